This is an optimization exercise on Yosys and OpenROAD, whose aim is small area, a short achievable clock period and few clock cycles, not a production implementation. At most, simulation tests tie the RTL to the original design; equivalence was not proved. The runs stand in the order in which they began. Some may have run side by side, so a run need not build on the results above it, and the first need not be the original design. Not every run is shown, and edits may drop behaviour that the tests do not exercise. For runs 7 to 10, 13 to 15, 19 and 20, only the layout was checked, not whether the RTL still works.

==> flow/design.v <==
`timescale 1ns/100ps
module ALU (OPERAND1, OPERAND2, ALU_OP, ALU_RESULT, COMPARATOR);
    input [7:0] OPERAND1, OPERAND2;              
    input [2:0] ALU_OP;                          
    output reg [7:0] ALU_RESULT;                 
    output wire COMPARATOR;                      
    wire [7:0] TEMP_FWD, TEMP_ADD, TEMP_AND, TEMP_OR;  
    assign TEMP_FWD = OPERAND2;  
    assign TEMP_ADD = OPERAND1 + OPERAND2;  
    assign TEMP_AND = OPERAND1 & OPERAND2;  
    assign TEMP_OR =  OPERAND1 | OPERAND2;  
    always @ (*) 
    begin
        case (ALU_OP)
            3'b000: begin ALU_RESULT = TEMP_FWD; end
            3'b001: begin ALU_RESULT = TEMP_ADD; end
            3'b010: begin ALU_RESULT = TEMP_OR; end
            3'b011: begin ALU_RESULT = TEMP_AND; end
            default ALU_RESULT = 8'b0;
        endcase
    end
    assign COMPARATOR = ~(ALU_RESULT[0] | ALU_RESULT[1] | ALU_RESULT[2] | ALU_RESULT[3] | ALU_RESULT[4] | ALU_RESULT[5] |ALU_RESULT[6] | ALU_RESULT[7]);
endmodule
`timescale 1ns/100ps
module REG_file(REGWRITE, REGOUT1, REGOUT2, WRITEREG, READREG1, READREG2, WRITEENABLE, CLK, RESET);
input CLK, RESET, WRITEENABLE;                               
input [7:0] REGWRITE;                                        
input [2:0] WRITEREG, READREG1, READREG2;                    
output wire [7:0] REGOUT1, REGOUT2;                          
integer i;                                                   
reg [7:0] register_array [0:7];
always @ (posedge CLK) begin
    if(RESET) begin
        for(i=0; i<8; i=i+1) begin
            register_array[i] <= 8'd0;
        end
    end
    else if(WRITEENABLE) begin
        register_array[WRITEREG] <= REGWRITE;
    end
end   
assign REGOUT1 =  register_array[READREG1];
assign REGOUT2 =  register_array[READREG2];
endmodule
`timescale 1ns/100ps
module Control_unit(
    INSTRCT_ARRAY, newPC, PC, 
    IM_INPUT, PC_offset, 
    READREG1, READREG2, WRITEREG, ALU_OP, SHIFT_AMOUNT, 
    WRITEENABLE,  ImMUX_SELECT, InvtMUX_SELECT, jump_SELECT, BEQ_SELECT, BNE_SELECT, SELECT_32x1, 
    READENABLE_CACHE, WRITEENABLE_CACHE, CACHE_BUSYWAIT, RegFileInMUX_SEL, INSTRUCT_CACHE_BUSYWAIT, 
    CLK, RESET
);
input CLK, RESET, CACHE_BUSYWAIT, INSTRUCT_CACHE_BUSYWAIT;         
input [31:0] INSTRCT_ARRAY, newPC;                                 
output reg [31:0] PC;            
output reg [2:0]  ALU_OP;        
output reg [2:0] SELECT_32x1;    
output reg ImMUX_SELECT, InvtMUX_SELECT, jump_SELECT, BEQ_SELECT, BNE_SELECT, RegFileInMUX_SEL; 
output wire READENABLE_CACHE, WRITEENABLE_CACHE;   
output wire [2:0] READREG1, READREG2, WRITEREG, SHIFT_AMOUNT;
output wire  [7:0] IM_INPUT, PC_offset;   
output wire WRITEENABLE;                 
reg REG_WRITE, MEM_READ, MEM_WRITE;      
always @ (posedge CLK) begin
  if(RESET) begin
    PC <= 32'd0;
  end
  else if(!(CACHE_BUSYWAIT | INSTRUCT_CACHE_BUSYWAIT)) begin
    PC <= newPC;
  end
end
assign WRITEREG = INSTRCT_ARRAY[18:16];      
assign READREG1 = INSTRCT_ARRAY[10:8];       
assign READREG2 = INSTRCT_ARRAY[2:0];        
assign IM_INPUT = INSTRCT_ARRAY[7:0];        
assign PC_offset = INSTRCT_ARRAY[23:16];     
assign SHIFT_AMOUNT = INSTRCT_ARRAY[2:0];    
assign READENABLE_CACHE = MEM_READ & !INSTRUCT_CACHE_BUSYWAIT;
assign WRITEENABLE_CACHE = MEM_WRITE & !INSTRUCT_CACHE_BUSYWAIT;
assign WRITEENABLE = REG_WRITE & !(CACHE_BUSYWAIT | INSTRUCT_CACHE_BUSYWAIT);
always @ (*) begin
  ALU_OP = 3'b111;
  BNE_SELECT = 1'b0;
  BEQ_SELECT = 1'b0;
  jump_SELECT = 1'b0;
  InvtMUX_SELECT = 1'b0;
  ImMUX_SELECT = 1'b0;
  SELECT_32x1 = 3'b000;
  MEM_READ = 1'b0;
  MEM_WRITE = 1'b0;
  RegFileInMUX_SEL = 1'b0;
  REG_WRITE = 1'b0;
  case(INSTRCT_ARRAY[28:24])
    5'b00000: begin ALU_OP = 3'b000; REG_WRITE = 1'b1; end                                   
    5'b00001: begin ALU_OP = 3'b000; ImMUX_SELECT = 1'b1; REG_WRITE = 1'b1; end              
    5'b00010: begin ALU_OP = 3'b001; REG_WRITE = 1'b1; end                                   
    5'b00011: begin ALU_OP = 3'b001; InvtMUX_SELECT = 1'b1; REG_WRITE = 1'b1; end            
    5'b00100: begin ALU_OP = 3'b010; REG_WRITE = 1'b1; end                                   
    5'b00101: begin ALU_OP = 3'b011; REG_WRITE = 1'b1; end                                   
    5'b00110: begin jump_SELECT = 1'b1; end                                                  
    5'b00111: begin ALU_OP = 3'b001; BEQ_SELECT = 1'b1; InvtMUX_SELECT = 1'b1; end           
    5'b01000: begin ALU_OP = 3'b001; BNE_SELECT = 1'b1; InvtMUX_SELECT = 1'b1; end           
    5'b01001: begin SELECT_32x1 = 3'b001; REG_WRITE = 1'b1; end                              
    5'b01010: begin SELECT_32x1 = 3'b010; REG_WRITE = 1'b1; end                              
    5'b01011: begin SELECT_32x1 = 3'b011; REG_WRITE = 1'b1; end                              
    5'b01100: begin SELECT_32x1 = 3'b100; REG_WRITE = 1'b1; end                              
    5'b01101: begin ALU_OP = 3'b000; ImMUX_SELECT = 1'b1; MEM_READ = 1'b1; RegFileInMUX_SEL = 1'b1; REG_WRITE = 1'b1; end   
    5'b01110: begin ALU_OP = 3'b000; MEM_READ = 1'b1; RegFileInMUX_SEL = 1'b1; REG_WRITE = 1'b1; end                        
    5'b01111: begin ALU_OP = 3'b000; ImMUX_SELECT = 1'b1; MEM_WRITE = 1'b1; RegFileInMUX_SEL = 1'b1; end                    
    5'b10000: begin ALU_OP = 3'b000; MEM_WRITE = 1'b1; RegFileInMUX_SEL = 1'b1; end                                         
    default ;                                                                                
  endcase
end
endmodule
`timescale 1ns/100ps
module Inverter(INPUT, COMPLIMENT);
  input [7:0] INPUT;               
  output reg [7:0] COMPLIMENT;     
  always @ (*) begin
    COMPLIMENT = ~INPUT + 8'b00000001;
  end
endmodule
module Inverter_MUX(INPUT, INVRTD_INPUT, OUTPUT, InvtMUX_SELECT);
  input [7:0] INPUT, INVRTD_INPUT;         
  input InvtMUX_SELECT;                    
  output reg [7:0] OUTPUT;                 
  always @ (*) begin 
    if(InvtMUX_SELECT) begin OUTPUT = INVRTD_INPUT; end
    else begin OUTPUT = INPUT; end
  end
endmodule
module Immediate_MUX(IM_INPUT, INPUT, OUTPUT, ImMUX_SELECT);
  input [7:0] IM_INPUT, INPUT;           
  input ImMUX_SELECT;                    
  output reg [7:0] OUTPUT;               
  always @ (*) begin
    if(ImMUX_SELECT) begin OUTPUT = IM_INPUT; end
    else begin OUTPUT = INPUT; end
  end
endmodule
module PC_incrementer(PC, updatedPC);
  input [31:0] PC;
  output reg [31:0] updatedPC;    
  always @ (*) begin
    updatedPC = PC + 32'd4;
  end
endmodule
module PC_updater(updatedPC, PC_offset, offsettedPC);
  input [31:0] updatedPC;            
  input [7:0] PC_offset;             
  output reg [31:0] offsettedPC;     
  always @ (*) begin
    offsettedPC = updatedPC + {{24{PC_offset[7]}}, PC_offset, 2'b00};
  end
endmodule
module PC_MUX(updatedPC, offsettedPC, PC_SELECT, newPC);
  input [31:0] updatedPC, offsettedPC;         
  input PC_SELECT;                             
  output reg [31:0] newPC;                     
  always @ (*) begin
    if(PC_SELECT) begin
      newPC = offsettedPC;
    end
    else begin newPC = updatedPC; end
  end
endmodule
module SELECT_32x8_MUX(ALU_RESULT, LSL_SHIFTER_OUT, LSR_SHIFTER_OUT, ASR_SHIFTER_OUT, ROR_SHIFTER_OUT, SELECT_32x1, SELECT_32x1_MUXOUT);
  input [7:0] ALU_RESULT, LSL_SHIFTER_OUT, LSR_SHIFTER_OUT, ASR_SHIFTER_OUT, ROR_SHIFTER_OUT;    
  input [2:0] SELECT_32x1;                   
  output reg [7:0] SELECT_32x1_MUXOUT;       
  always @ (*) begin
    if(SELECT_32x1 == 3'b000) begin SELECT_32x1_MUXOUT = ALU_RESULT; end
    else if(SELECT_32x1 == 3'b001) begin SELECT_32x1_MUXOUT = LSL_SHIFTER_OUT; end
    else if(SELECT_32x1 == 3'b010) begin SELECT_32x1_MUXOUT = LSR_SHIFTER_OUT; end
    else if(SELECT_32x1 == 3'b011) begin SELECT_32x1_MUXOUT = ASR_SHIFTER_OUT; end
    else if(SELECT_32x1 == 3'b100) begin SELECT_32x1_MUXOUT = ROR_SHIFTER_OUT; end
    else begin SELECT_32x1_MUXOUT = ALU_RESULT; end
  end
endmodule
module REGIN_MUX(SELECT_32x1_MUXOUT, DataMem_READDATA, RegFileInMUX_SEL, REGWRITE_FINAL);
  input [7:0] SELECT_32x1_MUXOUT, DataMem_READDATA;    
  input RegFileInMUX_SEL;                              
  output reg [7:0] REGWRITE_FINAL;                     
  always @ (*) begin
    if(RegFileInMUX_SEL) begin
      REGWRITE_FINAL = DataMem_READDATA;
    end
    else begin
      REGWRITE_FINAL = SELECT_32x1_MUXOUT;
    end
  end
endmodule
`timescale 1ns/100ps
module MUX_2x1 (INPUT1, INPUT2, OUTPUT, SELECT );
    input INPUT1, INPUT2, SELECT;
    output wire OUTPUT;
    assign OUTPUT = (SELECT) ? INPUT1 : INPUT2;
endmodule
module barrelShifter_LSL( INPUT, SHIFTED_OUTPUT, SHIFT_AMOUNT);        
  input  [7:0] INPUT;                    
  output  [7:0] SHIFTED_OUTPUT;          
  input [2:0] SHIFT_AMOUNT;              
  wire [7:0] INTERIM_1,INTERIM_2;        
  MUX_2x1 MUX_C0R0 (1'b0,  INPUT[0], INTERIM_1[0], SHIFT_AMOUNT[0]); 
  MUX_2x1 MUX_C0R1 (INPUT[0], INPUT[1], INTERIM_1[1], SHIFT_AMOUNT[0]); 
  MUX_2x1 MUX_C0R2 (INPUT[1], INPUT[2], INTERIM_1[2], SHIFT_AMOUNT[0]); 
  MUX_2x1 MUX_C0R3 (INPUT[2], INPUT[3], INTERIM_1[3], SHIFT_AMOUNT[0]); 
  MUX_2x1 MUX_C0R4 (INPUT[3], INPUT[4], INTERIM_1[4], SHIFT_AMOUNT[0]); 
  MUX_2x1 MUX_C0R5 (INPUT[4], INPUT[5], INTERIM_1[5], SHIFT_AMOUNT[0]); 
  MUX_2x1 MUX_C0R6 (INPUT[5], INPUT[6], INTERIM_1[6], SHIFT_AMOUNT[0]); 
  MUX_2x1 MUX_C0R7 (INPUT[6], INPUT[7], INTERIM_1[7], SHIFT_AMOUNT[0]); 
  MUX_2x1 MUX_C1R0 (1'b0  , INTERIM_1[0], INTERIM_2[0], SHIFT_AMOUNT[1]); 
  MUX_2x1 MUX_C1R1 (1'b0  , INTERIM_1[1], INTERIM_2[1], SHIFT_AMOUNT[1]); 
  MUX_2x1 MUX_C1R2 (INTERIM_1[0], INTERIM_1[2], INTERIM_2[2], SHIFT_AMOUNT[1]); 
  MUX_2x1 MUX_C1R3 (INTERIM_1[1], INTERIM_1[3], INTERIM_2[3], SHIFT_AMOUNT[1]); 
  MUX_2x1 MUX_C1R4 (INTERIM_1[2], INTERIM_1[4], INTERIM_2[4], SHIFT_AMOUNT[1]); 
  MUX_2x1 MUX_C1R5 (INTERIM_1[3], INTERIM_1[5], INTERIM_2[5], SHIFT_AMOUNT[1]); 
  MUX_2x1 MUX_C1R6 (INTERIM_1[4], INTERIM_1[6], INTERIM_2[6], SHIFT_AMOUNT[1]); 
  MUX_2x1 MUX_C1R7 (INTERIM_1[5], INTERIM_1[7], INTERIM_2[7], SHIFT_AMOUNT[1]); 
  MUX_2x1 MUX_C2R0 (1'b0  , INTERIM_2[0], SHIFTED_OUTPUT[0], SHIFT_AMOUNT[2]); 
  MUX_2x1 MUX_C2R1 (1'b0  , INTERIM_2[1], SHIFTED_OUTPUT[1], SHIFT_AMOUNT[2]); 
  MUX_2x1 MUX_C2R2 (1'b0  , INTERIM_2[2], SHIFTED_OUTPUT[2], SHIFT_AMOUNT[2]); 
  MUX_2x1 MUX_C2R3 (1'b0  , INTERIM_2[3], SHIFTED_OUTPUT[3], SHIFT_AMOUNT[2]); 
  MUX_2x1 MUX_C2R4 (INTERIM_2[0], INTERIM_2[4], SHIFTED_OUTPUT[4], SHIFT_AMOUNT[2]); 
  MUX_2x1 MUX_C2R5 (INTERIM_2[1], INTERIM_2[5], SHIFTED_OUTPUT[5], SHIFT_AMOUNT[2]); 
  MUX_2x1 MUX_C2R6 (INTERIM_2[2], INTERIM_2[6], SHIFTED_OUTPUT[6], SHIFT_AMOUNT[2]); 
  MUX_2x1 MUX_C2R7 (INTERIM_2[3], INTERIM_2[7], SHIFTED_OUTPUT[7], SHIFT_AMOUNT[2]); 
endmodule
module barrelShifter_LSR( INPUT, SHIFTED_OUTPUT, SHIFT_AMOUNT);        
  input  [7:0] INPUT;                    
  output  [7:0] SHIFTED_OUTPUT;          
  input [2:0] SHIFT_AMOUNT;              
  wire [7:0] INTERIM_1,INTERIM_2;        
  MUX_2x1 MUX_C0R0 (1'b0,  INPUT[7], INTERIM_1[0], SHIFT_AMOUNT[0]); 
  MUX_2x1 MUX_C0R1 (INPUT[7], INPUT[6], INTERIM_1[1], SHIFT_AMOUNT[0]); 
  MUX_2x1 MUX_C0R2 (INPUT[6], INPUT[5], INTERIM_1[2], SHIFT_AMOUNT[0]); 
  MUX_2x1 MUX_C0R3 (INPUT[5], INPUT[4], INTERIM_1[3], SHIFT_AMOUNT[0]); 
  MUX_2x1 MUX_C0R4 (INPUT[4], INPUT[3], INTERIM_1[4], SHIFT_AMOUNT[0]); 
  MUX_2x1 MUX_C0R5 (INPUT[3], INPUT[2], INTERIM_1[5], SHIFT_AMOUNT[0]); 
  MUX_2x1 MUX_C0R6 (INPUT[2], INPUT[1], INTERIM_1[6], SHIFT_AMOUNT[0]); 
  MUX_2x1 MUX_C0R7 (INPUT[1], INPUT[0], INTERIM_1[7], SHIFT_AMOUNT[0]); 
  MUX_2x1 MUX_C1R0 (1'b0  , INTERIM_1[0], INTERIM_2[0], SHIFT_AMOUNT[1]); 
  MUX_2x1 MUX_C1R1 (1'b0  , INTERIM_1[1], INTERIM_2[1], SHIFT_AMOUNT[1]); 
  MUX_2x1 MUX_C1R2 (INTERIM_1[0], INTERIM_1[2], INTERIM_2[2], SHIFT_AMOUNT[1]); 
  MUX_2x1 MUX_C1R3 (INTERIM_1[1], INTERIM_1[3], INTERIM_2[3], SHIFT_AMOUNT[1]); 
  MUX_2x1 MUX_C1R4 (INTERIM_1[2], INTERIM_1[4], INTERIM_2[4], SHIFT_AMOUNT[1]); 
  MUX_2x1 MUX_C1R5 (INTERIM_1[3], INTERIM_1[5], INTERIM_2[5], SHIFT_AMOUNT[1]); 
  MUX_2x1 MUX_C1R6 (INTERIM_1[4], INTERIM_1[6], INTERIM_2[6], SHIFT_AMOUNT[1]); 
  MUX_2x1 MUX_C1R7 (INTERIM_1[5], INTERIM_1[7], INTERIM_2[7], SHIFT_AMOUNT[1]); 
  MUX_2x1 MUX_C2R0 (1'b0  , INTERIM_2[0], SHIFTED_OUTPUT[7], SHIFT_AMOUNT[2]); 
  MUX_2x1 MUX_C2R1 (1'b0  , INTERIM_2[1], SHIFTED_OUTPUT[6], SHIFT_AMOUNT[2]); 
  MUX_2x1 MUX_C2R2 (1'b0  , INTERIM_2[2], SHIFTED_OUTPUT[5], SHIFT_AMOUNT[2]); 
  MUX_2x1 MUX_C2R3 (1'b0  , INTERIM_2[3], SHIFTED_OUTPUT[4], SHIFT_AMOUNT[2]); 
  MUX_2x1 MUX_C2R4 (INTERIM_2[0], INTERIM_2[4], SHIFTED_OUTPUT[3], SHIFT_AMOUNT[2]); 
  MUX_2x1 MUX_C2R5 (INTERIM_2[1], INTERIM_2[5], SHIFTED_OUTPUT[2], SHIFT_AMOUNT[2]); 
  MUX_2x1 MUX_C2R6 (INTERIM_2[2], INTERIM_2[6], SHIFTED_OUTPUT[1], SHIFT_AMOUNT[2]); 
  MUX_2x1 MUX_C2R7 (INTERIM_2[3], INTERIM_2[7], SHIFTED_OUTPUT[0], SHIFT_AMOUNT[2]); 
endmodule
module barrelShifter_ASR( INPUT, SHIFTED_OUTPUT, SHIFT_AMOUNT);        
  input  [7:0] INPUT;                    
  output  [7:0] SHIFTED_OUTPUT;          
  input [2:0] SHIFT_AMOUNT;              
  wire [7:0] INTERIM_1,INTERIM_2;        
  MUX_2x1 MUX_C0R0 (INPUT[7],  INPUT[7], INTERIM_1[0], SHIFT_AMOUNT[0]); 
  MUX_2x1 MUX_C0R1 (INPUT[7], INPUT[6], INTERIM_1[1], SHIFT_AMOUNT[0]); 
  MUX_2x1 MUX_C0R2 (INPUT[6], INPUT[5], INTERIM_1[2], SHIFT_AMOUNT[0]); 
  MUX_2x1 MUX_C0R3 (INPUT[5], INPUT[4], INTERIM_1[3], SHIFT_AMOUNT[0]); 
  MUX_2x1 MUX_C0R4 (INPUT[4], INPUT[3], INTERIM_1[4], SHIFT_AMOUNT[0]); 
  MUX_2x1 MUX_C0R5 (INPUT[3], INPUT[2], INTERIM_1[5], SHIFT_AMOUNT[0]); 
  MUX_2x1 MUX_C0R6 (INPUT[2], INPUT[1], INTERIM_1[6], SHIFT_AMOUNT[0]); 
  MUX_2x1 MUX_C0R7 (INPUT[1], INPUT[0], INTERIM_1[7], SHIFT_AMOUNT[0]); 
  MUX_2x1 MUX_C1R0 (INPUT[7], INTERIM_1[0], INTERIM_2[0], SHIFT_AMOUNT[1]); 
  MUX_2x1 MUX_C1R1 (INPUT[7], INTERIM_1[1], INTERIM_2[1], SHIFT_AMOUNT[1]); 
  MUX_2x1 MUX_C1R2 (INTERIM_1[0], INTERIM_1[2], INTERIM_2[2], SHIFT_AMOUNT[1]); 
  MUX_2x1 MUX_C1R3 (INTERIM_1[1], INTERIM_1[3], INTERIM_2[3], SHIFT_AMOUNT[1]); 
  MUX_2x1 MUX_C1R4 (INTERIM_1[2], INTERIM_1[4], INTERIM_2[4], SHIFT_AMOUNT[1]); 
  MUX_2x1 MUX_C1R5 (INTERIM_1[3], INTERIM_1[5], INTERIM_2[5], SHIFT_AMOUNT[1]); 
  MUX_2x1 MUX_C1R6 (INTERIM_1[4], INTERIM_1[6], INTERIM_2[6], SHIFT_AMOUNT[1]); 
  MUX_2x1 MUX_C1R7 (INTERIM_1[5], INTERIM_1[7], INTERIM_2[7], SHIFT_AMOUNT[1]); 
  MUX_2x1 MUX_C2R0 (INPUT[7], INTERIM_2[0], SHIFTED_OUTPUT[7], SHIFT_AMOUNT[2]); 
  MUX_2x1 MUX_C2R1 (INPUT[7], INTERIM_2[1], SHIFTED_OUTPUT[6], SHIFT_AMOUNT[2]); 
  MUX_2x1 MUX_C2R2 (INPUT[7], INTERIM_2[2], SHIFTED_OUTPUT[5], SHIFT_AMOUNT[2]); 
  MUX_2x1 MUX_C2R3 (INPUT[7], INTERIM_2[3], SHIFTED_OUTPUT[4], SHIFT_AMOUNT[2]); 
  MUX_2x1 MUX_C2R4 (INTERIM_2[0], INTERIM_2[4], SHIFTED_OUTPUT[3], SHIFT_AMOUNT[2]); 
  MUX_2x1 MUX_C2R5 (INTERIM_2[1], INTERIM_2[5], SHIFTED_OUTPUT[2], SHIFT_AMOUNT[2]); 
  MUX_2x1 MUX_C2R6 (INTERIM_2[2], INTERIM_2[6], SHIFTED_OUTPUT[1], SHIFT_AMOUNT[2]); 
  MUX_2x1 MUX_C2R7 (INTERIM_2[3], INTERIM_2[7], SHIFTED_OUTPUT[0], SHIFT_AMOUNT[2]); 
endmodule
`timescale 1ns/100ps
module Rotate_Right(INPUT, SHIFTED_OUTPUT, SHIFT_AMOUNT);
    input [7:0] INPUT;                   
    input [2:0] SHIFT_AMOUNT;            
    output reg [7:0] SHIFTED_OUTPUT;     
    always @ (*) begin
      case(SHIFT_AMOUNT)
        3'b000: begin SHIFTED_OUTPUT = INPUT; end
        3'b001: begin SHIFTED_OUTPUT = {INPUT[0], INPUT[7:1]}; end
        3'b010: begin SHIFTED_OUTPUT = {INPUT[1:0], INPUT[7:2]}; end
        3'b011: begin SHIFTED_OUTPUT = {INPUT[2:0], INPUT[7:3]}; end
        3'b100: begin SHIFTED_OUTPUT = {INPUT[3:0], INPUT[7:4]}; end
        3'b101: begin SHIFTED_OUTPUT = {INPUT[4:0], INPUT[7:5]}; end
        3'b110: begin SHIFTED_OUTPUT = {INPUT[5:0], INPUT[7:6]}; end
        3'b111: begin SHIFTED_OUTPUT = {INPUT[6:0], INPUT[7]}; end
      endcase
    end
endmodule
`timescale 1ns/100ps
module CPU(PC, INSTRCT_ARRAY, CLK, RESET, READENABLE_CACHE, WRITEENABLE_CACHE, ALU_RESULT, REGOUT1, CACHE_READDATA, CACHE_BUSYWAIT, INSTRUCT_CACHE_BUSYWAIT,
           RET_VALID, RF_WE, RF_WADDR, RF_WDATA);
    input [31:0] INSTRCT_ARRAY;                                          
    input CLK, RESET, CACHE_BUSYWAIT, INSTRUCT_CACHE_BUSYWAIT;           
    input [7:0] CACHE_READDATA;                                          
    output [31:0] PC;                    
    output wire READENABLE_CACHE, WRITEENABLE_CACHE;   
    output wire [7:0] ALU_RESULT, REGOUT1;             
    output wire RET_VALID, RF_WE;
    output wire [2:0] RF_WADDR;
    output wire [7:0] RF_WDATA;
    wire [7:0]   REGOUT2, OPERAND1, OPERAND2,   REGWRITE_FINAL;    
    wire [7:0] SHIFT_LSL, SHIFT_LSR, SHIFT_ASR, SHIFT_ROR, LSL_SHIFTER_OUT, LSR_SHIFTER_OUT, ASR_SHIFTER_OUT, ROR_SHIFTER_OUT;
    wire [7:0] COMPLIMENT, Inverter_MUX_OUT, IM_INPUT, PC_offset;
    wire [7:0] SELECT_32x1_MUXOUT;       
    wire [2:0] READREG1, READREG2, WRITEREG, ALU_OP, SHIFT_AMOUNT;
    wire [2:0] SELECT_32x1;                
    wire WRITEENABLE, bneAND_OUT, InvtMUX_SELECT, ImMUX_SELECT, PC_SELECT, COMPARATOR, beqAND_OUT, jump_SELECT, BEQ_SELECT, BNE_SELECT;
    wire RegFileInMUX_SEL;          
    wire [31:0] updatedPC, offsettedPC, newPC;     
    assign SHIFT_LSL = REGOUT1;   
    assign SHIFT_LSR = REGOUT1;   
    assign SHIFT_ASR = REGOUT1;   
    assign  SHIFT_ROR = REGOUT1;     
    PC_incrementer myPC_Incrementer(PC, updatedPC);
    PC_updater myPC_updater(updatedPC, PC_offset, offsettedPC);
    PC_MUX myPC_MUX(updatedPC, offsettedPC, PC_SELECT, newPC);
    Control_unit myControl_unit(
        INSTRCT_ARRAY, newPC, PC, 
        IM_INPUT, PC_offset, 
        READREG1, READREG2, WRITEREG, ALU_OP, SHIFT_AMOUNT, 
        WRITEENABLE,  ImMUX_SELECT, InvtMUX_SELECT, jump_SELECT, BEQ_SELECT, BNE_SELECT, SELECT_32x1, 
        READENABLE_CACHE, WRITEENABLE_CACHE, CACHE_BUSYWAIT, RegFileInMUX_SEL, INSTRUCT_CACHE_BUSYWAIT, 
        CLK, RESET );
    REG_file myREG_file(REGWRITE_FINAL, REGOUT1, REGOUT2, WRITEREG, READREG1, READREG2, WRITEENABLE, CLK, RESET);
    Inverter myInverter(REGOUT2, COMPLIMENT);
    Inverter_MUX myInverter_MUX(REGOUT2, COMPLIMENT, Inverter_MUX_OUT, InvtMUX_SELECT);
    Immediate_MUX myImmediate_MUX(IM_INPUT, Inverter_MUX_OUT, OPERAND2, ImMUX_SELECT); 
    barrelShifter_LSL myBarrelShifter_LSL(SHIFT_LSL, LSL_SHIFTER_OUT, SHIFT_AMOUNT);
    barrelShifter_LSR myBarrelShifter_LSR(SHIFT_LSR, LSR_SHIFTER_OUT, SHIFT_AMOUNT);
    barrelShifter_ASR myBarrelShifter_ASR(SHIFT_ASR, ASR_SHIFTER_OUT, SHIFT_AMOUNT);
    Rotate_Right myRotate_Right(SHIFT_ROR, ROR_SHIFTER_OUT, SHIFT_AMOUNT);
    ALU myALU(REGOUT1, OPERAND2, ALU_OP, ALU_RESULT, COMPARATOR);
    SELECT_32x8_MUX mySELECT_32x8_MUX(ALU_RESULT, LSL_SHIFTER_OUT, LSR_SHIFTER_OUT, ASR_SHIFTER_OUT, ROR_SHIFTER_OUT, SELECT_32x1, SELECT_32x1_MUXOUT);
    REGIN_MUX myREGIN_MUX(SELECT_32x1_MUXOUT, CACHE_READDATA, RegFileInMUX_SEL, REGWRITE_FINAL);
    and myAND_BEQ(beqAND_OUT, COMPARATOR, BEQ_SELECT);
    and myAND_BNE(bneAND_OUT, ~COMPARATOR, BNE_SELECT); 
    or myOR(PC_SELECT, beqAND_OUT, bneAND_OUT, jump_SELECT);
    assign RET_VALID = !(CACHE_BUSYWAIT | INSTRUCT_CACHE_BUSYWAIT);
    assign RF_WE = WRITEENABLE;
    assign RF_WADDR = WRITEREG;
    assign RF_WDATA = REGWRITE_FINAL;
endmodule
`timescale 1ns/100ps
module Cache_Controller(ADDRESS, CACHE_WRITEDATA, MEM_READDATA, MEM_BUSYWAIT, READENABLE_CACHE, WRITEENABLE_CACHE,
                        MEM_ADDRESS, MEM_WRITEDATA, READENABLE_MEM, WRITEENABLE_MEM, CACHE_BUSYWAIT, CACHE_READDATA,
                        CLK, RESET);
    input CLK, RESET;
    input READENABLE_CACHE, WRITEENABLE_CACHE, MEM_BUSYWAIT;
    input [7:0] CACHE_WRITEDATA, ADDRESS;
    input [31:0] MEM_READDATA;
    output wire CACHE_BUSYWAIT ; 
    output reg READENABLE_MEM, WRITEENABLE_MEM;
    output reg [7:0] CACHE_READDATA;
    output reg [31:0] MEM_WRITEDATA;
    output reg [5:0] MEM_ADDRESS;
    wire Cache_HIT;                      
    reg [31:0] Cache_table [7:0];        
    reg [2:0] Tag_array [7:0];           
    reg [7:0] ValidBit_array;            
    reg [7:0] DirtyBit_array;            
    wire [2:0] TAG;
    wire VALID, DIRTY;
    assign TAG = Tag_array[ADDRESS[4:2]];             
    assign VALID = ValidBit_array[ADDRESS[4:2]];      
    assign DIRTY = DirtyBit_array[ADDRESS[4:2]];      
    assign Cache_HIT = (TAG == ADDRESS[7:5] && VALID) ? 1'b1 : 1'b0;
    assign CACHE_BUSYWAIT = (READENABLE_CACHE || WRITEENABLE_CACHE) && !Cache_HIT;
    always @ (*) begin
        case(ADDRESS[1:0])
            2'b00: begin CACHE_READDATA = Cache_table[ADDRESS[4:2]][7:0]; end
            2'b01: begin CACHE_READDATA = Cache_table[ADDRESS[4:2]][15:8]; end
            2'b10: begin CACHE_READDATA = Cache_table[ADDRESS[4:2]][23:16]; end
            default: begin CACHE_READDATA = Cache_table[ADDRESS[4:2]][31:24]; end
        endcase
    end  
    parameter IDLE = 2'b00, MEM_READ = 2'b01, MEM_WRITEBACK = 2'b10;
    reg [1:0] state, next_state;
    always @ (*)
    begin
        case (state)
            IDLE:
                if((READENABLE_CACHE || WRITEENABLE_CACHE) && !DIRTY && !Cache_HIT)  
                    next_state = MEM_READ;
                else if((READENABLE_CACHE || WRITEENABLE_CACHE) && DIRTY && !Cache_HIT)
                    next_state = MEM_WRITEBACK;
                else
                    next_state = IDLE;
            MEM_READ:
                if (!MEM_BUSYWAIT)
                    next_state = IDLE;
                else  
                    next_state = MEM_READ;
            MEM_WRITEBACK:
                if(!MEM_BUSYWAIT)
                    next_state = MEM_READ;
                else
                    next_state = MEM_WRITEBACK;
            default:
                next_state = IDLE;
        endcase
    end
    always @ (*)
    begin
        case(state)
            MEM_READ: 
            begin
                READENABLE_MEM = 1'b1;                       
                WRITEENABLE_MEM = 1'b0;                      
                MEM_ADDRESS = ADDRESS[7:2];                  
                MEM_WRITEDATA = 32'd0;
            end
            MEM_WRITEBACK:
            begin
                READENABLE_MEM = 1'b0;                       
                WRITEENABLE_MEM = 1'b1;                      
                MEM_ADDRESS = {TAG, ADDRESS[4:2]};           
                MEM_WRITEDATA = Cache_table[ADDRESS[4:2]];   
            end
            default:
            begin
                READENABLE_MEM = 1'b0;                       
                WRITEENABLE_MEM = 1'b0;                      
                MEM_ADDRESS = 6'd0;
                MEM_WRITEDATA = 32'd0;
            end
        endcase
    end
    always @(posedge CLK)
    begin
        if(RESET) begin
            state <= IDLE;
            ValidBit_array <= 8'd0;
            DirtyBit_array <= 8'd0;
        end
        else begin
            state <= next_state;
            if(state == IDLE && Cache_HIT && WRITEENABLE_CACHE)
                DirtyBit_array[ADDRESS[4:2]] <= 1'b1;
            if(state == MEM_READ && !MEM_BUSYWAIT) begin
                DirtyBit_array[ADDRESS[4:2]] <= 1'b0;
                ValidBit_array[ADDRESS[4:2]] <= 1'b1;
            end
        end
    end
    always @(posedge CLK)
    begin
        if(!RESET) begin
            if(state == IDLE && Cache_HIT && WRITEENABLE_CACHE) begin
                case(ADDRESS[1:0])
                    2'b11: begin Cache_table[ADDRESS[4:2]][31:24] <= CACHE_WRITEDATA; end
                    2'b10: begin Cache_table[ADDRESS[4:2]][23:16] <= CACHE_WRITEDATA; end
                    2'b01: begin Cache_table[ADDRESS[4:2]][15:8] <= CACHE_WRITEDATA; end
                    default: begin Cache_table[ADDRESS[4:2]][7:0] <= CACHE_WRITEDATA; end
                endcase
            end
            if(state == MEM_READ && !MEM_BUSYWAIT) begin
                Cache_table[ADDRESS[4:2]] <= MEM_READDATA;
                Tag_array[ADDRESS[4:2]] <= ADDRESS[7:5];
            end
        end
    end
endmodule
`timescale 1ns/100ps
module Instruct_Cache_Controller(INSTRUCT_ADDRESS, INSTRUCT_MEM_BUSYWAIT, INSTRUCT_MEM_READDATA, INSTRUCT_CACHE_BUSYWAIT, INSTRUCT_MEM_READENABLE, INSTRUCTION, INSTRUCT_MEM_ADDRESS, CLK, RESET);
    input CLK, RESET;
    input INSTRUCT_MEM_BUSYWAIT; 
    input [9:0] INSTRUCT_ADDRESS;
    input [127:0] INSTRUCT_MEM_READDATA;
    output wire INSTRUCT_CACHE_BUSYWAIT;
    output reg INSTRUCT_MEM_READENABLE;
    output reg [31:0] INSTRUCTION;
    output reg [5:0] INSTRUCT_MEM_ADDRESS;
    wire Cache_HIT;                     
    reg [127:0] Cache_table [7:0];        
    reg [2:0] Tag_array [7:0];           
    reg [7:0] ValidBit_array;            
    wire [2:0] TAG;
    wire VALID;
    assign TAG = Tag_array[INSTRUCT_ADDRESS[6:4]];             
    assign VALID = ValidBit_array[INSTRUCT_ADDRESS[6:4]];      
    assign Cache_HIT = (TAG == INSTRUCT_ADDRESS[9:7] && VALID) ? 1'b1 : 1'b0;
    assign INSTRUCT_CACHE_BUSYWAIT = !Cache_HIT;
    always @ (*) begin
        case(INSTRUCT_ADDRESS[3:2])
            2'b00: begin INSTRUCTION = Cache_table[INSTRUCT_ADDRESS[6:4]][31:0]; end
            2'b01: begin INSTRUCTION = Cache_table[INSTRUCT_ADDRESS[6:4]][63:32]; end
            2'b10: begin INSTRUCTION = Cache_table[INSTRUCT_ADDRESS[6:4]][95:64]; end
            default: begin INSTRUCTION = Cache_table[INSTRUCT_ADDRESS[6:4]][127:96]; end
        endcase
    end  
    always @ (posedge CLK) begin
        if(RESET) begin
            ValidBit_array <= 8'd0;
            INSTRUCT_MEM_READENABLE <= 1'b0;
            INSTRUCT_MEM_ADDRESS <= 6'd0;
        end
        else if(INSTRUCT_MEM_READENABLE) begin
            if(!INSTRUCT_MEM_BUSYWAIT) begin
                ValidBit_array[INSTRUCT_ADDRESS[6:4]] <= 1'b1;                   
                INSTRUCT_MEM_READENABLE <= 1'b0;                                 
            end
        end
        else if(!Cache_HIT) begin
            INSTRUCT_MEM_READENABLE <= 1'b1;
            INSTRUCT_MEM_ADDRESS <= INSTRUCT_ADDRESS[9:4];
        end
    end
    always @ (posedge CLK) begin
        if(!RESET && INSTRUCT_MEM_READENABLE && !INSTRUCT_MEM_BUSYWAIT) begin
            Cache_table[INSTRUCT_ADDRESS[6:4]] <= INSTRUCT_MEM_READDATA;    
            Tag_array[INSTRUCT_ADDRESS[6:4]] <= INSTRUCT_ADDRESS[9:7];      
        end
    end
endmodule
`timescale 1ns/100ps
module cpu_system(
    input          clk,
    input          reset,
    output         imem_read,
    output [5:0]   imem_addr,
    input  [127:0] imem_rdata,
    input          imem_busywait,
    output         dmem_read,
    output         dmem_write,
    output [5:0]   dmem_addr,
    output [31:0]  dmem_wdata,
    input  [31:0]  dmem_rdata,
    input          dmem_busywait,
    output         ret_valid,
    output [31:0]  ret_pc,
    output         ret_rf_we,
    output [2:0]   ret_rf_waddr,
    output [7:0]   ret_rf_wdata
);
    wire [31:0] PC, INSTRUCTION;
    wire [7:0] ALU_RESULT, REGOUT1, CACHE_READDATA;
    wire READENABLE_CACHE, WRITEENABLE_CACHE, CACHE_BUSYWAIT, INSTRUCT_CACHE_BUSYWAIT;
    CPU myCPU(PC, INSTRUCTION, clk, reset, READENABLE_CACHE, WRITEENABLE_CACHE, ALU_RESULT, REGOUT1, CACHE_READDATA, CACHE_BUSYWAIT, INSTRUCT_CACHE_BUSYWAIT,
              ret_valid, ret_rf_we, ret_rf_waddr, ret_rf_wdata);
    Instruct_Cache_Controller myInstruct_Cache_Controller(PC[9:0], imem_busywait, imem_rdata, INSTRUCT_CACHE_BUSYWAIT, imem_read, INSTRUCTION, imem_addr, clk, reset);
    Cache_Controller myCache_Controller(ALU_RESULT, REGOUT1, dmem_rdata, dmem_busywait, READENABLE_CACHE, WRITEENABLE_CACHE,
                                        dmem_addr, dmem_wdata, dmem_read, dmem_write, CACHE_BUSYWAIT, CACHE_READDATA,
                                        clk, reset);
    assign ret_pc = PC;
endmodule
==> flow/run.sh <==
#!/bin/bash
# synth_recipe.tcl (not shown) runs the flow's synth.tcl, then flattens the netlist and writes it again
# the make line also repeats each setting of config.mk as NAME=value (left out here)
make -C /OpenROAD-flow-scripts/flow DESIGN_CONFIG=/design/flow/config.mk WORK_HOME=/design/flow/orfs CLKGATE_MAP_FILE= SYNTH_SCRIPT=/design/flow/synth_recipe.tcl finish
==> flow/config.mk <==
export PLATFORM = sky130hd
export DESIGN_NAME = cpu_system
export DESIGN_NICKNAME = cpu_system
export VERILOG_FILES = /design/flow/design.v
export SDC_FILE = /design/flow/constraint.sdc
export NUM_CORES = 4
export LEC_CHECK = 0
export CAP_MARGIN = 20
export CORE_MARGIN = 2
export CORE_UTILIZATION = 40
export SLEW_MARGIN = 20
==> flow/constraint.sdc <==
create_clock -name core_clock -period 10.0 [get_ports {clk}]
set_input_delay 2.0000 -clock core_clock [delete_from_list [all_inputs] [get_ports {clk}]]
set_output_delay 2.0000 -clock core_clock [all_outputs]
set_load 0.01 [all_outputs]
==> impl_metrics.csv, run 1 <==
group,metric,value,unit
layout,drive_above_1_share,20.6,%
timing,skew,0.0545,ns
setup_path,worst_path_max_delay_cell,"o211ai_1",
placed_design,dp_hpwl,98700,um
timing,report.final.hold_viol_count,0,
layout,final_util,48.0,%
logic_synthesis,postSynthCellCount,3647,
clock_tree,clkSinkCount,1202,
global_routing,grt_usage,21.9,%
min_path,hold_class,"register to register",
setup_path,crit_fanout,17,
setup_path,crit_required,8.00,ns
timing,fin_crit,9.88,ns
timing,hold_ws,0.467,ns
timing,setup-violations-final,0,
logic_synthesis,netlist_area,54200,sq um
timing,setup_ws,0.123,ns
logic_synthesis,async_flop_share,0,%
clock_tree,clockRootBuffer,"clkbuf_16",
floorplanning,die_x,372,um
detailed_routing,dr.pass1.iters,8,
run_status,status,"no timing/DRC/antenna violations",
floorplanning,initial_core_util,40.2,%
detailed_routing,drc,0,
min_path,min_to,"myCache_Controller.ValidBit_array[6]",
detailed_routing,first_iter_violations,3129,
global_routing,antenna_found_initial,12,
floorplanning,die-area,138000,sq um
clock_tree,path_clk_slew,0.05,ns
setup_path,r2r_setup_slack,1.34,ns
layout,seq_area,35400,sq um
logic_synthesis,yosysSeqAreaShare,65.4,%
run,maxCapViolations,0,
placed_design,place_ws,-0.163,ns
layout,fill_cells,11576,
setup_path,rr_worst_depth,34,
setup_path,worst-path-buf-inv,12,
global_routing,grt_max_degree,82,
clock_tree,cts_buffer_depth,3,
detailed_routing,num_vias,34157,
layout,mostFrequentLayoutCell,"edfxtp_1",
timing,rsz0062_at_grt,"yes",
global_routing,overflow,0,
setup_path,slowest_delay,0.55,ns
detailed_routing,ant_nets,0,
floorplanning,row_count,135,
logic_synthesis,synth.avg_cell_area,14.9,sq um
logic_synthesis,yosysUniqueCellTypes,96,
detailed_routing,via_per_inst,5.73,
logic_synthesis,synth_edf_count,1136,
layout,final_cell_mix,"edfxtp_1 (1136), nand2_1 (370), buf_4 (248)",
logic_synthesis,ys.flop_type,"edfxtp_1",
clock_tree,cts_max_level,4,
detailed_routing,wirelength,152000,um
setup_path,r2r-end,"myCache_Controller.Cache_table[0][19]",
setup_path,startpoint_type,"register",
layout,multi_input_area,18000,sq um
placed_design,io_buffers,221,
clock_tree,insertion_delay,0.77,ns
timing,period_share,98.8,%
floorplanning,core-area,135000,sq um
setup_path,crit_family,"compound AO/OA/AOI/OAI gates",
clock_tree,cts_tree,"yes",
timing,slew_headroom,22.7,%
setup_path,crit_type,"register to output port",
floorplanning,io_pins,256,
setup_path,cp.arrival,7.88,ns
floorplanning,die_h,372,um
logic_synthesis,synth-seq-cells,1202,
detailed_routing,post_drt_wl_per_cell,25.4,um
layout,synthToLayoutAreaGrowth,19.6,%
clock_tree,cts_made_buffers,133,
setup_path,cpMostUsedCell,"buf_4",
logic_synthesis,synth_warnings,14,
min_path,hold_path_depth,2,
placed_design,gp_congestion,0.908,
setup_path,endpoint_kind,"output port",
timing,max_freq,101,MHz
timing,max_slew.worst_pin.slew,1.15,ns
min_path,hold_start,"myCache_Controller.ValidBit_array[6]",
global_routing,first_global_vias,33979,
timing,slew_viol_final,0,
global_routing,grt_pass1_wl,224000,um
layout,fin_nets,4314,
==> synth_stat cells, types with 9 or more instances <==
cell | instances | area, sq um
o211ai_1 | 22 | 165
and3_1 | 53 | 332
edfxtp_1 | 1136 | 34100
a21oi_1 | 116 | 581
mux2i_1 | 214 | 2140
o22ai_1 | 30 | 188
o22a_1 | 11 | 96.3
o21ai_0 | 69 | 345
buf_6 | 10 | 113
a221oi_1 | 29 | 254
mux4_2 | 186 | 4190
xor2_1 | 15 | 131
a2111oi_0 | 13 | 114
nor2b_1 | 28 | 175
a221oi_2 | 9 | 135
buf_1 | 19 | 71.3
buf_4 | 26 | 195
xnor2_1 | 50 | 438
a222oi_1 | 17 | 170
nor3_1 | 47 | 235
dfxtp_1 | 66 | 1320
nand2_1 | 373 | 1400
and2_1 | 84 | 526
buf_2 | 68 | 340
a211oi_1 | 45 | 338
nand4_1 | 11 | 68.8
a21o_1 | 37 | 278
nor2_1 | 203 | 762
ha_1 | 68 | 851
inv_1 | 74 | 278
a221o_1 | 12 | 120
nand2b_1 | 9 | 56.3
a31oi_1 | 27 | 169
clkbuf_1 | 77 | 289
nand3_1 | 92 | 460
o21a_1 | 12 | 90.1
mux2_2 | 56 | 631
or4_1 | 12 | 90.1
a22oi_1 | 29 | 218
==> flip-flops by register name, indices dropped and copies added (netlist names), 6 cells and up, named ones only <==
signal,cells
myInstruct_Cache_Controller.Cache_table,768
myInstruct_Cache_Controller.ValidBit_array,8
myInstruct_Cache_Controller.Tag_array,24
myCPU.myControl_unit.PC,30
myInstruct_Cache_Controller.INSTRUCT_MEM_ADDRESS,6
myCache_Controller.Cache_table,256
myCache_Controller.Tag_array,24
myCache_Controller.ValidBit_array,8
myCPU.myREG_file.register_array,64
==> worst max path at each step <==
stage	from	cells past startpoint	end	slack, ns
6_report	register	33	ret_rf_wdata[5]	0.12
5_1_grt	register	32	ret_rf_wdata[5]	-0.11
4_1_cts	register	32	ret_valid	0.03
3_5_place_dp	myCPU.myControl_unit.PC[2]	26	ret_rf_we	-0.16
3_3_place_gp	myCPU.myControl_unit.PC[2]	26	ret_rf_we	-0.17
2_1_floorplan	reset	4	myInstruct_Cache_Controller.Cache_table[1][0]	0.19
==> kinds of logic (layout without fill, tap and decap cells) <==
group | after synthesis | after routing | synth area share, %
AO/OA/AOI/OAI | 602 | 602 | 8.13
XOR/XNOR | 67 | 67 | 1.11
adder cells (fa/ha/maj) | 70 | 70 | 1.64
buffers and inverters | 275 | 806 | 2.38
flip-flops | 1202 | 1202 | 65.4
multiplexers | 459 | 459 | 12.9
other | 1 | 8 | 0.00692
AND/OR/NAND/NOR | 971 | 971 | 8.41
==> stage by stage <==
step / std cells / setup TNS [ns] / cell area [sq um]
finish: 5966 / 0 / 64800
global route: 5961 / -0.211 / 64800
CTS: 5949 / 0 / 64600
detailed placement: 5672 / -0.454 / 59600
global placement: 5672 / -0.397 / 59600
floorplan: 3648 / 0 / 54200
==> metal layers <==
layer,share of wire [%],global-route usage (%),wire length [um],up-vias
met5,0.069,0,105,-
met4,3.4,7.92,5140,14
met3,8.2,5.07,12400,287
met2,48,35.4,72500,1310
met1,41,28.7,61700,17331
li1,-,-,-,15215
==> tightest hold or removal path, delay by kind of cell (launching register included) <==
family | cells | cell delay, ns
flops | 1 | 0.32
simple gates | 1 | 0.07
compound gates | 1 | 0.04
==> what timing repair did <==
action / 4_1_cts / 5_1_grt
hold buffers: 0 / 0
setup endpoints to repair: 45 / 31
cloned: 3 / 0
setup buffers: 40 / 11
gates resized for setup: 84 / 41
pin swaps: 23 / 19
==> area by class of cell <==
| type | count | share of cell area (%) |
|---|---|---|
| flip-flops and latches | 1202 | 54.7 |
| multi-input cells | 2171 | 27.8 |
| repair buffers | 497 | 7.12 |
| clock buffers | 163 | 5.52 |
| well taps | 1781 | 3.44 |
| clock inverters | 71 | 0.948 |
| inverters | 75 | 0.442 |
| diodes | 6 | 0.0232 |
Testbench counts, summed over its fixed seeds: cycles 183,873.
Power of run 1 is not shown: the default activity estimate is doubtful for this run.
==> inputs of run 2 (changes only) <==
==> flow/design.v (replaced) <==
`timescale 1ns/100ps
module cpu_system(
    input          clk,
    input          reset,
    output         imem_read,
    output [5:0]   imem_addr,
    input  [127:0] imem_rdata,
    input          imem_busywait,
    output         dmem_read,
    output         dmem_write,
    output [5:0]   dmem_addr,
    output [31:0]  dmem_wdata,
    input  [31:0]  dmem_rdata,
    input          dmem_busywait,
    output         ret_valid,
    output [31:0]  ret_pc,
    output         ret_rf_we,
    output [2:0]   ret_rf_waddr,
    output [7:0]   ret_rf_wdata
);
    localparam OP_LOADI = 4'd0,  OP_ADD = 4'd1,  OP_SUB = 4'd2,  OP_OR  = 4'd3,
               OP_AND   = 4'd4,  OP_J   = 4'd5,  OP_BEQ = 4'd6,  OP_BNE = 4'd7,
               OP_LSL   = 4'd8,  OP_LSR = 4'd9,  OP_ASR = 4'd10, OP_ROR = 4'd11,
               OP_LWI   = 4'd12, OP_LWD = 4'd13, OP_SWI = 4'd14, OP_SWD = 4'd15;
    function [15:0] compress(input [31:0] ins, input [7:0] pclo);
        reg [4:0] op;
        reg [2:0] rd, rs, rt, hi, lo;
        reg [7:0] tgt;
        begin
            op  = ins[28:24];
            rd  = ins[18:16];
            rs  = ins[10:8];
            rt  = ins[2:0];
            tgt = pclo + 8'd1 + ins[23:16];
            hi  = (rs > rt) ? rs : rt;
            lo  = (rs > rt) ? rt : rs;
            case (op)
                5'd0:  compress = {1'b0, OP_OR,  rd, 2'b00, rt, rt};
                5'd1:  compress = {1'b0, OP_LOADI, rd, ins[7:0]};
                5'd2:  compress = {1'b0, OP_ADD, rd, 2'b00, rs, rt};
                5'd3:  compress = {1'b0, OP_SUB, rd, 2'b00, rs, rt};
                5'd4:  compress = {1'b0, OP_OR,  rd, 2'b00, rs, rt};
                5'd5:  compress = {1'b0, OP_AND, rd, 2'b00, rs, rt};
                5'd6:  compress = {1'b0, OP_J,   3'b000, tgt};
                5'd7:  compress = (rs == rt) ? {1'b0, OP_J, 3'b000, tgt}
                                             : (ins[23] ? {2'b10, hi, lo, tgt} : {2'b10, lo, hi, tgt});
                5'd8:  compress = (rs == rt) ? 16'hC000
                                             : (ins[23] ? {2'b11, hi, lo, tgt} : {2'b11, lo, hi, tgt});
                5'd9:  compress = {1'b0, OP_LSL, rd, 2'b00, rs, rt};
                5'd10: compress = {1'b0, OP_LSR, rd, 2'b00, rs, rt};
                5'd11: compress = {1'b0, OP_ASR, rd, 2'b00, rs, rt};
                5'd12: compress = {1'b0, OP_ROR, rd, 2'b00, rs, rt};
                5'd13: compress = {1'b0, OP_LWI, rd, ins[7:0]};
                5'd14: compress = {1'b0, OP_LWD, rd, 5'b00000, rt};
                5'd15: compress = {1'b0, OP_SWI, rs, ins[7:0]};
                5'd16: compress = {1'b0, OP_SWD, rs, 5'b00000, rt};
                default: compress = 16'hC000;    
            endcase
        end
    endfunction
    reg  [7:0]  pcf;                  
    reg  [63:0] ic_blk [0:7];
    reg  [2:0]  ic_tag [0:7];
    reg  [7:0]  ic_valid;
    reg         ireq;
    reg  [5:0]  iaddr;
    wire [2:0]  fidx = pcf[4:2];
    wire        fhit = ic_valid[fidx] && (ic_tag[fidx] == pcf[7:5]);
    wire [63:0] fblk = ic_blk[fidx];
    reg  [15:0] C;
    always @(*) begin
        case (pcf[1:0])
            2'd0: C = fblk[15:0];
            2'd1: C = fblk[31:16];
            2'd2: C = fblk[47:32];
            default: C = fblk[63:48];
        endcase
    end
    wire        c_br  = C[15];
    wire [3:0]  c_op  = c_br ? {3'b011, C[14]} : C[14:11];
    wire        c_st  = !c_br && (C[14:12] == 3'b111);
    wire [2:0]  c_ra  = c_br ? C[13:11] : (c_st ? C[10:8] : C[5:3]);
    wire [2:0]  c_rb  = c_br ? C[10:8] : C[2:0];
    wire        c_pt  = c_br ? (C[13:11] > C[10:8]) : (C[14:11] == OP_J);
    reg         xv, xpt;
    reg  [3:0]  xop;
    reg  [2:0]  xra, xrb, xwa;
    reg  [7:0]  ximm, xpc;
    reg  [7:0]  rf [0:7];
    reg         wv, wwe;
    reg  [2:0]  wwa;
    reg  [7:0]  wwd, wpc;
    reg  [21:0] whi;
    reg         wdinc, wddec;
    wire [7:0]  ra_v = (wwe && wwa == xra) ? wwd : rf[xra];
    wire [7:0]  rb_v = (wwe && wwa == xrb) ? wwd : rf[xrb];
    wire        x_mem   = (xop[3:2] == 2'b11);
    wire        x_store = (xop[3:1] == 3'b111);
    wire        x_we    = (xop <= OP_AND) || (xop[3] && !x_store);
    wire        x_sub   = (xop == OP_SUB);
    wire [7:0]  sum   = ra_v + (x_sub ? ~rb_v : rb_v) + {7'd0, x_sub};
    wire [2:0]  sh    = xrb;
    wire [7:0]  lsl   = ra_v << sh;
    wire [7:0]  lsr   = ra_v >> sh;
    wire [15:0] sx    = {{8{ra_v[7]}}, ra_v} >> sh;
    wire [7:0]  asr   = sx[7:0];
    wire [15:0] rr    = {ra_v, ra_v} >> sh;
    wire [7:0]  ror   = rr[7:0];
    reg  [31:0] dd [0:7];
    reg  [5:0]  dt [0:7];
    reg  [7:0]  dv, ddirty;
    reg  [1:0]  dstate;               
    reg  [5:0]  maddr;
    wire [7:0]  daddr = xop[0] ? rb_v : ximm;    
    wire [7:0]  hitv;
    genvar gi;
    generate for (gi = 0; gi < 8; gi = gi + 1) begin : g_hit
        assign hitv[gi] = dv[gi] && (dt[gi] == daddr[7:2]);
    end endgenerate
    wire        dhit = |hitv;
    reg  [31:0] hdata;
    integer k;
    always @(*) begin
        hdata = 32'd0;
        for (k = 0; k < 8; k = k + 1)
            hdata = hdata | (hitv[k] ? dd[k] : 32'd0);
    end
    wire        hdirty = |(hitv & ddirty);
    reg  [7:0]  ldb;
    reg  [31:0] merged;
    always @(*) begin
        case (daddr[1:0])
            2'd0: ldb = hdata[7:0];
            2'd1: ldb = hdata[15:8];
            2'd2: ldb = hdata[23:16];
            default: ldb = hdata[31:24];
        endcase
        merged = hdata;
        case (daddr[1:0])
            2'd0: merged[7:0]   = ra_v;
            2'd1: merged[15:8]  = ra_v;
            2'd2: merged[23:16] = ra_v;
            default: merged[31:24] = ra_v;
        endcase
    end
    wire        xhold     = xv && x_mem && !dhit;
    wire        xcomplete = xv && !(x_mem && !dhit);
    reg  [7:0]  result;
    always @(*) begin
        case (xop)
            OP_LOADI: result = ximm;
            OP_ADD, OP_SUB: result = sum;
            OP_OR:    result = ra_v | rb_v;
            OP_AND:   result = ra_v & rb_v;
            OP_LSL:   result = lsl;
            OP_LSR:   result = lsr;
            OP_ASR:   result = asr;
            OP_ROR:   result = ror;
            default:  result = ldb;
        endcase
    end
    wire        eq      = (ra_v == rb_v);
    wire        x_taken = (xop == OP_J) || (xop == OP_BEQ && eq) || (xop == OP_BNE && !eq);
    wire        mispred = xv && (x_taken != xpt);
    wire [7:0]  xpc1    = xpc + 8'd1;
    wire [7:0]  redir   = x_taken ? ximm : xpc1;
    wire [7:0]  off     = ximm - xpc1;
    wire        d_inc   = x_taken ? (!off[7] && (ximm <= xpc)) : (xpc == 8'hFF);
    wire        d_dec   = x_taken && off[7] && (ximm > xpc);
    always @(posedge clk) begin
        if (reset) begin
            xv  <= 1'b0;
            pcf <= 8'd0;
        end else if (mispred) begin
            xv  <= 1'b0;
            pcf <= redir;
        end else if (!xhold) begin
            xv <= fhit;
            if (fhit) begin
                xop  <= c_op;
                xpt  <= c_pt;
                xra  <= c_ra;
                xrb  <= c_rb;
                xwa  <= C[10:8];
                ximm <= C[7:0];
                xpc  <= pcf;
                pcf  <= c_pt ? C[7:0] : pcf + 8'd1;
            end
        end
    end
    integer wi;
    always @(posedge clk) begin
        if (reset) begin
            ireq     <= 1'b0;
            ic_valid <= 8'd0;
        end else if (ireq) begin
            if (!imem_busywait) begin
                ireq <= 1'b0;
                ic_valid[iaddr[2:0]] <= 1'b1;
            end
        end else if (!fhit && !mispred) begin
            ireq  <= 1'b1;
            iaddr <= pcf[7:2];
        end
    end
    always @(posedge clk) begin
        if (ireq && !imem_busywait) begin
            ic_tag[iaddr[2:0]] <= iaddr[5:3];
            ic_blk[iaddr[2:0]] <= {compress(imem_rdata[127:96], {iaddr, 2'd3}),
                                   compress(imem_rdata[95:64],  {iaddr, 2'd2}),
                                   compress(imem_rdata[63:32],  {iaddr, 2'd1}),
                                   compress(imem_rdata[31:0],   {iaddr, 2'd0})};
        end
    end
    wire        dupd  = xv && x_mem && dhit;
    wire        dfill = (dstate == 2'd1) && !dmem_busywait;
    integer j;
    always @(posedge clk) begin
        if (reset) begin
            dv     <= 8'd0;
            dstate <= 2'd0;
        end else begin
            if (dupd) begin
                for (j = 1; j < 8; j = j + 1)
                    if (|(hitv >> j)) begin
                        dv[j]     <= dv[j-1];
                        ddirty[j] <= ddirty[j-1];
                    end
                dv[0]     <= 1'b1;
                ddirty[0] <= hdirty | x_store;
            end
            if (dfill) begin
                dv[7]     <= 1'b1;
                ddirty[7] <= 1'b0;
            end
            case (dstate)
                2'd0: if (xhold) begin
                          dstate <= (dv[7] && ddirty[7]) ? 2'd2 : 2'd1;
                          maddr  <= daddr[7:2];
                      end
                2'd1: if (!dmem_busywait) dstate <= 2'd0;
                2'd2: if (!dmem_busywait) dstate <= 2'd1;
                default: dstate <= 2'd0;
            endcase
        end
    end
    always @(posedge clk) begin
        if (dupd) begin
            for (j = 1; j < 8; j = j + 1)
                if (|(hitv >> j)) begin
                    dd[j] <= dd[j-1];
                    dt[j] <= dt[j-1];
                end
            dd[0] <= x_store ? merged : hdata;
            dt[0] <= daddr[7:2];
        end
        if (dfill) begin
            dd[7] <= dmem_rdata;
            dt[7] <= maddr;
        end
    end
    assign dmem_read  = (dstate == 2'd1);
    assign dmem_write = (dstate == 2'd2);
    assign dmem_addr  = (dstate == 2'd2) ? dt[7] : maddr;
    assign dmem_wdata = dd[7];
    assign imem_read  = ireq;
    assign imem_addr  = iaddr;
    always @(posedge clk) begin
        if (reset) begin
            wv    <= 1'b0;
            wwe   <= 1'b0;
            whi   <= 22'd0;
            wdinc <= 1'b0;
            wddec <= 1'b0;
        end else begin
            wv  <= xcomplete;
            wwe <= xcomplete && x_we;
            if (xcomplete) begin
                wwa   <= xwa;
                wwd   <= result;
                wpc   <= xpc;
                whi   <= whi + {{21{wddec}}, wdinc | wddec};
                wdinc <= d_inc;
                wddec <= d_dec;
            end
        end
    end
    integer r;
    always @(posedge clk) begin
        if (reset) begin
            for (r = 0; r < 8; r = r + 1) rf[r] <= 8'd0;
        end else if (wwe) begin
            rf[wwa] <= wwd;
        end
    end
    assign ret_valid    = wv;
    assign ret_pc       = {whi, wpc, 2'b00};
    assign ret_rf_we    = wwe;
    assign ret_rf_waddr = wwa;
    assign ret_rf_wdata = wwd;
endmodule
==> run 2 against run 1 <==
Net effect: setup slack gained 3.3 ns; first-iteration DRC count grew 33%; cell count is 7.8% lower; critical path type is now register to register.
==> impl_metrics.csv, run 2 <==
group,metric,value,unit
layout,antenna_cells,0,
setup_path,r2r-start,"wwa[1]",
floorplanning,initial_core_util,40.3,%
run,maxCapViolations,0,
clock_tree,cts_made_buffers,111,
floorplanning,io_pins,256,
layout,fill_cells,10880,
logic_synthesis,ys.flop_type,"edfxtp_1",
setup_path,crit_family,"buffers and inverters",
setup_path,crit_required,10.41,ns
logic_synthesis,synth_area_leaders,"edfxtp_1 (59%), mux4_2 (7.3%), ha_1 (2.6%)",
setup_path,crit_fanout,31,
logic_synthesis,synth_area_leader_cell,"edfxtp_1",
setup_path,slowest_delay,0.81,ns
setup_path,worst_path_max_delay_cell,"clkinv_1",
clock_tree,clkSinkCount,1036,
layout,fin_nets,4041,
detailed_routing,wirelength,147000,um
clock_tree,insertion_delay,0.74,ns
setup_path,cp_cell_sequence,"buf_4, xnor2_1, nand4_1, o311ai_0, nand4b_1, nor4_2, buf_4, and2_1, buf_4, or4_1, o21ai_0, clkinv_1, buf_4",
clock_tree,cts_max_level,3,
floorplanning,die-area,127000,sq um
timing,rsz0062_at_grt,"no",
timing,max_slew.worst_pin.slew,1.07,ns
logic_synthesis,yosysUniqueCellTypes,101,
floorplanning,die_x,357,um
logic_synthesis,yosysSeqAreaShare,61.2,%
logic_synthesis,synth_edf_count,973,
global_routing,overflow,0,
layout,synthToLayoutAreaGrowth,16.2,%
logic_synthesis,synth_warnings,3,
layout,drive_above_1_share,15.8,%
clock_tree,cts.repair.resized,0,
layout,largest_register_ffs,512,
logic_synthesis,synth.most_common_cell,"edfxtp_1",
layout,final_util,46.8,%
setup_path,cp.arrival,6.99,ns
setup_path,endpoint_kind,"register",
setup_path,r2r-end,"dt[3][3]",
timing,setup_ws,3.42,ns
global_routing,grt_max_degree,93,
clock_tree,postCtsSetupBuffers,0,
logic_synthesis,ys_top_cells_by_count,"edfxtp_1 (973), nor2_1 (182), nand2_1 (178)",
layout,mostFrequentLayoutCell,"edfxtp_1",
clock_tree,cts_buffer_depth,3,
global_routing,first_global_vias,32210,
timing,max_freq,152,MHz
setup_path,startpoint_type,"register",
setup_path,worst-path-buf-inv,5,
layout,final_cell_mix,"edfxtp_1 (973), clkdlybuf4s50_1 (220), nand2_1 (178)",
global_routing,grt_usage,22.8,%
detailed_routing,ant_nets,0,
floorplanning,die_h,357,um
detailed_routing,dr.pass1.iters,7,
floorplanning,core-area,124000,sq um
setup_path,cp.depth,13,
setup_path,cp-endpoint,"dt[3][3]",
detailed_routing,drc,0,
min_path,hold_class,"register to register",
timing,fin_crit,6.58,ns
placed_design,place_ws,3.64,ns
timing,period_share,65.8,%
global_routing,antenna_found_initial,0,
detailed_routing,via_per_inst,6.00,
timing,skew,0.0363,ns
placed_design,gp_congestion,0.962,
clock_tree,clockRootBuffer,"clkbuf_16",
timing,slew_headroom,28.8,%
detailed_routing,num_vias,33033,
logic_synthesis,synth_top_cell_area_share,58.7,%
logic_synthesis,synth-seq-cells,1036,
setup_path,crit_start,"wwa[1]",
timing,report.final.hold_viol_count,0,
detailed_routing,post_drt_wl_per_cell,26.8,um
detailed_routing,first_iter_violations,4150,
floorplanning,row_count,129,
clock_tree,cts_tree,"yes",
clock_tree,path_clk_slew,0.06,ns
clock_tree,hold_buffers,0,
timing,setup_tns,0,ns
logic_synthesis,synth.avg_cell_area,14.1,sq um
global_routing,grt_pass1_wl,215000,um
setup_path,rr_worst_depth,13,
placed_design,io_buffers,221,
setup_path,r2r_setup_slack,3.42,ns
run_status,status,"no timing/DRC/antenna violations",
timing,setup-violations-final,0,
setup_path,crit_type,"register to register",
logic_synthesis,async_flop_share,0,%
logic_synthesis,netlist_area,49800,sq um
timing,slew_viol_final,0,
placed_design,dp_hpwl,95500,um
setup_path,cpMostUsedCell,"buf_4",
timing,hold_ws,0.417,ns
logic_synthesis,postSynthCellCount,3536,
run 2: how the worst min path moves through the flow:
stage	slack, ns	from	end	cells past startpoint
finish	0.42	dd[0][30]	dd[1][30]	0
detailed placement	0.40	xwa[2]	wwa[2]	0
global placement	0.40	xwa[0]	wwa[0]	0
CTS	0.41	dd[0][30]	dd[1][30]	0
floorplan	0.40	xwa[0]	wwa[0]	0
global route	0.43	xwa[2]	wwa[2]	0
run 2: metrics by stage:
stage / cells / area, sq um
2_1_floorplan: 3537 / 49800
3_3_place_gp: 5287 / 54100
3_5_place_dp: 5288 / 54100
4_1_cts: 5497 / 57800
5_1_grt: 5502 / 57900
6_report: 5502 / 57900
run 2: cells by family (layout without fill, tap and decap cells):
family / Yosys count / in the layout / share of synthesized area, %
simple gates: 854 / 854 / 8.93
other cells: 1 / 2 / 0.00753
flops: 1036 / 1036 / 61.2
xor+xnor: 143 / 143 / 2.57
buf+inv: 336 / 664 / 2.84
fa+ha+maj: 108 / 108 / 2.77
mux: 380 / 380 / 12.0
compound gates: 678 / 678 / 9.74
run 2: final cells by class:
| class | count | area, sq um | area share (%) |
|---|---|---|---|
| Sequential cell | 1036 | 30500 | 52.7 |
| Multi-Input combinational cell | 2165 | 18100 | 31.3 |
| Timing Repair Buffer | 322 | 3030 | 5.24 |
| Clock buffer | 136 | 2930 | 5.07 |
| Tap cell | 1637 | 2050 | 3.54 |
| Clock inverter | 73 | 795 | 1.37 |
| Inverter | 133 | 499 | 0.863 |
run 2: layer usage:
| metal | share of wire (%) | wire length [um] | GRT usage (%) | vias up |
|---|---|---|---|---|
| met5 | 0 | 0 | 0 | - |
| met4 | 2.9 | 4200 | 6.84 | 0 |
| met3 | 8.2 | 12000 | 3.54 | 237 |
| met2 | 47 | 69200 | 36.5 | 1587 |
| met1 | 42 | 61800 | 32.0 | 16685 |
| li1 | - | - | - | 14524 |
Testbench counts for the RTL of run 2, summed over its fixed seeds: cycles 139,270.
Power of run 2 is not shown: the default activity estimate is doubtful for this run.
==> inputs of run 3 (changes only) <==
--- a/flow/config.mk
+++ b/flow/config.mk
@@ -9,3 +9,4 @@
 export CORE_MARGIN = 2
 export CORE_UTILIZATION = 40
+export SETUP_SLACK_MARGIN = 5
 export SLEW_MARGIN = 20
==> run 3 against run 2 <==
Net effect: first-iteration DRC count shrank 10%; largest cell class unchanged; area after synthesis unchanged; sequential cell count unchanged; sequential share of layout area fell by 0.54 points; hold slack improved by 0.0056 ns; design area increased by 1.0%; via count rose by 0.44%; register-to-register slack better by 1.6 ns; fmax increased by 33%; synthesized cell count unchanged.
==> impl_metrics.csv, run 3 <==
group,metric,value,unit
floorplanning,initial_core_util,40.3,%
setup_path,crit_fanout,39,
layout,largest_register_ffs,512,
clock_tree,path_clk_slew,0.06,ns
floorplanning,core-area,124000,sq um
logic_synthesis,yosysSeqAreaShare,61.2,%
floorplanning,die_h,357,um
global_routing,grt_pass1_wl,216000,um
detailed_routing,first_iter_violations,3722,
min_path,hold_class,"register to register",
floorplanning,row_count,129,
placed_design,dp_hpwl,94900,um
placed_design,io_buffers,221,
timing,period_share,49.5,%
timing,setup_ws,5.05,ns
timing,max_slew.worst_pin.slew,1.14,ns
global_routing,grt_usage,22.7,%
detailed_routing,num_vias,33179,
logic_synthesis,synth.avg_cell_area,14.1,sq um
timing,fin_crit,4.95,ns
placed_design,place_ws,3.25,ns
detailed_routing,drc,0,
detailed_routing,post_drt_wl_per_cell,26.5,um
clock_tree,insertion_delay,0.73,ns
global_routing,overflow,0,
timing,setup-violations-final,0,
logic_synthesis,async_flop_share,0,%
timing,max_freq,202,MHz
logic_synthesis,netlist_area,49800,sq um
detailed_routing,wirelength,146000,um
global_routing,antenna_found_initial,1,
layout,final_cell_mix,"edfxtp_1 (973), clkdlybuf4s50_1 (220), nand2_1 (176)",
logic_synthesis,synth-seq-cells,1036,
logic_synthesis,synth_warnings,3,
setup_path,startpoint_type,"register",
logic_synthesis,synth.most_common_cell,"edfxtp_1",
clock_tree,cts_buffer_depth,3,
detailed_routing,via_per_inst,6.01,
clock_tree,cts_tree,"yes",
setup_path,endpoint_kind,"register",
placed_design,gp_congestion,0.946,
clock_tree,cts_made_buffers,109,
setup_path,cp.arrival,5.27,ns
logic_synthesis,synth_edf_count,973,
logic_synthesis,synth_area_leader_cell,"edfxtp_1",
clock_tree,clockRootBuffer,"clkbuf_16",
setup_path,crit_type,"register to register",
detailed_routing,ant_nets,0,
timing,rsz0062_at_grt,"no",
timing,skew,0.0411,ns
timing,report.final.hold_viol_count,0,
floorplanning,die_x,357,um
timing,setup_tns,0,ns
logic_synthesis,yosysUniqueCellTypes,101,
logic_synthesis,synth_top_cell_area_share,58.7,%
timing,slew_viol_final,0,
logic_synthesis,postSynthCellCount,3536,
logic_synthesis,synth_area_leaders,"edfxtp_1 (59%), mux4_2 (7.3%), ha_1 (2.6%)",
detailed_routing,dr.pass1.iters,8,
global_routing,first_global_vias,32578,
timing,slew_headroom,24.3,%
layout,antenna_cells,0,
layout,synthToLayoutAreaGrowth,17.4,%
run_status,status,"no timing/DRC/antenna violations",
layout,mostFrequentLayoutCell,"edfxtp_1",
floorplanning,io_pins,256,
floorplanning,die-area,127000,sq um
layout,fin_nets,4063,
layout,fill_cells,10831,
layout,drive_above_1_share,17.0,%
clock_tree,cts_max_level,3,
setup_path,crit_required,10.32,ns
run,maxCapViolations,0,
logic_synthesis,ys.flop_type,"edfxtp_1",
global_routing,grt_max_degree,59,
clock_tree,clkSinkCount,1036,
logic_synthesis,ys_top_cells_by_count,"edfxtp_1 (973), nor2_1 (182), nand2_1 (178)",
[run 3: repair_timing]
action | 4_1_cts | 5_1_grt
gates resized for setup | 33 | 38
setup endpoints to repair | 466 | 323
buffers inserted | 21 | 5
gates cloned | 1 | 0
pin swaps | 7 | 2
hold buffers | 0 | 0
[run 3: logic make-up after synthesis]
logic type | share of synthesized area [%]
AO/OA/AOI/OAI | 9.74
XOR/XNOR | 2.57
adder cells (fa/ha/maj) | 2.77
buffers and inverters | 2.84
flip-flops | 61.2
multiplexers | 12.0
other | 0.00753
AND/OR/NAND/NOR | 8.93
[run 3: worst max-delay path: stages, from the launching register on]
cell and delay [ns]:
edfxtp_1 0.37, buf_6 0.21, xor2_2 0.24, nor4_4 0.30, buf_6 0.31, nor3_2 0.11
a21oi_2 0.28, inv_2 0.21, and2_1 0.24, o41ai_4 0.59, and2_1 0.31, buf_6 0.37
nor4_2 0.20, nor2_4 0.12, buf_4 0.62
[run 3: final timing paths]
check	end	startpoint	slack, ns	depth (start not counted)
worst min register to register	wwa[0]	xwa[0]	0.42	0
worst min-delay path	wwa[0]	xwa[0]	0.42	0
worst max register to register	dt[4][1]	wwa[1]	5.05	14
worst max-delay path	dt[4][1]	wwa[1]	5.05	14
[run 3: stage by stage]
stage	hold slack (ns)	utilization (%)	area [sq um]	cells
final	0.422	47.3	58500	5519
after global routing	0.431	47.3	58500	5519
after CTS	0.422	47.1	58300	5513
after detailed placement	0.411	43.7	54100	5289
after global placement	0.409	43.7	54000	5287
after floorplan	0.400	-	49900	3537
[run 3: layout make-up]
cell class | instances | area [sq um] | area share [%]
Timing Repair Buffer | 345 | 3290 | 5.63
Clock inverter | 71 | 960 | 1.64
Inverter | 133 | 508 | 0.869
Timing Repair inverter | 1 | 7.51 | 0.0128
Clock buffer | 131 | 2860 | 4.89
Tap cell | 1637 | 2050 | 3.50
Sequential cell | 1036 | 30500 | 52.1
Multi-Input combinational cell | 2165 | 18300 | 31.3
[run 3: routing by layer]
| layer | track usage [%] | vias up | wire length (um) |
|---|---|---|---|
| li1 | - | 14583 | - |
| met1 | 31.3 | 16694 | 60400 |
| met2 | 36.3 | 1598 | 68700 |
| met3 | 4.04 | 304 | 11900 |
| met4 | 7.87 | 0 | 5370 |
| met5 | 0 | - | 0 |
Power of run 3 is not shown: the default activity estimate is doubtful for this run.
==> inputs of run 4 (changes only) <==
--- a/flow/config.mk
+++ b/flow/config.mk
@@ -6,4 +6,5 @@
 export NUM_CORES = 4
 export LEC_CHECK = 0
+export ABC_CLOCK_PERIOD_IN_PS = 4000
 export CAP_MARGIN = 20
 export CORE_MARGIN = 2
==> run 4 against run 3 <==
Net effect: setup slack unchanged; global-route usage unchanged; design area is the same; sequential cell count unchanged; register-to-register slack about the same; critical path type unchanged; sequential share of layout area unchanged; synthesized cell count did not move; first-iteration DRC count unchanged.
==> impl_metrics.csv, run 4 <==
group,metric,value,unit
setup_path,worst_path_max_delay_cell,"buf_4",
setup_path,crit_family,"buffers and inverters",
setup_path,crit_fanout,39,
placed_design,io_buffers,221,
timing,fin_crit,4.95,ns
setup_path,crit_type,"register to register",
timing,max_freq,202,MHz
setup_path,startpoint_type,"register",
logic_synthesis,synth_edf_count,973,
layout,fin_nets,4063,
timing,skew,0.0411,ns
detailed_routing,drc,0,
clock_tree,cts_made_buffers,109,
logic_synthesis,netlist_area,49800,sq um
layout,mostFrequentLayoutCell,"edfxtp_1",
logic_synthesis,synth_top_cell_area_share,58.7,%
floorplanning,core-area,124000,sq um
logic_synthesis,yosysSeqAreaShare,61.2,%
placed_design,gp_congestion,0.946,
setup_path,worst-path-buf-inv,5,
layout,final_util,47.3,%
logic_synthesis,synth.most_common_cell,"edfxtp_1",
global_routing,antenna_found_initial,1,
logic_synthesis,synth_area_leaders,"edfxtp_1 (59%), mux4_2 (7.3%), ha_1 (2.6%)",
detailed_routing,post_drt_wl_per_cell,26.5,um
min_path,hold_path_depth,0,
setup_path,cp_cell_sequence,"buf_6, xor2_2, nor4_4, buf_6, nor3_2, a21oi_2, inv_2, and2_1, o41ai_4, and2_1, buf_6, nor4_2, nor2_4, buf_4",
clock_tree,insertion_delay,0.73,ns
timing,report.final.hold_viol_count,0,
logic_synthesis,synth_compound_area_share,9.74,%
global_routing,grt_pass1_wl,216000,um
clock_tree,path_clk_slew,0.06,ns
logic_synthesis,synth-seq-cells,1036,
logic_synthesis,ys.flop_type,"edfxtp_1",
logic_synthesis,synth_mux_area_share,12.0,%
detailed_routing,num_vias,33179,
global_routing,grt_usage,22.7,%
layout,final_cell_area,58500,sq um
logic_synthesis,synth-simple-area-share,8.93,%
logic_synthesis,synthAdderAreaFrac,2.77,%
detailed_routing,ant_nets,0,
timing,period_share,49.5,%
floorplanning,die_h,357,um
run_status,status,"no timing/DRC/antenna violations",
layout,final_cell_mix,"edfxtp_1 (973), clkdlybuf4s50_1 (220), nand2_1 (176)",
logic_synthesis,synth_xor_area_share,2.57,%
setup_path,r2r-start,"wwa[1]",
timing,setup-violations-final,0,
setup_path,cpMostUsedCell,"buf_6",
setup_path,cp.arrival,5.27,ns
setup_path,crit_required,10.32,ns
timing,max_slew.worst_pin.slew,1.14,ns
logic_synthesis,postSynthCellCount,3536,
setup_path,rr_worst_depth,14,
detailed_routing,first_iter_violations,3722,
placed_design,placed_area,54100,sq um
logic_synthesis,ys_top_cells_by_count,"edfxtp_1 (973), nor2_1 (182), nand2_1 (178)",
clock_tree,clkSinkCount,1036,
setup_path,slowest_delay,0.62,ns
global_routing,overflow,0,
detailed_routing,dr.pass1.iters,8,
detailed_routing,via_per_inst,6.01,
layout,drive_above_1_share,17.0,%
global_routing,first_global_vias,32578,
setup_path,r2r_setup_slack,5.05,ns
floorplanning,initial_core_util,40.3,%
logic_synthesis,synth_warnings,3,
min_path,hold_class,"register to register",
timing,slew_viol_final,0,
clock_tree,cts_max_level,3,
run,maxCapViolations,0,
clock_tree,cts_tree,"yes",
setup_path,endpoint_kind,"register",
timing,slew_headroom,24.3,%
detailed_routing,wirelength,146000,um
timing,setup_tns,0,ns
placed_design,dp_hpwl,94900,um
setup_path,r2r-end,"dt[4][1]",
logic_synthesis,synth_top_family_by_area,"multiplexers",
layout,antenna_cells,0,
clock_tree,cts_buffer_depth,3,
logic_synthesis,synth.avg_cell_area,14.1,sq um
min_path,hold_start,"xwa[0]",
floorplanning,io_pins,256,
logic_synthesis,async_flop_share,0,%
layout,largest_register_ffs,512,
layout,synthToLayoutAreaGrowth,17.4,%
logic_synthesis,yosysUniqueCellTypes,101,
floorplanning,die-area,127000,sq um
global_routing,grt_max_degree,59,
logic_synthesis,synth_area_leader_cell,"edfxtp_1",
floorplanning,row_count,129,
floorplanning,die_x,357,um
clock_tree,clockRootBuffer,"clkbuf_16",
timing,rsz0062_at_grt,"no",
min_path,min_to,"wwa[0]",
run 4: stage by stage:
step           hold slack (ns)  setup WS (ns)  std cells
6_report                 0.422           5.05       5519
5_1_grt                  0.431           4.99       5519
4_1_cts                  0.422           4.90       5513
3_5_place_dp             0.411           3.25       5289
3_3_place_gp             0.409           3.44       5287
2_1_floorplan            0.400           4.19       3537
run 4: logic make-up after synthesis:
logic type	count (synthesis)
simple gates	854
fa+ha+maj	108
buf+inv	336
compound gates	678
other cells	1
flops	1036
xor+xnor	143
mux	380
run 4: worst max path at each step:
stage	to	cells past startpoint	from	slack [ns]
final	dt[4][1]	14	wwa[1]	5.05
after CTS	maddr[4]	15	wwa[1]	4.90
after detailed placement	maddr[4]	14	xrb[2]	3.25
after global placement	maddr[4]	14	xrb[2]	3.44
after global routing	dt[4][1]	14	wwa[1]	4.99
after floorplan	ic_blk[2][0]	4	imem_busywait	4.19
run 4: layout make-up:
type / instances / area [sq um]
Fill cell: 10831 / 65200
Sequential cell: 1036 / 30500
Multi-Input combinational cell: 2165 / 18300
Timing Repair Buffer: 345 / 3290
Clock buffer: 131 / 2860
Tap cell: 1637 / 2050
Clock inverter: 71 / 960
Inverter: 133 / 508
Timing Repair inverter: 1 / 7.51
run 4: timing repair:
item,4_1_cts,5_1_grt
resized for setup,33,38
hold buffers,0,0
setup buffers,21,5
cloned,1,0
pin swaps,7,2
endpoints found under the setup margin,466,323
run 4: per-layer routing:
layer	GRT usage, %	part of all wire [%]	vias up
li1	-	-	14583
met1	31.3	41	16694
met2	36.3	47	1598
met3	4.04	8.2	304
met4	7.87	3.7	0
met5	0	0	-
Power of run 4 is not shown: the default activity estimate is doubtful for this run.
==> inputs of run 5 (changes only) <==
==> flow/flow/run.sh (new file) <==
#!/bin/bash
# Standard layout, with timing repair aiming further below the clock period.
set -euo pipefail
bash standard.sh SETUP_SLACK_MARGIN=7 finish > standard_flow.log 2>&1
==> flow/standard.sh (new file) <==
#!/bin/bash
# synth_recipe.tcl (not shown) runs the flow's synth.tcl, then flattens the netlist and writes it again
# the make line also repeats each setting of config.mk as NAME=value (left out here)
make -C /OpenROAD-flow-scripts/flow DESIGN_CONFIG=/design/flow/config.mk WORK_HOME=/design/flow/orfs CLKGATE_MAP_FILE= SYNTH_SCRIPT=/design/flow/synth_recipe.tcl "${@:-finish}"
--- a/flow/config.mk
+++ b/flow/config.mk
@@ -6,8 +6,6 @@
 export NUM_CORES = 4
 export LEC_CHECK = 0
-export ABC_CLOCK_PERIOD_IN_PS = 4000
 export CAP_MARGIN = 20
 export CORE_MARGIN = 2
 export CORE_UTILIZATION = 40
-export SETUP_SLACK_MARGIN = 5
 export SLEW_MARGIN = 20
removed: flow/run.sh
==> run 5 against run 4 <==
Net effect: still clean on timing, DRC and antenna; design area rose by 22%; cell count rose by 12%; non-clock buffer count rose by 640; register-to-register slack improved by 0.45 ns; critical endpoint is now wwd[0].
==> impl_metrics.csv, run 5 <==
group,metric,value,unit
timing,skew,0.0553,ns
clock_tree,cts_made_buffers,111,
floorplanning,io_pins,256,
logic_synthesis,yosysUniqueCellTypes,101,
layout,drive_above_1_share,44.5,%
logic_synthesis,synth_edf_count,973,
floorplanning,core-area,124000,sq um
setup_path,worst_path_max_delay_cell,"o211ai_1",
floorplanning,die_x,357,um
setup_path,crit_start,"xrb[0]",
setup_path,cp.arrival,4.88,ns
global_routing,grt_usage,26.9,%
timing,slew_viol_final,0,
detailed_routing,num_vias,38207,
setup_path,cpMostUsedCell,"buf_6",
floorplanning,row_count,129,
logic_synthesis,netlist_area,49800,sq um
detailed_routing,via_per_inst,6.19,
setup_path,worst-path-buf-inv,10,
setup_path,cp-endpoint,"wwd[0]",
setup_path,rr_worst_depth,20,
setup_path,startpoint_type,"register",
global_routing,overflow,0,
logic_synthesis,ys.flop_type,"edfxtp_1",
clock_tree,clkSinkCount,1036,
timing,fin_crit,4.49,ns
floorplanning,die-area,127000,sq um
setup_path,r2r-start,"xrb[0]",
detailed_routing,dr.pass1.iters,12,
timing,setup_tns,0,ns
global_routing,antenna_found_initial,5,
layout,fill_cells,9336,
timing,rsz0062_at_grt,"yes",
setup_path,endpoint_kind,"register",
logic_synthesis,synth_warnings,3,
clock_tree,path_clk_slew,0.06,ns
setup_path,cp.depth,20,
global_routing,first_global_vias,36697,
floorplanning,die_h,357,um
timing,hold_ws,0.422,ns
run,maxCapViolations,0,
logic_synthesis,yosysSeqAreaShare,61.2,%
setup_path,slowest_delay,0.73,ns
layout,final_cell_mix,"edfxtp_1 (973), buf_4 (385), buf_6 (246)",
detailed_routing,ant_nets,0,
clock_tree,clockRootBuffer,"clkbuf_16",
clock_tree,hold_buffers,0,
global_routing,grt_max_degree,59,
setup_path,crit_family,"buffers and inverters",
logic_synthesis,synth-seq-cells,1036,
detailed_routing,post_drt_wl_per_cell,29.6,um
logic_synthesis,synth.avg_cell_area,14.1,sq um
logic_synthesis,synth_area_leaders,"edfxtp_1 (59%), mux4_2 (7.3%), ha_1 (2.6%)",
layout,fin_nets,4717,
setup_path,r2r_setup_slack,5.51,ns
logic_synthesis,ys_top_cells_by_count,"edfxtp_1 (973), nor2_1 (182), nand2_1 (178)",
logic_synthesis,postSynthCellCount,3536,
clock_tree,cts_tree,"yes",
logic_synthesis,synth_top_cell_area_share,58.7,%
min_path,hold_class,"register to register",
timing,report.final.hold_viol_count,0,
detailed_routing,first_iter_violations,5219,
setup_path,crit_fanout,5,
global_routing,grt_pass1_wl,251000,um
placed_design,io_buffers,221,
placed_design,dp_hpwl,95600,um
placed_design,gp_congestion,0.938,
clock_tree,cts_buffer_depth,3,
logic_synthesis,synth_area_leader_cell,"edfxtp_1",
clock_tree,cts_max_level,3,
clock_tree,insertion_delay,0.75,ns
layout,largest_register_ffs,512,
timing,slew_headroom,27.7,%
layout,synthToLayoutAreaGrowth,42.8,%
run_status,status,"no timing/DRC/antenna violations",
logic_synthesis,async_flop_share,0,%
timing,max_freq,223,MHz
floorplanning,initial_core_util,40.3,%
setup_path,r2r-end,"wwd[0]",
detailed_routing,wirelength,183000,um
setup_path,cp_cell_sequence,"buf_6, xor2_4, buf_6, buf_6, nor4_4, buf_4, buf_6, buf_4, a2111oi_4, a21oi_2, nand4_1, nor4_4, buf_6, buf_12, buf_4, buf_6, a22o_1, a221oi_2, and3_1, o211ai_1",
setup_path,crit_required,10.39,ns
layout,mostFrequentLayoutCell,"edfxtp_1",
timing,period_share,44.9,%
timing,setup-violations-final,0,
logic_synthesis,synth.most_common_cell,"edfxtp_1",
timing,max_slew.worst_pin.slew,1.08,ns
detailed_routing,drc,0,
setup_path,crit_type,"register to register",
[run 5: how the worst min path moves through the flow]
stage                       from      to  depth (start not counted)
after floorplan           xwa[0]  wwa[0]                          0
after global placement    xwa[0]  wwa[0]                          0
after detailed placement  xwa[0]  wwa[0]                          0
after CTS                 xwa[0]  wwa[0]                          0
after global routing      xwa[0]  wwa[0]                          0
final                     xwa[0]  wwa[0]                          0
[run 5: per-stage QoR]
step | util [%] | cells | cell area, sq um | setup slack, ns
after global routing | 57.5 | 6172 | 71100 | 5.55
after CTS | 55.6 | 6036 | 68800 | 5.88
final | 57.5 | 6173 | 71100 | 5.51
after detailed placement | 45.1 | 5261 | 55800 | 3.84
after global placement | 45.1 | 5261 | 55800 | 3.82
after floorplan | - | 3537 | 52600 | 5.55
[run 5: repair_timing]
item                       in CTS  in global routing
pin swaps                     249                160
setup endpoints to repair    1683               1116
gates resized for setup      1423                289
buffers inserted              505                129
cloned                         67                  7
[run 5: routing by layer]
metal	routed length (um)	track usage [%]	vias to the layer above
met5	159	0	-
met3	20200	5.97	719
met2	82600	41.4	2517
li1	-	-	15965
met1	68000	35.7	18996
met4	11900	14.3	10
[run 5: logic make-up after synthesis]
| group | share of synthesized area [%] |
|---|---|
| DFF | 61.2 |
| xor gates and xnor gates | 2.57 |
| AOI/OAI and AO/OA | 9.74 |
| adders and majority gates | 2.77 |
| muxes | 12.0 |
| buffers and inverters | 2.84 |
| and+or+nand+nor | 8.93 |
| other | 0.00753 |
[run 5: cell type report]
class	instances	area [sq um]	area share, %
flip-flops and latches	1036	30500	43.0
clock buffers	140	3030	4.26
clock inverters	63	781	1.10
inverters	133	657	0.924
repair inverters	1	7.51	0.0106
multi-input cells	2177	22700	31.9
repair buffers	985	11300	15.9
diodes	1	2.50	0.00352
well taps	1637	2050	2.88
[run 5: worst register-to-register path: cells and delay by family (launching register included)]
family	cells	cell delay [ns]
buffers and inverters	10	1.34
AOI/OAI and AO/OA	5	1.21
xor gates and xnor gates	1	0.19
and+or+nand+nor	4	0.94
DFF	1	0.48
Power of run 5 is not shown: the default activity estimate is doubtful for this run.
==> inputs of run 6 (changes only) <==
--- a/flow/design.v
+++ b/flow/design.v
@@ -20,10 +20,11 @@
 );
     localparam OP_LOADI = 4'd0,  OP_ADD = 4'd1,  OP_SUB = 4'd2,  OP_OR  = 4'd3,
-               OP_AND   = 4'd4,  OP_J   = 4'd5,  OP_BEQ = 4'd6,  OP_BNE = 4'd7,
+               OP_AND   = 4'd4,  OP_NOP = 4'd5,  OP_BEQ = 4'd6,  OP_BNE = 4'd7,
                OP_LSL   = 4'd8,  OP_LSR = 4'd9,  OP_ASR = 4'd10, OP_ROR = 4'd11,
                OP_LWI   = 4'd12, OP_LWD = 4'd13, OP_SWI = 4'd14, OP_SWD = 4'd15;
     function [15:0] compress(input [31:0] ins, input [7:0] pclo);
         reg [4:0] op;
-        reg [2:0] rd, rs, rt, hi, lo;
+        reg [2:0] rd, rs, rt;
+        reg [5:0] ab;
         reg [7:0] tgt;
         begin
@@ -33,6 +34,6 @@
             rt  = ins[2:0];
             tgt = pclo + 8'd1 + ins[23:16];
-            hi  = (rs > rt) ? rs : rt;
-            lo  = (rs > rt) ? rt : rs;
+            if ((rs > rt) == ins[23]) ab = {rs, rt};
+            else                      ab = {rt, rs};
             case (op)
                 5'd0:  compress = {1'b0, OP_OR,  rd, 2'b00, rt, rt};
@@ -42,9 +43,7 @@
                 5'd4:  compress = {1'b0, OP_OR,  rd, 2'b00, rs, rt};
                 5'd5:  compress = {1'b0, OP_AND, rd, 2'b00, rs, rt};
-                5'd6:  compress = {1'b0, OP_J,   3'b000, tgt};
-                5'd7:  compress = (rs == rt) ? {1'b0, OP_J, 3'b000, tgt}
-                                             : (ins[23] ? {2'b10, hi, lo, tgt} : {2'b10, lo, hi, tgt});
-                5'd8:  compress = (rs == rt) ? 16'hC000
-                                             : (ins[23] ? {2'b11, hi, lo, tgt} : {2'b11, lo, hi, tgt});
+                5'd6:  compress = {2'b10, tgt, 6'd0};
+                5'd7:  compress = (rs == rt) ? {2'b10, tgt, 6'd0} : {2'b10, tgt, ab};
+                5'd8:  compress = (rs == rt) ? {1'b0, OP_NOP, 11'd0} : {2'b11, tgt, ab};
                 5'd9:  compress = {1'b0, OP_LSL, rd, 2'b00, rs, rt};
                 5'd10: compress = {1'b0, OP_LSR, rd, 2'b00, rs, rt};
@@ -52,8 +51,8 @@
                 5'd12: compress = {1'b0, OP_ROR, rd, 2'b00, rs, rt};
                 5'd13: compress = {1'b0, OP_LWI, rd, ins[7:0]};
-                5'd14: compress = {1'b0, OP_LWD, rd, 5'b00000, rt};
-                5'd15: compress = {1'b0, OP_SWI, rs, ins[7:0]};
-                5'd16: compress = {1'b0, OP_SWD, rs, 5'b00000, rt};
-                default: compress = 16'hC000;    
+                5'd14: compress = {1'b0, OP_LWD, rd, 2'b00, rt, 3'd0};
+                5'd15: compress = {1'b0, OP_SWI, ins[7:0], rs};
+                5'd16: compress = {1'b0, OP_SWD, 5'd0, rt, rs};
+                default: compress = {1'b0, OP_NOP, 11'd0};
             endcase
         end
@@ -65,4 +64,19 @@
     reg         ireq;
     reg  [5:0]  iaddr;
+    reg         xv, xpt, xiaddr;
+    reg  [3:0]  xop;
+    reg  [2:0]  xwa, xsh;
+    reg  [7:0]  ximm, xpc, xa, xb;
+    reg  [7:0]  rf [0:7];
+    reg         wv, wwe;
+    reg  [2:0]  wwa;
+    reg  [7:0]  wwd, wpc;
+    reg  [21:0] whi;
+    reg         wdinc, wddec;
+    reg  [31:0] dd [0:7];
+    reg  [5:0]  dt [0:7];
+    reg  [7:0]  dv, ddirty;
+    reg  [1:0]  dstate;               
+    reg  [5:0]  maddr;
     wire [2:0]  fidx = pcf[4:2];
     wire        fhit = ic_valid[fidx] && (ic_tag[fidx] == pcf[7:5]);
@@ -79,38 +93,19 @@
     wire        c_br  = C[15];
     wire [3:0]  c_op  = c_br ? {3'b011, C[14]} : C[14:11];
-    wire        c_st  = !c_br && (C[14:12] == 3'b111);
-    wire [2:0]  c_ra  = c_br ? C[13:11] : (c_st ? C[10:8] : C[5:3]);
-    wire [2:0]  c_rb  = c_br ? C[10:8] : C[2:0];
-    wire        c_pt  = c_br ? (C[13:11] > C[10:8]) : (C[14:11] == OP_J);
-    reg         xv, xpt;
-    reg  [3:0]  xop;
-    reg  [2:0]  xra, xrb, xwa;
-    reg  [7:0]  ximm, xpc;
-    reg  [7:0]  rf [0:7];
-    reg         wv, wwe;
-    reg  [2:0]  wwa;
-    reg  [7:0]  wwd, wpc;
-    reg  [21:0] whi;
-    reg         wdinc, wddec;
-    wire [7:0]  ra_v = (wwe && wwa == xra) ? wwd : rf[xra];
-    wire [7:0]  rb_v = (wwe && wwa == xrb) ? wwd : rf[xrb];
+    wire        c_pt  = c_br && (C[5:3] >= C[2:0]);
+    wire [7:0]  c_imm = c_br ? C[13:6] : ((C[14:11] == OP_SWI) ? C[10:3] : C[7:0]);
+    wire        c_iaddr = !c_br && (C[14:11] == OP_LWI || C[14:11] == OP_SWI);
     wire        x_mem   = (xop[3:2] == 2'b11);
     wire        x_store = (xop[3:1] == 3'b111);
     wire        x_we    = (xop <= OP_AND) || (xop[3] && !x_store);
     wire        x_sub   = (xop == OP_SUB);
-    wire [7:0]  sum   = ra_v + (x_sub ? ~rb_v : rb_v) + {7'd0, x_sub};
-    wire [2:0]  sh    = xrb;
-    wire [7:0]  lsl   = ra_v << sh;
-    wire [7:0]  lsr   = ra_v >> sh;
-    wire [15:0] sx    = {{8{ra_v[7]}}, ra_v} >> sh;
+    wire [7:0]  sum   = xa + (x_sub ? ~xb : xb) + {7'd0, x_sub};
+    wire [7:0]  lsl   = xa << xsh;
+    wire [7:0]  lsr   = xa >> xsh;
+    wire [15:0] sx    = {{8{xa[7]}}, xa} >> xsh;
     wire [7:0]  asr   = sx[7:0];
-    wire [15:0] rr    = {ra_v, ra_v} >> sh;
+    wire [15:0] rr    = {xa, xa} >> xsh;
     wire [7:0]  ror   = rr[7:0];
-    reg  [31:0] dd [0:7];
-    reg  [5:0]  dt [0:7];
-    reg  [7:0]  dv, ddirty;
-    reg  [1:0]  dstate;               
-    reg  [5:0]  maddr;
-    wire [7:0]  daddr = xop[0] ? rb_v : ximm;    
+    wire [7:0]  daddr = xiaddr ? ximm : xa;
     wire [7:0]  hitv;
     genvar gi;
@@ -138,8 +133,8 @@
         merged = hdata;
         case (daddr[1:0])
-            2'd0: merged[7:0]   = ra_v;
-            2'd1: merged[15:8]  = ra_v;
-            2'd2: merged[23:16] = ra_v;
-            default: merged[31:24] = ra_v;
+            2'd0: merged[7:0]   = xb;
+            2'd1: merged[15:8]  = xb;
+            2'd2: merged[23:16] = xb;
+            default: merged[31:24] = xb;
         endcase
     end
@@ -151,6 +146,6 @@
             OP_LOADI: result = ximm;
             OP_ADD, OP_SUB: result = sum;
-            OP_OR:    result = ra_v | rb_v;
-            OP_AND:   result = ra_v & rb_v;
+            OP_OR:    result = xa | xb;
+            OP_AND:   result = xa & xb;
             OP_LSL:   result = lsl;
             OP_LSR:   result = lsr;
@@ -160,6 +155,6 @@
         endcase
     end
-    wire        eq      = (ra_v == rb_v);
-    wire        x_taken = (xop == OP_J) || (xop == OP_BEQ && eq) || (xop == OP_BNE && !eq);
+    wire        eq      = (xa == xb);
+    wire        x_taken = (xop == OP_BEQ && eq) || (xop == OP_BNE && !eq);
     wire        mispred = xv && (x_taken != xpt);
     wire [7:0]  xpc1    = xpc + 8'd1;
@@ -168,4 +163,9 @@
     wire        d_inc   = x_taken ? (!off[7] && (ximm <= xpc)) : (xpc == 8'hFF);
     wire        d_dec   = x_taken && off[7] && (ximm > xpc);
+    wire [2:0]  c_a = C[5:3];
+    wire [2:0]  c_b = C[2:0];
+    wire        xfw = xv && x_we;
+    wire [7:0]  fa  = (xfw && xwa == c_a) ? result : (wwe && wwa == c_a) ? wwd : rf[c_a];
+    wire [7:0]  fb  = (xfw && xwa == c_b) ? result : (wwe && wwa == c_b) ? wwd : rf[c_b];
     always @(posedge clk) begin
         if (reset) begin
@@ -177,17 +177,21 @@
         end else if (!xhold) begin
             xv <= fhit;
-            if (fhit) begin
-                xop  <= c_op;
-                xpt  <= c_pt;
-                xra  <= c_ra;
-                xrb  <= c_rb;
-                xwa  <= C[10:8];
-                ximm <= C[7:0];
-                xpc  <= pcf;
-                pcf  <= c_pt ? C[7:0] : pcf + 8'd1;
-            end
+            if (fhit)
+                pcf <= c_pt ? C[13:6] : pcf + 8'd1;
+        end
+    end
+    always @(posedge clk) begin
+        if (!xhold) begin
+            xop    <= c_op;
+            xpt    <= c_pt;
+            xiaddr <= c_iaddr;
+            xwa    <= C[10:8];
+            xsh    <= C[2:0];
+            ximm   <= c_imm;
+            xpc    <= pcf;
+            xa     <= fa;
+            xb     <= fb;
         end
     end
-    integer wi;
     always @(posedge clk) begin
         if (reset) begin
==> flow/run.sh (new file) <==
#!/bin/bash
# synth_recipe.tcl (not shown) runs the flow's synth.tcl, then flattens the netlist and writes it again
# the make line also repeats each setting of config.mk as NAME=value (left out here)
make -C /OpenROAD-flow-scripts/flow DESIGN_CONFIG=/design/flow/config.mk WORK_HOME=/design/flow/orfs CLKGATE_MAP_FILE= SYNTH_SCRIPT=/design/flow/synth_recipe.tcl finish
--- a/flow/config.mk
+++ b/flow/config.mk
@@ -9,3 +9,4 @@
 export CORE_MARGIN = 2
 export CORE_UTILIZATION = 40
+export SETUP_SLACK_MARGIN = 5
 export SLEW_MARGIN = 20
removed: flow/flow/run.sh
removed: flow/standard.sh
==> run 6 against run 5 <==
Net effect: hold slack better by 0.011 ns; register-to-register slack worse by 0.20 ns; setup slack worse by 0.20 ns; area after synthesis is 3.1% lower; critical path type unchanged; clock skew is 0.025 ns lower; highest routed layer unchanged; sequential cell count is 8 higher; largest cell class unchanged; sequential share of layout area is 12 points higher; cell count is 14% lower; design area is 21% lower; synthesized cell count is 5.4% lower; die area is 3.1% lower; via count is 22% lower; still clean on timing, DRC and antenna.
==> impl_metrics.csv, run 6 <==
group,metric,value,unit
run_status,status,"no timing/DRC/antenna violations",
timing,setup_tns,0,ns
floorplanning,die_h,351,um
layout,largest_register_ffs,512,
min_path,hold_class,"register to register",
layout,multi_input_area,16500,sq um
timing,setup-violations-final,0,
floorplanning,row_count,127,
logic_synthesis,yosysSeqAreaShare,63.8,%
timing,slew_viol_final,0,
detailed_routing,ant_nets,0,
logic_synthesis,synth_area_leaders,"edfxtp_1 (61%), mux4_2 (6.1%), mux2i_1 (3.1%)",
floorplanning,initial_core_util,40.3,%
timing,period_share,46.9,%
logic_synthesis,synth_warnings,3,
logic_synthesis,synth.avg_cell_area,14.4,sq um
detailed_routing,drc,0,
logic_synthesis,synth_top_cell_area_share,61.4,%
floorplanning,io_pins,256,
clock_tree,cts_max_level,3,
timing,max_slew.worst_pin.slew,1.11,ns
timing,fin_crit,4.69,ns
setup_path,rr_worst_depth,16,
layout,drive_above_1_share,13.4,%
logic_synthesis,yosysUniqueCellTypes,84,
setup_path,cp.arrival,5.34,ns
logic_synthesis,netlist_area,48300,sq um
global_routing,grt_usage,20.5,%
clock_tree,cts_buffer_depth,3,
global_routing,groute.layer.met1.usage,27.3,%
run,maxCapViolations,0,
global_routing,antenna_found_initial,3,
detailed_routing,via_per_inst,5.63,
timing,hold_ws,0.432,ns
min_path,min_to,"dd[1][23]",
layout,synthToLayoutAreaGrowth,16.2,%
min_path,hold_path_depth,0,
layout,fill_cells,10629,
setup_path,endpoint_kind,"register",
floorplanning,die-area,123000,sq um
setup_path,r2r-end,"pcf[6]",
setup_path,startpoint_type,"register",
detailed_routing,post_drt_wl_per_cell,24.1,um
global_routing,overflow,0,
logic_synthesis,synth-seq-cells,1044,
setup_path,crit_fanout,34,
layout,mostFrequentLayoutCell,"edfxtp_1",
global_routing,first_global_vias,29823,
layout,fin_nets,3849,
min_path,hold_start,"dd[0][23]",
floorplanning,die_x,351,um
timing,max_freq,213,MHz
detailed_routing,dr.pass1.iters,6,
logic_synthesis,ys_top_cells_by_count,"edfxtp_1 (987), nand2_1 (226), nor2_1 (157)",
logic_synthesis,ys.flop_type,"edfxtp_1",
timing,skew,0.0299,ns
setup_path,crit_required,10.64,ns
timing,report.final.hold_viol_count,0,
clock_tree,cts_made_buffers,108,
timing,rsz0062_at_grt,"no",
global_routing,grt.met3_usage,3.64,%
global_routing,use_met2,33.6,%
global_routing,grt_pass1_wl,189000,um
logic_synthesis,synth_area_leader_cell,"edfxtp_1",
setup_path,crit_type,"register to register",
logic_synthesis,synth_edf_count,987,
layout,final_cell_mix,"edfxtp_1 (987), nand2_1 (226), clkdlybuf4s50_1 (220)",
detailed_routing,first_iter_violations,2765,
clock_tree,insertion_delay,0.71,ns
clock_tree,clockRootBuffer,"clkbuf_16",
global_routing,top_usage_layer,"met2",
logic_synthesis,synth.most_common_cell,"edfxtp_1",
layout,seq_area,30800,sq um
setup_path,r2r_setup_slack,5.31,ns
placed_design,dp_hpwl,83200,um
timing,slew_headroom,24.9,%
clock_tree,cts_tree,"yes",
clock_tree,path_clk_slew,0.06,ns
floorplanning,core-area,120000,sq um
detailed_routing,wirelength,127000,um
logic_synthesis,postSynthCellCount,3345,
placed_design,gp_congestion,0.915,
clock_tree,clkSinkCount,1044,
placed_design,io_buffers,221,
logic_synthesis,async_flop_share,0,%
global_routing,grt_max_degree,58,
detailed_routing,num_vias,29736,
==> run 6: changes by cell type after synthesis, moves of 32 or more <==
| cell | delta |
|---|---|
| a22oi_1 | +94 |
| and2_1 | +62 |
| nor3_1 | -54 |
| nand2_1 | +48 |
| mux2i_1 | +32 |
| mux4_2 | -32 |
==> run 6: worst max-delay path by stage <==
| stage | endpoint | slack [ns] | cells after the start |
|---|---|---|---|
| 6_report | pcf[6] | 5.31 | 16 |
| 5_1_grt | pcf[6] | 5.03 | 16 |
| 4_1_cts | pcf[6] | 5.03 | 16 |
| 3_5_place_dp | ic_blk[7][43] | 4.58 | 5 |
| 3_3_place_gp | ic_blk[7][45] | 4.59 | 5 |
| 2_1_floorplan | ic_blk[7][0] | 4.28 | 3 |
==> run 6: layout make-up <==
| class | instances | area share (%) |
|---|---|---|
| inverters | 116 | 0.777 |
| repair buffers | 294 | 5.09 |
| diodes | 2 | 0.00893 |
| multi-input cells | 2014 | 29.4 |
| well taps | 1612 | 3.60 |
| clock buffers | 137 | 5.12 |
| clock inverters | 67 | 1.12 |
| flip-flops and latches | 1044 | 54.9 |
==> run 6: timing repair <==
item	in CTS	in global routing
setup endpoints to repair	31	59
cloned	1	0
gates resized for setup	3	3
hold buffers	0	0
setup buffers	0	4
==> run 6: critical path, stage by stage, from the launching register on <==
cell and delay (ns):
dfxtp_4 0.52, buf_4 0.55, mux2i_1 0.27, o22ai_1 0.11, nor4_1 0.28, o21ai_0 0.32
o21ai_4 0.21, buf_4 0.51, ha_1 0.33, nand2b_1 0.14, a21o_1 0.17, a21oi_1 0.37
nor2_4 0.14, mux2_2 0.29, o21ai_0 0.18, mux2i_1 0.10, nor2_1 0.10
==> run 6: layer usage <==
metal | wire, um | vias up | part of all wire (%)
met5 | 12 | - | 0.0094
met4 | 4490 | 2 | 3.5
met3 | 8530 | 206 | 6.7
met2 | 60800 | 1053 | 48
met1 | 53600 | 14931 | 42
li1 | - | 13544 | -
==> run 6: cell families (layout without fill, tap and decap cells) <==
kind of cell | Yosys count | after routing | synth area share [%]
buffers and inverters | 288 | 614 | 2.52
and+or+nand+nor | 783 | 783 | 8.19
xor gates and xnor gates | 142 | 142 | 2.58
other | 1 | 4 | 0.00777
DFF | 1044 | 1044 | 63.8
adders and majority gates | 107 | 107 | 2.84
AOI/OAI and AO/OA | 620 | 620 | 8.94
muxes | 360 | 360 | 11.2
==> run 6: per-stage QoR <==
step / cells / worst slack (ns) / area [sq um] / utilization (%)
after floorplan: 3346 / 4.28 / 48300 / -
final: 5286 / 5.31 / 56100 / 46.8
after detailed placement: 5074 / 4.58 / 52400 / 43.7
after global placement: 5074 / 4.59 / 52400 / 43.7
after global routing: 5284 / 5.03 / 56100 / 46.8
after CTS: 5279 / 5.03 / 55900 / 46.7
Testbench counts for the RTL of run 6, summed over its fixed seeds: cycles 139,270.
Power of run 6 is not shown: the default activity estimate is doubtful for this run.
==> inputs of run 7 (changes only) <==
--- a/flow/design.v
+++ b/flow/design.v
@@ -62,4 +62,5 @@
     reg  [2:0]  ic_tag [0:7];
     reg  [7:0]  ic_valid;
+    reg  [31:0] bflip;                
     reg         ireq;
     reg  [5:0]  iaddr;
@@ -77,6 +78,6 @@
     reg  [5:0]  dt [0:7];
     reg  [7:0]  dv, ddirty;
-    reg  [1:0]  dstate;               
-    reg  [5:0]  maddr;
+    reg         drd, dwr;             
+    reg  [5:0]  maddr, dma;           
     wire [2:0]  fidx = pcf[4:2];
     wire        fhit = ic_valid[fidx] && (ic_tag[fidx] == pcf[7:5]);
@@ -93,5 +94,5 @@
     wire        c_br  = C[15];
     wire [3:0]  c_op  = c_br ? {3'b011, C[14]} : C[14:11];
-    wire        c_pt  = c_br && (C[5:3] >= C[2:0]);
+    wire        c_pt  = c_br && ((C[5:3] >= C[2:0]) ^ bflip[pcf[4:0]]);
     wire [7:0]  c_imm = c_br ? C[13:6] : ((C[14:11] == OP_SWI) ? C[10:3] : C[7:0]);
     wire        c_iaddr = !c_br && (C[14:11] == OP_LWI || C[14:11] == OP_SWI);
@@ -209,4 +210,10 @@
     end
     always @(posedge clk) begin
+        if (mispred)
+            bflip[xpc[4:0]] <= !bflip[xpc[4:0]];
+        if (ireq && !imem_busywait)
+            bflip[{iaddr[2:0], 2'd0} +: 4] <= 4'd0;
+    end
+    always @(posedge clk) begin
         if (ireq && !imem_busywait) begin
             ic_tag[iaddr[2:0]] <= iaddr[5:3];
@@ -218,10 +225,11 @@
     end
     wire        dupd  = xv && x_mem && dhit;
-    wire        dfill = (dstate == 2'd1) && !dmem_busywait;
+    wire        dfill = drd && !dmem_busywait;
     integer j;
     always @(posedge clk) begin
         if (reset) begin
-            dv     <= 8'd0;
-            dstate <= 2'd0;
+            dv  <= 8'd0;
+            drd <= 1'b0;
+            dwr <= 1'b0;
         end else begin
             if (dupd) begin
@@ -238,13 +246,22 @@
                 ddirty[7] <= 1'b0;
             end
-            case (dstate)
-                2'd0: if (xhold) begin
-                          dstate <= (dv[7] && ddirty[7]) ? 2'd2 : 2'd1;
-                          maddr  <= daddr[7:2];
-                      end
-                2'd1: if (!dmem_busywait) dstate <= 2'd0;
-                2'd2: if (!dmem_busywait) dstate <= 2'd1;
-                default: dstate <= 2'd0;
-            endcase
+            if (drd) begin
+                if (!dmem_busywait) drd <= 1'b0;
+            end else if (dwr) begin
+                if (!dmem_busywait) begin
+                    dwr <= 1'b0;
+                    drd <= 1'b1;
+                    dma <= maddr;
+                end
+            end else if (xhold) begin
+                if (dv[7] && ddirty[7]) begin
+                    dwr <= 1'b1;
+                    dma <= dt[7];
+                end else begin
+                    drd <= 1'b1;
+                    dma <= daddr[7:2];
+                end
+                maddr <= daddr[7:2];
+            end
         end
     end
@@ -264,7 +281,7 @@
         end
     end
-    assign dmem_read  = (dstate == 2'd1);
-    assign dmem_write = (dstate == 2'd2);
-    assign dmem_addr  = (dstate == 2'd2) ? dt[7] : maddr;
+    assign dmem_read  = drd;
+    assign dmem_write = dwr;
+    assign dmem_addr  = dma;
     assign dmem_wdata = dd[7];
     assign imem_read  = ireq;
==> flow/flow/run.sh (new file) <==
#!/bin/bash
# The standard layout (standard.sh), with timing repair aiming below
# the clock period. The whole make output goes to standard_flow.log here; each
# tool's own log is under orfs/logs/.
set -euo pipefail
bash standard.sh SETUP_SLACK_MARGIN=6.5 finish > standard_flow.log 2>&1
==> flow/standard.sh (new file) <==
#!/bin/bash
# synth_recipe.tcl (not shown) runs the flow's synth.tcl, then flattens the netlist and writes it again
# the make line also repeats each setting of config.mk as NAME=value (left out here)
make -C /OpenROAD-flow-scripts/flow DESIGN_CONFIG=/design/flow/config.mk WORK_HOME=/design/flow/orfs CLKGATE_MAP_FILE= SYNTH_SCRIPT=/design/flow/synth_recipe.tcl "${@:-finish}"
--- a/flow/config.mk
+++ b/flow/config.mk
@@ -9,4 +9,3 @@
 export CORE_MARGIN = 2
 export CORE_UTILIZATION = 40
-export SETUP_SLACK_MARGIN = 5
 export SLEW_MARGIN = 20
removed: flow/run.sh
==> run 7 against run 6 <==
Net effect: still clean on timing, DRC and antenna; sequential share of layout area fell by 5.7 points; fmax rose by 21%; setup slack improved by 0.82 ns; cell count rose by 12%; first-iteration DRC count rose by 38%; wire length rose by 21%; clock skew rose by 0.013 ns; critical path type unchanged; highest routed layer unchanged.
==> impl_metrics.csv, run 7 <==
group,metric,value,unit
logic_synthesis,synth.most_common_cell,"edfxtp_1",
detailed_routing,ant_nets,0,
logic_synthesis,ys_top_cells_by_count,"edfxtp_1 (993), nand2_1 (271), a21oi_1 (180)",
layout,final_cell_mix,"edfxtp_1 (993), buf_4 (267), nand2_1 (264)",
setup_path,cp.arrival,4.50,ns
detailed_routing,num_vias,34647,
placed_design,gp_congestion,0.920,
logic_synthesis,postSynthCellCount,3617,
clock_tree,cts_tree,"yes",
logic_synthesis,yosysSeqAreaShare,62.2,%
detailed_routing,drc,0,
detailed_routing,wirelength,154000,um
timing,setup_tns,0,ns
logic_synthesis,yosysUniqueCellTypes,91,
detailed_routing,dr.pass1.iters,6,
timing,report.final.hold_viol_count,0,
setup_path,startpoint_type,"register",
clock_tree,hold_buffers,0,
placed_design,placed_area,55200,sq um
placed_design,io_buffers,221,
setup_path,crit_fanout,6,
logic_synthesis,synth-seq-cells,1082,
layout,fin_nets,4473,
floorplanning,initial_core_util,40.4,%
detailed_routing,post_drt_wl_per_cell,26.0,um
global_routing,antenna_found_initial,8,
logic_synthesis,synth_edf_count,993,
timing,skew,0.0425,ns
setup_path,r2r_setup_slack,6.13,ns
setup_path,cp-endpoint,"pcf[5]",
global_routing,overflow,0,
logic_synthesis,synth_top_cell_area_share,58.7,%
timing,setup-violations-final,0,
placed_design,dp_hpwl,90800,um
clock_tree,cts_made_buffers,114,
layout,largest_register_ffs,512,
timing,max_slew.worst_pin.slew,1.06,ns
floorplanning,row_count,130,
timing,fin_crit,3.87,ns
timing,period_share,38.7,%
floorplanning,die_h,360,um
clock_tree,path_clk_slew,0.07,ns
floorplanning,io_pins,256,
layout,final_cell_area,64300,sq um
global_routing,grt_usage,22.7,%
floorplanning,core-area,126000,sq um
logic_synthesis,synth.avg_cell_area,14.0,sq um
logic_synthesis,synth_warnings,3,
clock_tree,cts_buffer_depth,3,
setup_path,endpoint_kind,"register",
timing,slew_headroom,28.0,%
logic_synthesis,synth_area_leaders,"edfxtp_1 (59%), mux4_2 (6.8%), dfxtp_1 (3.5%)",
setup_path,rr_worst_depth,18,
timing,max_freq,258,MHz
min_path,hold_class,"register to register",
floorplanning,die_x,360,um
run,maxCapViolations,0,
clock_tree,insertion_delay,0.76,ns
global_routing,grt_pass1_wl,221000,um
layout,drive_above_1_share,29.2,%
timing,rsz0062_at_grt,"yes",
run_status,status,"no timing/DRC/antenna violations",
clock_tree,cts_max_level,3,
logic_synthesis,netlist_area,50800,sq um
layout,synthToLayoutAreaGrowth,26.6,%
global_routing,first_global_vias,33125,
layout,mostFrequentLayoutCell,"edfxtp_1",
detailed_routing,via_per_inst,5.83,
setup_path,crit_type,"register to register",
timing,hold_ws,0.408,ns
detailed_routing,first_iter_violations,3803,
setup_path,crit_required,10.63,ns
logic_synthesis,ys.flop_type,"edfxtp_1",
logic_synthesis,synth_area_leader_cell,"edfxtp_1",
logic_synthesis,async_flop_share,0,%
clock_tree,clkSinkCount,1082,
setup_path,r2r-end,"pcf[5]",
timing,slew_viol_final,0,
layout,fill_cells,10537,
global_routing,grt_max_degree,54,
floorplanning,die-area,130000,sq um
clock_tree,clockRootBuffer,"clkbuf_16",
[run 7: changes by cell type after synthesis, sizes merged, moves of 21 or more]
cell | before | now
a21oi | 123 | 182
buf | 54 | 88
nand2 | 226 | 271
dfxtp | 57 | 89
nor2 | 157 | 178
mux4 | 130 | 153
a22o | 19 | 42
mux2i | 157 | 117
nor3 | 42 | 64
nand3 | 62 | 87
a22oi | 144 | 116
[run 7: per-stage QoR]
| stage | util, % | std cells | setup WS [ns] |
|---|---|---|---|
| 2_1_floorplan | - | 3618 | 5.62 |
| 3_3_place_gp | 43.9 | 5360 | 4.43 |
| 3_5_place_dp | 43.9 | 5360 | 4.44 |
| 4_1_cts | 49.3 | 5808 | 6.14 |
| 5_1_grt | 51.1 | 5939 | 5.96 |
| 6_report | 51.1 | 5943 | 6.13 |
[run 7: what timing repair did]
action | CTS | global route
pin swaps | 76 | 102
gates cloned | 19 | 12
setup endpoints to repair | 1416 | 919
gates resized for setup | 590 | 323
setup buffers | 221 | 119
[run 7: worst min-delay path by stage]
stage | slack (ns) | startpoint | end | cells past startpoint
3_5_place_dp | 0.43 | dd[4][15] | dd[5][15] | 0
6_report | 0.41 | dd[4][15] | dd[5][15] | 0
4_1_cts | 0.41 | dd[4][15] | dd[5][15] | 0
2_1_floorplan | 0.42 | pcf[2] | iaddr[0] | 0
5_1_grt | 0.41 | dd[4][15] | dd[5][15] | 0
3_3_place_gp | 0.43 | dd[3][13] | dd[4][13] | 0
[run 7: kinds of logic after synthesis]
family | after synthesis | share of synthesized area, %
flip-flops | 1082 | 62.2
AND/OR/NAND/NOR | 897 | 8.83
AO/OA/AOI/OAI | 704 | 9.52
multiplexers | 363 | 11.3
buffers and inverters | 320 | 2.91
XOR/XNOR | 138 | 2.38
adder cells (fa/ha/maj) | 112 | 2.82
other | 1 | 0.00738
[run 7: layout make-up]
| cell class | count | area, sq um | area share (%) |
|---|---|---|---|
| clock inverters | 63 | 563 | 0.875 |
| diodes | 4 | 10.0 | 0.0156 |
| well taps | 1650 | 2060 | 3.21 |
| repair buffers | 642 | 6640 | 10.3 |
| flip-flops and latches | 1082 | 31600 | 49.2 |
| clock buffers | 145 | 3000 | 4.66 |
| multi-input cells | 2221 | 19800 | 30.7 |
| repair inverters | 5 | 42.5 | 0.0661 |
| inverters | 131 | 601 | 0.934 |
[run 7: metal layers]
| metal | vias up | share of wire [%] | track usage [%] |
|---|---|---|---|
| met1 | 17540 | 42 | 31.8 |
| met3 | 273 | 8.5 | 4.00 |
| met5 | - | 0.043 | 0 |
| met2 | 1537 | 47 | 36.5 |
| li1 | 15287 | - | - |
| met4 | 10 | 2.9 | 6.30 |
[run 7: worst max-delay path, cell delays in order, from the launching register on]
cell and delay (ns):
dfxtp_4 0.43, buf_12 0.14, buf_6 0.10, mux4_2 0.49
a222oi_1 0.44, a21oi_2 0.13, o31ai_4 0.25, buf_12 0.17
inv_8 0.05, ha_4 0.20, nand2b_4 0.13, a21o_1 0.16
a21oi_2 0.18, xnor2_2 0.19, nor2_4 0.11, buf_4 0.19
nand2_1 0.07, o211ai_1 0.10, a311oi_1 0.22
Power of run 7 is not shown: the default activity estimate is doubtful for this run.
==> inputs of run 8 (changes only) <==
--- a/flow/flow/run.sh
+++ b/flow/flow/run.sh
@@ -4,3 +4,3 @@
 # tool's own log is under orfs/logs/.
 set -euo pipefail
-bash standard.sh SETUP_SLACK_MARGIN=6.5 finish > standard_flow.log 2>&1
+bash standard.sh SETUP_SLACK_MARGIN=6.5 TNS_END_PERCENT=0 finish > standard_flow.log 2>&1
==> run 8 against run 7 <==
Net effect: die area stayed put; non-clock buffer count is 245 lower; setup slack worse by 0.21 ns; critical path type unchanged; critical endpoint is now ximm[6].
==> impl_metrics.csv, run 8 <==
group,metric,value,unit
placed_design,gp_congestion,0.915,
setup_path,endpoint_kind,"register",
floorplanning,io_pins,256,
logic_synthesis,synth_xor_area_share,2.38,%
setup_path,crit_required,10.48,ns
detailed_routing,ant_nets,0,
layout,seq_area,31600,sq um
timing,skew,0.0718,ns
detailed_routing,dr.pass1.iters,6,
clock_tree,insertion_delay,0.78,ns
logic_synthesis,synth-seq-cells,1082,
layout,drive_above_1_share,17.8,%
timing,max_slew.worst_pin.slew,1.11,ns
global_routing,top_usage_layer,"met2",
logic_synthesis,synth_top_cell_area_share,58.7,%
placed_design,dp_hpwl,90300,um
logic_synthesis,netlist_area,50800,sq um
logic_synthesis,synthAdderAreaFrac,2.82,%
global_routing,antenna_found_initial,4,
layout,multi_input_area,18200,sq um
detailed_routing,via_per_inst,5.71,
setup_path,crit_type,"register to register",
timing,slew_viol_final,0,
timing,period_share,40.8,%
setup_path,cp.arrival,4.56,ns
min_path,hold_class,"register to register",
clock_tree,cts_max_level,3,
layout,mostFrequentLayoutCell,"edfxtp_1",
layout,fill_cells,10846,
detailed_routing,num_vias,32482,
detailed_routing,wirelength,142000,um
logic_synthesis,synth_edf_count,993,
floorplanning,row_count,130,
global_routing,grt_usage,21.5,%
logic_synthesis,synth_area_leaders,"edfxtp_1 (59%), mux4_2 (6.8%), dfxtp_1 (3.5%)",
timing,report.final.hold_viol_count,0,
clock_tree,path_clk_slew,0.06,ns
logic_synthesis,postSynthCellCount,3617,
clock_tree,cts_tree,"yes",
clock_tree,clockRootBuffer,"clkbuf_16",
global_routing,groute.layer.met1.usage,29.5,%
floorplanning,core-area,126000,sq um
global_routing,grt.met3_usage,4.62,%
logic_synthesis,synth.avg_cell_area,14.0,sq um
layout,final_cell_mix,"edfxtp_1 (993), nand2_1 (268), clkdlybuf4s50_1 (203)",
timing,setup-violations-final,0,
logic_synthesis,ys.flop_type,"edfxtp_1",
global_routing,grt_max_degree,55,
setup_path,slowest_delay,0.86,ns
clock_tree,cts_buffer_depth,3,
logic_synthesis,async_flop_share,0,%
logic_synthesis,synth.most_common_cell,"edfxtp_1",
clock_tree,cts_made_buffers,114,
global_routing,first_global_vias,31681,
floorplanning,initial_core_util,40.4,%
logic_synthesis,synth_warnings,3,
timing,max_freq,245,MHz
floorplanning,die_x,360,um
logic_synthesis,synth_top_family_by_area,"multiplexers",
global_routing,grt_pass1_wl,209000,um
clock_tree,clkSinkCount,1082,
layout,synthToLayoutAreaGrowth,18.6,%
detailed_routing,post_drt_wl_per_cell,24.9,um
setup_path,cp_cell_sequence,"buf_12, buf_12, buf_16, buf_8, mux4_2, mux2_4, a222oi_1, mux2_4, nand2b_4, or3_4, mux2_1, nand2_1, o21ai_0",
logic_synthesis,synth_compound_area_share,9.52,%
timing,slew_headroom,26.2,%
logic_synthesis,synth-simple-area-share,8.83,%
global_routing,overflow,0,
layout,fin_nets,4219,
logic_synthesis,yosysUniqueCellTypes,91,
timing,rsz0062_at_grt,"yes",
floorplanning,die-area,130000,sq um
setup_path,startpoint_type,"register",
logic_synthesis,yosysSeqAreaShare,62.2,%
setup_path,crit_fanout,6,
run,maxCapViolations,0,
logic_synthesis,synth_mux_area_share,11.3,%
detailed_routing,first_iter_violations,3508,
global_routing,use_met2,34.1,%
logic_synthesis,ys_top_cells_by_count,"edfxtp_1 (993), nand2_1 (271), a21oi_1 (180)",
run_status,status,"no timing/DRC/antenna violations",
detailed_routing,drc,0,
logic_synthesis,synth_area_leader_cell,"edfxtp_1",
setup_path,worst_path_max_delay_cell,"a222oi_1",
layout,largest_register_ffs,512,
floorplanning,die_h,360,um
timing,fin_crit,4.08,ns
placed_design,io_buffers,221,
timing,setup_tns,0,ns
-- run 8: cell type report --
cell class	count	area share [%]
Antenna cell	1	0.00416
Multi-Input combinational cell	2217	30.3
Clock buffer	143	4.95
Tap cell	1650	3.43
Timing Repair Buffer	397	6.78
Clock inverter	71	1.21
Inverter	131	0.864
Sequential cell	1082	52.5
-- run 8: critical path: cells and delay by family (launching register included) --
| family | cells | cell delay (ns) |
|---|---|---|
| AO/OA/AOI/OAI | 2 | 0.93 |
| flip-flops | 1 | 0.37 |
| AND/OR/NAND/NOR | 3 | 0.55 |
| multiplexers | 4 | 1.46 |
| buffers and inverters | 4 | 0.46 |
-- run 8: cells by family (layout without fill, tap and decap cells) --
logic type                 after synthesis  after routing
adders and majority gates              112            112
AOI/OAI and AO/OA                      704            704
DFF                                   1082           1082
muxes                                  363            363
buffers and inverters                  320            742
other                                    1              3
xor gates and xnor gates               138            138
and+or+nand+nor                        897            898
-- run 8: through the flow --
step | hold slack [ns] | utilization (%) | worst slack (ns) | std cells | instance area (sq um)
4_1_cts | 0.408 | 47.8 | 6.06 | 5689 | 60200
5_1_grt | 0.416 | 47.9 | 5.85 | 5691 | 60200
3_3_place_gp | 0.427 | 43.5 | 3.95 | 5367 | 54700
6_report | 0.403 | 47.9 | 5.92 | 5692 | 60200
3_5_place_dp | 0.434 | 43.5 | 3.94 | 5367 | 54800
2_1_floorplan | 0.424 | - | 5.62 | 3618 | 50900
-- run 8: repair_timing --
| item | 4_1_cts | 5_1_grt |
|---|---|---|
| endpoints found under the setup margin | 1428 | 1426 |
| cloned | 8 | 0 |
| buffers inserted | 100 | 2 |
| pin swaps | 37 | 12 |
| resized for setup | 157 | 6 |
| hold buffers | 0 | 0 |
-- run 8: worst paths after layout --
kind                  start   endpoint  slack [ns]  depth (start not counted)
hold / removal    dd[2][25]  dd[3][25]        0.40                          0
setup reg to reg   register    ximm[6]        5.92                         13
setup / recovery   register    ximm[6]        5.92                         13
hold reg to reg   dd[2][25]  dd[3][25]        0.40                          0
-- run 8: routing by layer --
layer | vias to the layer above | part of all wire (%)
met1 | 16274 | 43
met5 | - | 0.023
met3 | 216 | 7.6
li1 | 14751 | -
met2 | 1235 | 46
met4 | 6 | 3.3
Power of run 8 is not shown: the default activity estimate is doubtful for this run.
==> inputs of run 9 (changes only) <==
==> flow/flow/run.sh (replaced) <==
#!/bin/bash
# The standard layout (standard.sh), with timing repair aiming below
# the clock period, and plain buffers on the ports. The whole make output goes
# to standard_flow.log here; each tool's own log is under orfs/logs/.
set -euo pipefail
bash standard.sh SETUP_SLACK_MARGIN=6.5 TNS_END_PERCENT=0 "BUFFER_PORTS_ARGS=-buffer_cell sky130_fd_sc_hd__buf_2" finish > standard_flow.log 2>&1
--- a/flow/config.mk
+++ b/flow/config.mk
@@ -8,4 +8,5 @@
 export CAP_MARGIN = 20
 export CORE_MARGIN = 2
-export CORE_UTILIZATION = 40
+export CORE_UTILIZATION = 55
+export CTS_BUF_LIST = sky130_fd_sc_hd__clkbuf_8
 export SLEW_MARGIN = 20
==> run 9 against run 8 <==
Net effect: highest routed layer unchanged; register-to-register slack gained 0.12 ns; first-iteration DRC count down 2.8%; design area down 4.2%; wire length shrank 1.0%; critical path depth shrank 1; hold slack improved by 0.036 ns; non-clock buffer count down 32; sequential cell count stayed put; critical endpoint is now wwd[5].
==> impl_metrics.csv, run 9 <==
group,metric,value,unit
run_status,status,"no timing/DRC/antenna violations",
setup_path,r2r-end,"wwd[5]",
detailed_routing,post_drt_wl_per_cell,26.4,um
layout,multi_input_area,18200,sq um
logic_synthesis,ys.flop_type,"edfxtp_1",
global_routing,groute.layer.met1.usage,37.1,%
timing,report.final.hold_viol_count,0,
timing,slew_headroom,29.8,%
setup_path,crit_fanout,31,
clock_tree,cts_tree,"yes",
floorplanning,die-area,94800,sq um
floorplanning,die_h,308,um
layout,fin_nets,4250,
layout,final_cell_mix,"edfxtp_1 (993), nand2_1 (268), buf_2 (222)",
clock_tree,cts_buffer_depth,3,
logic_synthesis,synth_edf_count,993,
timing,max_slew.worst_pin.slew,1.05,ns
logic_synthesis,ys_top_cells_by_count,"edfxtp_1 (993), nand2_1 (271), a21oi_1 (180)",
logic_synthesis,yosysSeqAreaShare,62.2,%
detailed_routing,first_iter_violations,3410,
timing,fin_crit,3.96,ns
layout,synthToLayoutAreaGrowth,13.6,%
setup_path,endpoint_kind,"register",
detailed_routing,dr.pass1.iters,6,
clock_tree,cts_made_buffers,176,
detailed_routing,via_per_inst,6.27,
detailed_routing,ant_nets,0,
detailed_routing,wirelength,140000,um
detailed_routing,drc,0,
logic_synthesis,synth.avg_cell_area,14.0,sq um
global_routing,antenna_found_initial,5,
clock_tree,path_clk_slew,0.06,ns
global_routing,grt_pass1_wl,209000,um
run,maxCapViolations,0,
setup_path,crit_required,10.57,ns
timing,max_freq,252,MHz
setup_path,r2r-start,"xiaddr",
global_routing,grt.met3_usage,4.58,%
logic_synthesis,synth-seq-cells,1082,
logic_synthesis,synth_top_cell_area_share,58.7,%
logic_synthesis,netlist_area,50800,sq um
setup_path,rr_worst_depth,12,
global_routing,use_met2,52.5,%
timing,rsz0062_at_grt,"yes",
clock_tree,hold_buffers,0,
logic_synthesis,synth_warnings,3,
placed_design,io_buffers,221,
layout,fill_cells,6847,
min_path,hold_start,"dd[0][9]",
clock_tree,cts_max_level,4,
floorplanning,core-area,91500,sq um
global_routing,overflow,0,
layout,drive_above_1_share,23.0,%
min_path,hold_path_depth,0,
layout,seq_area,31600,sq um
min_path,min_to,"dd[1][9]",
clock_tree,clkSinkCount,1082,
floorplanning,io_pins,256,
timing,slew_viol_final,0,
logic_synthesis,synth.most_common_cell,"edfxtp_1",
setup_path,crit_type,"register to register",
logic_synthesis,async_flop_share,0,%
placed_design,gp_congestion,0.922,
timing,setup_tns,0,ns
clock_tree,insertion_delay,0.87,ns
setup_path,r2r_setup_slack,6.04,ns
global_routing,grt_usage,29.7,%
floorplanning,row_count,111,
detailed_routing,num_vias,33258,
clock_tree,clockRootBuffer,"clkbuf_8",
timing,period_share,39.6,%
logic_synthesis,synth_area_leader_cell,"edfxtp_1",
layout,mostFrequentLayoutCell,"edfxtp_1",
floorplanning,die_x,308,um
min_path,hold_class,"register to register",
setup_path,cp.arrival,4.53,ns
layout,largest_register_ffs,512,
timing,setup-violations-final,0,
global_routing,grt_max_degree,65,
logic_synthesis,synth_area_leaders,"edfxtp_1 (59%), mux4_2 (6.8%), dfxtp_1 (3.5%)",
placed_design,dp_hpwl,90100,um
setup_path,startpoint_type,"register",
global_routing,top_usage_layer,"met2",
timing,skew,0.0354,ns
logic_synthesis,postSynthCellCount,3617,
floorplanning,initial_core_util,55.5,%
global_routing,first_global_vias,33720,
logic_synthesis,yosysUniqueCellTypes,91,
==> run 9: cells by family (layout without fill, tap and decap cells) <==
group,after synthesis,after routing,share of synthesized area (%)
XOR/XNOR,138,138,2.38
AND/OR/NAND/NOR,897,899,8.83
flip-flops,1082,1082,62.2
multiplexers,363,363,11.3
AO/OA/AOI/OAI,704,704,9.52
other,1,6,0.00738
buffers and inverters,320,816,2.91
adder cells (fa/ha/maj),112,112,2.82
==> run 9: what timing repair did <==
item                                    in CTS  in global routing
endpoints found under the setup margin     937               1004
gates cloned                                 7                  1
pin swaps                                   12                 16
resized for setup                           70                 23
hold endpoints to repair                     0                  0
setup buffers                               51                 29
==> run 9: layer usage <==
metal / part of all wire, % / up-vias / wire, um
met5: 0.014 / - / 20
li1: - / 14832 / -
met1: 39 / 16811 / 54600
met2: 52 / 1385 / 72500
met4: 2.8 / 4 / 3920
met3: 6.6 / 226 / 9310
==> run 9: worst max-delay path by stage <==
stage / cells past startpoint / from / endpoint
after floorplan: 3 / imem_busywait / ic_blk[2][0]
after global placement: 17 / register / pcf[0]
after detailed placement: 17 / register / pcf[0]
after CTS: 14 / register / pcf[0]
after global routing: 17 / register / pcf[0]
final: 12 / xiaddr / wwd[5]
==> run 9: final cells by class <==
type	instances	share of cell area, %
inverters	131	0.880
clock inverters	134	1.21
well taps	1186	2.57
repair buffers	365	4.61
diodes	4	0.0173
flip-flops and latches	1082	54.8
multi-input cells	2218	31.5
clock buffers	186	4.44
==> run 9: critical path, cell delays in order, from the launching register on <==
cell      delay, ns
edfxtp_1       0.41
buf_12         0.18
mux2i_4        0.19
buf_12         0.17
buf_4          0.15
xor2_1         0.13
and4_1         0.36
and2_4         0.30
or4_1          0.72
o31ai_4        0.30
buf_6          0.29
nor2_2         0.14
buf_4          0.28
==> run 9: metrics by stage <==
stage / cells / hold slack, ns / instance area, sq um / setup slack, ns / utilization [%]
2_1_floorplan: 3618 / 0.424 / 50900 / 5.62 / -
3_3_place_gp: 4891 / 0.428 / 53000 / 3.86 / 57.9
3_5_place_dp: 4893 / 0.434 / 53000 / 3.89 / 57.9
4_1_cts: 5271 / 0.433 / 57300 / 6.02 / 62.6
5_1_grt: 5304 / 0.452 / 57700 / 5.91 / 63.1
6_report: 5306 / 0.440 / 57700 / 6.04 / 63.1
Power of run 9 is not shown: the default activity estimate is doubtful for this run.
==> inputs of run 10 (changes only) <==
==> flow/run.sh (new file) <==
#!/bin/bash
# synth_recipe.tcl (not shown) runs the flow's synth.tcl, then flattens the netlist and writes it again
# the make line also repeats each setting of config.mk as NAME=value (left out here)
make -C /OpenROAD-flow-scripts/flow DESIGN_CONFIG=/design/flow/config.mk WORK_HOME=/design/flow/orfs CLKGATE_MAP_FILE= SYNTH_SCRIPT=/design/flow/synth_recipe.tcl finish
--- a/flow/config.mk
+++ b/flow/config.mk
@@ -10,3 +10,5 @@
 export CORE_UTILIZATION = 55
 export CTS_BUF_LIST = sky130_fd_sc_hd__clkbuf_8
+export SETUP_SLACK_MARGIN = 5
 export SLEW_MARGIN = 20
+export TNS_END_PERCENT = 0
removed: flow/flow/run.sh
removed: flow/standard.sh
==> run 10 against run 9 <==
Net effect: fmax decreased by 19%; count of clock-buffer cells in the layout decreased by 8; sequential cell count unchanged; die area unchanged; cell count decreased by 1.6%; core utilization decreased by 0.24 points; wire length decreased by 2.2%; first-iteration DRC count decreased by 11%; still clean on timing, DRC and antenna.
==> impl_metrics.csv, run 10 <==
group,metric,value,unit
setup_path,cp_cell_sequence,"clkdlybuf4s50_1, inv_1, ha_1, and3_1, or3_1, or2_2, a21oi_1, inv_1, o21ai_0",
timing,slew_headroom,23.8,%
setup_path,crit_required,10.52,ns
logic_synthesis,ys_top_cells_by_count,"edfxtp_1 (993), nand2_1 (271), a21oi_1 (180)",
detailed_routing,dr.pass1.iters,7,
logic_synthesis,synthAdderAreaFrac,2.82,%
clock_tree,insertion_delay,0.87,ns
logic_synthesis,synth_edf_count,993,
setup_path,slowest_delay,0.78,ns
run,maxCapViolations,0,
timing,max_freq,204,MHz
logic_synthesis,synth_warnings,3,
global_routing,grt_usage,29.1,%
floorplanning,die-area,94800,sq um
logic_synthesis,postSynthCellCount,3617,
clock_tree,cts_made_buffers,175,
timing,rsz0062_at_grt,"yes",
floorplanning,core-area,91500,sq um
setup_path,worst_path_max_delay_cell,"a21oi_1",
logic_synthesis,synth.avg_cell_area,14.0,sq um
setup_path,cpMostUsedCell,"inv_1",
logic_synthesis,async_flop_share,0,%
global_routing,antenna_found_initial,3,
clock_tree,clockRootBuffer,"clkbuf_8",
floorplanning,row_count,111,
timing,period_share,49.1,%
layout,fin_nets,4165,
detailed_routing,drc,0,
detailed_routing,via_per_inst,6.29,
global_routing,overflow,0,
detailed_routing,wirelength,137000,um
clock_tree,cts_tree,"yes",
floorplanning,die_x,308,um
detailed_routing,first_iter_violations,3021,
setup_path,cp.arrival,5.43,ns
logic_synthesis,synth_top_cell_area_share,58.7,%
placed_design,io_buffers,221,
timing,report.final.hold_viol_count,0,
logic_synthesis,synth_area_leaders,"edfxtp_1 (59%), mux4_2 (6.8%), dfxtp_1 (3.5%)",
timing,fin_crit,4.91,ns
layout,fill_cells,6896,
layout,mostFrequentLayoutCell,"edfxtp_1",
floorplanning,die_h,308,um
timing,setup_tns,0,ns
run_status,status,"no timing/DRC/antenna violations",
detailed_routing,post_drt_wl_per_cell,26.3,um
global_routing,grt_max_degree,65,
logic_synthesis,netlist_area,50800,sq um
logic_synthesis,yosysUniqueCellTypes,91,
layout,multi_input_area,17900,sq um
global_routing,grt_pass1_wl,206000,um
clock_tree,path_clk_slew,0.06,ns
logic_synthesis,synth_mux_area_share,11.3,%
logic_synthesis,synth_area_leader_cell,"edfxtp_1",
min_path,hold_class,"register to register",
layout,seq_area,31600,sq um
layout,final_cell_mix,"edfxtp_1 (993), nand2_1 (271), clkdlybuf4s50_1 (220)",
layout,drive_above_1_share,15.2,%
layout,synthToLayoutAreaGrowth,13.2,%
clock_tree,clkSinkCount,1082,
logic_synthesis,synth-simple-area-share,8.83,%
detailed_routing,ant_nets,0,
placed_design,gp_congestion,0.943,
layout,largest_register_ffs,512,
timing,max_slew.worst_pin.slew,1.14,ns
clock_tree,cts_max_level,4,
placed_design,dp_hpwl,91200,um
floorplanning,io_pins,256,
logic_synthesis,synth.most_common_cell,"edfxtp_1",
timing,setup-violations-final,0,
setup_path,endpoint_kind,"register",
floorplanning,initial_core_util,55.5,%
setup_path,crit_type,"primary input to register",
logic_synthesis,synth-seq-cells,1082,
logic_synthesis,ys.flop_type,"edfxtp_1",
logic_synthesis,synth_xor_area_share,2.38,%
logic_synthesis,synth_compound_area_share,9.52,%
timing,skew,0.0322,ns
logic_synthesis,synth_top_family_by_area,"multiplexers",
logic_synthesis,yosysSeqAreaShare,62.2,%
setup_path,startpoint_type,"primary input",
global_routing,first_global_vias,33183,
timing,slew_viol_final,0,
detailed_routing,num_vias,32863,
setup_path,crit_fanout,13,
clock_tree,cts_buffer_depth,3,
-- run 10: worst max-delay path: cells and delay by family --
kind | cells | cell delay [ns]
adders and majority gates | 1 | 0.33
and+or+nand+nor | 3 | 0.84
AOI/OAI and AO/OA | 2 | 1.53
buffers and inverters | 3 | 0.73
-- run 10: through the flow --
stage	hold slack (ns)	setup slack, ns	cell area [sq um]	util (%)	cells
floorplan	0.424	4.22	50800	-	3618
global placement	0.428	4.00	54100	59.1	4893
detailed placement	0.432	4.01	54100	59.1	4893
CTS	0.429	4.75	57400	62.7	5215
global route	0.444	4.74	57500	62.8	5221
finish	0.441	5.09	57500	62.8	5222
-- run 10: what timing repair did --
item	CTS	global route
setup buffers	2	2
gates cloned	0	0
hold buffers	0	0
endpoints found under the setup margin	209	399
resized for setup	11	7
-- run 10: layout make-up --
| class | count | share of cell area (%) |
|---|---|---|
| flip-flops and latches | 1082 | 55.0 |
| multi-input cells | 2216 | 31.1 |
| repair buffers | 283 | 4.76 |
| clock buffers | 178 | 4.26 |
| well taps | 1186 | 2.58 |
| clock inverters | 142 | 1.41 |
| inverters | 131 | 0.857 |
| diodes | 4 | 0.0174 |
-- run 10: final timing paths --
path | startpoint | to | slack, ns | cells after the start
worst max-delay path | imem_rdata[34] | ic_blk[6][23] | 5.09 | 9
worst min-delay path | dd[1][2] | dd[2][2] | 0.44 | 0
worst max register to register | register | pcf[1] | 5.09 | 16
worst min register to register | dd[1][2] | dd[2][2] | 0.44 | 0
-- run 10: cells by family (layout without fill, tap and decap cells) --
group,after synthesis,after routing
adder cells (fa/ha/maj),112,112
AO/OA/AOI/OAI,704,704
multiplexers,363,363
buffers and inverters,320,734
other,1,6
XOR/XNOR,138,138
AND/OR/NAND/NOR,897,897
flip-flops,1082,1082
-- run 10: routing by layer --
metal	global-route usage, %	up-vias	wire, um
met5	0	-	0
met4	10.5	0	4340
met3	5.22	275	9170
met2	51.1	1381	70700
met1	36.2	16542	53000
li1	-	14665	-
Power of run 10 is not shown: the default activity estimate is doubtful for this run.
==> inputs of run 11 (changes only) <==
--- a/flow/design.v
+++ b/flow/design.v
@@ -24,8 +24,8 @@
                OP_LWI   = 4'd12, OP_LWD = 4'd13, OP_SWI = 4'd14, OP_SWD = 4'd15;
     function [15:0] compress(input [31:0] ins, input [7:0] pclo);
-        reg [4:0] op;
-        reg [2:0] rd, rs, rt;
-        reg [5:0] ab;
-        reg [7:0] tgt;
+        reg [4:0]  op;
+        reg [2:0]  rd, rs, rt;
+        reg [7:0]  tgt;
+        reg [14:0] nb;
         begin
             op  = ins[28:24];
@@ -34,26 +34,35 @@
             rt  = ins[2:0];
             tgt = pclo + 8'd1 + ins[23:16];
-            if ((rs > rt) == ins[23]) ab = {rs, rt};
-            else                      ab = {rt, rs};
             case (op)
-                5'd0:  compress = {1'b0, OP_OR,  rd, 2'b00, rt, rt};
-                5'd1:  compress = {1'b0, OP_LOADI, rd, ins[7:0]};
-                5'd2:  compress = {1'b0, OP_ADD, rd, 2'b00, rs, rt};
-                5'd3:  compress = {1'b0, OP_SUB, rd, 2'b00, rs, rt};
-                5'd4:  compress = {1'b0, OP_OR,  rd, 2'b00, rs, rt};
-                5'd5:  compress = {1'b0, OP_AND, rd, 2'b00, rs, rt};
-                5'd6:  compress = {2'b10, tgt, 6'd0};
-                5'd7:  compress = (rs == rt) ? {2'b10, tgt, 6'd0} : {2'b10, tgt, ab};
-                5'd8:  compress = (rs == rt) ? {1'b0, OP_NOP, 11'd0} : {2'b11, tgt, ab};
-                5'd9:  compress = {1'b0, OP_LSL, rd, 2'b00, rs, rt};
-                5'd10: compress = {1'b0, OP_LSR, rd, 2'b00, rs, rt};
-                5'd11: compress = {1'b0, OP_ASR, rd, 2'b00, rs, rt};
-                5'd12: compress = {1'b0, OP_ROR, rd, 2'b00, rs, rt};
-                5'd13: compress = {1'b0, OP_LWI, rd, ins[7:0]};
-                5'd14: compress = {1'b0, OP_LWD, rd, 2'b00, rt, 3'd0};
-                5'd15: compress = {1'b0, OP_SWI, ins[7:0], rs};
-                5'd16: compress = {1'b0, OP_SWD, 5'd0, rt, rs};
-                default: compress = {1'b0, OP_NOP, 11'd0};
+                5'd0:  nb = {OP_OR,  rd, 2'b00, rt, rt};
+                5'd1:  nb = {OP_LOADI, rd, ins[7:0]};
+                5'd2:  nb = {OP_ADD, rd, 2'b00, rs, rt};
+                5'd3:  nb = {OP_SUB, rd, 2'b00, rs, rt};
+                5'd4:  nb = {OP_OR,  rd, 2'b00, rs, rt};
+                5'd5:  nb = {OP_AND, rd, 2'b00, rs, rt};
+                5'd9:  nb = {OP_LSL, rd, 2'b00, rs, rt};
+                5'd10: nb = {OP_LSR, rd, 2'b00, rs, rt};
+                5'd11: nb = {OP_ASR, rd, 2'b00, rs, rt};
+                5'd12: nb = {OP_ROR, rd, 2'b00, rs, rt};
+                5'd13: nb = {OP_LWI, rd, ins[7:0]};
+                5'd14: nb = {OP_LWD, rd, 2'b00, rt, 3'd0};
+                5'd15: nb = {OP_SWI, ins[7:0], rs};
+                5'd16: nb = {OP_SWD, 5'd0, rt, rs};
+                default: nb = {OP_NOP, 11'd0};
             endcase
+            if (op == 5'd6 || op == 5'd7 || op == 5'd8)
+                compress = {1'b1, op == 5'd8, tgt, (op == 5'd6) ? rt : rs, rt};
+            else
+                compress = {1'b0, nb};
+        end
+    endfunction
+    function predict(input [31:0] ins);
+        reg [4:0] op;
+        reg       same;
+        begin
+            op   = ins[28:24];
+            same = (ins[10:8] == ins[2:0]);
+            predict = (op == 5'd6) || (op == 5'd7 && (same || ins[23])) ||
+                      (op == 5'd8 && !same && ins[23]);
         end
     endfunction
@@ -62,5 +71,5 @@
     reg  [2:0]  ic_tag [0:7];
     reg  [7:0]  ic_valid;
-    reg  [31:0] bflip;                
+    reg  [31:0] pbit;                 
     reg         ireq;
     reg  [5:0]  iaddr;
@@ -79,5 +88,5 @@
     reg  [7:0]  dv, ddirty;
     reg         drd, dwr;             
-    reg  [5:0]  maddr, dma;           
+    reg  [5:0]  dma;                  
     wire [2:0]  fidx = pcf[4:2];
     wire        fhit = ic_valid[fidx] && (ic_tag[fidx] == pcf[7:5]);
@@ -94,5 +103,5 @@
     wire        c_br  = C[15];
     wire [3:0]  c_op  = c_br ? {3'b011, C[14]} : C[14:11];
-    wire        c_pt  = c_br && ((C[5:3] >= C[2:0]) ^ bflip[pcf[4:0]]);
+    wire        c_pt  = c_br && pbit[pcf[4:0]];
     wire [7:0]  c_imm = c_br ? C[13:6] : ((C[14:11] == OP_SWI) ? C[10:3] : C[7:0]);
     wire        c_iaddr = !c_br && (C[14:11] == OP_LWI || C[14:11] == OP_SWI);
@@ -211,7 +220,8 @@
     always @(posedge clk) begin
         if (mispred)
-            bflip[xpc[4:0]] <= !bflip[xpc[4:0]];
+            pbit[xpc[4:0]] <= x_taken;
         if (ireq && !imem_busywait)
-            bflip[{iaddr[2:0], 2'd0} +: 4] <= 4'd0;
+            pbit[{iaddr[2:0], 2'd0} +: 4] <= {predict(imem_rdata[127:96]), predict(imem_rdata[95:64]),
+                                              predict(imem_rdata[63:32]),  predict(imem_rdata[31:0])};
     end
     always @(posedge clk) begin
@@ -252,5 +262,5 @@
                     dwr <= 1'b0;
                     drd <= 1'b1;
-                    dma <= maddr;
+                    dma <= daddr[7:2];
                 end
             end else if (xhold) begin
@@ -262,5 +272,4 @@
                     dma <= daddr[7:2];
                 end
-                maddr <= daddr[7:2];
             end
         end
@@ -278,5 +287,5 @@
         if (dfill) begin
             dd[7] <= dmem_rdata;
-            dt[7] <= maddr;
+            dt[7] <= dma;
         end
     end
==> flow/flow/run.sh (new file) <==
#!/bin/bash
# The standard layout (standard.sh), with timing repair aiming below
# the clock period, and plain buffers on the ports. The whole make output goes
# to standard_flow.log here; each tool's own log is under orfs/logs/.
set -euo pipefail
bash standard.sh SETUP_SLACK_MARGIN=6.5 TNS_END_PERCENT=0 "BUFFER_PORTS_ARGS=-buffer_cell sky130_fd_sc_hd__buf_2" finish > standard_flow.log 2>&1
==> flow/standard.sh (new file) <==
#!/bin/bash
# synth_recipe.tcl (not shown) runs the flow's synth.tcl, then flattens the netlist and writes it again
# the make line also repeats each setting of config.mk as NAME=value (left out here)
make -C /OpenROAD-flow-scripts/flow DESIGN_CONFIG=/design/flow/config.mk WORK_HOME=/design/flow/orfs CLKGATE_MAP_FILE= SYNTH_SCRIPT=/design/flow/synth_recipe.tcl "${@:-finish}"
--- a/flow/config.mk
+++ b/flow/config.mk
@@ -10,5 +10,3 @@
 export CORE_UTILIZATION = 55
 export CTS_BUF_LIST = sky130_fd_sc_hd__clkbuf_8
-export SETUP_SLACK_MARGIN = 5
 export SLEW_MARGIN = 20
-export TNS_END_PERCENT = 0
removed: flow/run.sh
==> run 11 against run 10 <==
Net effect: count of clock-buffer cells in the layout increased by 3; global-route usage grew 1.1 points; sequential share of layout area down 0.28 points; hold slack got worse by 0.0014 ns; fmax is 30% higher; via count rose by 0.45%; area after synthesis decreased by 1.2%; register-to-register slack improved by 1.1 ns; highest routed layer unchanged; synthesized cell count is 1.8% lower; wire length increased by 3.0%; largest cell class unchanged; first-iteration DRC count is 7.8% higher; sequential cell count is 6 lower.
==> impl_metrics.csv, run 11 <==
group,metric,value,unit
run_status,status,"no timing/DRC/antenna violations",
timing,max_slew.worst_pin.slew,1.11,ns
setup_path,endpoint_kind,"register",
setup_path,slowest_delay,0.46,ns
timing,setup-violations-final,0,
clock_tree,hold_buffers,0,
setup_path,crit_fanout,30,
placed_design,dp_hpwl,89900,um
min_path,hold_start,"dd[1][5]",
timing,report.final.hold_viol_count,0,
layout,final_cell_mix,"edfxtp_1 (987), nand2_1 (305), buf_2 (221)",
timing,skew,0.0361,ns
global_routing,first_global_vias,33708,
global_routing,grt_pass1_wl,211000,um
logic_synthesis,synth_mux_area_share,11.5,%
setup_path,crit_start,"xiaddr",
setup_path,crit_required,10.60,ns
logic_synthesis,synth_area_leader_cell,"edfxtp_1",
logic_synthesis,yosysSeqAreaShare,62.6,%
logic_synthesis,synthAdderAreaFrac,2.50,%
floorplanning,die_h,306,um
timing,rsz0062_at_grt,"yes",
logic_synthesis,synth_warnings,3,
setup_path,cpMostUsedCell,"buf_12",
timing,period_share,37.7,%
setup_path,cp_cell_sequence,"buf_12, buf_12, mux2i_4, buf_12, xor2_1, and4_2, and2_1, buf_12, a2111o_1, nor4_2, a211oi_1, nor3_2, o22ai_1",
logic_synthesis,synth_area_leaders,"edfxtp_1 (59%), mux4_2 (6.4%), dfxtp_1 (3.6%)",
logic_synthesis,synth_xor_area_share,2.60,%
placed_design,io_buffers,221,
logic_synthesis,synth.avg_cell_area,14.1,sq um
setup_path,r2r-start,"xiaddr",
clock_tree,clockRootBuffer,"clkbuf_8",
logic_synthesis,ys_top_cells_by_count,"edfxtp_1 (987), nand2_1 (307), nor2_1 (179)",
clock_tree,cts_max_level,4,
clock_tree,cts_made_buffers,174,
detailed_routing,wirelength,141000,um
layout,layoutNonFillerInstCount,5255,
logic_synthesis,synth-seq-cells,1076,
logic_synthesis,synth_edf_count,987,
logic_synthesis,synth.most_common_cell,"edfxtp_1",
floorplanning,row_count,110,
clock_tree,path_clk_slew,0.06,ns
timing,setup_tns,0,ns
clock_tree,cts_buffer_depth,3,
min_path,hold_class,"register to register",
clock_tree,clkSinkCount,1076,
timing,slew_viol_final,0,
global_routing,antenna_found_initial,6,
layout,fin_nets,4205,
layout,drive_above_1_share,23.9,%
timing,hold_ws,0.439,ns
timing,max_freq,266,MHz
logic_synthesis,synth_top_family_by_area,"multiplexers",
floorplanning,initial_core_util,55.6,%
detailed_routing,via_per_inst,6.28,
setup_path,startpoint_type,"register",
detailed_routing,first_iter_violations,3258,
detailed_routing,dr.pass1.iters,7,
timing,slew_headroom,25.9,%
detailed_routing,num_vias,33011,
logic_synthesis,yosysUniqueCellTypes,97,
detailed_routing,ant_nets,0,
clock_tree,cts_tree,"yes",
clock_tree,insertion_delay,0.86,ns
detailed_routing,drc,0,
logic_synthesis,synth_top_cell_area_share,59.1,%
setup_path,crit_type,"register to register",
placed_design,gp_congestion,0.910,
global_routing,overflow,0,
global_routing,grt_usage,30.2,%
floorplanning,die-area,93600,sq um
run,maxCapViolations,0,
logic_synthesis,postSynthCellCount,3552,
floorplanning,core-area,90100,sq um
timing,fin_crit,3.77,ns
floorplanning,die_x,306,um
global_routing,grt_max_degree,50,
placed_design,dp.cells,4812,
layout,mostFrequentLayoutCell,"edfxtp_1",
setup_path,worst_path_max_delay_cell,"a2111o_1",
logic_synthesis,async_flop_share,0,%
logic_synthesis,synth-simple-area-share,8.83,%
logic_synthesis,ys.flop_type,"edfxtp_1",
layout,largest_register_ffs,512,
setup_path,cp.arrival,4.36,ns
logic_synthesis,synth_compound_area_share,9.24,%
logic_synthesis,netlist_area,50200,sq um
floorplanning,io_pins,256,
layout,synthToLayoutAreaGrowth,14.6,%
detailed_routing,post_drt_wl_per_cell,26.9,um
-- run 11: cell count changes after synthesis, moves of 14 or more --
cell     before  now
ha_1        108   94
a22oi_1     116  143
inv_1       125  108
mux2_1        3   20
a21oi_1     180  128
nand2_1     271  307
o21ai_0     111   67
o22ai_1       7   50
-- run 11: worst max-delay path, delay by kind of cell (launching register included) --
family | cells | cell delay [ns]
buffers and inverters | 4 | 0.68
AND/OR/NAND/NOR | 4 | 1.36
multiplexers | 1 | 0.18
flip-flops | 1 | 0.41
AO/OA/AOI/OAI | 3 | 0.72
XOR/XNOR | 1 | 0.14
-- run 11: cells by family (layout without fill, tap and decap cells) --
group / after synthesis / count (layout)
flops: 1076 / 1076
simple gates: 896 / 897
compound gates: 666 / 666
mux: 363 / 364
buf+inv: 304 / 823
xor+xnor: 148 / 148
fa+ha+maj: 98 / 98
other cells: 1 / 7
-- run 11: worst paths after layout --
check	endpoint	slack, ns	cells past startpoint
worst max-delay path	xb[7]	6.23	13
worst min-delay path	dd[2][5]	0.44	0
worst max register to register	xb[7]	6.23	13
worst min register to register	dd[2][5]	0.44	0
-- run 11: repair_timing --
| item | CTS | global route |
|---|---|---|
| setup endpoints to repair | 741 | 755 |
| cloned | 4 | 1 |
| setup buffers | 94 | 32 |
| pin swaps | 18 | 18 |
| gates resized for setup | 126 | 32 |
-- run 11: area by class of cell --
cell class / instances / area [sq um]
Clock buffer: 181 / 2490
Timing Repair Buffer: 406 / 2970
Multi-Input combinational cell: 2175 / 18000
Antenna cell: 5 / 12.5
Fill cell: 6757 / 32700
Tap cell: 1176 / 1470
Inverter: 110 / 423
Clock inverter: 126 / 661
Sequential cell: 1076 / 31400
-- run 11: metrics by stage --
stage / setup slack [ns] / area (sq um) / util, %
detailed placement: 4.18 / 52400 / 58.1
floorplan: 5.62 / 50300 / -
global route: 6.14 / 57500 / 63.8
finish: 6.23 / 57500 / 63.8
global placement: 4.29 / 52400 / 58.1
CTS: 6.25 / 57000 / 63.3
-- run 11: metal layers --
metal	up-vias	GRT usage, %	routed length [um]
li1	14659	-	-
met1	16719	37.7	54800
met2	1351	53.6	73000
met3	282	4.26	8640
met4	0	11.1	4770
met5	-	0	0
Testbench counts for the RTL of run 11, summed over its fixed seeds: cycles 133,427.
Power of run 11 is not shown: the default activity estimate is doubtful for this run.
==> inputs of run 12 (changes only) <==
==> flow/flow/run.sh (replaced) <==
#!/bin/bash
# The standard layout (standard.sh), with timing repair aiming below
# the clock period, and plain buffers on the ports. The whole make output goes
# to standard_flow.log here; each tool's own log is under orfs/logs/.
set -euo pipefail
bash standard.sh SETUP_SLACK_MARGIN=7 TNS_END_PERCENT=0 "BUFFER_PORTS_ARGS=-buffer_cell sky130_fd_sc_hd__buf_2" finish > standard_flow.log 2>&1
--- a/flow/config.mk
+++ b/flow/config.mk
@@ -8,5 +8,5 @@
 export CAP_MARGIN = 20
 export CORE_MARGIN = 2
-export CORE_UTILIZATION = 55
+export CORE_UTILIZATION = 65
 export CTS_BUF_LIST = sky130_fd_sc_hd__clkbuf_8
 export SLEW_MARGIN = 20
==> run 12 against run 11 <==
Net effect: still clean; global-route usage increased by 4.8 points; design area increased by 0.60%; fmax increased by 3.5%; sequential cell count unchanged; wire length decreased by 0.88%; clock skew increased by 0.019 ns; first-iteration DRC count increased by 5.8%; setup slack improved by 0.13 ns; critical path depth decreased by 1; non-clock buffer count increased by 18; area after synthesis unchanged; largest cell class unchanged.
==> impl_metrics.csv, run 12 <==
group,metric,value,unit
run_status,status,"no timing/DRC/antenna violations",
logic_synthesis,yosysSeqAreaShare,62.6,%
timing,skew,0.0556,ns
floorplanning,row_count,101,
placed_design,io_buffers,221,
timing,period_share,36.4,%
setup_path,endpoint_kind,"register",
timing,slew_headroom,23.8,%
logic_synthesis,netlist_area,50200,sq um
logic_synthesis,synth_area_leaders,"edfxtp_1 (59%), mux4_2 (6.4%), dfxtp_1 (3.6%)",
logic_synthesis,synth_area_leader_cell,"edfxtp_1",
timing,setup_tns,0,ns
floorplanning,die_h,282,um
setup_path,worst-path-buf-inv,3,
layout,fin_nets,4223,
setup_path,startpoint_type,"register",
global_routing,antenna_found_initial,8,
layout,seq_area,31400,sq um
logic_synthesis,synth-seq-cells,1076,
timing,report.final.hold_viol_count,0,
logic_synthesis,ys.flop_type,"edfxtp_1",
logic_synthesis,yosysUniqueCellTypes,97,
detailed_routing,wirelength,140000,um
setup_path,worst_path_max_delay_cell,"or4_4",
timing,setup-violations-final,0,
detailed_routing,drc,0,
clock_tree,cts_tree,"yes",
setup_path,r2r_setup_slack,6.36,ns
floorplanning,initial_core_util,65.8,%
detailed_routing,wl_met2,70400,um
clock_tree,path_clk_slew,0.07,ns
clock_tree,clockRootBuffer,"clkbuf_8",
layout,largest_register_ffs,512,
detailed_routing,highest_layer,"met5",
logic_synthesis,synth.avg_cell_area,14.1,sq um
clock_tree,cts_max_level,4,
setup_path,cp_cell_sequence,"inv_2, ha_4, or4_4, or3_4, a211o_4, xnor2_4, buf_6, nand3_4, buf_4, nor4_2, mux2i_1, o22ai_1",
floorplanning,die-area,79400,sq um
timing,max_freq,275,MHz
min_path,hold_class,"register to register",
detailed_routing,dr.pass1.iters,8,
detailed_routing,num_vias,33954,
global_routing,grt_usage,35.0,%
global_routing,grt_pass1_wl,205000,um
clock_tree,cts_made_buffers,169,
global_routing,overflow,0,
detailed_routing,first_iter_violations,3447,
timing,max_slew.worst_pin.slew,1.13,ns
setup_path,slowest_delay,0.53,ns
placed_design,gp_congestion,0.934,
clock_tree,cts_buffer_depth,3,
setup_path,crit_required,10.67,ns
logic_synthesis,async_flop_share,0,%
logic_synthesis,postSynthCellCount,3552,
floorplanning,die_x,282,um
layout,final_cell_mix,"edfxtp_1 (987), nand2_1 (305), buf_2 (221)",
setup_path,r2r-start,"xa[6]",
timing,slew_viol_final,0,
layout,mostFrequentLayoutCell,"edfxtp_1",
logic_synthesis,synth.most_common_cell,"edfxtp_1",
logic_synthesis,synth_warnings,3,
clock_tree,clkSinkCount,1076,
run,maxCapViolations,0,
setup_path,crit_type,"register to register",
clock_tree,insertion_delay,0.85,ns
detailed_routing,dr_wl_met3,11800,um
timing,rsz0062_at_grt,"yes",
detailed_routing,post_drt_wl_per_cell,27.3,um
detailed_routing,m1WireLength,50400,um
min_path,hold_start,"dd[4][6]",
placed_design,dp_hpwl,86100,um
timing,fin_crit,3.64,ns
logic_synthesis,ys_top_cells_by_count,"edfxtp_1 (987), nand2_1 (307), nor2_1 (179)",
floorplanning,io_pins,256,
global_routing,first_global_vias,33777,
layout,drive_above_1_share,25.1,%
layout,multi_input_area,18300,sq um
detailed_routing,via_per_inst,6.61,
global_routing,grt_max_degree,68,
setup_path,crit_start,"xa[6]",
logic_synthesis,synth_top_cell_area_share,59.1,%
layout,fill_cells,4700,
logic_synthesis,synth_edf_count,987,
layout,synthToLayoutAreaGrowth,15.3,%
setup_path,crit_fanout,5,
floorplanning,core-area,76200,sq um
detailed_routing,ant_nets,0,
setup_path,crit_family,"simple AND/OR/NAND/NOR gates",
setup_path,cp.arrival,4.31,ns
==> run 12: cell counts after synthesis <==
Identical to the previous run, type by type.
==> run 12: final timing paths <==
path	to	cells past startpoint
worst max-delay path	pbit[28]	12
worst min-delay path	dd[5][6]	0
worst max register to register	pbit[28]	12
worst min register to register	dd[5][6]	0
==> run 12: metal layers <==
metal	vias to the layer above	GRT usage, %
met5	-	0
met3	403	5.88
met4	6	18.1
li1	14701	-
met1	16884	43.4
met2	1960	59.4
==> run 12: layout make-up <==
type	instances	area share, %
Antenna cell	7	0.0303
Clock buffer	173	4.12
Clock inverter	136	1.27
Inverter	110	0.727
Multi-Input combinational cell	2180	31.6
Sequential cell	1076	54.4
Tap cell	1030	2.23
Timing Repair Buffer	424	5.62
==> run 12: logic make-up (layout without fill, tap and decap cells) <==
family / after synthesis / count (layout) / share of synthesized area (%)
mux: 363 / 364 / 11.5
xor+xnor: 148 / 148 / 2.60
buf+inv: 304 / 843 / 2.71
compound gates: 666 / 668 / 9.24
fa+ha+maj: 98 / 98 / 2.50
simple gates: 896 / 900 / 8.83
other cells: 1 / 9 / 0.00748
flops: 1076 / 1076 / 62.6
==> run 12: per-stage QoR <==
| step | cell area (sq um) | setup WS [ns] | hold slack (ns) | std cells | utilization (%) |
|---|---|---|---|---|---|
| after floorplan | 50300 | 5.62 | 0.417 | 3553 | - |
| after global placement | 52200 | 5.08 | 0.424 | 4662 | 68.5 |
| after detailed placement | 52200 | 4.98 | 0.434 | 4662 | 68.5 |
| after CTS | 56900 | 6.39 | 0.397 | 5077 | 74.7 |
| after global routing | 57800 | 6.28 | 0.422 | 5131 | 75.9 |
| final | 57800 | 6.36 | 0.417 | 5136 | 75.9 |
==> run 12: repair_timing <==
item | in CTS | in global routing
gates resized for setup | 139 | 88
pin swaps | 27 | 29
setup buffers | 95 | 44
hold buffers | 0 | 0
endpoints found under the setup margin | 1330 | 1410
cloned | 11 | 8
Power of run 12 is not shown: the default activity estimate is doubtful for this run.
==> inputs of run 13 (changes only) <==
--- a/flow/design.v
+++ b/flow/design.v
@@ -307,7 +307,4 @@
             wwe <= xcomplete && x_we;
             if (xcomplete) begin
-                wwa   <= xwa;
-                wwd   <= result;
-                wpc   <= xpc;
                 whi   <= whi + {{21{wddec}}, wdinc | wddec};
                 wdinc <= d_inc;
@@ -316,4 +313,9 @@
         end
     end
+    always @(posedge clk) begin
+        wwa <= xwa;
+        wwd <= result;
+        wpc <= xpc;
+    end
     integer r;
     always @(posedge clk) begin
==> flow/flow/run.sh (replaced) <==
#!/bin/bash
# The standard layout (standard.sh), with timing repair aiming below
# the clock period, and plain buffers on the ports. The whole make output goes
# to standard_flow.log here; each tool's own log is under orfs/logs/.
set -euo pipefail
bash standard.sh SETUP_SLACK_MARGIN=8 TNS_END_PERCENT=0 "BUFFER_PORTS_ARGS=-buffer_cell sky130_fd_sc_hd__buf_2" finish > standard_flow.log 2>&1
--- a/flow/config.mk
+++ b/flow/config.mk
@@ -8,5 +8,5 @@
 export CAP_MARGIN = 20
 export CORE_MARGIN = 2
-export CORE_UTILIZATION = 65
+export CORE_UTILIZATION = 70
 export CTS_BUF_LIST = sky130_fd_sc_hd__clkbuf_8
 export SLEW_MARGIN = 20
==> run 13 against run 12 <==
Net effect: hold slack worse by 0.019 ns; cell count is 5.1% lower; global-route usage is 2.4 points higher; fmax is 2.3% lower; critical path depth is 1 lower; setup slack worse by 0.085 ns; first-iteration DRC count is 33% higher; sequential cell count stayed put; wire length is 0.27% lower; design area is 2.2% lower; area after synthesis is 0.99% lower; die area is 8.0% lower; largest cell class unchanged.
==> impl_metrics.csv, run 13 <==
group,metric,value,unit
run_status,status,"no timing/DRC/antenna violations",
timing,max_freq,269,MHz
timing,setup_tns,0,ns
placed_design,dp_hpwl,84500,um
layout,fill_cells,3690,
layout,final_util,80.6,%
setup_path,crit_type,"register to register",
timing,period_share,37.2,%
detailed_routing,drc,0,
clock_tree,cts_tree,"yes",
layout,layoutNonFillerInstCount,4876,
setup_path,r2r-end,"pcf[4]",
clock_tree,cts_max_level,4,
timing,rsz0062_at_grt,"yes",
floorplanning,die_x,270,um
floorplanning,io_pins,256,
setup_path,crit_family,"multiplexers",
setup_path,cpMostUsedCell,"mux2i_1",
logic_synthesis,synth_warnings,3,
min_path,hold_class,"register to register",
logic_synthesis,yosysUniqueCellTypes,88,
setup_path,cp.arrival,4.42,ns
global_routing,grt_max_degree,51,
setup_path,cp_cell_sequence,"buf_4, buf_12, mux4_2, nand2_1, nand2_1, a222oi_1, mux2i_1, mux2i_1, o21ai_0, mux2i_1, nor2_2",
layout,synthToLayoutAreaGrowth,13.9,%
timing,setup-violations-final,0,
detailed_routing,num_vias,33743,
logic_synthesis,postSynthCellCount,3420,
clock_tree,path_clk_slew,0.06,ns
floorplanning,core-area,70100,sq um
global_routing,antenna_found_initial,8,
logic_synthesis,synth_top_cell_area_share,58.5,%
timing,skew,0.0606,ns
setup_path,slowest_delay,0.86,ns
logic_synthesis,synth_area_leaders,"edfxtp_1 (59%), mux4_2 (6.9%), dfxtp_1 (4.4%)",
timing,report.final.hold_viol_count,0,
setup_path,cp-endpoint,"pcf[4]",
logic_synthesis,synthAdderAreaFrac,2.53,%
setup_path,startpoint_type,"register",
logic_synthesis,ys.flop_type,"edfxtp_1",
clock_tree,clockRootBuffer,"clkbuf_8",
setup_path,crit_fanout,12,
setup_path,worst_path_max_delay_cell,"a222oi_1",
floorplanning,die-area,73100,sq um
detailed_routing,first_iter_violations,4577,
global_routing,grt_usage,37.3,%
clock_tree,cts_buffer_depth,3,
clock_tree,insertion_delay,0.87,ns
setup_path,worst-path-buf-inv,2,
logic_synthesis,synth_area_leader_cell,"edfxtp_1",
logic_synthesis,netlist_area,49700,sq um
global_routing,grt_pass1_wl,204000,um
logic_synthesis,synth.avg_cell_area,14.5,sq um
timing,slew_headroom,21.4,%
setup_path,endpoint_kind,"register",
global_routing,first_global_vias,34162,
detailed_routing,ant_nets,0,
detailed_routing,wirelength,140000,um
global_routing,overflow,0,
logic_synthesis,synth-simple-area-share,7.84,%
setup_path,rr_worst_depth,11,
floorplanning,die_h,270,um
floorplanning,initial_core_util,70.8,%
layout,mostFrequentLayoutCell,"edfxtp_1",
setup_path,cp.depth,11,
logic_synthesis,ys_top_cells_by_count,"edfxtp_1 (968), nand2_1 (252), a22oi_1 (176)",
placed_design,dp.cells,4467,
clock_tree,hold_buffers,0,
clock_tree,cts_made_buffers,166,
setup_path,crit_required,10.69,ns
layout,largest_register_ffs,512,
logic_synthesis,synth_top_family_by_area,"multiplexers",
detailed_routing,post_drt_wl_per_cell,28.6,um
placed_design,io_buffers,221,
logic_synthesis,synth_compound_area_share,9.22,%
logic_synthesis,synth-seq-cells,1076,
logic_synthesis,synth_edf_count,968,
timing,fin_crit,3.72,ns
setup_path,r2r_setup_slack,6.28,ns
logic_synthesis,synth_xor_area_share,2.66,%
placed_design,gp_congestion,0.963,
logic_synthesis,yosysSeqAreaShare,62.9,%
logic_synthesis,synth_mux_area_share,12.4,%
timing,max_slew.worst_pin.slew,1.17,ns
logic_synthesis,async_flop_share,0,%
timing,slew_viol_final,0,
layout,drive_above_1_share,25.7,%
detailed_routing,via_per_inst,6.92,
floorplanning,row_count,97,
run,maxCapViolations,0,
clock_tree,clkSinkCount,1076,
detailed_routing,dr.pass1.iters,7,
logic_synthesis,synth.most_common_cell,"edfxtp_1",
layout,fin_nets,4064,
layout,final_cell_mix,"edfxtp_1 (968), nand2_1 (249), buf_2 (221)",
-- run 13: cell count changes after synthesis, moves of 13 or more --
cell	previous run	this run
nand2_1	307	252
mux2_2	75	115
a22oi_1	143	176
nand3_1	74	44
dfxtp_1	89	108
edfxtp_1	987	968
nand4_1	23	42
buf_2	44	28
clkbuf_1	104	88
mux2_1	20	4
nor2_1	179	164
a32oi_1	14	1
buf_4	11	24
-- run 13: how the worst min path moves through the flow --
stage | startpoint | to | slack (ns) | cells past startpoint
2_1_floorplan | xpc[2] | wpc[2] | 0.35 | 0
3_3_place_gp | xpc[5] | wpc[5] | 0.39 | 0
3_5_place_dp | xpc[5] | wpc[5] | 0.39 | 0
4_1_cts | xpc[5] | wpc[5] | 0.40 | 0
5_1_grt | xpc[5] | wpc[5] | 0.41 | 0
6_report | xpc[5] | wpc[5] | 0.40 | 0
-- run 13: cells by family (layout without fill, tap and decap cells) --
group	count (synthesis)	in the layout
AOI/OAI and AO/OA	658	660
xor gates and xnor gates	151	151
adders and majority gates	98	98
buffers and inverters	269	778
DFF	1076	1076
muxes	401	401
other	1	5
and+or+nand+nor	766	767
-- run 13: through the flow --
step / cell area (sq um) / setup WS, ns / hold slack [ns]
after floorplan: 49800 / 5.67 / 0.346
after global placement: 51700 / 4.96 / 0.387
after detailed placement: 51700 / 4.95 / 0.389
after CTS: 55900 / 6.41 / 0.402
after global routing: 56500 / 6.32 / 0.413
final: 56500 / 6.28 / 0.398
-- run 13: what timing repair did --
item	CTS	global route
pin swaps	8	18
buffers inserted	56	42
setup endpoints to repair	1841	1839
gates resized for setup	103	66
cloned	5	4
-- run 13: cell type report --
cell class / count / area, sq um / area share (%)
Clock buffer: 174 / 2390 / 4.24
Sequential cell: 1076 / 31300 / 55.3
Inverter: 101 / 399 / 0.706
Tap cell: 940 / 1180 / 2.08
Multi-Input combinational cell: 2079 / 17700 / 31.4
Timing Repair Buffer: 378 / 2850 / 5.04
Antenna cell: 3 / 7.51 / 0.0133
Clock inverter: 125 / 703 / 1.24
-- run 13: metal layers --
layer | up-vias | track usage (%) | part of all wire, %
met1 | 16499 | 46.6 | 35
met2 | 2485 | 61.8 | 50
met4 | 12 | 19.7 | 5.0
met3 | 500 | 8.05 | 11
li1 | 14247 | - | -
met5 | - | 0 | 0.044
Power of run 13 is not shown: the default activity estimate is doubtful for this run.
==> inputs of run 14 (changes only) <==
--- a/flow/design.v
+++ b/flow/design.v
@@ -204,4 +204,7 @@
         end
     end
+    wire [5:0]  nblk      = pcf[7:2] + 6'd1;
+    wire        nhit      = ic_valid[nblk[2:0]] && (ic_tag[nblk[2:0]] == nblk[5:3]);
+    wire        fseq_miss = fhit && !c_pt && (pcf[1:0] == 2'd3) && !nhit && !xhold && !mispred;
     always @(posedge clk) begin
         if (reset) begin
@@ -216,4 +219,7 @@
             ireq  <= 1'b1;
             iaddr <= pcf[7:2];
+        end else if (fseq_miss) begin
+            ireq  <= 1'b1;
+            iaddr <= nblk;
         end
     end
==> run 14 against run 13 <==
Net effect: critical path depth up 2; wire length down 0.23%; highest routed layer is now met4; sequential share of layout area down 0.29 points; still clean on timing, DRC and antenna; non-clock buffer count down 20; setup slack worse by 0.13 ns; die area up 0.78%; area after synthesis up 0.80%; cell count up 2.7%; clock skew down 0.0038 ns; synthesized cell count up 4.2%; design area up 0.49%; via count up 2.1%.
==> impl_metrics.csv, run 14 <==
group,metric,value,unit
logic_synthesis,netlist_area,50100,sq um
setup_path,slowest_delay,0.56,ns
setup_path,r2r_setup_slack,6.14,ns
layout,drive_above_1_share,23.1,%
placed_design,io_buffers,221,
timing,report.final.hold_viol_count,0,
clock_tree,cts_made_buffers,169,
setup_path,r2r-start,"xb[5]",
clock_tree,insertion_delay,0.85,ns
floorplanning,die-area,73700,sq um
detailed_routing,drc,0,
run,maxCapViolations,0,
detailed_routing,num_vias,34441,
floorplanning,io_pins,256,
min_path,hold_class,"register to register",
floorplanning,die_h,271,um
timing,slew_viol_final,0,
logic_synthesis,yosysUniqueCellTypes,93,
logic_synthesis,synth_area_leader_cell,"edfxtp_1",
placed_design,gp_congestion,0.891,
timing,fin_crit,3.86,ns
timing,rsz0062_at_grt,"yes",
global_routing,grt_max_degree,60,
timing,max_slew.worst_pin.slew,1.14,ns
floorplanning,die_x,271,um
timing,max_freq,259,MHz
logic_synthesis,synth_warnings,3,
setup_path,r2r-end,"pbit[14]",
detailed_routing,ant_nets,0,
setup_path,cp.arrival,4.54,ns
clock_tree,clkSinkCount,1076,
logic_synthesis,synth.avg_cell_area,14.0,sq um
setup_path,crit_family,"simple AND/OR/NAND/NOR gates",
layout,synthToLayoutAreaGrowth,13.5,%
logic_synthesis,ys.flop_type,"edfxtp_1",
setup_path,cp.depth,13,
setup_path,crit_required,10.68,ns
global_routing,first_global_vias,34746,
detailed_routing,first_iter_violations,4579,
layout,fin_nets,4174,
setup_path,worst_path_max_delay_cell,"or4_4",
detailed_routing,post_drt_wl_per_cell,27.8,um
floorplanning,row_count,98,
global_routing,overflow,0,
setup_path,rr_worst_depth,13,
setup_path,worst-path-buf-inv,2,
logic_synthesis,ys_top_cells_by_count,"edfxtp_1 (968), nand2_1 (295), nor2_1 (191)",
floorplanning,core-area,71100,sq um
logic_synthesis,yosysSeqAreaShare,62.4,%
logic_synthesis,synth_area_leaders,"edfxtp_1 (58%), mux4_2 (6.9%), dfxtp_1 (4.3%)",
detailed_routing,dr.pass1.iters,9,
layout,final_cell_mix,"edfxtp_1 (968), nand2_1 (292), buf_2 (221)",
timing,setup_tns,0,ns
global_routing,antenna_found_initial,2,
timing,slew_headroom,22.9,%
clock_tree,cts_tree,"yes",
layout,mostFrequentLayoutCell,"edfxtp_1",
clock_tree,path_clk_slew,0.06,ns
global_routing,grt_pass1_wl,207000,um
detailed_routing,via_per_inst,6.88,
clock_tree,cts_buffer_depth,3,
logic_synthesis,synth-seq-cells,1076,
setup_path,crit_start,"xb[5]",
logic_synthesis,synth.most_common_cell,"edfxtp_1",
setup_path,crit_fanout,8,
clock_tree,hold_buffers,0,
setup_path,startpoint_type,"register",
setup_path,endpoint_kind,"register",
logic_synthesis,synth_top_cell_area_share,58.1,%
setup_path,cp_cell_sequence,"inv_1, ha_1, or4_4, or3_4, a211oi_4, buf_12, xnor2_1, nand2b_4, or2_4, or4_4, nor2_2, mux2i_1, o22ai_1",
placed_design,dp_hpwl,86700,um
layout,largest_register_ffs,512,
timing,skew,0.0568,ns
logic_synthesis,synth_edf_count,968,
logic_synthesis,postSynthCellCount,3565,
timing,period_share,38.6,%
timing,setup-violations-final,0,
run_status,status,"no timing/DRC/antenna violations",
floorplanning,initial_core_util,70.4,%
clock_tree,clockRootBuffer,"clkbuf_8",
setup_path,cpMostUsedCell,"or4_4",
global_routing,grt_usage,37.8,%
setup_path,cp-endpoint,"pbit[14]",
setup_path,crit_type,"register to register",
clock_tree,cts_max_level,4,
detailed_routing,wirelength,139000,um
logic_synthesis,async_flop_share,0,%
## run 14: changes by cell type after synthesis, sizes merged, moves of 19 or more
cell,before,now
nand2,252,295
o211ai,11,31
a221oi,12,43
a22o,24,43
clkbuf,88,116
o21ai,83,105
nor2,165,192
a22oi,179,138
mux2,122,87
## run 14: metal layers
layer / part of all wire (%) / global-route usage, %
met5: 0 / 0
met4: 6.0 / 21.7
met3: 9.5 / 6.77
met2: 50 / 63.7
met1: 35 / 46.3
## run 14: cells by family (layout without fill, tap and decap cells)
kind of cell,Yosys count,after routing,share of synthesized area (%)
AOI/OAI and AO/OA,721,722,10.0
xor gates and xnor gates,160,160,2.80
adders and majority gates,99,99,2.53
buffers and inverters,301,786,2.47
DFF,1076,1076,62.4
muxes,362,362,11.5
other,1,4,0.00749
and+or+nand+nor,845,848,8.31
## run 14: repair_timing
item | 4_1_cts | 5_1_grt
endpoints found under the setup margin | 1848 | 1845
setup buffers | 73 | 5
gates resized for setup | 89 | 14
pin swaps | 11 | 3
gates cloned | 6 | 0
## run 14: cell type report
type	instances	area, sq um
antenna	2	5.00
tap	950	1190
multi-input combinational	2193	18200
inverter	113	429
fill	3870	14300
sequential	1076	31300
timing repair buffer	358	2460
clock inverter	138	877
clock buffer	177	2440
## run 14: how the worst min path moves through the flow
| stage | startpoint | depth (start not counted) | end | slack, ns |
|---|---|---|---|---|
| after floorplan | xpc[2] | 0 | wpc[2] | 0.35 |
| after global placement | xpc[5] | 0 | wpc[5] | 0.37 |
| after detailed placement | xpc[5] | 0 | wpc[5] | 0.37 |
| after CTS | xpc[5] | 0 | wpc[5] | 0.39 |
| after global routing | xpc[5] | 0 | wpc[5] | 0.40 |
| final | xpc[5] | 0 | wpc[5] | 0.38 |
## run 14: per-stage QoR
stage                     worst slack [ns]  instance area [sq um]  utilization [%]  hold WS [ns]  std cells
after floorplan                       5.67                  50200                -         0.346       3566
after global placement                4.35                  52200             73.4         0.366       4606
after detailed placement              4.17                  52200             73.4         0.370       4606
after CTS                             6.23                  56700             79.8         0.385       5000
after global routing                  6.06                  56800             79.9         0.400       5007
final                                 6.14                  56800             79.9         0.379       5007
## run 14: worst register-to-register path, cell delays in order, from the launching register on
cell and delay [ns]:
edfxtp_1 0.50, inv_1 0.15, ha_1 0.24, or4_4 0.56, or3_4 0.41, a211oi_4 0.28, buf_12 0.14, xnor2_1 0.07
nand2b_4 0.19, or2_4 0.27, or4_4 0.48, nor2_2 0.14, mux2i_1 0.20, o22ai_1 0.09
Power of run 14 is not shown: the default activity estimate is doubtful for this run.
==> inputs of run 15 (changes only) <==
--- a/flow/config.mk
+++ b/flow/config.mk
@@ -6,4 +6,5 @@
 export NUM_CORES = 4
 export LEC_CHECK = 0
+export ABC_AREA = 1
 export CAP_MARGIN = 20
 export CORE_MARGIN = 2
==> run 15 against run 14 <==
Net effect: critical path type is now register to output port; non-clock buffer count rose by 4; largest cell class unchanged; sequential cell count unchanged; highest routed layer is now met5; synthesized cell count grew 63%; critical path depth is 12 lower; clock skew down 0.013 ns; cell count increased by 46%; core utilization down 0.74 points; design area rose by 6.0%.
==> impl_metrics.csv, run 15 <==
group,metric,value,unit
layout,final_cell_mix,"nand2_1 (1468), edfxtp_1 (968), nor2_1 (636)",
logic_synthesis,synth_warnings,3,
detailed_routing,first_iter_violations,6350,
timing,hold_ws,0.413,ns
setup_path,worst_path_max_delay_cell,"edfxtp_1",
layout,fill_cells,5070,
timing,setup-violations-final,0,
detailed_routing,ant_nets,0,
timing,period_share,36.1,%
setup_path,crit_fanout,3,
placed_design,dp_hpwl,101000,um
logic_synthesis,synth_area_leaders,"edfxtp_1 (54%), nand2_1 (10%), nand3_1 (5.5%)",
detailed_routing,num_vias,45788,
layout,mostFrequentLayoutCell,"nand2_1",
setup_path,crit_family,"flip-flops",
timing,setup_tns,0,ns
logic_synthesis,postSynthCellCount,5824,
floorplanning,die_x,281,um
setup_path,startpoint_type,"register",
detailed_routing,wirelength,162000,um
global_routing,grt_usage,40.0,%
setup_path,cp_cell_sequence,"buf_2",
global_routing,antenna_found_initial,6,
timing,slew_viol_final,0,
min_path,hold_class,"register to register",
detailed_routing,post_drt_wl_per_cell,22.2,um
layout,synthToLayoutAreaGrowth,11.8,%
logic_synthesis,synth.most_common_cell,"nand2_1",
timing,max_slew.worst_pin.slew,1.17,ns
detailed_routing,dr.pass1.iters,6,
clock_tree,insertion_delay,0.85,ns
clock_tree,path_clk_slew,0.06,ns
placed_design,gp_congestion,0.978,
layout,drive_above_1_share,12.1,%
setup_path,crit_required,8.00,ns
detailed_routing,drc,0,
setup_path,worst-path-buf-inv,1,
floorplanning,die_h,281,um
layout,largest_register_ffs,512,
floorplanning,core-area,76100,sq um
floorplanning,row_count,101,
floorplanning,io_pins,256,
clock_tree,clkSinkCount,1076,
logic_synthesis,netlist_area,53900,sq um
logic_synthesis,synth_edf_count,968,
layout,final_cell_area,60200,sq um
timing,rsz0062_at_grt,"yes",
setup_path,slowest_delay,0.55,ns
timing,slew_headroom,22.0,%
logic_synthesis,ys_top_cells_by_count,"nand2_1 (1486), edfxtp_1 (968), nor2_1 (656)",
floorplanning,initial_core_util,70.8,%
timing,skew,0.0441,ns
logic_synthesis,synth-seq-cells,1076,
timing,report.final.hold_viol_count,0,
logic_synthesis,yosysSeqAreaShare,58.0,%
clock_tree,cts_made_buffers,168,
clock_tree,cts_tree,"yes",
setup_path,cp.arrival,1.61,ns
layout,seq_area,31200,sq um
setup_path,r2r_setup_slack,6.45,ns
layout,fin_nets,6394,
floorplanning,die-area,79200,sq um
run_status,status,"no timing/DRC/antenna violations",
timing,max_freq,277,MHz
logic_synthesis,synth_area_leader_cell,"edfxtp_1",
logic_synthesis,async_flop_share,0,%
global_routing,overflow,0,
global_routing,first_global_vias,42183,
setup_path,crit_type,"register to output port",
run,maxCapViolations,0,
placed_design,io_buffers,221,
logic_synthesis,synth_top_cell_area_share,54.0,%
clock_tree,cts_buffer_depth,3,
global_routing,grt_pass1_wl,240000,um
clock_tree,clockRootBuffer,"clkbuf_8",
global_routing,grt_max_degree,81,
logic_synthesis,ys.flop_type,"edfxtp_1",
detailed_routing,via_per_inst,6.27,
logic_synthesis,synth.avg_cell_area,9.25,sq um
timing,fin_crit,3.61,ns
setup_path,endpoint_kind,"output port",
clock_tree,cts_max_level,4,
placed_design,placed_area,55600,sq um
layout,multi_input_area,19800,sq um
logic_synthesis,yosysUniqueCellTypes,64,
-- run 15: changes by cell type in the layout (fill, tap and decap cells not counted), sizes merged, moves of 68 or more --
cell,previous run,this run
nor2,193,675
and2,74,6
a22oi,138,7
mux2,87,0
nand2,295,1519
xnor2,116,27
inv,169,586
mux2i,121,3
nand3,50,598
o21ai,106,505
mux4,154,0
-- run 15: what timing repair did --
| item | in CTS | in global routing |
|---|---|---|
| endpoints found under the hold margin | 0 | 0 |
| endpoints found under the setup margin | 1845 | 1845 |
| gates resized for setup | 80 | 87 |
| buffers inserted | 30 | 44 |
| pin swaps | 9 | 6 |
| hold buffers | 0 | 0 |
| cloned | 8 | 7 |
-- run 15: final cells by class --
class / instances / share of cell area, %
antenna: 4 / 0.0166
inverter: 531 / 3.47
sequential: 1076 / 51.9
timing repair inverter: 6 / 0.0706
multi-input combinational: 3986 / 32.9
clock buffer: 180 / 4.11
tap: 1030 / 2.14
timing repair buffer: 362 / 4.21
clock inverter: 126 / 1.20
-- run 15: cells by family after synthesis --
group | share of synthesized area, %
adder cells (fa/ha/maj) | 2.35
other | 0.00696
buffers and inverters | 6.12
XOR/XNOR | 1.15
flip-flops | 58.0
multiplexers | 0.0557
AND/OR/NAND/NOR | 23.0
AO/OA/AOI/OAI | 9.35
-- run 15: final timing paths --
path,startpoint,end,cells past startpoint
setup / recovery,iaddr[2],imem_addr[2],1
hold / removal,xwa[0],wwa[0],0
setup reg to reg,xiaddr,ddirty[2],18
hold reg to reg,xwa[0],wwa[0],0
-- run 15: per-stage QoR --
step / cells / utilization, % / worst slack [ns]
after floorplan: 5825 / - / 6.18
after global placement: 6901 / 73.0 / 4.36
after detailed placement: 6901 / 73.0 / 4.35
after CTS: 7245 / 78.1 / 6.37
after global routing: 7298 / 79.1 / 6.32
final: 7301 / 79.2 / 6.39
-- run 15: routing by layer --
layer	wire (um)	global-route usage, %
met5	23	0
met3	21800	8.92
met2	73100	62.4
met4	7570	18.1
met1	59200	54.3
Power of run 15 is not shown: the default activity estimate is doubtful for this run.
==> inputs of run 16 (changes only) <==
--- a/flow/design.v
+++ b/flow/design.v
@@ -224,7 +224,14 @@
         end
     end
+    reg         pupd, ptaken;
+    reg  [4:0]  pidx;
     always @(posedge clk) begin
-        if (mispred)
-            pbit[xpc[4:0]] <= x_taken;
+        pupd   <= mispred && !reset;
+        ptaken <= x_taken;
+        pidx   <= xpc[4:0];
+    end
+    always @(posedge clk) begin
+        if (pupd)
+            pbit[pidx] <= ptaken;
         if (ireq && !imem_busywait)
             pbit[{iaddr[2:0], 2'd0} +: 4] <= {predict(imem_rdata[127:96]), predict(imem_rdata[95:64]),
--- a/flow/config.mk
+++ b/flow/config.mk
@@ -6,5 +6,4 @@
 export NUM_CORES = 4
 export LEC_CHECK = 0
-export ABC_AREA = 1
 export CAP_MARGIN = 20
 export CORE_MARGIN = 2
==> run 16 against run 15 <==
Net effect: still clean; setup slack lost 0.040 ns; design area shrank 4.7%; clock skew grew 0.010 ns; global-route usage shrank 4.1 points; wire length shrank 16%; hold slack lost 0.013 ns; synthesized cell count shrank 39%; first-iteration DRC count shrank 29%; cell count shrank 32%; critical endpoint is now xa[4].
==> impl_metrics.csv, run 16 <==
group,metric,value,unit
run_status,status,"no timing/DRC/antenna violations",
logic_synthesis,synth_xor_area_share,2.59,%
logic_synthesis,synthAdderAreaFrac,2.51,%
setup_path,crit_type,"register to register",
detailed_routing,num_vias,34139,
floorplanning,core-area,71600,sq um
floorplanning,die-area,74500,sq um
timing,max_freq,274,MHz
detailed_routing,dr.pass1.iters,6,
logic_synthesis,synth_area_leaders,"edfxtp_1 (57%), mux4_2 (6.3%), dfxtp_1 (4.3%)",
logic_synthesis,yosysSeqAreaShare,61.8,%
clock_tree,path_clk_slew,0.08,ns
detailed_routing,post_drt_wl_per_cell,27.2,um
setup_path,r2r_setup_slack,6.35,ns
timing,rsz0062_at_grt,"yes",
layout,mostFrequentLayoutCell,"edfxtp_1",
clock_tree,clockRootBuffer,"clkbuf_8",
logic_synthesis,synth.most_common_cell,"edfxtp_1",
run,maxCapViolations,0,
global_routing,antenna_found_initial,4,
detailed_routing,first_iter_violations,4523,
setup_path,cp_cell_sequence,"buf_12, mux4_2, and3_1, a31oi_1, o2111ai_4, nand2_4, buf_12, mux2_2, o22ai_1, mux2i_1, mux2i_1",
setup_path,rr_worst_depth,11,
timing,slew_viol_final,0,
global_routing,grt_usage,35.9,%
detailed_routing,drc,0,
placed_design,io_buffers,221,
logic_synthesis,synth_warnings,3,
logic_synthesis,ys.flop_type,"edfxtp_1",
logic_synthesis,yosysUniqueCellTypes,97,
timing,skew,0.0542,ns
logic_synthesis,synth.avg_cell_area,14.3,sq um
setup_path,worst_path_max_delay_cell,"dfxtp_4",
floorplanning,die_x,273,um
logic_synthesis,synth_mux_area_share,12.2,%
timing,max_slew.worst_pin.slew,1.11,ns
layout,drive_above_1_share,24.8,%
placed_design,dp_hpwl,84800,um
logic_synthesis,synth-seq-cells,1078,
clock_tree,cts_buffer_depth,3,
setup_path,endpoint_kind,"register",
clock_tree,clkSinkCount,1078,
layout,fill_cells,3875,
timing,slew_headroom,25.5,%
setup_path,crit_required,10.65,ns
global_routing,grt_pass1_wl,201000,um
timing,period_share,36.5,%
logic_synthesis,ys_top_cells_by_count,"edfxtp_1 (968), nand2_1 (250), nor2_1 (176)",
detailed_routing,via_per_inst,6.83,
global_routing,grt_max_degree,61,
clock_tree,cts_made_buffers,165,
clock_tree,hold_buffers,0,
logic_synthesis,async_flop_share,0,%
logic_synthesis,synth_edf_count,968,
floorplanning,die_h,273,um
timing,report.final.hold_viol_count,0,
setup_path,slowest_delay,0.57,ns
setup_path,crit_fanout,40,
layout,largest_register_ffs,512,
timing,setup_tns,0,ns
clock_tree,cts_max_level,4,
layout,synthToLayoutAreaGrowth,13.3,%
setup_path,cp-endpoint,"xa[4]",
global_routing,overflow,0,
floorplanning,initial_core_util,70.7,%
placed_design,gp_congestion,0.907,
setup_path,r2r-end,"xa[4]",
clock_tree,cts_tree,"yes",
floorplanning,io_pins,256,
clock_tree,insertion_delay,0.85,ns
detailed_routing,ant_nets,0,
logic_synthesis,synth_area_leader_cell,"edfxtp_1",
timing,fin_crit,3.65,ns
timing,setup-violations-final,0,
setup_path,startpoint_type,"register",
logic_synthesis,postSynthCellCount,3552,
logic_synthesis,synth_compound_area_share,9.52,%
layout,fin_nets,4182,
logic_synthesis,netlist_area,50600,sq um
layout,final_cell_mix,"edfxtp_1 (968), nand2_1 (249), buf_2 (218)",
logic_synthesis,synth_top_family_by_area,"multiplexers",
global_routing,first_global_vias,33958,
setup_path,cp.arrival,4.30,ns
logic_synthesis,synth_top_cell_area_share,57.4,%
detailed_routing,wirelength,136000,um
floorplanning,row_count,98,
min_path,hold_class,"register to register",
logic_synthesis,synth-simple-area-share,8.43,%
-- run 16: cell type report --
class | instances | area (sq um) | area share, %
multi-input combinational | 2176 | 18500 | 32.3
inverter | 113 | 428 | 0.746
timing repair buffer | 385 | 2900 | 5.05
clock buffer | 172 | 2370 | 4.12
clock inverter | 123 | 689 | 1.20
antenna | 3 | 7.51 | 0.0131
sequential | 1078 | 31300 | 54.5
tap | 950 | 1190 | 2.07
-- run 16: worst min-delay path by stage --
stage / from / endpoint / cells after the start
final: xpc[4] / wpc[4] / 0
after CTS: xpc[4] / wpc[4] / 0
after global routing: xpc[5] / wpc[5] / 0
after global placement: xpc[4] / wpc[4] / 0
after floorplan: xpc[4] / wpc[4] / 0
after detailed placement: xpc[5] / wpc[5] / 0
-- run 16: kinds of logic after synthesis --
group / after synthesis
other cells: 1
flops: 1078
fa+ha+maj: 99
mux: 398
simple gates: 839
buf+inv: 300
compound gates: 687
xor+xnor: 150
-- run 16: what timing repair did --
| item | 4_1_cts | 5_1_grt |
|---|---|---|
| setup endpoints to repair | 1847 | 1847 |
| resized for setup | 95 | 73 |
| pin swaps | 10 | 20 |
| hold endpoints to repair | 0 | 0 |
| gates cloned | 2 | 3 |
| buffers inserted | 70 | 38 |
-- run 16: worst max-delay path: cells and delay by family, from the launching register on --
family                 cells  cell delay (ns)
AOI/OAI and AO/OA          3             0.98
muxes                      4             0.98
and+or+nand+nor            2             0.41
buffers and inverters      2             0.47
DFF                        1             0.57
-- run 16: metal layers --
layer  routed length, um  global-route usage, %  vias up
met3               14200                   7.01      404
met2               67100                   59.2     2390
met4                6440                   18.3        2
met1               48200                   45.9    16708
li1                    -                      -    14635
met5                  13                      0        -
-- run 16: stage by stage --
stage	instances	hold slack, ns	utilization [%]	area (sq um)	setup slack, ns
6_report	5000	0.401	80.1	57400	6.35
5_1_grt	4999	0.422	80.1	57400	6.29
4_1_cts	4955	0.402	79.1	56700	6.41
3_5_place_dp	4588	0.371	73.2	52400	4.70
3_3_place_gp	4587	0.367	73.2	52400	4.78
2_1_floorplan	3553	0.348	-	50700	5.67
Testbench counts for the RTL of run 16, summed over its fixed seeds: cycles 132,922.
Power of run 16 is not shown: the default activity estimate is doubtful for this run.
==> inputs of run 17 (changes only) <==
--- a/flow/config.mk
+++ b/flow/config.mk
@@ -9,4 +9,6 @@
 export CORE_MARGIN = 2
 export CORE_UTILIZATION = 70
-export CTS_BUF_LIST = sky130_fd_sc_hd__clkbuf_8
+export CTS_BUF_LIST = sky130_fd_sc_hd__clkbuf_16
+export CTS_CLUSTER_DIAMETER = 60
+export CTS_CLUSTER_SIZE = 25
 export SLEW_MARGIN = 20
==> run 17 against run 16 <==
Net effect: largest cell class unchanged; die area is the same; count of clock-buffer cells in the layout shrank 100; hold slack lost 0.0015 ns; critical endpoint is now xa[5].
==> impl_metrics.csv, run 17 <==
group,metric,value,unit
global_routing,overflow,0,
clock_tree,cts_buffer_depth,3,
setup_path,crit_fanout,8,
logic_synthesis,synth_area_leaders,"edfxtp_1 (57%), mux4_2 (6.3%), dfxtp_1 (4.3%)",
logic_synthesis,netlist_area,50600,sq um
setup_path,endpoint_kind,"register",
layout,mostFrequentLayoutCell,"edfxtp_1",
layout,largest_register_ffs,512,
setup_path,crit_type,"register to register",
run,maxCapViolations,0,
placed_design,gp_congestion,0.907,
logic_synthesis,async_flop_share,0,%
layout,fill_cells,3776,
setup_path,crit_required,10.47,ns
detailed_routing,num_vias,34347,
clock_tree,cts_made_buffers,67,
logic_synthesis,postSynthCellCount,3552,
logic_synthesis,synth.most_common_cell,"edfxtp_1",
timing,skew,0.0358,ns
logic_synthesis,synth.avg_cell_area,14.3,sq um
clock_tree,clkSinkCount,1078,
logic_synthesis,synth-seq-cells,1078,
layout,drive_above_1_share,24.9,%
floorplanning,die-area,74500,sq um
setup_path,cp.arrival,4.05,ns
placed_design,dp_hpwl,84800,um
setup_path,r2r_setup_slack,6.42,ns
min_path,hold_class,"register to register",
global_routing,grt_max_degree,61,
floorplanning,initial_core_util,70.7,%
logic_synthesis,ys.flop_type,"edfxtp_1",
detailed_routing,drc,0,
global_routing,grt_usage,38.1,%
timing,setup-violations-final,0,
clock_tree,cts_max_level,3,
placed_design,io_buffers,221,
layout,synthToLayoutAreaGrowth,13.7,%
placed_design,placed_area,52400,sq um
floorplanning,row_count,98,
timing,report.final.hold_viol_count,0,
timing,fin_crit,3.58,ns
floorplanning,io_pins,256,
clock_tree,cts_tree,"yes",
detailed_routing,first_iter_violations,5039,
timing,slew_viol_final,0,
global_routing,first_global_vias,34316,
logic_synthesis,ys_top_cells_by_count,"edfxtp_1 (968), nand2_1 (250), nor2_1 (176)",
timing,setup_tns,0,ns
run_status,status,"no timing/DRC/antenna violations",
min_path,hold_path_depth,0,
clock_tree,path_clk_slew,0.10,ns
layout,final_cell_mix,"edfxtp_1 (968), nand2_1 (249), buf_2 (220)",
detailed_routing,post_drt_wl_per_cell,29.4,um
clock_tree,insertion_delay,0.65,ns
logic_synthesis,yosysSeqAreaShare,61.8,%
logic_synthesis,synth_edf_count,968,
detailed_routing,ant_nets,0,
logic_synthesis,yosysUniqueCellTypes,97,
layout,final_cell_area,57600,sq um
logic_synthesis,synth_top_cell_area_share,57.4,%
floorplanning,die_h,273,um
logic_synthesis,synth_area_leader_cell,"edfxtp_1",
setup_path,startpoint_type,"register",
timing,period_share,35.8,%
timing,rsz0062_at_grt,"yes",
clock_tree,clockRootBuffer,"clkbuf_16",
global_routing,antenna_found_initial,4,
floorplanning,die_x,273,um
timing,max_slew.worst_pin.slew,1.10,ns
detailed_routing,wirelength,142000,um
global_routing,grt_pass1_wl,211000,um
timing,slew_headroom,26.7,%
setup_path,rr_worst_depth,14,
floorplanning,core-area,71600,sq um
layout,fin_nets,4116,
detailed_routing,via_per_inst,7.08,
detailed_routing,dr.pass1.iters,10,
logic_synthesis,synth_warnings,3,
timing,max_freq,279,MHz
==> run 17: cell counts after synthesis <==
Identical to the previous run, type by type.
==> run 17: logic make-up after synthesis <==
family                     count (synthesis)  synth area share, %
other                                      1              0.00741
DFF                                     1078                 61.8
muxes                                    398                 12.2
and+or+nand+nor                          839                 8.43
adders and majority gates                 99                 2.51
xor gates and xnor gates                 150                 2.59
AOI/OAI and AO/OA                        687                 9.52
buffers and inverters                    300                 2.95
==> run 17: timing repair <==
item	CTS	global route
buffers inserted	107	24
pin swaps	59	11
gates resized for setup	245	8
cloned	14	1
hold buffers	0	0
endpoints found under the setup margin	1850	1847
==> run 17: final cells by class <==
| cell class | count | area, sq um | area share [%] |
|---|---|---|---|
| antenna | 1 | 2.50 | 0.00434 |
| clock buffer | 72 | 1800 | 3.13 |
| clock inverter | 44 | 587 | 1.02 |
| inverter | 113 | 429 | 0.745 |
| multi-input combinational | 2180 | 18900 | 32.8 |
| sequential | 1078 | 31300 | 54.3 |
| tap | 950 | 1190 | 2.06 |
| timing repair buffer | 413 | 3380 | 5.87 |
==> run 17: metal layers <==
metal,GRT usage [%],part of all wire [%],vias to the layer above
li1,-,-,14425
met1,47.7,34,16890
met2,63.9,49,2522
met3,6.83,10,506
met4,20.3,6.2,4
met5,0,0.018,-
==> run 17: metrics by stage <==
step           hold slack [ns]  setup slack (ns)  utilization [%]  instances
5_1_grt                  0.423              6.36             80.4       4851
6_report                 0.399              6.42             80.4       4851
3_5_place_dp             0.371              4.70             73.2       4588
3_3_place_gp             0.367              4.78             73.2       4587
2_1_floorplan            0.348              5.67                -       3553
4_1_cts                  0.398              6.58             80.0       4825
==> run 17: final timing paths <==
kind	end	from
worst max-delay path	xa[5]	xiaddr
worst max register to register	xa[5]	xiaddr
worst min-delay path	wpc[4]	xpc[4]
worst min register to register	wpc[4]	xpc[4]
==> run 17: worst max-delay path: stages, from the launching register on <==
cell and delay (ns):
edfxtp_1 0.42, buf_12 0.18, buf_4 0.15, mux2i_4 0.20, buf_12 0.18, buf_4 0.15
xnor2_4 0.12, nor3_4 0.57, and2_4 0.33, buf_12 0.13, a22oi_1 0.08, and4_1 0.20
a22oi_1 0.27, nand3_1 0.20, mux2i_1 0.23
Power of run 17 is not shown: the default activity estimate is doubtful for this run.
==> inputs of run 18 (changes only) <==
--- a/flow/config.mk
+++ b/flow/config.mk
@@ -9,6 +9,6 @@
 export CORE_MARGIN = 2
 export CORE_UTILIZATION = 70
-export CTS_BUF_LIST = sky130_fd_sc_hd__clkbuf_16
-export CTS_CLUSTER_DIAMETER = 60
-export CTS_CLUSTER_SIZE = 25
+export CTS_BUF_LIST = sky130_fd_sc_hd__clkbuf_8
+export CTS_CLUSTER_DIAMETER = 45
+export CTS_CLUSTER_SIZE = 14
 export SLEW_MARGIN = 20
==> run 18 against run 17 <==
Net effect: register-to-register slack is essentially flat; critical path depth rose by 1; via count down 1.3%; first-iteration DRC count is 7.5% lower; core utilization down 0.71 points; fmax rose by 0.11%; wire length fell by 4.2%; sequential cell count did not move; synthesized cell count unchanged; largest cell class unchanged; highest routed layer unchanged.
==> impl_metrics.csv, run 18 <==
group,metric,value,unit
run_status,status,"no timing/DRC/antenna violations",
layout,largest_register_ffs,512,
clock_tree,cts_made_buffers,111,
logic_synthesis,async_flop_share,0,%
clock_tree,cts_buffer_depth,3,
setup_path,r2r-end,"xb[4]",
timing,slew_headroom,27.0,%
logic_synthesis,yosysUniqueCellTypes,97,
logic_synthesis,netlist_area,50600,sq um
setup_path,r2r_setup_slack,6.43,ns
placed_design,io_buffers,221,
global_routing,antenna_found_initial,4,
setup_path,crit_fanout,13,
layout,layoutNonFillerInstCount,4917,
global_routing,grt_usage,35.5,%
detailed_routing,via_per_inst,6.90,
detailed_routing,dr.pass1.iters,6,
floorplanning,die_x,273,um
timing,period_share,35.7,%
logic_synthesis,synth_warnings,3,
floorplanning,die-area,74500,sq um
logic_synthesis,synth_top_cell_area_share,57.4,%
placed_design,dp_hpwl,84800,um
setup_path,endpoint_kind,"register",
logic_synthesis,postSynthCellCount,3552,
setup_path,crit_required,10.49,ns
layout,mostFrequentLayoutCell,"edfxtp_1",
timing,rsz0062_at_grt,"yes",
global_routing,grt_max_degree,61,
logic_synthesis,synth_edf_count,968,
setup_path,crit_family,"buffers and inverters",
logic_synthesis,synth_area_leaders,"edfxtp_1 (57%), mux4_2 (6.3%), dfxtp_1 (4.3%)",
clock_tree,hold_buffers,0,
min_path,min_to,"wpc[5]",
setup_path,worst-path-buf-inv,7,
detailed_routing,post_drt_wl_per_cell,27.7,um
logic_synthesis,yosysSeqAreaShare,61.8,%
floorplanning,die_h,273,um
setup_path,cp_cell_sequence,"buf_12, buf_6, mux2i_4, buf_12, buf_4, xnor2_4, nor3_4, buf_12, and2_4, buf_4, a22oi_1, nand4_1, a311oi_4, buf_4, o21bai_1",
min_path,hold_path_depth,0,
run,maxCapViolations,0,
timing,skew,0.0468,ns
logic_synthesis,synth-seq-cells,1078,
floorplanning,io_pins,256,
setup_path,startpoint_type,"register",
min_path,hold_class,"register to register",
placed_design,gp_congestion,0.907,
setup_path,r2r-start,"xiaddr",
setup_path,cp.arrival,4.07,ns
detailed_routing,num_vias,33906,
clock_tree,cts_tree,"yes",
layout,fin_nets,4145,
timing,slew_viol_final,0,
timing,max_slew.worst_pin.slew,1.09,ns
clock_tree,cts_max_level,3,
setup_path,rr_worst_depth,15,
timing,hold_ws,0.388,ns
detailed_routing,first_iter_violations,4662,
floorplanning,initial_core_util,70.7,%
min_path,hold_start,"xpc[5]",
placed_design,placed_area,52400,sq um
detailed_routing,ant_nets,0,
detailed_routing,drc,0,
setup_path,crit_type,"register to register",
timing,fin_crit,3.57,ns
timing,report.final.hold_viol_count,0,
layout,final_cell_mix,"edfxtp_1 (968), nand2_1 (248), buf_2 (219)",
global_routing,grt_pass1_wl,199000,um
timing,setup-violations-final,0,
setup_path,slowest_delay,0.42,ns
logic_synthesis,synth.most_common_cell,"edfxtp_1",
logic_synthesis,synth_area_leader_cell,"edfxtp_1",
placed_design,dp.cells,4588,
clock_tree,clockRootBuffer,"clkbuf_8",
logic_synthesis,synth.avg_cell_area,14.3,sq um
floorplanning,row_count,98,
clock_tree,insertion_delay,0.78,ns
setup_path,worst_path_max_delay_cell,"edfxtp_1",
timing,setup_tns,0,ns
logic_synthesis,ys_top_cells_by_count,"edfxtp_1 (968), nand2_1 (250), nor2_1 (176)",
layout,drive_above_1_share,25.2,%
layout,synthToLayoutAreaGrowth,12.7,%
global_routing,first_global_vias,33566,
global_routing,overflow,0,
layout,final_cell_area,57100,sq um
logic_synthesis,ys.flop_type,"edfxtp_1",
clock_tree,path_clk_slew,0.08,ns
clock_tree,clkSinkCount,1078,
detailed_routing,wirelength,136000,um
timing,max_freq,280,MHz
floorplanning,core-area,71600,sq um
-- run 18: cell counts after synthesis --
Identical to the previous run, type by type.
-- run 18: worst max-delay path by stage --
stage,startpoint,endpoint,cells past startpoint
2_1_floorplan,imem_busywait,ic_blk[2][0],3
3_3_place_gp,register,xb[7],10
3_5_place_dp,register,xb[1],10
4_1_cts,iaddr[5],imem_addr[5],2
5_1_grt,xiaddr,xb[4],14
6_report,xiaddr,xb[4],15
-- run 18: kinds of logic (layout without fill, tap and decap cells) --
group,Yosys count,count (layout),share of synthesized area [%]
and+or+nand+nor,839,843,8.43
adders and majority gates,99,99,2.51
muxes,398,398,12.2
buffers and inverters,300,706,2.95
DFF,1078,1078,61.8
xor gates and xnor gates,150,150,2.59
other,1,6,0.00741
AOI/OAI and AO/OA,687,687,9.52
-- run 18: per-layer routing --
metal | track usage (%) | routed length (um)
met1 | 45.4 | 48400
met2 | 59.7 | 68000
met3 | 6.55 | 13600
met4 | 15.8 | 6420
met5 | 0 | 23
-- run 18: worst reg2reg max path: cells and delay by family (launching register included) --
family | cells | cell delay (ns)
buf+inv | 7 | 1.18
compound gates | 3 | 0.72
simple gates | 3 | 0.58
flops | 1 | 0.42
mux | 1 | 0.21
xor+xnor | 1 | 0.21
-- run 18: layout make-up --
type | instances | area (sq um)
clock inverter | 80 | 757
multi-input combinational | 2179 | 18700
inverter | 113 | 430
antenna | 4 | 10.0
clock buffer | 114 | 1570
timing repair buffer | 399 | 3150
sequential | 1078 | 31300
fill | 3881 | 14500
tap | 950 | 1190
-- run 18: timing repair --
action	in CTS	in global routing
endpoints found under the setup margin	1849	1847
gates resized for setup	114	99
pin swaps	18	32
buffers inserted	73	44
gates cloned	3	11
-- run 18: metrics by stage --
step           worst slack (ns)  utilization, %
5_1_grt                    6.39            79.7
3_3_place_gp               4.78            73.2
4_1_cts                    6.46            78.3
3_5_place_dp               4.70            73.2
6_report                   6.43            79.7
2_1_floorplan              5.67               -
Power of run 18 is not shown: the default activity estimate is doubtful for this run.
==> inputs of run 19 (changes only) <==
--- a/flow/design.v
+++ b/flow/design.v
@@ -111,10 +111,15 @@
     wire        x_sub   = (xop == OP_SUB);
     wire [7:0]  sum   = xa + (x_sub ? ~xb : xb) + {7'd0, x_sub};
-    wire [7:0]  lsl   = xa << xsh;
-    wire [7:0]  lsr   = xa >> xsh;
-    wire [15:0] sx    = {{8{xa[7]}}, xa} >> xsh;
-    wire [7:0]  asr   = sx[7:0];
     wire [15:0] rr    = {xa, xa} >> xsh;
-    wire [7:0]  ror   = rr[7:0];
+    wire [7:0]  rot   = rr[7:0];
+    reg  [7:0]  keep_r;               
+    integer m;
+    always @(*)
+        for (m = 0; m < 8; m = m + 1)
+            keep_r[m] = ({1'b0, xsh} <= 4'd7 - m);
+    wire [7:0]  keep  = (xop[1:0] == 2'b00) ? ((xsh == 3'd0) ? 8'hFF : ~keep_r) :
+                        (xop[1:0] == 2'b11) ? 8'hFF : keep_r;
+    wire        fill  = (xop[1:0] == 2'b10) && xa[7];
+    wire [7:0]  shres = (rot & keep) | ({8{fill}} & ~keep);
     wire [7:0]  daddr = xiaddr ? ximm : xa;
     wire [7:0]  hitv;
@@ -158,8 +163,5 @@
             OP_OR:    result = xa | xb;
             OP_AND:   result = xa & xb;
-            OP_LSL:   result = lsl;
-            OP_LSR:   result = lsr;
-            OP_ASR:   result = asr;
-            OP_ROR:   result = ror;
+            OP_LSL, OP_LSR, OP_ASR, OP_ROR: result = shres;
             default:  result = ldb;
         endcase
@@ -197,5 +199,5 @@
             xiaddr <= c_iaddr;
             xwa    <= C[10:8];
-            xsh    <= C[2:0];
+            xsh    <= (!c_br && C[14:11] == OP_LSL) ? 3'd0 - C[2:0] : C[2:0];
             ximm   <= c_imm;
             xpc    <= pcf;
==> run 19 against run 18 <==
Net effect: still clean; core utilization up 0.058 points; register-to-register slack about the same; hold slack worse by 0.0046 ns; global-route usage up 1.6 points; die area down 0.18%; sequential cell count unchanged; area after synthesis down 0.19%; cell count up 0.89%; non-clock buffer count down 10; largest cell class unchanged.
==> impl_metrics.csv, run 19 <==
group,metric,value,unit
detailed_routing,ant_nets,0,
layout,largest_register_ffs,512,
placed_design,place_ws,4.58,ns
setup_path,cpMostUsedCell,"buf_12",
detailed_routing,num_vias,34510,
min_path,min_to,"wpc[4]",
clock_tree,cts_buffer_depth,3,
layout,fill_cells,3832,
setup_path,cp.arrival,4.08,ns
clock_tree,cts_made_buffers,112,
logic_synthesis,synth.most_common_cell,"edfxtp_1",
run,maxCapViolations,0,
layout,drive_above_1_share,23.8,%
global_routing,grt_max_degree,68,
global_routing,use_met2,62.9,%
min_path,hold_path_depth,0,
detailed_routing,via_per_inst,6.96,
logic_synthesis,synth_area_leader_cell,"edfxtp_1",
run_status,status,"no timing/DRC/antenna violations",
layout,mostFrequentLayoutCell,"edfxtp_1",
global_routing,antenna_found_initial,10,
logic_synthesis,async_flop_share,0,%
setup_path,r2r-end,"dma[4]",
placed_design,io_buffers,221,
logic_synthesis,postSynthCellCount,3611,
global_routing,top_usage_layer,"met2",
layout,synthToLayoutAreaGrowth,12.8,%
timing,slew_viol_final,0,
placed_design,placed_area,52500,sq um
timing,report.final.hold_viol_count,0,
timing,setup_ws,6.42,ns
logic_synthesis,synth_edf_count,968,
setup_path,r2r_setup_slack,6.42,ns
setup_path,rr_worst_depth,14,
floorplanning,die_h,273,um
setup_path,endpoint_kind,"register",
setup_path,cp_cell_sequence,"buf_6, mux2i_4, buf_6, buf_4, xnor2_1, nor3_2, and2_4, buf_12, or4_4, or3_4, buf_12, mux2_4, nor3_4, buf_12",
logic_synthesis,netlist_area,50500,sq um
setup_path,crit_type,"register to register",
placed_design,dp_hpwl,85600,um
timing,max_slew.worst_pin.slew,0.994,ns
logic_synthesis,synth_warnings,3,
floorplanning,die_x,273,um
detailed_routing,first_iter_violations,4900,
logic_synthesis,synth-seq-cells,1078,
layout,seq_area,31300,sq um
floorplanning,initial_core_util,70.7,%
logic_synthesis,ys.flop_type,"edfxtp_1",
min_path,hold_start,"xpc[4]",
setup_path,crit_required,10.50,ns
global_routing,overflow,0,
clock_tree,cts_tree,"yes",
timing,setup-violations-final,0,
floorplanning,io_pins,256,
layout,final_cell_mix,"edfxtp_1 (968), nand2_1 (259), buf_2 (223)",
timing,fin_crit,3.58,ns
clock_tree,cts_max_level,3,
setup_path,r2r-start,"xiaddr",
setup_path,startpoint_type,"register",
timing,period_share,35.8,%
global_routing,grt_pass1_wl,206000,um
setup_path,slowest_delay,0.43,ns
layout,final_cell_area,57000,sq um
detailed_routing,drc,0,
min_path,hold_class,"register to register",
logic_synthesis,synth.avg_cell_area,14.0,sq um
clock_tree,insertion_delay,0.78,ns
timing,slew_headroom,33.2,%
floorplanning,row_count,98,
global_routing,groute.layer.met1.usage,46.4,%
timing,skew,0.0498,ns
detailed_routing,dr.pass1.iters,7,
floorplanning,core-area,71500,sq um
global_routing,grt_usage,37.0,%
detailed_routing,post_drt_wl_per_cell,28.2,um
detailed_routing,wirelength,140000,um
global_routing,grt.met3_usage,6.45,%
logic_synthesis,ys_top_cells_by_count,"edfxtp_1 (968), nand2_1 (261), nor2_1 (191)",
clock_tree,path_clk_slew,0.08,ns
placed_design,gp_congestion,0.971,
logic_synthesis,synth_top_cell_area_share,57.5,%
clock_tree,hold_buffers,0,
logic_synthesis,yosysSeqAreaShare,61.9,%
clock_tree,clkSinkCount,1078,
layout,fin_nets,4195,
timing,rsz0062_at_grt,"yes",
logic_synthesis,yosysUniqueCellTypes,86,
global_routing,first_global_vias,34490,
setup_path,worst_path_max_delay_cell,"edfxtp_1",
layout,final_util,79.8,%
logic_synthesis,synth_area_leaders,"edfxtp_1 (58%), mux4_2 (5.8%), dfxtp_1 (4.4%)",
timing,setup_tns,0,ns
clock_tree,clockRootBuffer,"clkbuf_8",
setup_path,crit_fanout,6,
layout,multi_input_area,18600,sq um
floorplanning,die-area,74400,sq um
timing,max_freq,279,MHz
-- run 19: cell types whose count changed in the layout (fill, tap and decap cells not counted), sizes merged, moves of 8 or more --
| cell | before | now |
|---|---|---|
| nand2b | 18 | 29 |
| o21ai | 95 | 109 |
| mux2i | 138 | 125 |
| a22oi | 164 | 128 |
| o22ai | 39 | 75 |
| a21oi | 147 | 132 |
| nand2 | 251 | 261 |
| mux2 | 104 | 112 |
| nand3 | 70 | 90 |
| o21bai | 15 | 7 |
| nor2 | 177 | 192 |
| buf | 389 | 379 |
| nor3 | 77 | 55 |
-- run 19: worst max-delay path by stage --
| stage | start | end | slack, ns | depth (start not counted) |
|---|---|---|---|---|
| 2_1_floorplan | imem_busywait | pbit[1] | 5.29 | 6 |
| 3_3_place_gp | xiaddr | dma[3] | 4.72 | 10 |
| 3_5_place_dp | xiaddr | dma[2] | 4.58 | 10 |
| 4_1_cts | xiaddr | dma[1] | 6.43 | 14 |
| 5_1_grt | xiaddr | dv[5] | 6.35 | 14 |
| 6_report | xiaddr | dma[4] | 6.42 | 14 |
-- run 19: worst max-delay path, delay by kind of cell, from the launching register on --
| kind | cells | cell delay [ns] |
|---|---|---|
| and+or+nand+nor | 5 | 1.28 |
| buffers and inverters | 6 | 0.92 |
| muxes | 2 | 0.57 |
| DFF | 1 | 0.43 |
| xor gates and xnor gates | 1 | 0.13 |
-- run 19: timing repair --
| action | CTS | global route |
|---|---|---|
| buffers inserted | 75 | 20 |
| cloned | 11 | 4 |
| setup endpoints to repair | 1849 | 1847 |
| gates resized for setup | 161 | 56 |
| pin swaps | 22 | 13 |
-- run 19: layout make-up --
cell class / count / share of cell area [%]
clock buffers: 116 / 2.80
inverters: 114 / 0.770
well taps: 950 / 2.08
repair buffers: 389 / 5.43
diodes: 3 / 0.0132
clock inverters: 76 / 1.36
flip-flops and latches: 1078 / 54.9
multi-input cells: 2235 / 32.7
-- run 19: cell families (layout without fill, tap and decap cells) --
| group | after synthesis | in the layout | synth area share [%] |
|---|---|---|---|
| AO/OA/AOI/OAI | 696 | 696 | 9.40 |
| XOR/XNOR | 154 | 154 | 2.67 |
| adder cells (fa/ha/maj) | 101 | 101 | 2.56 |
| buffers and inverters | 301 | 695 | 2.80 |
| flip-flops | 1078 | 1078 | 61.9 |
| multiplexers | 390 | 390 | 12.0 |
| other | 1 | 5 | 0.00742 |
| AND/OR/NAND/NOR | 890 | 892 | 8.70 |
-- run 19: layer usage --
layer	routed length [um]	vias up	part of all wire, %
met1	48500	16857	35
li1	-	14694	-
met5	95	-	0.068
met2	68900	2433	49
met3	14300	512	10
met4	7860	14	5.6
-- run 19: stage by stage --
stage | hold slack (ns) | cells
final | 0.383 | 4961
after global routing | 0.394 | 4959
after CTS | 0.385 | 4934
after detailed placement | 0.367 | 4656
after global placement | 0.365 | 4656
after floorplan | 0.348 | 3612
Power of run 19 is not shown: the default activity estimate is doubtful for this run.
==> inputs of run 20 (changes only) <==
==> flow/flow/run.sh (replaced) <==
#!/bin/bash
# The standard layout (standard.sh), with timing repair aiming below
# the clock period, and plain buffers on the ports. The whole make output goes
# to standard_flow.log here; each tool's own log is under orfs/logs/.
set -euo pipefail
bash standard.sh SETUP_SLACK_MARGIN=9 TNS_END_PERCENT=0 "BUFFER_PORTS_ARGS=-buffer_cell sky130_fd_sc_hd__buf_2" finish > standard_flow.log 2>&1
==> run 20 against run 19 <==
Net effect: register-to-register slack is essentially flat; cell count did not move; fmax unchanged; hold slack unchanged; first-iteration DRC count stayed put; area after synthesis stayed put; synthesized cell count is the same; highest routed layer unchanged; sequential share of layout area did not move; global-route usage unchanged; critical path depth is the same; clock skew unchanged; design area unchanged.
==> impl_metrics.csv, run 20 <==
group,metric,value,unit
run_status,status,"no timing/DRC/antenna violations",
detailed_routing,post_drt_wl_per_cell,28.2,um
global_routing,first_global_vias,34490,
logic_synthesis,synth.most_common_cell,"edfxtp_1",
setup_path,crit_family,"simple AND/OR/NAND/NOR gates",
setup_path,cp.arrival,4.08,ns
global_routing,grt_usage,37.0,%
logic_synthesis,ys_top_cells_by_count,"edfxtp_1 (968), nand2_1 (261), nor2_1 (191)",
timing,report.final.hold_viol_count,0,
setup_path,r2r-end,"dma[4]",
timing,rsz0062_at_grt,"yes",
timing,fin_crit,3.58,ns
clock_tree,insertion_delay,0.78,ns
timing,period_share,35.8,%
timing,setup_tns,0,ns
layout,multi_input_area,18600,sq um
timing,max_freq,279,MHz
logic_synthesis,synth_top_cell_area_share,57.5,%
global_routing,use_met2,62.9,%
placed_design,gp_congestion,0.971,
layout,final_cell_area,57000,sq um
global_routing,overflow,0,
logic_synthesis,synth_area_leader_cell,"edfxtp_1",
min_path,hold_class,"register to register",
clock_tree,cts_buffer_depth,3,
layout,mostFrequentLayoutCell,"edfxtp_1",
run,maxCapViolations,0,
logic_synthesis,synth.avg_cell_area,14.0,sq um
global_routing,top_usage_layer,"met2",
clock_tree,cts_max_level,3,
setup_path,worst_path_max_delay_cell,"edfxtp_1",
layout,fill_cells,3832,
global_routing,groute.layer.met1.usage,46.4,%
layout,synthToLayoutAreaGrowth,12.8,%
floorplanning,die_x,273,um
clock_tree,path_clk_slew,0.08,ns
logic_synthesis,yosysSeqAreaShare,61.9,%
logic_synthesis,ys.flop_type,"edfxtp_1",
detailed_routing,drc,0,
logic_synthesis,synth_warnings,3,
logic_synthesis,postSynthCellCount,3611,
logic_synthesis,netlist_area,50500,sq um
setup_path,worst-path-buf-inv,6,
setup_path,r2r_setup_slack,6.42,ns
logic_synthesis,yosysUniqueCellTypes,86,
floorplanning,io_pins,256,
detailed_routing,ant_nets,0,
logic_synthesis,async_flop_share,0,%
min_path,hold_start,"xpc[4]",
layout,largest_register_ffs,512,
global_routing,grt_max_degree,68,
setup_path,crit_type,"register to register",
detailed_routing,num_vias,34510,
floorplanning,initial_core_util,70.7,%
placed_design,io_buffers,221,
detailed_routing,dr.pass1.iters,7,
min_path,min_to,"wpc[4]",
setup_path,endpoint_kind,"register",
timing,max_slew.worst_pin.slew,0.994,ns
logic_synthesis,synth_edf_count,968,
global_routing,grt.met3_usage,6.45,%
floorplanning,row_count,98,
timing,slew_headroom,33.2,%
logic_synthesis,synth_area_leaders,"edfxtp_1 (58%), mux4_2 (5.8%), dfxtp_1 (4.4%)",
timing,slew_viol_final,0,
setup_path,crit_required,10.50,ns
timing,skew,0.0498,ns
timing,setup-violations-final,0,
clock_tree,clkSinkCount,1078,
setup_path,cpMostUsedCell,"buf_12",
logic_synthesis,synth-seq-cells,1078,
clock_tree,hold_buffers,0,
clock_tree,clockRootBuffer,"clkbuf_8",
floorplanning,die_h,273,um
global_routing,grt_pass1_wl,206000,um
setup_path,startpoint_type,"register",
layout,final_cell_mix,"edfxtp_1 (968), nand2_1 (259), buf_2 (223)",
min_path,hold_path_depth,0,
floorplanning,core-area,71500,sq um
detailed_routing,via_per_inst,6.96,
clock_tree,cts_made_buffers,112,
setup_path,slowest_delay,0.43,ns
clock_tree,cts_tree,"yes",
placed_design,placed_area,52500,sq um
setup_path,rr_worst_depth,14,
detailed_routing,wirelength,140000,um
placed_design,dp_hpwl,85600,um
setup_path,cp_cell_sequence,"buf_6, mux2i_4, buf_6, buf_4, xnor2_1, nor3_2, and2_4, buf_12, or4_4, or3_4, buf_12, mux2_4, nor3_4, buf_12",
setup_path,r2r-start,"xiaddr",
layout,seq_area,31300,sq um
detailed_routing,first_iter_violations,4900,
global_routing,antenna_found_initial,10,
floorplanning,die-area,74400,sq um
layout,fin_nets,4195,
layout,drive_above_1_share,23.8,%
setup_path,crit_fanout,6,
==> run 20: cell counts after synthesis <==
No cell type changed its count.
==> run 20: cell families (layout without fill, tap and decap cells) <==
logic type	after synthesis	in the layout	synth area share, %
AO/OA/AOI/OAI	696	696	9.40
XOR/XNOR	154	154	2.67
adder cells (fa/ha/maj)	101	101	2.56
buffers and inverters	301	695	2.80
flip-flops	1078	1078	61.9
multiplexers	390	390	12.0
other	1	5	0.00742
AND/OR/NAND/NOR	890	892	8.70
==> run 20: final cells by class <==
cell class                      count  share of cell area [%]
Antenna cell                        3                  0.0132
Sequential cell                  1078                    54.9
Inverter                          114                   0.770
Clock buffer                      116                    2.80
Timing Repair Buffer              389                    5.43
Tap cell                          950                    2.08
Clock inverter                     76                    1.36
Multi-Input combinational cell   2235                    32.7
==> run 20: worst max-delay path by stage <==
stage	from	to	slack (ns)	depth (start not counted)
2_1_floorplan	imem_busywait	pbit[1]	5.29	6
3_3_place_gp	xiaddr	dma[3]	4.72	10
3_5_place_dp	xiaddr	dma[2]	4.58	10
4_1_cts	xiaddr	dma[1]	6.43	14
5_1_grt	xiaddr	dv[5]	6.35	14
6_report	xiaddr	dma[4]	6.42	14
==> run 20: repair_timing <==
item | CTS | global route
buffers inserted | 75 | 20
gates cloned | 11 | 4
pin swaps | 22 | 13
endpoints found under the setup margin | 1885 | 1883
resized for setup | 161 | 56
endpoints found under the hold margin | 0 | 0
==> run 20: metrics by stage <==
stage | util, % | hold WS [ns] | instances | setup slack (ns)
final | 79.8 | 0.383 | 4961 | 6.42
after global placement | 73.4 | 0.365 | 4656 | 4.72
after floorplan | - | 0.348 | 3612 | 5.29
after CTS | 79.1 | 0.385 | 4934 | 6.43
after detailed placement | 73.4 | 0.367 | 4656 | 4.58
after global routing | 79.8 | 0.394 | 4959 | 6.35
==> run 20: per-layer routing <==
layer / up-vias / share of wire [%]
li1: 14694 / -
met1: 16857 / 35
met2: 2433 / 49
met3: 512 / 10
met4: 14 / 5.6
met5: - / 0.068
Power of run 20 is not shown: the default activity estimate is doubtful for this run.
==> inputs of run 21 (changes only) <==
--- a/flow/design.v
+++ b/flow/design.v
@@ -111,15 +111,10 @@
     wire        x_sub   = (xop == OP_SUB);
     wire [7:0]  sum   = xa + (x_sub ? ~xb : xb) + {7'd0, x_sub};
+    wire [7:0]  lsl   = xa << xsh;
+    wire [7:0]  lsr   = xa >> xsh;
+    wire [15:0] sx    = {{8{xa[7]}}, xa} >> xsh;
+    wire [7:0]  asr   = sx[7:0];
     wire [15:0] rr    = {xa, xa} >> xsh;
-    wire [7:0]  rot   = rr[7:0];
-    reg  [7:0]  keep_r;               
-    integer m;
-    always @(*)
-        for (m = 0; m < 8; m = m + 1)
-            keep_r[m] = ({1'b0, xsh} <= 4'd7 - m);
-    wire [7:0]  keep  = (xop[1:0] == 2'b00) ? ((xsh == 3'd0) ? 8'hFF : ~keep_r) :
-                        (xop[1:0] == 2'b11) ? 8'hFF : keep_r;
-    wire        fill  = (xop[1:0] == 2'b10) && xa[7];
-    wire [7:0]  shres = (rot & keep) | ({8{fill}} & ~keep);
+    wire [7:0]  ror   = rr[7:0];
     wire [7:0]  daddr = xiaddr ? ximm : xa;
     wire [7:0]  hitv;
@@ -163,5 +158,8 @@
             OP_OR:    result = xa | xb;
             OP_AND:   result = xa & xb;
-            OP_LSL, OP_LSR, OP_ASR, OP_ROR: result = shres;
+            OP_LSL:   result = lsl;
+            OP_LSR:   result = lsr;
+            OP_ASR:   result = asr;
+            OP_ROR:   result = ror;
             default:  result = ldb;
         endcase
@@ -199,5 +197,5 @@
             xiaddr <= c_iaddr;
             xwa    <= C[10:8];
-            xsh    <= (!c_br && C[14:11] == OP_LSL) ? 3'd0 - C[2:0] : C[2:0];
+            xsh    <= C[2:0];
             ximm   <= c_imm;
             xpc    <= pcf;
==> flow/flow/run.sh (replaced) <==
#!/bin/bash
# The standard layout (standard.sh), with timing repair aiming below
# the clock period, and plain buffers on the ports. The whole make output goes
# to standard_flow.log here; each tool's own log is under orfs/logs/.
set -euo pipefail
bash standard.sh SETUP_SLACK_MARGIN=8 TNS_END_PERCENT=0 "BUFFER_PORTS_ARGS=-buffer_cell sky130_fd_sc_hd__buf_2" finish > standard_flow.log 2>&1
--- a/flow/config.mk
+++ b/flow/config.mk
@@ -8,5 +8,5 @@
 export CAP_MARGIN = 20
 export CORE_MARGIN = 2
-export CORE_UTILIZATION = 70
+export CORE_UTILIZATION = 75
 export CTS_BUF_LIST = sky130_fd_sc_hd__clkbuf_8
 export CTS_CLUSTER_DIAMETER = 45
==> run 21 against run 20 <==
Net effect: sequential share of layout area down 0.17 points; sequential cell count unchanged; die area shrank 6.4%; via count grew 3.5%; design area increased by 0.34%; hold slack got worse by 0.011 ns; wire length grew 8.1%; non-clock buffer count up 42; critical path depth is 2 lower; highest routed layer unchanged.
==> impl_metrics.csv, run 21 <==
group,metric,value,unit
placed_design,place_ws,4.65,ns
detailed_routing,wirelength,151000,um
detailed_routing,drc,0,
timing,skew,0.0636,ns
global_routing,antenna_found_initial,3,
setup_path,crit_fanout,9,
layout,mostFrequentLayoutCell,"edfxtp_1",
timing,slew_viol_final,0,
floorplanning,initial_core_util,75.5,%
run_status,status,"no timing/DRC/antenna violations",
floorplanning,die-area,69600,sq um
setup_path,cp.arrival,4.11,ns
clock_tree,clockRootBuffer,"clkbuf_8",
detailed_routing,num_vias,35734,
floorplanning,die_x,264,um
logic_synthesis,synth_area_leader_cell,"edfxtp_1",
detailed_routing,first_iter_violations,5602,
placed_design,placed_area,52300,sq um
detailed_routing,dr.pass1.iters,9,
floorplanning,row_count,95,
clock_tree,cts_max_level,3,
setup_path,rr_worst_depth,12,
layout,final_cell_mix,"edfxtp_1 (968), nand2_1 (249), buf_2 (218)",
timing,setup-violations-final,0,
floorplanning,core-area,67000,sq um
setup_path,endpoint_kind,"register",
timing,slew_headroom,23.0,%
logic_synthesis,synth.most_common_cell,"edfxtp_1",
timing,fin_crit,3.59,ns
timing,setup_ws,6.41,ns
timing,period_share,35.9,%
setup_path,crit_required,10.51,ns
logic_synthesis,synth_top_cell_area_share,57.4,%
floorplanning,io_pins,256,
logic_synthesis,netlist_area,50600,sq um
setup_path,r2r_setup_slack,6.41,ns
global_routing,first_global_vias,34947,
placed_design,gp_congestion,0.967,
timing,report.final.hold_viol_count,0,
global_routing,grt_pass1_wl,212000,um
setup_path,crit_type,"register to register",
layout,synthToLayoutAreaGrowth,13.0,%
layout,drive_above_1_share,25.6,%
timing,rsz0062_at_grt,"yes",
logic_synthesis,synth_edf_count,968,
setup_path,startpoint_type,"register",
clock_tree,path_clk_slew,0.10,ns
layout,fin_nets,4174,
detailed_routing,post_drt_wl_per_cell,31.1,um
clock_tree,cts_made_buffers,106,
logic_synthesis,synth_area_leaders,"edfxtp_1 (57%), mux4_2 (6.3%), dfxtp_1 (4.3%)",
global_routing,grt_max_degree,59,
timing,setup_tns,0,ns
logic_synthesis,ys_top_cells_by_count,"edfxtp_1 (968), nand2_1 (250), nor2_1 (176)",
clock_tree,insertion_delay,0.80,ns
min_path,hold_class,"register to register",
global_routing,grt_usage,41.0,%
clock_tree,clkSinkCount,1078,
logic_synthesis,yosysUniqueCellTypes,97,
clock_tree,cts_buffer_depth,3,
setup_path,r2r-end,"xb[7]",
logic_synthesis,async_flop_share,0,%
logic_synthesis,synth-seq-cells,1078,
logic_synthesis,ys.flop_type,"edfxtp_1",
timing,max_slew.worst_pin.slew,1.15,ns
timing,max_freq,278,MHz
min_path,hold_start,"xpc[4]",
global_routing,overflow,0,
layout,final_cell_area,57200,sq um
logic_synthesis,synth_warnings,3,
placed_design,io_buffers,221,
layout,fill_cells,2925,
clock_tree,cts_tree,"yes",
placed_design,dp_hpwl,87500,um
min_path,min_to,"wpc[4]",
logic_synthesis,postSynthCellCount,3552,
run,maxCapViolations,0,
layout,largest_register_ffs,512,
floorplanning,die_h,264,um
logic_synthesis,yosysSeqAreaShare,61.8,%
detailed_routing,ant_nets,0,
min_path,hold_path_depth,0,
logic_synthesis,synth.avg_cell_area,14.3,sq um
clock_tree,hold_buffers,0,
detailed_routing,via_per_inst,7.36,
run 21: worst max path at each step:
stage | startpoint | to | slack, ns | cells past startpoint
3_3_place_gp | register | xb[7] | 4.76 | 11
3_5_place_dp | register | xb[5] | 4.65 | 11
4_1_cts | iaddr[5] | imem_addr[5] | 6.50 | 2
2_1_floorplan | imem_busywait | ic_blk[2][0] | 5.67 | 3
6_report | register | xb[7] | 6.41 | 12
5_1_grt | register | ximm[0] | 6.36 | 11
run 21: repair_timing:
action / in CTS / in global routing
setup buffers: 88 / 59
gates resized for setup: 155 / 87
pin swaps: 25 / 34
cloned: 9 / 7
endpoints found under the setup margin: 1851 / 1847
run 21: kinds of logic after synthesis:
| logic type | after synthesis | synth area share (%) |
|---|---|---|
| flops | 1078 | 61.8 |
| simple gates | 839 | 8.43 |
| compound gates | 687 | 9.52 |
| mux | 398 | 12.2 |
| buf+inv | 300 | 2.95 |
| xor+xnor | 150 | 2.59 |
| fa+ha+maj | 99 | 2.51 |
| other cells | 1 | 0.00741 |
run 21: cell type report:
class | instances | area, sq um | share of cell area [%]
Clock buffer | 110 | 1510 | 2.65
Antenna cell | 2 | 5.00 | 0.00875
Sequential cell | 1078 | 31300 | 54.7
Tap cell | 873 | 1090 | 1.91
Multi-Input combinational cell | 2181 | 18700 | 32.7
Inverter | 113 | 439 | 0.768
Timing Repair Buffer | 431 | 3500 | 6.12
Clock inverter | 67 | 624 | 1.09
run 21: metrics by stage:
stage / utilization [%] / hold WS [ns] / std cells
2_1_floorplan: - / 0.348 / 3553
3_3_place_gp: 78.1 / 0.371 / 4512
3_5_place_dp: 78.1 / 0.354 / 4513
4_1_cts: 83.8 / 0.375 / 4787
5_1_grt: 85.4 / 0.391 / 4855
6_report: 85.4 / 0.372 / 4855
run 21: critical path, cell delays in order (launching register included):
cell and delay, ns:
dfxtp_4 0.44, buf_16 0.17, buf_16 0.16, mux4_1 0.59, mux2_2 0.30, a22oi_2 0.46
a32oi_4 0.20, buf_4 0.23, nor2_4 0.20, a22oi_1 0.17, nand2_1 0.11, a21oi_1 0.10
o21bai_1 0.17
run 21: per-layer routing:
layer  vias up  wire (um)  global-route usage (%)
met4         2      12000                    24.9
met3       788      18400                    8.14
met2      3337      72700                    68.5
met1     17060      47800                    50.0
met5         -         11                       0
li1      14547          -                       -
Testbench counts for the RTL of run 21, summed over its fixed seeds: cycles 132,922.
Power of run 21 is not shown: the default activity estimate is doubtful for this run.

[static timing again, ports no longer ideal]
How much do the figures lean on ideal ports? The routed layouts below were timed once more, with nothing changed but the port constraints.
Step 1 (the two cells are an assumption about what drives the block):
set clk [get_ports {clk}]
set_driving_cell -lib_cell sky130_fd_sc_hd__clkbuf_16 $clk
set_driving_cell -lib_cell sky130_fd_sc_hd__buf_2 [delete_from_list [all_inputs] $clk]
Step 2 adds t to the input delays and takes it off the output delays; t is the mean of the earliest and latest rising clock arrival at the registers after step 1. Input paths then give back, and output paths get back, about the clock's delay inside the block.
Slacks: ideal ports / drivers / drivers and shift; pairs: ideal ports / drivers.
run | t (ns) | slack for setup (ns) | worst hold slack (ns) | clock arrival spread, ns | slew at the worst register clock pin (ns)
run 1 | 0.824 | 0.123 / 0.046 / 0.869 | 0.467 / 0.467 / 0.467 | 0.055 / 0.055 | 0.06 / 0.06
run 2 | 0.793 | 3.423 / 3.423 / 3.423 | 0.417 / 0.417 / 0.417 | 0.041 / 0.041 | 0.07 / 0.07
run 3 | 0.784 | 5.052 / 5.052 / 4.525 | 0.422 / 0.422 / 0.422 | 0.041 / 0.041 | 0.07 / 0.07
run 4 | 0.784 | 5.052 / 5.052 / 4.525 | 0.422 / 0.422 / 0.422 | 0.041 / 0.041 | 0.07 / 0.07
run 5 | 0.799 | 5.507 / 5.507 / 5.507 | 0.422 / 0.422 / 0.422 | 0.056 / 0.056 | 0.07 / 0.07
run 6 | 0.761 | 5.307 / 5.269 / 4.508 | 0.432 / 0.432 / 0.432 | 0.030 / 0.030 | 0.07 / 0.07
run 7 | 0.818 | 6.127 / 6.127 / 5.696 | 0.408 / 0.408 / 0.408 | 0.045 / 0.045 | 0.07 / 0.07
run 8 | 0.818 | 5.919 / 5.919 / 5.197 | 0.403 / 0.403 / 0.403 | 0.072 / 0.073 | 0.07 / 0.07
run 9 | 0.929 | 6.039 / 6.039 / 5.163 | 0.440 / 0.440 / 0.440 | 0.037 / 0.038 | 0.07 / 0.07
run 10 | 0.919 | 5.088 / 5.094 / 4.215 | 0.441 / 0.441 / 0.441 | 0.037 / 0.037 | 0.07 / 0.07
run 11 | 0.903 | 6.234 / 6.234 / 5.404 | 0.439 / 0.439 / 0.439 | 0.037 / 0.037 | 0.07 / 0.07
run 12 | 0.885 | 6.362 / 6.362 / 5.579 | 0.417 / 0.417 / 0.417 | 0.058 / 0.059 | 0.07 / 0.07
run 13 | 0.893 | 6.276 / 6.276 / 5.567 | 0.398 / 0.398 / 0.398 | 0.074 / 0.073 | 0.08 / 0.08
run 14 | 0.893 | 6.144 / 6.144 / 5.388 | 0.379 / 0.379 / 0.379 | 0.057 / 0.057 | 0.07 / 0.07
run 15 | 0.895 | 6.389 / 6.323 / 5.601 | 0.413 / 0.413 / 0.413 | 0.046 / 0.045 | 0.07 / 0.07
run 16 | 0.888 | 6.349 / 6.349 / 5.664 | 0.401 / 0.401 / 0.401 | 0.058 / 0.058 | 0.08 / 0.08
run 17 | 0.703 | 6.422 / 6.422 / 5.851 | 0.399 / 0.399 / 0.399 | 0.038 / 0.038 | 0.10 / 0.10
run 18 | 0.825 | 6.426 / 6.408 / 5.655 | 0.388 / 0.388 / 0.388 | 0.047 / 0.047 | 0.10 / 0.10
run 19 | 0.817 | 6.422 / 6.422 / 5.659 | 0.383 / 0.383 / 0.383 | 0.052 / 0.052 | 0.09 / 0.09
run 20 | 0.817 | 6.422 / 6.422 / 5.659 | 0.383 / 0.383 / 0.383 | 0.052 / 0.052 | 0.09 / 0.09
run 21 | 0.841 | 6.405 / 6.388 / 5.631 | 0.372 / 0.372 / 0.372 | 0.064 / 0.063 | 0.11 / 0.11
After both steps setup and hold are still met in every run listed. For run 9, which loses most, drivers alone change the setup slack by 0.000 ns; drivers and shift together by -0.876 ns.
